Source: an optimization exercise on an open RTL-to-GDS flow (aim: a short achievable clock period and few clock cycles). Production flows keep margins and buffers that such runs may drop. Function was checked by simulation only, so behaviour that the tests miss may differ from the original. Order is by start time. A run may have started before the one above it ended, and the first run may already hold edits. The series may have gaps, and a smaller design here may also do less where the tests do not look.

--- flow/run.sh ---
#!/bin/bash
# synth_recipe.tcl (not shown) runs the flow's synth.tcl, then flattens the netlist and writes it again
# the make line also repeats each setting of config.mk as NAME=value (left out here)
make -C /OpenROAD-flow-scripts/flow DESIGN_CONFIG=/design/flow/config.mk WORK_HOME=/design/flow/orfs CLKGATE_MAP_FILE= SYNTH_SCRIPT=/design/flow/synth_recipe.tcl finish
--- flow/config.mk ---
export PLATFORM = sky130hd
export DESIGN_NAME = F_cpu
export DESIGN_NICKNAME = F_cpu
export VERILOG_FILES = /design/flow/design.v
export SDC_FILE = /design/flow/constraint.sdc
export NUM_CORES = 4
export LEC_CHECK = 0
export CAP_MARGIN = 20
export CORE_MARGIN = 2
export CORE_UTILIZATION = 30
export SLEW_MARGIN = 20
--- flow/constraint.sdc ---
create_clock -name core_clock -period 17.5 [get_ports {clk}]
set_input_delay 3.5000 -clock core_clock [delete_from_list [all_inputs] [get_ports {clk}]]
set_output_delay 3.5000 -clock core_clock [all_outputs]
set_load 0.01 [all_outputs]
--- flow/design.v ---
module F_cpu (
    input wire clk,
    input wire reset,
    output wire [31:0] mem_addr,
    output wire        mem_wr,
    output wire [31:0] mem_wdata,
    input  wire [31:0] mem_rdata
);
    wire PC_write;
    wire PC_write_cond;
    wire MEMRead;
    wire IRWrite;
    wire MDRWrite;
    wire RegWrite;
    wire A_Write; 
    wire B_Write; 
    wire Hi_Write       = 1;
    wire Lo_Write       = 1;
    wire divMultControl = 1;
    wire AluOutWrite;
    wire EPCWrite;
    wire Overflow;
    wire [1:0] RegDst;
    wire [1:0] ALUSourceA;
    wire [1:0] store_control_sign;
    wire [1:0] load_size_control;
    wire [1:0] shamt_control;
    wire [1:0] shiftSource_control;
    wire [2:0] IorD;
    wire [2:0] MemToReg;
    wire [2:0] AluOp;
    wire [2:0] ALU_control;
    wire [2:0] ALUSourceB;
    wire [2:0] ShiftControl;
    wire [2:0] PCSource;
    wire [31:0] PC_out;
    wire [31:0] MEM_out;
    wire [31:0] RegA_out;
    wire [31:0] RegB_out;
    wire [31:0] ALUOut_out;
    wire [31:0] MDR_out;
    wire [31:0] LS_out;
    wire [31:0] REGS_out1;
    wire [31:0] REGS_out2;
    wire [31:0] SL2_out;
    wire [31:0] SE16_32_out;
    wire [31:0] SE1_32_out;
    wire [31:0] EPC_out;
    wire [31:0] SC_out;
    wire [31:0] Shift_Reg_out;
    wire [31:0] shiftSource_out;
    wire [31:0] HI_out;
    wire [31:0] LO_out;
    wire [31:0] mux_IorD_out;
    wire [31:0] mux_PCSource_out;
    wire [31:0] mux_MemToReg_out;
    wire [31:0] mux_aluA_out;
    wire [31:0] mux_aluB_out;
    wire [31:0] mux_Hi_out;
    wire [31:0] mux_Lo_out;
    wire [4:0]  mux_regDst_out;
    wire [15:0]     OFFSET;
    wire [5:0]      FUNCT       = OFFSET[5:0];
    wire [5:0]      OPCODE;
    wire [4:0]      RS;
    wire [4:0]      RT;
    wire [4:0]      RD          = OFFSET[15:11];
    wire [4:0]  SHAMT           = OFFSET[10:6];
    wire [4:0]  Shamt_Memory    = MDR_out[4:0];
    wire [4:0]  Shamt_B         = RegB_out[4:0];
    wire [4:0]  Shamt_Out;       
    wire [4:0] TW_NINE          = 5'd29;
    wire [4:0] TH_ONE           = 5'd31;
    wire [31:0] OPCODE_INEXISTENTE  = 32'd253;
    wire [31:0] OVERFLOW_EXP        = 32'd254;
    wire [31:0] DIV_ZERO_EXP        = 32'd255;
    wire [31:0] STACK_START         = 32'd227;
    wire [31:0] Data1_Four          = 32'd4;    
    wire [4:0]  Data1_Sixteen       = 5'd16;    
    wire [27:0] extend_26_28_out;
    wire [31:0] extend_28_32_out;
    wire [31:0] ALU_result;
	wire Negativo;
    wire zero;
    wire LT;
    wire GT;
    wire Igual;
    wire PC_w;
    Registrador PC_ (
        clk,
        reset,
        PC_w,
        mux_PCSource_out,
        PC_out
    );
    F_mux_mem M_MEM_ (
        IorD,
        PC_out,
        OPCODE_INEXISTENTE,
        OVERFLOW_EXP,
        DIV_ZERO_EXP,
        RegA_out,
        RegB_out,
        ALUOut_out,
        mux_IorD_out
    );
    assign mem_addr  = mux_IorD_out;
    assign mem_wr    = MEMRead;      
    assign mem_wdata = SC_out;
    assign MEM_out   = mem_rdata;
    F_store_control SC_ (
        store_control_sign,
        RegB_out,
        MDR_out,
        SC_out
    );
    Instr_Reg IR_ (
        clk,
        reset,
        IRWrite,
        MEM_out,
        OPCODE,
        RS,
        RT,
        OFFSET
    );
    F_sign_extend_16_32 SE16_32_ (
        OFFSET,
        SE16_32_out
    );
    F_sign_extend_1_32 SE1_32_ (
        LT,
        SE1_32_out
    );
    F_shift_left_2 Shift_Left2_ (
        SE16_32_out,
		SL2_out
    );
    Registrador MDR_ (
        clk,
        reset,
        MDRWrite,
        MEM_out,
        MDR_out
    );
    F_mux_hi Mux_HI(
        divMultControl,
        32'd7,
        32'd8,
        mux_Hi_out
    );
    Registrador HI_ (
        clk,
        reset,
        Hi_Write,
        mux_Hi_out,
        HI_out
    );
    F_mux_lo Mux_LO(
        divMultControl,
        32'd9,
        32'd10,
        mux_Lo_out
    );
    Registrador LO_ (
        clk,
        reset,
        Lo_Write,
        mux_Lo_out,
        LO_out
    );
    F_load_size LS_ (
        load_size_control,
        MDR_out,
        LS_out
    );
    F_mux_shiftSource shiftSource_ (
        shiftSource_control,
        RegA_out,
        RegB_out,
        SE16_32_out,
        shiftSource_out
    );
    F_mux_shamtControl shamtSource_ (
        shamt_control,
        SHAMT,
        Data1_Sixteen,
        Shamt_Memory,
        Shamt_B,
        Shamt_Out
    );
    RegDesloc Shift_Reg_ (
        clk,
        reset,
        ShiftControl,
        Shamt_Out,		
        shiftSource_out,
        Shift_Reg_out
    );
    F_mux_regDst M_DST_ ( 
        RegDst,           
        RT,
        TW_NINE,
        TH_ONE,                
        RD, 
        mux_regDst_out
    );
    F_mux_regData M_RDATA_ (
        MemToReg,
        ALUOut_out,
        HI_out,
        Shift_Reg_out,
        STACK_START,
        SE1_32_out,
        LO_out,
        LS_out,
        mux_MemToReg_out
    );
    Banco_reg REGS_ (
        clk,
		reset,
		RegWrite,
		RS,
		RT,
		mux_regDst_out,
	    mux_MemToReg_out,
		REGS_out1,
		REGS_out2
    );
    Registrador A_ (
        clk,
        reset,
        A_Write,
        REGS_out1,
        RegA_out
    );
    Registrador B_ (
        clk,
        reset,
        B_Write,
        REGS_out2,
        RegB_out
    );
    F_mux_ulaA M_A_ (
        ALUSourceA,
        PC_out,
        RegA_out,
        MDR_out,
        mux_aluA_out 
    );
    F_mux_ulaB M_B_ (
        ALUSourceB,
        RegB_out,
        Data1_Four, 
        MEM_out,
        SE16_32_out,
        SL2_out,
        MDR_out,  
        mux_aluB_out 
    );
    ula32 ALU_ (
        mux_aluA_out, 				
		mux_aluB_out, 				
		AluOp, 		        
		ALU_result, 				  
		Overflow, 				    
		Negativo,   
		zero, 						
		Igual,	 
		GT,							
		LT
    );
    Registrador ALUOut_ (
        clk,
        reset,
        AluOutWrite,
        ALU_result,
        ALUOut_out
    );
    Registrador EPC_ (
        clk,
        reset,
        EPCWrite,
        ALUOut_out,
        EPC_out
    );
    F_extend_26_28 EX_26_to_28_ (
        RS, 
        RT,
        OFFSET,
        extend_26_28_out
    );
    F_extend_28_32 EX_28_to_32_ (
        PC_out, 
        extend_26_28_out,
        extend_28_32_out
    );
    F_mux_pcSource M_PCS_ (
        PCSource,
        ALU_result,
        ALUOut_out,
        EPC_out,
        extend_28_32_out,
        LS_out,
        RegA_out, 
        mux_PCSource_out 
    );
    F_orgate OR_ (
       PC_write_cond,   
       PC_write,      
       PC_w         
    );
    F_ctrl_unit CONTROL_ (
        clk,
        reset,
        Overflow,
        Negativo,
	    zero,
	    Igual,
	    GT,
	    LT,
        OPCODE,
        FUNCT,
     PC_write,                    
        PC_write_cond,
        MEMRead,
        IRWrite,
        RegWrite,
        A_Write,
        B_Write,
        MDRWrite,
        EPCWrite,
        AluOutWrite,
        RegDst,
        ALUSourceA,
        store_control_sign,
        load_size_control,
        shamt_control,
        shiftSource_control,
        IorD,
        MemToReg,
        ALUSourceB,
        AluOp,
        ShiftControl,
        PCSource
    );
endmodule
module F_ctrl_unit(
    input wire clk,
    input wire reset,
    input wire overflow,
    input wire negativo,
	input wire zero,
	input wire igual,
	input wire gt,
	input lt,
    input wire [5:0] opcode,
    input wire [5:0] funct,
    output reg PC_write,
    output reg PC_write_cond,
    output reg MEMRead,
    output reg IRWrite,
    output reg RegWrite,
    output reg A_write,
    output reg B_write,
    output reg MDR_load,
    output reg EPCWrite,
    output reg AluOutWrite,
    output reg [1:0] RegDst,
    output reg [1:0] ALUSourceA,
    output reg [1:0] storeControl,
    output reg [1:0] loadSizeControl,
    output reg [1:0] shamtControl,
    output reg [1:0] shiftSourceControl,
    output reg [2:0] IorD,
    output reg [2:0] MemToReg,
    output reg [2:0] ALUSourceB,
    output reg [2:0] AluOp,
    output reg [2:0] ShiftControl,
    output reg [2:0] PCSource
);
reg [6:0] STATE;
parameter RESET             = 7'd0;
parameter INSTRUCTION_FETCH = 7'd1;
parameter WAIT              = 7'd2;
parameter WAIT_2            = 7'd3;
parameter DECODE            = 7'd4;
parameter DECODE_WAIT       = 7'd5;  
parameter ADD               = 7'd6;
parameter AND               = 7'd7;
parameter SUB               = 7'd8;
parameter DIV               = 7'd10;
parameter MULT              = 7'd11;
parameter JR                = 7'd12;
parameter MFHI              = 7'd13;
parameter MFLO              = 7'd14;
parameter SLL               = 7'd15;
parameter SLLV              = 7'd16;
parameter SLT               = 7'd17;
parameter SRA               = 7'd18;
parameter SRAV              = 7'd19;
parameter SRL               = 7'd20;
parameter BREAK             = 7'd21;
parameter RTE               = 7'd22;
parameter ADDM              = 7'd23;
parameter ADDI              = 7'd24;
parameter ADDIU             = 7'd25;
parameter BEQ               = 7'd26;
parameter BNE               = 7'd27;
parameter BLE               = 7'd28;
parameter BGT               = 7'd29;
parameter SLLM              = 7'd30;
parameter LB                = 7'd31;
parameter LH                = 7'd32;
parameter LUI               = 7'd33;
parameter LW                = 7'd34;
parameter SB                = 7'd35;
parameter SH                = 7'd36;
parameter SLTI              = 7'd37;
parameter SW                = 7'd38;
parameter J                 = 7'd39;
parameter JAL               = 7'd40;
parameter JAL_FINAL         = 7'd76;
parameter END_ADD_SUB_AND   = 7'd41;
parameter END_IMMEDIATE     = 7'd42;
parameter ATRASA_PROX_INSTR = 7'd43;  
parameter SHIFT_WITH_SHAMT  = 7'd44;
parameter SHIFT_WITH_RT     = 7'd45;
parameter END_SHIFT         = 7'd46;
parameter SHIFT_WAIT        = 7'd47;
parameter END_SLT_SLTI      = 7'd48;
parameter END_BEQ           = 7'd54;
parameter END_BNE           = 7'd55;
parameter END_BLE           = 7'd56;
parameter END_BGT           = 7'd57;
parameter LOAD_STORE_COMMON = 7'd49;
parameter LOAD_BASIC_STEP   = 7'd50;
parameter LOAD_INTER_STEP   = 7'd51;
parameter LOAD_FINAL_STEP   = 7'd52;
parameter LW_FINAL          = 7'd53;
parameter LH_FINAL          = 7'd68;
parameter LB_FINAL          = 7'd69;
parameter STORE_BASIC_STEP  = 7'd58;
parameter STORE_INTER_STEP  = 7'd59;
parameter STORE_FINAL_STEP  = 7'd60;
parameter SW_FINAL          = 7'd61;
parameter SH_FINAL          = 7'd66;
parameter SB_FINAL          = 7'd67;
parameter ADDM_STEP2        = 7'd62;
parameter ADDM_STEP3        = 7'd63;
parameter ADDM_STEP4        = 7'd64;
parameter ADDM_STEP5        = 7'd65;
parameter ADDM_STEP6        = 7'd73;
parameter ADDM_STEP7        = 7'd74;
parameter ADDM_FINAL        = 7'd75;
parameter SHIFT_WITH_CTE    = 7'd70;
parameter LUI_WAIT          = 7'd71;
parameter END_LUI           = 7'd72;
parameter SHIFT_WITH_MEMORY = 7'd85;
parameter SLLM_WAIT         = 7'd86;
parameter END_SLLM          = 7'd87;
parameter OPCODE_EXCEPTION   = 7'd77;
parameter OPCODE_STEP2       = 7'd78;
parameter EXCEPTION_WAIT     = 7'd79;
parameter EXCEPTION_FINAL    = 7'd80;
parameter OVERFLOW_EXCEPTION = 7'd81;
parameter OVERFLOW_STEP2     = 7'd82;
parameter OVERFLOW_WAIT      = 7'd83;
parameter OVERFLOW_FINAL     = 7'd84;
parameter R_FORMAT_OPCODE    = 7'h0;
parameter R_FORMAT_ADD       = 7'h20;
parameter R_FORMAT_AND       = 7'h24;
parameter R_FORMAT_DIV       = 7'h1A;
parameter R_FORMAT_MULT      = 7'h18;
parameter R_FORMAT_JR        = 7'h8;
parameter R_FORMAT_MFHI      = 7'h10;
parameter R_FORMAT_MFLO      = 7'h12;
parameter R_FORMAT_SLL       = 7'h0;
parameter R_FORMAT_SLLV      = 7'h4;
parameter R_FORMAT_SLT       = 7'h2A;
parameter R_FORMAT_SRA       = 7'h3;
parameter R_FORMAT_SRAV      = 7'h7;
parameter R_FORMAT_SRL       = 7'h2;
parameter R_FORMAT_SUB       = 7'h22;
parameter R_FORMAT_BREAK     = 7'hD;
parameter R_FORMAT_RTE       = 7'h13;
parameter R_FORMAT_ADDM      = 7'h5;
parameter I_FORMAT_ADDI    = 7'h8;
parameter I_FORMAT_ADDIU   = 7'h9;
parameter I_FORMAT_BEQ     = 7'h4;
parameter I_FORMAT_BNE     = 7'h5;
parameter I_FORMAT_BLE     = 7'h6;
parameter I_FORMAT_BGT     = 7'h7;
parameter I_FORMAT_SLLM    = 7'h1;
parameter I_FORMAT_LB      = 7'h20;
parameter I_FORMAT_LH      = 7'h21;
parameter I_FORMAT_LUI     = 7'hF;
parameter I_FORMAT_LW      = 7'h23;
parameter I_FORMAT_SB      = 7'h28;
parameter I_FORMAT_SH      = 7'h29;
parameter I_FORMAT_SLTI    = 7'hA;
parameter I_FORMAT_SW      = 7'h2B;
parameter J_FORMAT_JUMP    = 7'h2;
parameter J_FORMAT_JAL     = 7'h3;
always @(posedge clk) begin
    if (reset) begin
            PC_write            <= 1'd0;
            PC_write_cond       <= 1'd0;
            MEMRead             <= 1'd0;
            IRWrite             <= 1'd0;
            RegWrite            <= 1'd1; 
            A_write             <= 1'd0;
            B_write             <= 1'd0;
            MDR_load            <= 1'd0;
            EPCWrite            <= 1'd0;
            AluOutWrite         <= 1'd0;
            RegDst              <= 2'd1; 
            ALUSourceA          <= 2'd0;
            storeControl        <= 2'd0;
            loadSizeControl     <= 2'd0;
            shamtControl        <= 2'd0;
            shiftSourceControl  <= 2'd0;
            IorD                <= 3'd0;
            MemToReg            <= 3'd3; 
            ALUSourceB          <= 3'd0;
            AluOp               <= 3'd0;
            ShiftControl        <= 3'd0;
            PCSource            <= 3'd0;
            STATE <= INSTRUCTION_FETCH;
    end
    else begin
        if(STATE == INSTRUCTION_FETCH) begin
            PC_write            <= 1'd0;
            PC_write_cond       <= 1'd0;
            MEMRead             <= 1'd0;
            IRWrite             <= 1'd0;
            RegWrite            <= 1'd1; 
            A_write             <= 1'd0;
            B_write             <= 1'd0;
            MDR_load            <= 1'd0;
            EPCWrite            <= 1'd0;
            AluOutWrite         <= 1'd0;
            RegDst              <= 2'd1; 
            ALUSourceA          <= 2'd0; 
            storeControl        <= 2'd0;
            loadSizeControl     <= 2'd0;
            shamtControl        <= 2'd0;
            shiftSourceControl  <= 2'd0;
            IorD                <= 3'd0;
            MemToReg            <= 3'd0; 
            ALUSourceB          <= 3'd1; 
            AluOp               <= 3'd1; 
            ShiftControl        <= 3'd0;
            PCSource            <= 3'd0;
            STATE <= WAIT;
        end
        else if(STATE == WAIT) begin
            PC_write            <= 1'd1; 
            PC_write_cond       <= 1'd0;
            MEMRead             <= 1'd0;
            IRWrite             <= 1'd0;
            RegWrite            <= 1'd0;
            A_write             <= 1'd0;
            B_write             <= 1'd0;
            MDR_load            <= 1'd0;
            EPCWrite            <= 1'd0;
            AluOutWrite         <= 1'd0;
            RegDst              <= 2'd0;
            ALUSourceA          <= 2'd0; 
            storeControl        <= 2'd0;
            loadSizeControl     <= 2'd0;
            shamtControl        <= 2'd0;
            shiftSourceControl  <= 2'd0;
            IorD                <= 3'd0;
            MemToReg            <= 3'd0; 
            ALUSourceB          <= 3'd1;
            AluOp               <= 3'd1; 
            ShiftControl        <= 3'd0;
            PCSource            <= 3'd0;
            STATE <= WAIT_2;
        end
        else if(STATE == WAIT_2) begin
            PC_write            <= 1'd0; 
            PC_write_cond       <= 1'd0;
            MEMRead             <= 1'd0;
            IRWrite             <= 1'd1; 
            RegWrite            <= 1'd0;
            A_write             <= 1'd0;
            B_write             <= 1'd0;
            MDR_load            <= 1'd0;
            EPCWrite            <= 1'd0;
            AluOutWrite         <= 1'd0;
            RegDst              <= 2'd0;
            ALUSourceA          <= 2'd0; 
            storeControl        <= 2'd0;
            loadSizeControl     <= 2'd0;
            shamtControl        <= 2'd0;
            shiftSourceControl  <= 2'd0;
            IorD                <= 3'd0;
            MemToReg            <= 3'd3;
            ALUSourceB          <= 3'd1; 
            AluOp               <= 3'd0;
            ShiftControl        <= 3'd0;
            PCSource            <= 3'd0;
            STATE <= DECODE;
        end
        else if(STATE == DECODE) begin
            PC_write            <= 1'd0;
            PC_write_cond       <= 1'd0;
            MEMRead             <= 1'd0;
            IRWrite             <= 1'd0; 
            RegWrite            <= 1'd0;
            A_write             <= 1'd1; 
            B_write             <= 1'd1; 
            MDR_load            <= 1'd0;
            EPCWrite            <= 1'd0; 
            AluOutWrite         <= 1'd1; 
            RegDst              <= 2'd0;
            ALUSourceA          <= 2'd0; 
            storeControl        <= 2'd0;
            loadSizeControl     <= 2'd0;
            shamtControl        <= 2'd0;
            shiftSourceControl  <= 2'd0;
            IorD                <= 3'd0;
            MemToReg            <= 3'd3;
            ALUSourceB          <= 3'd4; 
            AluOp               <= 3'd1; 
            ShiftControl        <= 3'd0;
            PCSource            <= 3'd0;
            STATE <= DECODE_WAIT;
        end
        else if(STATE == DECODE_WAIT) begin
            PC_write            <= 1'd0;
            PC_write_cond       <= 1'd0;
            MEMRead             <= 1'd0;
            IRWrite             <= 1'd0;
            RegWrite            <= 1'd0;
            A_write             <= 1'd0; 
            B_write             <= 1'd0; 
            MDR_load            <= 1'd0;
            EPCWrite            <= 1'd0;
            AluOutWrite         <= 1'd0; 
            RegDst              <= 2'd0;
            ALUSourceA          <= 2'd0;
            storeControl        <= 2'd0;
            loadSizeControl     <= 2'd0;
            shamtControl        <= 2'd0;
            shiftSourceControl  <= 2'd0;
            IorD                <= 3'd0;
            MemToReg            <= 3'd3;
            ALUSourceB          <= 3'd0; 
            AluOp               <= 3'd1;
            ShiftControl        <= 3'd0;
            PCSource            <= 3'd0;
            case (opcode)    
                R_FORMAT_OPCODE: begin          
                    case (funct)     
                        R_FORMAT_ADD: begin
                            STATE <= ADD;
                        end
                        R_FORMAT_SUB: begin
                            STATE <= SUB;
                        end
                        R_FORMAT_AND: begin
                            STATE <= AND;
                        end
                        R_FORMAT_JR: begin
                            STATE <= JR;
                        end
                        R_FORMAT_SLL: begin
                            STATE <= SHIFT_WITH_SHAMT;
                        end
                        R_FORMAT_SRL: begin
                            STATE <= SHIFT_WITH_SHAMT;
                        end
                        R_FORMAT_SRA: begin
                            STATE <= SHIFT_WITH_SHAMT;
                        end
                        R_FORMAT_SRAV: begin
                            STATE <= SHIFT_WITH_RT;
                        end
                        R_FORMAT_SLLV: begin
                            STATE <= SHIFT_WITH_RT;
                        end
                        R_FORMAT_SLT: begin
                            STATE <= SLT;
                        end
                        R_FORMAT_BREAK: begin
                            STATE <= BREAK;
                        end
                        R_FORMAT_ADDM: begin
                            STATE <= ADDM;
                        end
                        R_FORMAT_MFHI: begin
                            STATE <= MFHI;
                        end
                        R_FORMAT_MFLO: begin
                            STATE <= MFLO;
                        end
                        R_FORMAT_RTE: begin
                            STATE <= RTE;
                        end
                        default     : begin
                             STATE <= OPCODE_EXCEPTION;
                        end
                    endcase
                end
                I_FORMAT_ADDI: begin
                    STATE <= ADDI;
                end
                I_FORMAT_ADDIU: begin
                    STATE <= ADDI;  
                end
                I_FORMAT_SLTI: begin
                    STATE <= SLTI;
                end
                I_FORMAT_LW: begin
                    STATE <= LOAD_STORE_COMMON;
                end
                I_FORMAT_LH: begin
                    STATE <= LOAD_STORE_COMMON;
                end
                I_FORMAT_LB: begin
                    STATE <= LOAD_STORE_COMMON;
                end
                I_FORMAT_SW: begin
                    STATE <= LOAD_STORE_COMMON;
                end
                I_FORMAT_SH: begin
                    STATE <= LOAD_STORE_COMMON;
                end
                I_FORMAT_SB: begin
                    STATE <= LOAD_STORE_COMMON;
                end
                I_FORMAT_BEQ: begin
                    STATE <= BEQ;
                end
                I_FORMAT_BNE: begin
                    STATE <= BNE;
                end
                I_FORMAT_BLE: begin
                    STATE <= BLE;
                end
                I_FORMAT_BGT: begin
                    STATE <= BGT;
                end
                I_FORMAT_LUI: begin
                    STATE <= SHIFT_WITH_CTE;
                end
                I_FORMAT_SLLM: begin
                    STATE <= LOAD_STORE_COMMON;
                end
                J_FORMAT_JUMP: begin
                    STATE <= J;
                end
                J_FORMAT_JAL: begin
                    STATE <= JAL;
                end
                default     : begin
                   STATE <= OPCODE_EXCEPTION;
                end
            endcase
        end
        else if(STATE == ADD) begin
            PC_write            <= 1'd0;
            PC_write_cond       <= 1'd0;
            MEMRead             <= 1'd0;
            IRWrite             <= 1'd0;
            RegWrite            <= 1'd0;
            A_write             <= 1'd0;
            B_write             <= 1'd0;
            MDR_load            <= 1'd0;
            EPCWrite            <= 1'd0;
            AluOutWrite         <= 1'd1; 
            RegDst              <= 2'd0;
            ALUSourceA          <= 2'd1; 
            storeControl        <= 2'd0;
            loadSizeControl     <= 2'd0;
            shamtControl        <= 2'd0;
            shiftSourceControl  <= 2'd0;
            IorD                <= 3'd0;
            MemToReg            <= 3'd0;
            ALUSourceB          <= 3'd0; 
            AluOp               <= 3'd1; 
            ShiftControl        <= 3'd0;
            PCSource            <= 3'd0;
            STATE <= END_ADD_SUB_AND;
            if (overflow == 1) begin
                STATE <= OVERFLOW_EXCEPTION;
            end
        end
        else if(STATE == SUB) begin
            PC_write            <= 1'd0;
            PC_write_cond       <= 1'd0;
            MEMRead             <= 1'd0;
            IRWrite             <= 1'd0;
            RegWrite            <= 1'd0;
            A_write             <= 1'd0;
            B_write             <= 1'd0;
            MDR_load            <= 1'd0;
            EPCWrite            <= 1'd0;
            AluOutWrite         <= 1'd1; 
            RegDst              <= 2'd0;
            ALUSourceA          <= 2'd1; 
            storeControl        <= 2'd0;
            loadSizeControl     <= 2'd0;
            shamtControl        <= 2'd0;
            shiftSourceControl  <= 2'd0;
            IorD                <= 3'd0;
            MemToReg            <= 3'd0;
            ALUSourceB          <= 3'd0; 
            AluOp               <= 3'd2; 
            ShiftControl        <= 3'd0;
            PCSource            <= 3'd0;
            STATE <= END_ADD_SUB_AND;
            if (overflow == 1) begin
                STATE <= OVERFLOW_EXCEPTION;
            end
        end
        else if(STATE == AND) begin
            PC_write            <= 1'd0;
            PC_write_cond       <= 1'd0;
            MEMRead             <= 1'd0;
            IRWrite             <= 1'd0;
            RegWrite            <= 1'd0;
            A_write             <= 1'd0;
            B_write             <= 1'd0;
            MDR_load            <= 1'd0;
            EPCWrite            <= 1'd0;
            AluOutWrite         <= 1'd1; 
            RegDst              <= 2'd0;
            ALUSourceA          <= 2'd1; 
            storeControl        <= 2'd0;
            loadSizeControl     <= 2'd0;
            shamtControl        <= 2'd0;
            shiftSourceControl  <= 2'd0;
            IorD                <= 3'd0;
            MemToReg            <= 3'd0;
            ALUSourceB          <= 3'd0; 
            AluOp               <= 3'd3; 
            ShiftControl        <= 3'd0;
            PCSource            <= 3'd0;
            STATE <= END_ADD_SUB_AND;
        end
        else if(STATE == END_ADD_SUB_AND) begin
            PC_write            <= 1'd0;
            PC_write_cond       <= 1'd0;
            MEMRead             <= 1'd0;
            IRWrite             <= 1'd0;
            RegWrite            <= 1'd1; 
            A_write             <= 1'd0;
            B_write             <= 1'd0;
            MDR_load            <= 1'd0;
            EPCWrite            <= 1'd0;
            AluOutWrite         <= 1'd0; 
            RegDst              <= 2'd3; 
            ALUSourceA          <= 2'd0; 
            storeControl        <= 2'd0;
            loadSizeControl     <= 2'd0;
            shamtControl        <= 2'd0;
            shiftSourceControl  <= 2'd0;
            IorD                <= 3'd0;
            MemToReg            <= 3'd0; 
            ALUSourceB          <= 3'd0; 
            AluOp               <= 3'd0; 
            ShiftControl        <= 3'd0;
            PCSource            <= 3'd0;
            STATE <= ATRASA_PROX_INSTR;
        end
        else if(STATE == RTE) begin
            PC_write            <= 1'd1; 
            PC_write_cond       <= 1'd1; 
            MEMRead             <= 1'd0;
            IRWrite             <= 1'd0;
            RegWrite            <= 1'd0;
            A_write             <= 1'd0;
            B_write             <= 1'd0;
            MDR_load            <= 1'd0;
            EPCWrite            <= 1'd0;
            AluOutWrite         <= 1'd0;
            RegDst              <= 2'd0;
            ALUSourceA          <= 2'd0;
            storeControl        <= 2'd0;
            loadSizeControl     <= 2'd0;
            shamtControl        <= 2'd0;
            shiftSourceControl  <= 2'd0;
            IorD                <= 3'd0;
            MemToReg            <= 3'd0;
            ALUSourceB          <= 3'd0;
            AluOp               <= 3'd0;
            ShiftControl        <= 3'd0;
            PCSource            <= 3'd2; 
            STATE <= ATRASA_PROX_INSTR;
        end
        else if(STATE == JR) begin
            PC_write            <= 1'd1;
            PC_write_cond       <= 1'd1;
            MEMRead             <= 1'd0;
            IRWrite             <= 1'd0;
            RegWrite            <= 1'd0;
            A_write             <= 1'd0;
            B_write             <= 1'd0;
            MDR_load            <= 1'd0;
            EPCWrite            <= 1'd0;
            AluOutWrite         <= 1'd0;
            RegDst              <= 2'd0;
            ALUSourceA          <= 2'd0;
            storeControl        <= 2'd0;
            loadSizeControl     <= 2'd0;
            shamtControl        <= 2'd0;
            shiftSourceControl  <= 2'd0;
            IorD                <= 3'd0;
            MemToReg            <= 3'd0;
            ALUSourceB          <= 3'd0;
            AluOp               <= 3'd0;
            ShiftControl        <= 3'd0;
            PCSource            <= 3'd5;
            STATE <= ATRASA_PROX_INSTR;
        end
        else if(STATE == SHIFT_WITH_SHAMT) begin
            PC_write            <= 1'd0;
            PC_write_cond       <= 1'd0;
            MEMRead             <= 1'd0;
            IRWrite             <= 1'd0;
            RegWrite            <= 1'd0;
            A_write             <= 1'd0;
            B_write             <= 1'd0;
            MDR_load            <= 1'd0;
            EPCWrite            <= 1'd0;
            AluOutWrite         <= 1'd0;
            RegDst              <= 2'd0;
            ALUSourceA          <= 2'd0;
            storeControl        <= 2'd0;
            loadSizeControl     <= 2'd0;
            shamtControl        <= 2'd0; 
            shiftSourceControl  <= 2'd1; 
            IorD                <= 3'd0;
            MemToReg            <= 3'd0;
            ALUSourceB          <= 3'd0;
            AluOp               <= 3'd0;
            ShiftControl        <= 3'd1; 
            PCSource            <= 3'd0;
            if(funct == R_FORMAT_SLL) begin
                STATE <= SLL;
            end
            else if(funct == R_FORMAT_SRA) begin
                STATE <= SRA; 
            end
            else if(funct == R_FORMAT_SRL) begin 
                STATE <= SRL;
            end
        end
        else if(STATE == SHIFT_WITH_RT) begin
            PC_write            <= 1'd0;
            PC_write_cond       <= 1'd0;
            MEMRead             <= 1'd0;
            IRWrite             <= 1'd0;
            RegWrite            <= 1'd0;
            A_write             <= 1'd0;
            B_write             <= 1'd0;
            MDR_load            <= 1'd0;
            EPCWrite            <= 1'd0;
            AluOutWrite         <= 1'd0;
            RegDst              <= 2'd0;
            ALUSourceA          <= 2'd0;
            storeControl        <= 2'd0;
            loadSizeControl     <= 2'd0;
            shamtControl        <= 2'd3; 
            shiftSourceControl  <= 2'd0; 
            IorD                <= 3'd0;
            MemToReg            <= 3'd0;
            ALUSourceB          <= 3'd0;
            AluOp               <= 3'd0;
            ShiftControl        <= 3'd1; 
            PCSource            <= 3'd0;
            if(funct == R_FORMAT_SLLV) begin
                STATE <= SLLV;
            end
            else if(funct == R_FORMAT_SRAV) begin
                STATE <= SRAV; 
            end
        end
        else if(STATE == SHIFT_WITH_CTE) begin
            PC_write            <= 1'd0;
            PC_write_cond       <= 1'd0;
            MEMRead             <= 1'd0;
            IRWrite             <= 1'd0;
            RegWrite            <= 1'd0;
            A_write             <= 1'd0;
            B_write             <= 1'd0;
            MDR_load            <= 1'd0;
            EPCWrite            <= 1'd0;
            AluOutWrite         <= 1'd0;
            RegDst              <= 2'd0;
            ALUSourceA          <= 2'd0;
            storeControl        <= 2'd0;
            loadSizeControl     <= 2'd0;
            shamtControl        <= 2'd1; 
            shiftSourceControl  <= 2'd2; 
            IorD                <= 3'd0;
            MemToReg            <= 3'd0;
            ALUSourceB          <= 3'd0;
            AluOp               <= 3'd0;
            ShiftControl        <= 3'd1; 
            PCSource            <= 3'd0;
            STATE <= LUI;
        end
        else if(STATE == SHIFT_WITH_MEMORY) begin
            PC_write            <= 1'd0;
            PC_write_cond       <= 1'd0;
            MEMRead             <= 1'd0;
            IRWrite             <= 1'd0;
            RegWrite            <= 1'd0;
            A_write             <= 1'd0;
            B_write             <= 1'd0;
            MDR_load            <= 1'd0;
            EPCWrite            <= 1'd0;
            AluOutWrite         <= 1'd0;
            RegDst              <= 2'd0;
            ALUSourceA          <= 2'd0;
            storeControl        <= 2'd0;
            loadSizeControl     <= 2'd0;
            shamtControl        <= 2'd2; 
            shiftSourceControl  <= 2'd1; 
            IorD                <= 3'd0;
            MemToReg            <= 3'd0;
            ALUSourceB          <= 3'd0;
            AluOp               <= 3'd0;
            ShiftControl        <= 3'd1; 
            PCSource            <= 3'd0;
            STATE <= SLLM;
        end
        else if(STATE == SLLM) begin
            PC_write            <= 1'd0;
            PC_write_cond       <= 1'd0;
            MEMRead             <= 1'd0;
            IRWrite             <= 1'd0;
            RegWrite            <= 1'd0;
            A_write             <= 1'd0;
            B_write             <= 1'd0;
            MDR_load            <= 1'd0;
            EPCWrite            <= 1'd0;
            AluOutWrite         <= 1'd0;
            RegDst              <= 2'd0;
            ALUSourceA          <= 2'd0;
            storeControl        <= 2'd0;
            loadSizeControl     <= 2'd0;
            shamtControl        <= 2'd2; 
            shiftSourceControl  <= 2'd1; 
            IorD                <= 3'd0;
            MemToReg            <= 3'd0;
            ALUSourceB          <= 3'd0;
            AluOp               <= 3'd0;
            ShiftControl        <= 3'd2; 
            PCSource            <= 3'd0;
            STATE <= END_SLLM;
        end
        else if(STATE == END_SLLM) begin
            PC_write            <= 1'd0;
            PC_write_cond       <= 1'd0;
            MEMRead             <= 1'd0;
            IRWrite             <= 1'd0;
            RegWrite            <= 1'd1; 
            A_write             <= 1'd0;
            B_write             <= 1'd0;
            MDR_load            <= 1'd0;
            EPCWrite            <= 1'd0;
            AluOutWrite         <= 1'd0;
            RegDst              <= 2'd0; 
            ALUSourceA          <= 2'd0;
            storeControl        <= 2'd0;
            loadSizeControl     <= 2'd0;
            shamtControl        <= 2'd0;
            shiftSourceControl  <= 2'd0;
            IorD                <= 3'd0;
            MemToReg            <= 3'd2; 
            ALUSourceB          <= 3'd0;
            AluOp               <= 3'd0;
            ShiftControl        <= 3'd0;
            PCSource            <= 3'd0;
            STATE <= ATRASA_PROX_INSTR;
        end
        else if(STATE == SLL) begin
            PC_write            <= 1'd0;
            PC_write_cond       <= 1'd0;
            MEMRead             <= 1'd0;
            IRWrite             <= 1'd0;
            RegWrite            <= 1'd0;
            A_write             <= 1'd0;
            B_write             <= 1'd0;
            MDR_load            <= 1'd0;
            EPCWrite            <= 1'd0;
            AluOutWrite         <= 1'd0;
            RegDst              <= 2'd0;
            ALUSourceA          <= 2'd0;
            storeControl        <= 2'd0;
            loadSizeControl     <= 2'd0;
            shamtControl        <= 2'd0; 
            shiftSourceControl  <= 2'd1; 
            IorD                <= 3'd0;
            MemToReg            <= 3'd0;
            ALUSourceB          <= 3'd0;
            AluOp               <= 3'd0;
            ShiftControl        <= 3'd2; 
            PCSource            <= 3'd0;
            STATE <= SHIFT_WAIT;
        end
        else if(STATE == SRL) begin
            PC_write            <= 1'd0;
            PC_write_cond       <= 1'd0;
            MEMRead             <= 1'd0;
            IRWrite             <= 1'd0;
            RegWrite            <= 1'd0;
            A_write             <= 1'd0;
            B_write             <= 1'd0;
            MDR_load            <= 1'd0;
            EPCWrite            <= 1'd0;
            AluOutWrite         <= 1'd0;
            RegDst              <= 2'd0;
            ALUSourceA          <= 2'd0;
            storeControl        <= 2'd0;
            loadSizeControl     <= 2'd0;
            shamtControl        <= 2'd0;
            shiftSourceControl  <= 2'd0;
            IorD                <= 3'd0;
            MemToReg            <= 3'd0;
            ALUSourceB          <= 3'd0;
            AluOp               <= 3'd0;
            ShiftControl        <= 3'd3; 
            PCSource            <= 3'd0;
            STATE <= SHIFT_WAIT;
        end
        else if(STATE == SRA) begin
            PC_write            <= 1'd0;
            PC_write_cond       <= 1'd0;
            MEMRead             <= 1'd0;
            IRWrite             <= 1'd0;
            RegWrite            <= 1'd0;
            A_write             <= 1'd0;
            B_write             <= 1'd0;
            MDR_load            <= 1'd0;
            EPCWrite            <= 1'd0;
            AluOutWrite         <= 1'd0;
            RegDst              <= 2'd0;
            ALUSourceA          <= 2'd0;
            storeControl        <= 2'd0;
            loadSizeControl     <= 2'd0;
            shamtControl        <= 2'd0;
            shiftSourceControl  <= 2'd0;
            IorD                <= 3'd0;
            MemToReg            <= 3'd0;
            ALUSourceB          <= 3'd0;
            AluOp               <= 3'd0;
            ShiftControl        <= 3'd4; 
            PCSource            <= 3'd0;
            STATE <= SHIFT_WAIT;
        end
        else if(STATE == SLLV) begin
            PC_write            <= 1'd0;
            PC_write_cond       <= 1'd0;
            MEMRead             <= 1'd0;
            IRWrite             <= 1'd0;
            RegWrite            <= 1'd0;
            A_write             <= 1'd0;
            B_write             <= 1'd0;
            MDR_load            <= 1'd0;
            EPCWrite            <= 1'd0;
            AluOutWrite         <= 1'd0;
            RegDst              <= 2'd0;
            ALUSourceA          <= 2'd0;
            storeControl        <= 2'd0;
            loadSizeControl     <= 2'd0;
            shamtControl        <= 2'd0;
            shiftSourceControl  <= 2'd0;
            IorD                <= 3'd0;
            MemToReg            <= 3'd0;
            ALUSourceB          <= 3'd0;
            AluOp               <= 3'd0;
            ShiftControl        <= 3'd2; 
            PCSource            <= 3'd0;
            STATE <= SHIFT_WAIT;
        end
        else if(STATE == SRAV) begin
            PC_write            <= 1'd0;
            PC_write_cond       <= 1'd0;
            MEMRead             <= 1'd0;
            IRWrite             <= 1'd0;
            RegWrite            <= 1'd0;
            A_write             <= 1'd0;
            B_write             <= 1'd0;
            MDR_load            <= 1'd0;
            EPCWrite            <= 1'd0;
            AluOutWrite         <= 1'd0;
            RegDst              <= 2'd0;
            ALUSourceA          <= 2'd0;
            storeControl        <= 2'd0;
            loadSizeControl     <= 2'd0;
            shamtControl        <= 2'd0;
            shiftSourceControl  <= 2'd0;
            IorD                <= 3'd0;
            MemToReg            <= 3'd0;
            ALUSourceB          <= 3'd0;
            AluOp               <= 3'd0;
            ShiftControl        <= 3'd4; 
            PCSource            <= 3'd0;
            STATE <= SHIFT_WAIT;
        end
        else if(STATE == SHIFT_WAIT) begin
            PC_write            <= 1'd0;
            PC_write_cond       <= 1'd0;
            MEMRead             <= 1'd0;
            IRWrite             <= 1'd0;
            RegWrite            <= 1'd0;
            A_write             <= 1'd0;
            B_write             <= 1'd0;
            MDR_load            <= 1'd0;
            EPCWrite            <= 1'd0;
            AluOutWrite         <= 1'd0;
            RegDst              <= 2'd0;
            ALUSourceA          <= 2'd0;
            storeControl        <= 2'd0;
            loadSizeControl     <= 2'd0;
            shamtControl        <= 2'd0; 
            shiftSourceControl  <= 2'd0; 
            IorD                <= 3'd0;
            MemToReg            <= 3'd0;
            ALUSourceB          <= 3'd0;
            AluOp               <= 3'd0;
            ShiftControl        <= 3'd0; 
            PCSource            <= 3'd0;
            STATE <= END_SHIFT;
        end
        else if(STATE == END_SHIFT) begin
            PC_write            <= 1'd0;
            PC_write_cond       <= 1'd0;
            MEMRead             <= 1'd0;
            IRWrite             <= 1'd0;
            RegWrite            <= 1'd1; 
            A_write             <= 1'd0;
            B_write             <= 1'd0;
            MDR_load            <= 1'd0;
            EPCWrite            <= 1'd0;
            AluOutWrite         <= 1'd0;
            RegDst              <= 2'd3; 
            ALUSourceA          <= 2'd0;
            storeControl        <= 2'd0;
            loadSizeControl     <= 2'd0;
            shamtControl        <= 2'd0; 
            shiftSourceControl  <= 2'd0;
            IorD                <= 3'd0;
            MemToReg            <= 3'd2; 
            ALUSourceB          <= 3'd0;
            AluOp               <= 3'd0;
            ShiftControl        <= 3'd0;
            PCSource            <= 3'd0;
            STATE <= ATRASA_PROX_INSTR;
        end
        else if(STATE == SLT) begin
            PC_write            <= 1'd0;
            PC_write_cond       <= 1'd0;
            MEMRead             <= 1'd0;
            IRWrite             <= 1'd0;
            RegWrite            <= 1'd1; 
            A_write             <= 1'd0;
            B_write             <= 1'd0;
            MDR_load            <= 1'd0;
            EPCWrite            <= 1'd0;
            AluOutWrite         <= 1'd0;
            RegDst              <= 2'd3; 
            ALUSourceA          <= 2'd1; 
            storeControl        <= 2'd0;
            loadSizeControl     <= 2'd0;
            shamtControl        <= 2'd0; 
            shiftSourceControl  <= 2'd0;
            IorD                <= 3'd0;
            MemToReg            <= 3'd4; 
            ALUSourceB          <= 3'd0; 
            AluOp               <= 3'd7; 
            ShiftControl        <= 3'd0;
            PCSource            <= 3'd0;
            STATE <= ATRASA_PROX_INSTR;
        end
        else if(STATE == BREAK) begin
            PC_write            <= 1'd1;
            PC_write_cond       <= 1'd0;
            MEMRead             <= 1'd0;
            IRWrite             <= 1'd0;
            RegWrite            <= 1'd0;
            A_write             <= 1'd0;
            B_write             <= 1'd0;
            MDR_load            <= 1'd0;
            EPCWrite            <= 1'd0;
            AluOutWrite         <= 1'd0;
            RegDst              <= 2'd0;
            ALUSourceA          <= 2'd0; 
            storeControl        <= 2'd0;
            loadSizeControl     <= 2'd0;
            shamtControl        <= 2'd0; 
            shiftSourceControl  <= 2'd0;
            IorD                <= 3'd0;
            MemToReg            <= 3'd0; 
            ALUSourceB          <= 3'd1; 
            AluOp               <= 3'd2; 
            ShiftControl        <= 3'd0;
            PCSource            <= 3'd0; 
            STATE <= ATRASA_PROX_INSTR;
        end
       else if(STATE == ADDM) begin   
            PC_write            <= 1'd0;
            PC_write_cond       <= 1'd0;
            MEMRead             <= 1'd0; 
            IRWrite             <= 1'd0;
            RegWrite            <= 1'd0;
            A_write             <= 1'd0;
            B_write             <= 1'd0;
            MDR_load            <= 1'd0;
            EPCWrite            <= 1'd0;
            AluOutWrite         <= 1'd0;
            RegDst              <= 2'd0;
            ALUSourceA          <= 2'd0;
            storeControl        <= 2'd0;
            loadSizeControl     <= 2'd0;
            shamtControl        <= 2'd0; 
            shiftSourceControl  <= 1'd0;
            IorD                <= 3'd4; 
            MemToReg            <= 3'd0; 
            ALUSourceB          <= 3'd0; 
            AluOp               <= 3'd0; 
            ShiftControl        <= 3'd0;
            PCSource            <= 3'd0;
            STATE <= ADDM_STEP2;
        end
        else if(STATE == ADDM_STEP2) begin  
            PC_write            <= 1'd0;
            PC_write_cond       <= 1'd0;
            MEMRead             <= 1'd0;
            IRWrite             <= 1'd0;
            RegWrite            <= 1'd0;
            A_write             <= 1'd0;
            B_write             <= 1'd0;
            MDR_load            <= 1'd0; 
            EPCWrite            <= 1'd0;
            AluOutWrite         <= 1'd0;
            RegDst              <= 2'd0;
            ALUSourceA          <= 2'd0; 
            storeControl        <= 2'd0;
            loadSizeControl     <= 2'd0;
            shamtControl        <= 2'd0; 
            shiftSourceControl  <= 1'd0;
            IorD                <= 3'd4;
            MemToReg            <= 3'd0; 
            ALUSourceB          <= 3'd0; 
            AluOp               <= 3'd0; 
            ShiftControl        <= 3'd0;
            PCSource            <= 3'd0;
            STATE <= ADDM_STEP3;
        end
        else if(STATE == ADDM_STEP3) begin  
            PC_write            <= 1'd0;
            PC_write_cond       <= 1'd0;
            MEMRead             <= 1'd0; 
            IRWrite             <= 1'd0;
            RegWrite            <= 1'd0;
            A_write             <= 1'd0;
            B_write             <= 1'd0;
            MDR_load            <= 1'd1; 
            EPCWrite            <= 1'd0;
            AluOutWrite         <= 1'd0;
            RegDst              <= 2'd0;
            ALUSourceA          <= 2'd0; 
            storeControl        <= 2'd0;
            loadSizeControl     <= 2'd0;
            shamtControl        <= 2'd0; 
            shiftSourceControl  <= 1'd0;
            IorD                <= 3'd4;
            MemToReg            <= 3'd0; 
            ALUSourceB          <= 3'd0; 
            AluOp               <= 3'd0; 
            ShiftControl        <= 3'd0;
            PCSource            <= 3'd0; 
            STATE <= ADDM_STEP4;
        end
        else if(STATE == ADDM_STEP4) begin  
            PC_write            <= 1'd0;
            PC_write_cond       <= 1'd0;
            MEMRead             <= 1'd0; 
            IRWrite             <= 1'd0;
            RegWrite            <= 1'd0;
            A_write             <= 1'd0;
            B_write             <= 1'd0;
            MDR_load            <= 1'd0;
            EPCWrite            <= 1'd0;
            AluOutWrite         <= 1'd1;
            RegDst              <= 2'd0;
            ALUSourceA          <= 2'd2;
            storeControl        <= 2'd0;
            loadSizeControl     <= 2'd0;
            shamtControl        <= 2'd0; 
            shiftSourceControl  <= 1'd0;
            IorD                <= 3'd5; 
            MemToReg            <= 3'd0; 
            ALUSourceB          <= 3'd2;
            AluOp               <= 3'd1; 
            ShiftControl        <= 3'd0;
            PCSource            <= 3'd0;
            STATE <= ADDM_STEP5;
        end
        else if(STATE == ADDM_STEP5) begin  
            PC_write            <= 1'd0;
            PC_write_cond       <= 1'd0;
            MEMRead             <= 1'd0;
            IRWrite             <= 1'd0;
            RegWrite            <= 1'd0;
            A_write             <= 1'd0;
            B_write             <= 1'd0;
            MDR_load            <= 1'd0;
            EPCWrite            <= 1'd0;
            AluOutWrite         <= 1'd1;
            RegDst              <= 2'd3;
            ALUSourceA          <= 2'd2; 
            storeControl        <= 2'd0;
            loadSizeControl     <= 2'd0;
            shamtControl        <= 2'd0; 
            shiftSourceControl  <= 1'd0;
            IorD                <= 3'd5;
            MemToReg            <= 3'd0;
            ALUSourceB          <= 3'd2; 
            AluOp               <= 3'd1; 
            ShiftControl        <= 3'd0;
            PCSource            <= 3'd0; 
            STATE <= ADDM_STEP6;
        end
        else if(STATE == ADDM_STEP6) begin  
            PC_write            <= 1'd0;
            PC_write_cond       <= 1'd0;
            MEMRead             <= 1'd0;
            IRWrite             <= 1'd0;
            RegWrite            <= 1'd0; 
            A_write             <= 1'd0;
            B_write             <= 1'd0;
            MDR_load            <= 1'd0;
            EPCWrite            <= 1'd0;
            AluOutWrite         <= 1'd0;
            RegDst              <= 2'd3; 
            ALUSourceA          <= 2'd2; 
            storeControl        <= 2'd0;
            loadSizeControl     <= 2'd0;
            shamtControl        <= 2'd0; 
            shiftSourceControl  <= 1'd0;
            IorD                <= 3'd5;
            MemToReg            <= 3'd0; 
            ALUSourceB          <= 3'd2; 
            AluOp               <= 3'd1; 
            ShiftControl        <= 3'd0;
            PCSource            <= 3'd0; 
            STATE <= ADDM_STEP7;
            if (overflow == 1) begin
                STATE <= OVERFLOW_EXCEPTION;
            end
        end
        else if(STATE == ADDM_STEP7) begin  
            PC_write            <= 1'd0;
            PC_write_cond       <= 1'd0;
            MEMRead             <= 1'd0;
            IRWrite             <= 1'd0;
            RegWrite            <= 1'd0; 
            A_write             <= 1'd0;
            B_write             <= 1'd0;
            MDR_load            <= 1'd0;
            EPCWrite            <= 1'd0;
            AluOutWrite         <= 1'd1;
            RegDst              <= 2'd3; 
            ALUSourceA          <= 2'd2; 
            storeControl        <= 2'd0;
            loadSizeControl     <= 2'd0;
            shamtControl        <= 2'd0; 
            shiftSourceControl  <= 1'd0;
            IorD                <= 3'd5;
            MemToReg            <= 3'd0; 
            ALUSourceB          <= 3'd2; 
            AluOp               <= 3'd1; 
            ShiftControl        <= 3'd0;
            PCSource            <= 3'd0; 
            STATE <= ADDM_FINAL;
        end
        else if(STATE == ADDM_FINAL) begin  
            PC_write            <= 1'd0;
            PC_write_cond       <= 1'd0;
            MEMRead             <= 1'd0;
            IRWrite             <= 1'd0;
            RegWrite            <= 1'd1; 
            A_write             <= 1'd0;
            B_write             <= 1'd0;
            MDR_load            <= 1'd0;
            EPCWrite            <= 1'd0;
            AluOutWrite         <= 1'd1;
            RegDst              <= 2'd3; 
            ALUSourceA          <= 2'd2; 
            storeControl        <= 2'd0;
            loadSizeControl     <= 2'd0;
            shamtControl        <= 2'd0; 
            shiftSourceControl  <= 1'd0;
            IorD                <= 3'd5;
            MemToReg            <= 3'd0; 
            ALUSourceB          <= 3'd2; 
            AluOp               <= 3'd1; 
            ShiftControl        <= 3'd0;
            PCSource            <= 3'd0; 
            STATE <= ATRASA_PROX_INSTR;
        end
        else if(STATE == MFHI) begin 
            PC_write            <= 1'd0;
            PC_write_cond       <= 1'd0;
            MEMRead             <= 1'd0;
            IRWrite             <= 1'd0;
            RegWrite            <= 1'd1; 
            A_write             <= 1'd0;
            B_write             <= 1'd0;
            MDR_load            <= 1'd0;
            EPCWrite            <= 1'd0;
            AluOutWrite         <= 1'd1;
            RegDst              <= 2'd3; 
            ALUSourceA          <= 2'd2; 
            storeControl        <= 2'd0;
            loadSizeControl     <= 2'd0;
            shamtControl        <= 2'd0; 
            shiftSourceControl  <= 1'd0;
            IorD                <= 3'd0;
            MemToReg            <= 3'd1; 
            ALUSourceB          <= 3'd0; 
            AluOp               <= 3'd0; 
            ShiftControl        <= 3'd0;
            PCSource            <= 3'd0; 
            STATE <= ATRASA_PROX_INSTR;
        end
        else if(STATE == MFLO) begin 
            PC_write            <= 1'd0;
            PC_write_cond       <= 1'd0;
            MEMRead             <= 1'd0;
            IRWrite             <= 1'd0;
            RegWrite            <= 1'd1; 
            A_write             <= 1'd0;
            B_write             <= 1'd0;
            MDR_load            <= 1'd0;
            EPCWrite            <= 1'd0;
            AluOutWrite         <= 1'd1;
            RegDst              <= 2'd3; 
            ALUSourceA          <= 2'd2; 
            storeControl        <= 2'd0;
            loadSizeControl     <= 2'd0;
            shamtControl        <= 2'd0; 
            shiftSourceControl  <= 1'd0;
            IorD                <= 3'd0;
            MemToReg            <= 3'd5; 
            ALUSourceB          <= 3'd0; 
            AluOp               <= 3'd0; 
            ShiftControl        <= 3'd0;
            PCSource            <= 3'd0; 
            STATE <= ATRASA_PROX_INSTR;
        end
        else if(STATE == ADDI) begin
            PC_write            <= 1'd0;
            PC_write_cond       <= 1'd0;
            MEMRead             <= 1'd0;
            IRWrite             <= 1'd0;
            RegWrite            <= 1'd0;
            A_write             <= 1'd0;
            B_write             <= 1'd0;
            MDR_load            <= 1'd0;
            EPCWrite            <= 1'd0;
            AluOutWrite         <= 1'd1; 
            RegDst              <= 2'd0;
            ALUSourceA          <= 2'd1; 
            storeControl        <= 2'd0;
            loadSizeControl     <= 2'd0;
            shamtControl        <= 2'd0;
            shiftSourceControl  <= 2'd0;
            IorD                <= 3'd0;
            MemToReg            <= 3'd0;
            ALUSourceB          <= 3'd3; 
            AluOp               <= 3'd1; 
            ShiftControl        <= 3'd0;
            PCSource            <= 3'd0;
            STATE <= END_IMMEDIATE;
            if (overflow == 1 && opcode == I_FORMAT_ADDI) begin
                STATE <= OVERFLOW_EXCEPTION;
            end
        end
        else if(STATE == LOAD_STORE_COMMON) begin
            PC_write            <= 1'd0;
            PC_write_cond       <= 1'd0;
            MEMRead             <= 1'd0;
            IRWrite             <= 1'd0;
            RegWrite            <= 1'd0;
            A_write             <= 1'd0;
            B_write             <= 1'd0;
            MDR_load            <= 1'd0;
            EPCWrite            <= 1'd0;
            AluOutWrite         <= 1'd1; 
            RegDst              <= 2'd0;
            ALUSourceA          <= 2'd1; 
            storeControl        <= 2'd0;
            loadSizeControl     <= 2'd0;
            shamtControl        <= 2'd0;
            shiftSourceControl  <= 2'd0;
            IorD                <= 3'd0;
            MemToReg            <= 3'd0;
            ALUSourceB          <= 3'd3; 
            AluOp               <= 3'd1; 
            ShiftControl        <= 3'd0;
            PCSource            <= 3'd0;
            if (opcode == I_FORMAT_LW || opcode == I_FORMAT_LH || opcode == I_FORMAT_LB || opcode == I_FORMAT_SLLM) begin
                STATE <= LOAD_BASIC_STEP;
            end
            else if (opcode == I_FORMAT_SW || opcode == I_FORMAT_SH || opcode == I_FORMAT_SB) begin
                STATE <= STORE_BASIC_STEP;
            end
        end
        else if(STATE == LOAD_BASIC_STEP) begin
            PC_write            <= 1'd0;
            PC_write_cond       <= 1'd0;
            MEMRead             <= 1'd0;
            IRWrite             <= 1'd0;
            RegWrite            <= 1'd0;
            A_write             <= 1'd0;
            B_write             <= 1'd0;
            MDR_load            <= 1'd0;
            EPCWrite            <= 1'd0;
            AluOutWrite         <= 1'd0; 
            RegDst              <= 2'd0;
            ALUSourceA          <= 2'd1; 
            storeControl        <= 2'd0;
            loadSizeControl     <= 2'd0;
            shamtControl        <= 2'd0;
            shiftSourceControl  <= 2'd0;
            IorD                <= 3'd6; 
            MemToReg            <= 3'd0;
            ALUSourceB          <= 3'd3; 
            AluOp               <= 3'd1; 
            ShiftControl        <= 3'd0;
            PCSource            <= 3'd0;
            STATE <= LOAD_INTER_STEP;
        end
        else if(STATE == LOAD_INTER_STEP) begin
            PC_write            <= 1'd0;
            PC_write_cond       <= 1'd0;
            MEMRead             <= 1'd0;
            IRWrite             <= 1'd0;
            RegWrite            <= 1'd0;
            A_write             <= 1'd0;
            B_write             <= 1'd0;
            MDR_load            <= 1'd0;
            EPCWrite            <= 1'd0;
            AluOutWrite         <= 1'd0; 
            RegDst              <= 2'd0;
            ALUSourceA          <= 2'd1; 
            storeControl        <= 2'd0;
            loadSizeControl     <= 2'd0;
            shamtControl        <= 2'd0;
            shiftSourceControl  <= 2'd0;
            IorD                <= 3'd6; 
            MemToReg            <= 3'd0;
            ALUSourceB          <= 3'd3; 
            AluOp               <= 3'd1; 
            ShiftControl        <= 3'd0;
            PCSource            <= 3'd0;
            STATE <= LOAD_FINAL_STEP;
        end
        else if(STATE == LOAD_FINAL_STEP) begin
            PC_write            <= 1'd0;
            PC_write_cond       <= 1'd0;
            MEMRead             <= 1'd0;
            IRWrite             <= 1'd0;
            RegWrite            <= 1'd0;
            A_write             <= 1'd0;
            B_write             <= 1'd0;
            MDR_load            <= 1'd1; 
            EPCWrite            <= 1'd0;
            AluOutWrite         <= 1'd0; 
            RegDst              <= 2'd0;
            ALUSourceA          <= 2'd1; 
            storeControl        <= 2'd0;
            loadSizeControl     <= 2'd0;
            shamtControl        <= 2'd0;
            shiftSourceControl  <= 2'd0;
            IorD                <= 3'd6; 
            MemToReg            <= 3'd0;
            ALUSourceB          <= 3'd3; 
            AluOp               <= 3'd1; 
            ShiftControl        <= 3'd0;
            PCSource            <= 3'd0;
            if(opcode == I_FORMAT_LB) begin
                STATE <= LB_FINAL;
            end
            else if(opcode == I_FORMAT_LH) begin
                STATE <= LH_FINAL;
            end
            else if(opcode == I_FORMAT_LW) begin
                STATE <= LW_FINAL;
            end
            else if(opcode == I_FORMAT_SLLM) begin
                STATE <= SHIFT_WITH_MEMORY;
            end
        end
        else if(STATE == LB_FINAL) begin
            PC_write            <= 1'd0;
            PC_write_cond       <= 1'd0;
            MEMRead             <= 1'd0;
            IRWrite             <= 1'd0;
            RegWrite            <= 1'd1; 
            A_write             <= 1'd0;
            B_write             <= 1'd0;
            MDR_load            <= 1'd0; 
            EPCWrite            <= 1'd0;
            AluOutWrite         <= 1'd0; 
            RegDst              <= 2'd0; 
            ALUSourceA          <= 2'd0; 
            storeControl        <= 2'd0;
            loadSizeControl     <= 2'd2; 
            shamtControl        <= 2'd0;
            shiftSourceControl  <= 2'd0;
            IorD                <= 3'd0; 
            MemToReg            <= 3'd6; 
            ALUSourceB          <= 3'd0; 
            AluOp               <= 3'd0; 
            ShiftControl        <= 3'd0;
            PCSource            <= 3'd0;
            STATE <= ATRASA_PROX_INSTR;
        end
        else if(STATE == LH_FINAL) begin
            PC_write            <= 1'd0;
            PC_write_cond       <= 1'd0;
            MEMRead             <= 1'd0;
            IRWrite             <= 1'd0;
            RegWrite            <= 1'd1; 
            A_write             <= 1'd0;
            B_write             <= 1'd0;
            MDR_load            <= 1'd0; 
            EPCWrite            <= 1'd0;
            AluOutWrite         <= 1'd0; 
            RegDst              <= 2'd0; 
            ALUSourceA          <= 2'd0; 
            storeControl        <= 2'd0;
            loadSizeControl     <= 2'd1; 
            shamtControl        <= 2'd0;
            shiftSourceControl  <= 2'd0;
            IorD                <= 3'd0; 
            MemToReg            <= 3'd6; 
            ALUSourceB          <= 3'd0; 
            AluOp               <= 3'd0; 
            ShiftControl        <= 3'd0;
            PCSource            <= 3'd0;
            STATE <= ATRASA_PROX_INSTR;
        end
        else if(STATE == LW_FINAL) begin
            PC_write            <= 1'd0;
            PC_write_cond       <= 1'd0;
            MEMRead             <= 1'd0;
            IRWrite             <= 1'd0;
            RegWrite            <= 1'd1; 
            A_write             <= 1'd0;
            B_write             <= 1'd0;
            MDR_load            <= 1'd0; 
            EPCWrite            <= 1'd0;
            AluOutWrite         <= 1'd0; 
            RegDst              <= 2'd0; 
            ALUSourceA          <= 2'd0; 
            storeControl        <= 2'd0;
            loadSizeControl     <= 2'd0; 
            shamtControl        <= 2'd0;
            shiftSourceControl  <= 2'd0;
            IorD                <= 3'd0; 
            MemToReg            <= 3'd6; 
            ALUSourceB          <= 3'd0; 
            AluOp               <= 3'd0; 
            ShiftControl        <= 3'd0;
            PCSource            <= 3'd0;
            STATE <= ATRASA_PROX_INSTR;
        end
        else if(STATE == STORE_BASIC_STEP) begin
            PC_write            <= 1'd0;
            PC_write_cond       <= 1'd0;
            MEMRead             <= 1'd0; 
            IRWrite             <= 1'd0;
            RegWrite            <= 1'd0;
            A_write             <= 1'd0;
            B_write             <= 1'd0;
            MDR_load            <= 1'd0;
            EPCWrite            <= 1'd0;
            AluOutWrite         <= 1'd0; 
            RegDst              <= 2'd0;
            ALUSourceA          <= 2'd1; 
            storeControl        <= 2'd0;
            loadSizeControl     <= 2'd0;
            shamtControl        <= 2'd0;
            shiftSourceControl  <= 2'd0;
            IorD                <= 3'd6; 
            MemToReg            <= 3'd0;
            ALUSourceB          <= 3'd3; 
            AluOp               <= 3'd1; 
            ShiftControl        <= 3'd0;
            PCSource            <= 3'd0;
            STATE <= STORE_INTER_STEP;
        end
         else if(STATE == STORE_INTER_STEP) begin
            PC_write            <= 1'd0;
            PC_write_cond       <= 1'd0;
            MEMRead             <= 1'd0; 
            IRWrite             <= 1'd0;
            RegWrite            <= 1'd0;
            A_write             <= 1'd0;
            B_write             <= 1'd0;
            MDR_load            <= 1'd0;
            EPCWrite            <= 1'd0;
            AluOutWrite         <= 1'd0; 
            RegDst              <= 2'd0;
            ALUSourceA          <= 2'd1; 
            storeControl        <= 2'd0;
            loadSizeControl     <= 2'd0;
            shamtControl        <= 2'd0;
            shiftSourceControl  <= 2'd0;
            IorD                <= 3'd6; 
            MemToReg            <= 3'd0;
            ALUSourceB          <= 3'd3; 
            AluOp               <= 3'd1;
            ShiftControl        <= 3'd0;
            PCSource            <= 3'd0;
            STATE <= STORE_FINAL_STEP;
        end
        else if(STATE == STORE_FINAL_STEP) begin
            PC_write            <= 1'd0;
            PC_write_cond       <= 1'd0;
            MEMRead             <= 1'd0; 
            IRWrite             <= 1'd0;
            RegWrite            <= 1'd0;
            A_write             <= 1'd0;
            B_write             <= 1'd0;
            MDR_load            <= 1'd1; 
            EPCWrite            <= 1'd0;
            AluOutWrite         <= 1'd0;
            RegDst              <= 2'd0;
            ALUSourceA          <= 2'd1; 
            storeControl        <= 2'd0;
            loadSizeControl     <= 2'd0;
            shamtControl        <= 2'd0;
            shiftSourceControl  <= 2'd0;
            IorD                <= 3'd6; 
            MemToReg            <= 3'd0;
            ALUSourceB          <= 3'd3; 
            AluOp               <= 3'd1; 
            ShiftControl        <= 3'd0;
            PCSource            <= 3'd0;
            if(opcode == I_FORMAT_SB) begin
                STATE <= SB_FINAL;
            end
            else if(opcode == I_FORMAT_SH) begin
                STATE <= SH_FINAL;
            end
            else if(opcode == I_FORMAT_SW) begin
                STATE <= SW_FINAL;
            end
        end
        else if(STATE == SB_FINAL) begin
            PC_write            <= 1'd0;
            PC_write_cond       <= 1'd0;
            MEMRead             <= 1'd1; 
            IRWrite             <= 1'd0;
            RegWrite            <= 1'd0;
            A_write             <= 1'd0;
            B_write             <= 1'd0;
            MDR_load            <= 1'd0;
            EPCWrite            <= 1'd0;
            AluOutWrite         <= 1'd0; 
            RegDst              <= 2'd0;
            ALUSourceA          <= 2'd0; 
            storeControl        <= 2'd2; 
            loadSizeControl     <= 2'd0; 
            shamtControl        <= 2'd0;
            shiftSourceControl  <= 2'd0;
            IorD                <= 3'd6; 
            MemToReg            <= 3'd0;
            ALUSourceB          <= 3'd0; 
            AluOp               <= 3'd0; 
            ShiftControl        <= 3'd0;
            PCSource            <= 3'd0;
            STATE <= ATRASA_PROX_INSTR;
        end
        else if(STATE == SH_FINAL) begin
            PC_write            <= 1'd0;
            PC_write_cond       <= 1'd0;
            MEMRead             <= 1'd1; 
            IRWrite             <= 1'd0;
            RegWrite            <= 1'd0;
            A_write             <= 1'd0;
            B_write             <= 1'd0;
            MDR_load            <= 1'd0;
            EPCWrite            <= 1'd0;
            AluOutWrite         <= 1'd0; 
            RegDst              <= 2'd0;
            ALUSourceA          <= 2'd0; 
            storeControl        <= 2'd1; 
            loadSizeControl     <= 2'd0; 
            shamtControl        <= 2'd0;
            shiftSourceControl  <= 2'd0;
            IorD                <= 3'd6; 
            MemToReg            <= 3'd0;
            ALUSourceB          <= 3'd0; 
            AluOp               <= 3'd0; 
            ShiftControl        <= 3'd0;
            PCSource            <= 3'd0;
            STATE <= ATRASA_PROX_INSTR;
        end
        else if(STATE == SW_FINAL) begin
            PC_write            <= 1'd0;
            PC_write_cond       <= 1'd0;
            MEMRead             <= 1'd1; 
            IRWrite             <= 1'd0;
            RegWrite            <= 1'd0;
            A_write             <= 1'd0;
            B_write             <= 1'd0;
            MDR_load            <= 1'd0;
            EPCWrite            <= 1'd0;
            AluOutWrite         <= 1'd0; 
            RegDst              <= 2'd0;
            ALUSourceA          <= 2'd0; 
            storeControl        <= 2'd0; 
            loadSizeControl     <= 2'd0; 
            shamtControl        <= 2'd0;
            shiftSourceControl  <= 2'd0;
            IorD                <= 3'd6; 
            MemToReg            <= 3'd0;
            ALUSourceB          <= 3'd0; 
            AluOp               <= 3'd0; 
            ShiftControl        <= 3'd0;
            PCSource            <= 3'd0;
            STATE <= ATRASA_PROX_INSTR;
        end
        else if(STATE == LUI) begin
            PC_write            <= 1'd0;
            PC_write_cond       <= 1'd0;
            MEMRead             <= 1'd0;
            IRWrite             <= 1'd0;
            RegWrite            <= 1'd0;
            A_write             <= 1'd0;
            B_write             <= 1'd0;
            MDR_load            <= 1'd0;
            EPCWrite            <= 1'd0;
            AluOutWrite         <= 1'd0; 
            RegDst              <= 2'd0;
            ALUSourceA          <= 2'd0; 
            storeControl        <= 2'd0;
            loadSizeControl     <= 2'd0; 
            shamtControl        <= 2'd1; 
            shiftSourceControl  <= 2'd2; 
            IorD                <= 3'd0; 
            MemToReg            <= 3'd0;
            ALUSourceB          <= 3'd0; 
            AluOp               <= 3'd0; 
            ShiftControl        <= 3'd2; 
            PCSource            <= 3'd0;
            STATE <= END_LUI;
        end
        else if(STATE == END_LUI) begin
            PC_write            <= 1'd0;
            PC_write_cond       <= 1'd0;
            MEMRead             <= 1'd0;
            IRWrite             <= 1'd0;
            RegWrite            <= 1'd1; 
            A_write             <= 1'd0;
            B_write             <= 1'd0;
            MDR_load            <= 1'd0;
            EPCWrite            <= 1'd0;
            AluOutWrite         <= 1'd0; 
            RegDst              <= 2'd0; 
            ALUSourceA          <= 2'd0; 
            storeControl        <= 2'd0;
            loadSizeControl     <= 2'd0; 
            shamtControl        <= 2'd0; 
            shiftSourceControl  <= 2'd0;
            IorD                <= 3'd0; 
            MemToReg            <= 3'd2; 
            ALUSourceB          <= 3'd0; 
            AluOp               <= 3'd0; 
            ShiftControl        <= 3'd0;
            PCSource            <= 3'd0;
            STATE <= ATRASA_PROX_INSTR;
        end
        else if(STATE == BEQ) begin
            PC_write            <= 1'd0;
            PC_write_cond       <= 1'd0;
            MEMRead             <= 1'd0;
            IRWrite             <= 1'd0;
            RegWrite            <= 1'd0;
            A_write             <= 1'd0;
            B_write             <= 1'd0;
            MDR_load            <= 1'd0;
            EPCWrite            <= 1'd0;
            AluOutWrite         <= 1'd0;
            RegDst              <= 2'd0;
            ALUSourceA          <= 2'd1; 
            storeControl        <= 2'd0;
            loadSizeControl     <= 2'd0;
            shamtControl        <= 2'd0;
            shiftSourceControl  <= 2'd0;
            IorD                <= 3'd0;
            MemToReg            <= 3'd0; 
            ALUSourceB          <= 3'd0; 
            AluOp               <= 3'd2; 
            ShiftControl        <= 3'd0;
            PCSource            <= 3'd1; 
            STATE <= END_BEQ;
        end
        else if(STATE == END_BEQ) begin
            if (igual == 1'd1) begin
                PC_write            <= 1'd0;
                PC_write_cond       <= 1'd1; 
                MEMRead             <= 1'd0;
                IRWrite             <= 1'd0;
                RegWrite            <= 1'd0;
                A_write             <= 1'd0;
                B_write             <= 1'd0;
                MDR_load            <= 1'd0;
                EPCWrite            <= 1'd0;
                AluOutWrite         <= 1'd0;
                RegDst              <= 2'd0; 
                ALUSourceA          <= 2'd0;
                storeControl        <= 2'd0;
                loadSizeControl     <= 2'd0;
                shamtControl        <= 2'd0;
                shiftSourceControl  <= 2'd0;
                IorD                <= 3'd0;
                MemToReg            <= 3'd0;
                ALUSourceB          <= 3'd0;
                AluOp               <= 3'd0;
                ShiftControl        <= 3'd0;
                PCSource            <= 3'd1;
                STATE <= ATRASA_PROX_INSTR;
            end
            else if (igual == 1'd0) begin
                PC_write            <= 1'd0;
                PC_write_cond       <= 1'd0;
                MEMRead             <= 1'd0;
                IRWrite             <= 1'd0;
                RegWrite            <= 1'd0;
                A_write             <= 1'd0;
                B_write             <= 1'd0;
                MDR_load            <= 1'd0;
                EPCWrite            <= 1'd0;
                AluOutWrite         <= 1'd0;
                RegDst              <= 2'd0; 
                ALUSourceA          <= 2'd0;
                storeControl        <= 2'd0;
                loadSizeControl     <= 2'd0;
                shamtControl        <= 2'd0;
                shiftSourceControl  <= 2'd0;
                IorD                <= 3'd0;
                MemToReg            <= 3'd0;
                ALUSourceB          <= 3'd0;
                AluOp               <= 3'd0;
                ShiftControl        <= 3'd0;
                PCSource            <= 3'd0;
                STATE <= ATRASA_PROX_INSTR;
            end
        end
        else if(STATE == BNE) begin
            PC_write            <= 1'd0;
            PC_write_cond       <= 1'd0;
            MEMRead             <= 1'd0;
            IRWrite             <= 1'd0;
            RegWrite            <= 1'd0;
            A_write             <= 1'd0;
            B_write             <= 1'd0;
            MDR_load            <= 1'd0;
            EPCWrite            <= 1'd0;
            AluOutWrite         <= 1'd0;
            RegDst              <= 2'd0;
            ALUSourceA          <= 2'd1; 
            storeControl        <= 2'd0;
            loadSizeControl     <= 2'd0;
            shamtControl        <= 2'd0;
            shiftSourceControl  <= 2'd0;
            IorD                <= 3'd0;
            MemToReg            <= 3'd0; 
            ALUSourceB          <= 3'd0; 
            AluOp               <= 3'd2; 
            ShiftControl        <= 3'd0;
            PCSource            <= 3'd1; 
            STATE <= END_BNE;
        end
        else if(STATE == END_BNE) begin
            if (igual == 1'd0) begin
                PC_write            <= 1'd0;
                PC_write_cond       <= 1'd1; 
                MEMRead             <= 1'd0;
                IRWrite             <= 1'd0;
                RegWrite            <= 1'd0;
                A_write             <= 1'd0;
                B_write             <= 1'd0;
                MDR_load            <= 1'd0;
                EPCWrite            <= 1'd0;
                AluOutWrite         <= 1'd0;
                RegDst              <= 2'd0; 
                ALUSourceA          <= 2'd0;
                storeControl        <= 2'd0;
                loadSizeControl     <= 2'd0;
                shamtControl        <= 2'd0;
                shiftSourceControl  <= 2'd0;
                IorD                <= 3'd0;
                MemToReg            <= 3'd0;
                ALUSourceB          <= 3'd0;
                AluOp               <= 3'd0;
                ShiftControl        <= 3'd0;
                PCSource            <= 3'd1;
                STATE <= ATRASA_PROX_INSTR;
            end
            else if (igual == 1'd1) begin
                PC_write            <= 1'd0;
                PC_write_cond       <= 1'd0;
                MEMRead             <= 1'd0;
                IRWrite             <= 1'd0;
                RegWrite            <= 1'd0;
                A_write             <= 1'd0;
                B_write             <= 1'd0;
                MDR_load            <= 1'd0;
                EPCWrite            <= 1'd0;
                AluOutWrite         <= 1'd0;
                RegDst              <= 2'd0; 
                ALUSourceA          <= 2'd0;
                storeControl        <= 2'd0;
                loadSizeControl     <= 2'd0;
                shamtControl        <= 2'd0;
                shiftSourceControl  <= 2'd0;
                IorD                <= 3'd0;
                MemToReg            <= 3'd0;
                ALUSourceB          <= 3'd0;
                AluOp               <= 3'd0;
                ShiftControl        <= 3'd0;
                PCSource            <= 3'd0;
                STATE <= ATRASA_PROX_INSTR;
            end
        end
        else if(STATE == BLE) begin
            PC_write            <= 1'd0;
            PC_write_cond       <= 1'd0;
            MEMRead             <= 1'd0;
            IRWrite             <= 1'd0;
            RegWrite            <= 1'd0;
            A_write             <= 1'd0;
            B_write             <= 1'd0;
            MDR_load            <= 1'd0;
            EPCWrite            <= 1'd0;
            AluOutWrite         <= 1'd0;
            RegDst              <= 2'd0;
            ALUSourceA          <= 2'd1; 
            storeControl        <= 2'd0;
            loadSizeControl     <= 2'd0;
            shamtControl        <= 2'd0;
            shiftSourceControl  <= 2'd0;
            IorD                <= 3'd0;
            MemToReg            <= 3'd0; 
            ALUSourceB          <= 3'd0; 
            AluOp               <= 3'd2; 
            ShiftControl        <= 3'd0;
            PCSource            <= 3'd1; 
            STATE <= END_BLE;
        end
        else if(STATE == END_BLE) begin
            if (gt == 1'd0) begin
                PC_write            <= 1'd0;
                PC_write_cond       <= 1'd1; 
                MEMRead             <= 1'd0;
                IRWrite             <= 1'd0;
                RegWrite            <= 1'd0;
                A_write             <= 1'd0;
                B_write             <= 1'd0;
                MDR_load            <= 1'd0;
                EPCWrite            <= 1'd0;
                AluOutWrite         <= 1'd0;
                RegDst              <= 2'd0; 
                ALUSourceA          <= 2'd0;
                storeControl        <= 2'd0;
                loadSizeControl     <= 2'd0;
                shamtControl        <= 2'd0;
                shiftSourceControl  <= 2'd0;
                IorD                <= 3'd0;
                MemToReg            <= 3'd0;
                ALUSourceB          <= 3'd0;
                AluOp               <= 3'd0;
                ShiftControl        <= 3'd0;
                PCSource            <= 3'd1;
                STATE <= ATRASA_PROX_INSTR;
            end
            else if (gt == 1'd1) begin
                PC_write            <= 1'd0;
                PC_write_cond       <= 1'd0;
                MEMRead             <= 1'd0;
                IRWrite             <= 1'd0;
                RegWrite            <= 1'd0;
                A_write             <= 1'd0;
                B_write             <= 1'd0;
                MDR_load            <= 1'd0;
                EPCWrite            <= 1'd0;
                AluOutWrite         <= 1'd0;
                RegDst              <= 2'd0; 
                ALUSourceA          <= 2'd0;
                storeControl        <= 2'd0;
                loadSizeControl     <= 2'd0;
                shamtControl        <= 2'd0;
                shiftSourceControl  <= 2'd0;
                IorD                <= 3'd0;
                MemToReg            <= 3'd0;
                ALUSourceB          <= 3'd0;
                AluOp               <= 3'd0;
                ShiftControl        <= 3'd0;
                PCSource            <= 3'd0;
                STATE <= ATRASA_PROX_INSTR;
            end
        end
        else if(STATE == BGT) begin
            PC_write            <= 1'd0;
            PC_write_cond       <= 1'd0;
            MEMRead             <= 1'd0;
            IRWrite             <= 1'd0;
            RegWrite            <= 1'd0;
            A_write             <= 1'd0;
            B_write             <= 1'd0;
            MDR_load            <= 1'd0;
            EPCWrite            <= 1'd0;
            AluOutWrite         <= 1'd0;
            RegDst              <= 2'd0;
            ALUSourceA          <= 2'd1; 
            storeControl        <= 2'd0;
            loadSizeControl     <= 2'd0;
            shamtControl        <= 2'd0;
            shiftSourceControl  <= 2'd0;
            IorD                <= 3'd0;
            MemToReg            <= 3'd0; 
            ALUSourceB          <= 3'd0; 
            AluOp               <= 3'd2; 
            ShiftControl        <= 3'd0;
            PCSource            <= 3'd1; 
            STATE <= END_BGT;
        end
        else if(STATE == END_BGT) begin
            if (gt == 1'd1) begin
                PC_write            <= 1'd0;
                PC_write_cond       <= 1'd1; 
                MEMRead             <= 1'd0;
                IRWrite             <= 1'd0;
                RegWrite            <= 1'd0;
                A_write             <= 1'd0;
                B_write             <= 1'd0;
                MDR_load            <= 1'd0;
                EPCWrite            <= 1'd0;
                AluOutWrite         <= 1'd0;
                RegDst              <= 2'd0; 
                ALUSourceA          <= 2'd0;
                storeControl        <= 2'd0;
                loadSizeControl     <= 2'd0;
                shamtControl        <= 2'd0;
                shiftSourceControl  <= 2'd0;
                IorD                <= 3'd0;
                MemToReg            <= 3'd0;
                ALUSourceB          <= 3'd0;
                AluOp               <= 3'd0;
                ShiftControl        <= 3'd0;
                PCSource            <= 3'd1;
                STATE <= ATRASA_PROX_INSTR;
            end
            else if (gt == 1'd0) begin
                PC_write            <= 1'd0;
                PC_write_cond       <= 1'd0;
                MEMRead             <= 1'd0;
                IRWrite             <= 1'd0;
                RegWrite            <= 1'd0;
                A_write             <= 1'd0;
                B_write             <= 1'd0;
                MDR_load            <= 1'd0;
                EPCWrite            <= 1'd0;
                AluOutWrite         <= 1'd0;
                RegDst              <= 2'd0; 
                ALUSourceA          <= 2'd0;
                storeControl        <= 2'd0;
                loadSizeControl     <= 2'd0;
                shamtControl        <= 2'd0;
                shiftSourceControl  <= 2'd0;
                IorD                <= 3'd0;
                MemToReg            <= 3'd0;
                ALUSourceB          <= 3'd0;
                AluOp               <= 3'd0;
                ShiftControl        <= 3'd0;
                PCSource            <= 3'd0;
                STATE <= ATRASA_PROX_INSTR;
            end
        end
        else if(STATE == END_IMMEDIATE) begin
            PC_write            <= 1'd0;
            PC_write_cond       <= 1'd0;
            MEMRead             <= 1'd0;
            IRWrite             <= 1'd0;
            RegWrite            <= 1'd1; 
            A_write             <= 1'd0;
            B_write             <= 1'd0;
            MDR_load            <= 1'd0;
            EPCWrite            <= 1'd0;
            AluOutWrite         <= 1'd0;
            RegDst              <= 2'd0; 
            ALUSourceA          <= 2'd0;
            storeControl        <= 2'd0;
            loadSizeControl     <= 2'd0;
            shamtControl        <= 2'd0;
            shiftSourceControl  <= 2'd0;
            IorD                <= 3'd0;
            MemToReg            <= 3'd0;
            ALUSourceB          <= 3'd0;
            AluOp               <= 3'd0;
            ShiftControl        <= 3'd0;
            PCSource            <= 3'd0;
            STATE <= ATRASA_PROX_INSTR;
        end
        else if(STATE == SLTI) begin
            PC_write            <= 1'd0;
            PC_write_cond       <= 1'd0;
            MEMRead             <= 1'd0;
            IRWrite             <= 1'd0;
            RegWrite            <= 1'd1; 
            A_write             <= 1'd0;
            B_write             <= 1'd0;
            MDR_load            <= 1'd0;
            EPCWrite            <= 1'd0;
            AluOutWrite         <= 1'd0;
            RegDst              <= 2'd0; 
            ALUSourceA          <= 2'd1; 
            storeControl        <= 2'd0;
            loadSizeControl     <= 2'd0;
            shamtControl        <= 2'd0;
            shiftSourceControl  <= 2'd0;
            IorD                <= 3'd0;
            MemToReg            <= 3'd4; 
            ALUSourceB          <= 3'd3; 
            AluOp               <= 3'd7; 
            ShiftControl        <= 3'd0;
            PCSource            <= 3'd0;
            STATE <= ATRASA_PROX_INSTR;
        end
        else if(STATE == J) begin
            PC_write            <= 1'd1; 
            PC_write_cond       <= 1'd0;
            MEMRead             <= 1'd0;
            IRWrite             <= 1'd0;
            RegWrite            <= 1'd0;
            A_write             <= 1'd0;
            B_write             <= 1'd0;
            MDR_load            <= 1'd0;
            EPCWrite            <= 1'd0;
            AluOutWrite         <= 1'd0;
            RegDst              <= 2'd0;
            ALUSourceA          <= 2'd0;
            storeControl        <= 2'd0;
            loadSizeControl     <= 2'd0;
            shamtControl        <= 2'd0;
            shiftSourceControl  <= 2'd0;
            IorD                <= 3'd0;
            MemToReg            <= 3'd0;
            ALUSourceB          <= 3'd0;
            AluOp               <= 3'd0;
            ShiftControl        <= 3'd0;
            PCSource            <= 3'd3;
            STATE <= ATRASA_PROX_INSTR;
        end
        else if(STATE == JAL) begin
            PC_write            <= 1'd0;
            PC_write_cond       <= 1'd0;
            MEMRead             <= 1'd0;
            IRWrite             <= 1'd0;
            RegWrite            <= 1'd0;
            A_write             <= 1'd0;
            B_write             <= 1'd0;
            MDR_load            <= 1'd0;
            EPCWrite            <= 1'd0;
            AluOutWrite         <= 1'd1; 
            RegDst              <= 2'd0;
            ALUSourceA          <= 2'd0; 
            storeControl        <= 2'd0;
            loadSizeControl     <= 2'd0;
            shamtControl        <= 2'd0;
            shiftSourceControl  <= 2'd0;
            IorD                <= 3'd0;
            MemToReg            <= 3'd4;
            ALUSourceB          <= 3'd0;
            AluOp               <= 3'd0; 
            ShiftControl        <= 3'd0;
            PCSource            <= 3'd3;
            STATE <= JAL_FINAL;
        end
        else if(STATE == JAL_FINAL) begin
            PC_write            <= 1'd1;
            PC_write_cond       <= 1'd0;
            MEMRead             <= 1'd0;
            IRWrite             <= 1'd0;
            RegWrite            <= 1'd1;
            A_write             <= 1'd0;
            B_write             <= 1'd0;
            MDR_load            <= 1'd0;
            EPCWrite            <= 1'd0;
            AluOutWrite         <= 1'd0; 
            RegDst              <= 2'd2;
            ALUSourceA          <= 2'd0; 
            storeControl        <= 2'd0;
            loadSizeControl     <= 2'd0;
            shamtControl        <= 2'd0;
            shiftSourceControl  <= 2'd0;
            IorD                <= 3'd0;
            MemToReg            <= 3'd0;
            ALUSourceB          <= 3'd0;
            AluOp               <= 3'd0; 
            ShiftControl        <= 3'd0;
            PCSource            <= 3'd3;
            STATE <= ATRASA_PROX_INSTR;
        end
        else if(STATE == OPCODE_EXCEPTION) begin
            PC_write            <= 1'd0;
            PC_write_cond       <= 1'd0;
            MEMRead             <= 1'd0;
            IRWrite             <= 1'd0;
            RegWrite            <= 1'd0;
            A_write             <= 1'd0;
            B_write             <= 1'd0;
            MDR_load            <= 1'd0;
            EPCWrite            <= 1'd0;
            AluOutWrite         <= 1'd1; 
            RegDst              <= 2'd0;
            ALUSourceA          <= 2'd0; 
            storeControl        <= 2'd0;
            loadSizeControl     <= 2'd0;
            shamtControl        <= 2'd0;
            shiftSourceControl  <= 2'd0;
            IorD                <= 3'd0;
            MemToReg            <= 3'd0;
            ALUSourceB          <= 3'd1; 
            AluOp               <= 3'd2; 
            ShiftControl        <= 3'd0;
            PCSource            <= 3'd0;
            STATE <= OPCODE_STEP2;
        end
        else if(STATE == OPCODE_STEP2) begin
            PC_write            <= 1'd0;
            PC_write_cond       <= 1'd0;
            MEMRead             <= 1'd0; 
            IRWrite             <= 1'd0;
            RegWrite            <= 1'd0;
            A_write             <= 1'd0;
            B_write             <= 1'd0;
            MDR_load            <= 1'd0;
            EPCWrite            <= 1'd1; 
            AluOutWrite         <= 1'd0; 
            RegDst              <= 2'd0;
            ALUSourceA          <= 2'd0;
            storeControl        <= 2'd0;
            loadSizeControl     <= 2'd0;
            shamtControl        <= 2'd0;
            shiftSourceControl  <= 2'd0;
            IorD                <= 3'd1; 
            MemToReg            <= 3'd0;
            ALUSourceB          <= 3'd1;
            AluOp               <= 3'd1;
            ShiftControl        <= 3'd0;
            PCSource            <= 3'd0;
            STATE <= EXCEPTION_WAIT;
        end
         else if(STATE == EXCEPTION_WAIT) begin
            PC_write            <= 1'd0;
            PC_write_cond       <= 1'd0;
            MEMRead             <= 1'd0;
            IRWrite             <= 1'd0;
            RegWrite            <= 1'd0;
            A_write             <= 1'd0;
            B_write             <= 1'd0;
            MDR_load            <= 1'd1;
            EPCWrite            <= 1'd0;
            AluOutWrite         <= 1'd0;
            RegDst              <= 2'd0;
            ALUSourceA          <= 2'd0;
            storeControl        <= 2'd0;
            loadSizeControl     <= 2'd0;
            shamtControl        <= 2'd0;
            shiftSourceControl  <= 2'd0;
            IorD                <= 3'd1;
            MemToReg            <= 3'd0;
            ALUSourceB          <= 3'd1;
            AluOp               <= 3'd1;
            ShiftControl        <= 3'd0;
            PCSource            <= 3'd0;
            STATE <= EXCEPTION_FINAL;
        end
        else if(STATE == EXCEPTION_FINAL) begin
            PC_write            <= 1'd1; 
            PC_write_cond       <= 1'd0;
            MEMRead             <= 1'd0;
            IRWrite             <= 1'd0;
            RegWrite            <= 1'd0;
            A_write             <= 1'd0;
            B_write             <= 1'd0;
            MDR_load            <= 1'd1; 
            EPCWrite            <= 1'd0;
            AluOutWrite         <= 1'd0;
            RegDst              <= 2'd0;
            ALUSourceA          <= 2'd0;
            storeControl        <= 2'd0;
            loadSizeControl     <= 2'd0;
            shamtControl        <= 2'd0;
            shiftSourceControl  <= 2'd0;
            IorD                <= 3'd1;
            MemToReg            <= 3'd0;
            ALUSourceB          <= 3'd1;
            AluOp               <= 3'd1;
            ShiftControl        <= 3'd0;
            PCSource            <= 3'd4; 
            STATE <= ATRASA_PROX_INSTR;
        end
        else if(STATE == OVERFLOW_EXCEPTION) begin
            PC_write            <= 1'd0;
            PC_write_cond       <= 1'd0;
            MEMRead             <= 1'd0;
            IRWrite             <= 1'd0;
            RegWrite            <= 1'd0;
            A_write             <= 1'd0;
            B_write             <= 1'd0;
            MDR_load            <= 1'd0;
            EPCWrite            <= 1'd0;
            AluOutWrite         <= 1'd1; 
            RegDst              <= 2'd0;
            ALUSourceA          <= 2'd0; 
            storeControl        <= 2'd0;
            loadSizeControl     <= 2'd0;
            shamtControl        <= 2'd0;
            shiftSourceControl  <= 2'd0;
            IorD                <= 3'd0;
            MemToReg            <= 3'd0;
            ALUSourceB          <= 3'd1; 
            AluOp               <= 3'd2; 
            ShiftControl        <= 3'd0;
            PCSource            <= 3'd0;
            STATE <= OVERFLOW_STEP2;
        end
        else if(STATE == OVERFLOW_STEP2) begin
            PC_write            <= 1'd0;
            PC_write_cond       <= 1'd0;
            MEMRead             <= 1'd0; 
            IRWrite             <= 1'd0;
            RegWrite            <= 1'd0;
            A_write             <= 1'd0;
            B_write             <= 1'd0;
            MDR_load            <= 1'd0;
            EPCWrite            <= 1'd1; 
            AluOutWrite         <= 1'd0; 
            RegDst              <= 2'd0;
            ALUSourceA          <= 2'd0;
            storeControl        <= 2'd0;
            loadSizeControl     <= 2'd0;
            shamtControl        <= 2'd0;
            shiftSourceControl  <= 2'd0;
            IorD                <= 3'd2; 
            MemToReg            <= 3'd0;
            ALUSourceB          <= 3'd1;
            AluOp               <= 3'd1;
            ShiftControl        <= 3'd0;
            PCSource            <= 3'd0;
            STATE <= OVERFLOW_WAIT;
        end
         else if(STATE == OVERFLOW_WAIT) begin
            PC_write            <= 1'd0;
            PC_write_cond       <= 1'd0;
            MEMRead             <= 1'd0;
            IRWrite             <= 1'd0;
            RegWrite            <= 1'd0;
            A_write             <= 1'd0;
            B_write             <= 1'd0;
            MDR_load            <= 1'd1;
            EPCWrite            <= 1'd0;
            AluOutWrite         <= 1'd0;
            RegDst              <= 2'd0;
            ALUSourceA          <= 2'd0;
            storeControl        <= 2'd0;
            loadSizeControl     <= 2'd0;
            shamtControl        <= 2'd0;
            shiftSourceControl  <= 2'd0;
            IorD                <= 3'd2;
            MemToReg            <= 3'd0;
            ALUSourceB          <= 3'd1;
            AluOp               <= 3'd1;
            ShiftControl        <= 3'd0;
            PCSource            <= 3'd0;
            STATE <= OVERFLOW_FINAL;
        end
        else if(STATE == OVERFLOW_FINAL) begin
            PC_write            <= 1'd1; 
            PC_write_cond       <= 1'd0;
            MEMRead             <= 1'd0;
            IRWrite             <= 1'd0;
            RegWrite            <= 1'd0;
            A_write             <= 1'd0;
            B_write             <= 1'd0;
            MDR_load            <= 1'd1; 
            EPCWrite            <= 1'd0;
            AluOutWrite         <= 1'd0;
            RegDst              <= 2'd0;
            ALUSourceA          <= 2'd0;
            storeControl        <= 2'd0;
            loadSizeControl     <= 2'd0;
            shamtControl        <= 2'd0;
            shiftSourceControl  <= 2'd0;
            IorD                <= 3'd2;
            MemToReg            <= 3'd0;
            ALUSourceB          <= 3'd1;
            AluOp               <= 3'd1;
            ShiftControl        <= 3'd0;
            PCSource            <= 3'd4; 
            STATE <= ATRASA_PROX_INSTR;
        end
        else if(STATE == ATRASA_PROX_INSTR) begin
            PC_write            <= 1'd0;
            PC_write_cond       <= 1'd0;
            MEMRead             <= 1'd0;
            IRWrite             <= 1'd0;
            RegWrite            <= 1'd0;
            A_write             <= 1'd0;
            B_write             <= 1'd0;
            MDR_load            <= 1'd0;
            EPCWrite            <= 1'd0;
            AluOutWrite         <= 1'd0;
            RegDst              <= 2'd0;
            ALUSourceA          <= 2'd0;
            storeControl        <= 2'd0;
            loadSizeControl     <= 2'd0;
            shamtControl        <= 2'd0;
            shiftSourceControl  <= 2'd0;
            IorD                <= 3'd0;
            MemToReg            <= 3'd0;
            ALUSourceB          <= 3'd0;
            AluOp               <= 3'd0;
            ShiftControl        <= 3'd0;
            PCSource            <= 3'd0;
            STATE <= INSTRUCTION_FETCH;
        end
    end
end
endmodule
module F_extend_26_28(
    input wire [4:0] RS,
    input wire [4:0] RT,
    input wire [15:0] Address_Immediate,
    output wire [27:0] extend_26_28_out
);
    assign extend_26_28_out = {RS, RT, Address_Immediate, 2'b00};  
endmodule
module F_extend_28_32(
    input wire [31:0] PC,
    input wire [27:0] extend_26_28,
    output wire [31:0] extend_28_32_out
);
    assign extend_28_32_out = {PC[31:28], extend_26_28};
endmodule
module F_load_size(
    input   wire  [1:0]   load_size_control, 
    input   wire  [31:0]  mdr_input,
    output  wire  [31:0]  load_size_out
);
    wire [31:0] LWH;  
    assign LWH = (load_size_control[0]) ? {{16'd0}, mdr_input[15:0]} : mdr_input;
    assign load_size_out = (load_size_control[1]) ? {{24'd0}, mdr_input[7:0]} : LWH;  
endmodule
module F_mux_hi (
    input  wire            selector,
    input  wire    [31:0]  Data_0,
    input  wire    [31:0]  Data_1, 
    output wire    [31:0]  Data_out 
);
    assign Data_out = (selector) ? Data_1 : Data_0;
endmodule
module F_mux_lo (
    input  wire            selector,
    input  wire    [31:0]  Data_0,
    input  wire    [31:0]  Data_1, 
    output wire    [31:0]  Data_out 
);
    assign Data_out = (selector) ? Data_1 : Data_0;
endmodule
module F_mux_mem (
    input  wire  [2:0]    selector,     
    input  wire  [31:0]   Data_0,
	input  wire  [31:0]   Data_1,		 
	input  wire  [31:0]   Data_2,		 
	input  wire  [31:0]   Data_3,		 
    input  wire  [31:0]   Data_4,
    input  wire  [31:0]   Data_5,
    input  wire  [31:0]   Data_6,
    output wire  [31:0]   Data_out
);
    wire [31:0] XOX;
    wire [31:0] XIX;
    wire [31:0] OXX;
    wire [31:0] IOX;
    wire [31:0] IXX;
    assign XOX      = (selector[0]) ? Data_1 : Data_0;
    assign XIX      = (selector[0]) ? Data_3 : Data_2;
    assign OXX      = (selector[1]) ? XIX    : XOX;
    assign IOX      = (selector[0]) ? Data_5 : Data_4;
    assign IXX      = (selector[1]) ? Data_6 : IOX;
    assign Data_out = (selector[2]) ? IXX    : OXX;
endmodule
module F_mux_pcSource (
    input  wire    [2:0]   selector,
    input  wire    [31:0]  Data_0,
    input  wire    [31:0]  Data_1,
    input  wire    [31:0]  Data_2,
    input  wire    [31:0]  Data_3,
    input  wire    [31:0]  Data_4,
    input  wire    [31:0]  Data_5, 
    output wire    [31:0]  Data_out 
);
    wire [31:0] W1;
    wire [31:0] W2;
    wire [31:0] W3;
    wire [31:0] W4;
    assign W1       = (selector[0]) ? Data_1 : Data_0; 
    assign W2       = (selector[0]) ? Data_3 : Data_2;
    assign W3       = (selector[0]) ? Data_5 : Data_4;
    assign W4       = (selector[1]) ? W2 : W1;
    assign Data_out = (selector[2]) ? W3 : W4;
endmodule
module F_mux_regData (
    input  wire  [2:0]    selector,    
    input  wire  [31:0]   Data_0,
    input  wire  [31:0]   Data_1,
    input  wire  [31:0]   Data_2,
    input  wire  [31:0]   Data_3,     
    input  wire  [31:0]   Data_4,
    input  wire  [31:0]   Data_5,
    input  wire  [31:0]   Data_6,
    output wire  [31:0]   Data_out
);
    wire [31:0] W1;
    wire [31:0] W2;
    wire [31:0] W3;
    wire [31:0] W4;
    wire [31:0] W5;
    assign W1       = (selector[0]) ? Data_1 : Data_0;  
    assign W2       = (selector[0]) ? Data_3 : Data_2;
    assign W3       = (selector[0]) ? Data_5 : Data_4;
    assign W4       = (selector[1]) ? W2 : W1;
    assign W5       = (selector[1]) ? Data_6 : W3;
    assign Data_out = (selector[2]) ? W5 : W4;
endmodule
module F_mux_regDst (
    input  wire  [1:0]  selector,
    input  wire  [4:0]  Data_0,
    input  wire  [4:0]  Data_1,
    input  wire  [4:0]  Data_2,
    input  wire  [4:0]  Data_3, 
    output wire  [4:0]  Data_out 
);
    wire [31:0] W1;
    wire [31:0] W2;
    assign W1       = (selector[0]) ? Data_1 : Data_0;
    assign W2       = (selector[0]) ? Data_3 : Data_2;
    assign Data_out = (selector[1]) ? W2 : W1;
endmodule
module F_mux_shamtControl (
    input  wire    [1:0]   selector,
    input  wire    [4:0]   Data_0,
    input  wire    [4:0]   Data_1,
    input  wire    [4:0]   Data_2,    
    input  wire    [4:0]   Data_3,
    output wire    [4:0]   Data_out 
);
    wire [4:0] W1;
    wire [4:0] W2;
    assign W1       = (selector[0]) ? Data_1 : Data_0;
    assign W2       = (selector[0]) ? Data_3 : Data_2;
    assign Data_out = (selector[1]) ? W2 : W1;
endmodule
module F_mux_shiftSource (
    input  wire    [1:0]   selector,
    input  wire    [31:0]  Data_0,
    input  wire    [31:0]  Data_1,
    input  wire    [31:0]  Data_2,
    output wire    [31:0]  Data_out 
);
    wire [31:0] W1;
    assign W1       = (selector[0]) ? Data_1 : Data_0;
    assign Data_out = (selector[1]) ? Data_2 : W1;
endmodule
module F_mux_ulaA (
    input  wire    [1:0]   selector,
    input  wire    [31:0]  Data_0,
    input  wire    [31:0]  Data_1,
    input  wire    [31:0]  Data_2, 
    output wire    [31:0]  Data_out 
);
    wire [31:0] W1;
    assign W1       = (selector[0]) ? Data_1 : Data_0;
    assign Data_out = (selector[1]) ? Data_2 : W1;
endmodule
module F_mux_ulaB (
    input  wire    [2:0]   selector,
    input  wire    [31:0]  Data_0,
    input  wire    [31:0]  Data_1,
    input  wire    [31:0]  Data_2,
    input  wire    [31:0]  Data_3,
    input  wire    [31:0]  Data_4,
    input  wire    [31:0]  Data_5, 
    output wire    [31:0]  Data_out 
);
    wire [31:0] W1;
    wire [31:0] W2;
    wire [31:0] W3;
    wire [31:0] W4;
    assign W1       = (selector[0]) ? Data_1 : Data_0; 
    assign W2       = (selector[0]) ? Data_3 : Data_2;
    assign W3       = (selector[0]) ? Data_5 : Data_4;
    assign W4       = (selector[1]) ? W2 : W1;
    assign Data_out = (selector[2]) ? W3 : W4;
endmodule
module F_orgate(
    input  wire   branch_signal,
    input  wire   PC_write_UC,
    output wire   PC_write
);
assign PC_write = branch_signal | PC_write_UC;
endmodule
module F_shift_left_2(
    input  wire [31:0] Data_in,
    output wire [31:0] Data_out
);
    assign Data_out = Data_in << 2;
endmodule
module F_sign_extend_16_32 (
    input  wire    [15:0]  Data_in,
    output wire    [31:0]  Data_out 
);
    assign Data_out = (Data_in[15]) ? {{16{1'b1}}, Data_in} : {{16{1'b0}}, Data_in};
endmodule
module F_sign_extend_1_32 (
    input  wire            Data_in,
    output wire    [31:0]  Data_out 
);
    assign Data_out = {{31{1'b0}}, Data_in};
endmodule
module F_store_control(
    input   wire [1:0]  store_control_sign,
    input   wire [31:0] B,         
    input   wire [31:0] mdr_data,  
    output  wire [31:0] store_control_out
);
    wire [31:0] SWH;
    assign SWH = (store_control_sign[0]) ? {mdr_data[31:16], B[15:0]} : B;
    assign store_control_out = (store_control_sign[1]) ? {mdr_data[31:8], B[7:0]} : SWH;
endmodule
module Registrador (
    input  wire        Clk,
    input  wire        Reset,
    input  wire        Load,
    input  wire [31:0] Entrada,
    output reg  [31:0] Saida
);
    always @(posedge Clk or posedge Reset) begin
        if (Reset)
            Saida <= 32'd0;
        else if (Load)
            Saida <= Entrada;
    end
endmodule
module Instr_Reg (
    input  wire        Clk,
    input  wire        Reset,
    input  wire        Load_ir,
    input  wire [31:0] Entrada,
    output reg  [5:0]  Instr31_26,
    output reg  [4:0]  Instr25_21,
    output reg  [4:0]  Instr20_16,
    output reg  [15:0] Instr15_0
);
    always @(posedge Clk or posedge Reset) begin
        if (Reset) begin
            Instr31_26 <= 6'd0;
            Instr25_21 <= 5'd0;
            Instr20_16 <= 5'd0;
            Instr15_0  <= 16'd0;
        end else if (Load_ir) begin
            Instr31_26 <= Entrada[31:26];
            Instr25_21 <= Entrada[25:21];
            Instr20_16 <= Entrada[20:16];
            Instr15_0  <= Entrada[15:0];
        end
    end
endmodule
module RegDesloc (
    input  wire        Clk,
    input  wire        Reset,
    input  wire [2:0]  Shift,
    input  wire [4:0]  N,
    input  wire [31:0] Entrada,
    output wire [31:0] Saida
);
    reg [31:0] temp;
    reg [4:0]  n_shift;
    always @(posedge Clk or posedge Reset) begin
        if (Reset)
            temp <= 32'd0;
        else begin
            case (Shift)
                3'b001: temp <= Entrada;
                3'b010: temp <= temp << n_shift;
                3'b011: temp <= temp >> n_shift;
                3'b100: temp <= $signed(temp) >>> n_shift;
                3'b101: temp <= (temp >> n_shift) | (temp << (6'd32 - {1'b0, n_shift}));
                3'b110: temp <= (temp << n_shift) | (temp >> (6'd32 - {1'b0, n_shift}));
                default: temp <= temp;
            endcase
        end
    end
    always @(posedge Clk) begin
        if (Shift == 3'b001)
            n_shift <= N;
    end
    assign Saida = temp;
endmodule
module Banco_reg (
    input  wire        Clk,
    input  wire        Reset,
    input  wire        RegWrite,
    input  wire [4:0]  ReadReg1,
    input  wire [4:0]  ReadReg2,
    input  wire [4:0]  WriteReg,
    input  wire [31:0] WriteData,
    output wire [31:0] ReadData1,
    output wire [31:0] ReadData2
);
    reg [31:0] Cluster [0:31];
    integer i;
    assign ReadData1 = Cluster[ReadReg1];
    assign ReadData2 = Cluster[ReadReg2];
    always @(posedge Clk or posedge Reset) begin
        if (Reset) begin
            for (i = 0; i < 32; i = i + 1)
                Cluster[i] <= 32'd0;
        end else if (RegWrite) begin
            Cluster[WriteReg] <= WriteData;
        end
    end
endmodule
module ula32 (
    input  wire [31:0] A,
    input  wire [31:0] B,
    input  wire [2:0]  Seletor,
    output wire [31:0] S,
    output wire        Overflow,
    output wire        Negativo,
    output wire        z,
    output wire        Igual,
    output wire        Maior,
    output wire        Menor
);
    reg  [31:0] s_temp;
    reg  [31:0] novo_B;
    wire [31:0] soma_temp;
    wire [31:0] carry_temp;
    wire        overflow_temp;
    wire        igual_temp;
    always @(*) begin
        case (Seletor)
            3'b000:  s_temp = A;
            3'b001:  s_temp = soma_temp;
            3'b010:  s_temp = soma_temp;
            3'b011:  s_temp = A & B;
            3'b110:  s_temp = A ^ B;
            3'b101:  s_temp = ~A;
            3'b100:  s_temp = soma_temp;
            default: s_temp = 32'd0;
        endcase
    end
    always @(*) begin
        case (Seletor)
            3'b001:  novo_B = B;
            3'b100:  novo_B = 32'd1;
            default: novo_B = ~B;
        endcase
    end
    assign soma_temp[0]  = A[0] ^ novo_B[0] ^ Seletor[1];
    assign carry_temp[0] = (Seletor[1] & (A[0] | novo_B[0])) | (A[0] & novo_B[0]);
    genvar k;
    generate
        for (k = 1; k < 32; k = k + 1) begin : g_add
            assign soma_temp[k]  = A[k] ^ novo_B[k] ^ carry_temp[k-1];
            assign carry_temp[k] = (carry_temp[k-1] & (A[k] | novo_B[k])) | (A[k] & novo_B[k]);
        end
    endgenerate
    assign overflow_temp = carry_temp[31] ^ carry_temp[30];
    assign Overflow      = overflow_temp;
    assign S             = s_temp;
    assign Negativo      = s_temp[31];
    assign z             = (s_temp == 32'd0);
    assign igual_temp    = (soma_temp == 32'd0) ? ~overflow_temp : 1'b0;
    assign Igual         = igual_temp;
    assign Maior         = ((~soma_temp[31] & ~overflow_temp) | (overflow_temp & ~A[31])) & ~igual_temp;
    assign Menor         = (soma_temp[31] & ~overflow_temp) | (overflow_temp & A[31]);
endmodule
==> notes.md, run 1 <==
Outcome:
- The flow ran to the end and the layout has no timing, DRC or antenna violations.

STA:
- The count of final hold-check violations is 0.
- Setup repair after global routing left no endpoint under its margin.
- The worst hold slack across all endpoints is 0.507 ns.
- The worst path needs 17.18 ns of the cycle, external delays included.
- At the pin with the least slew margin, the transition time is 1.29 ns.
- Setup violations remaining at the end of the flow were counted as 0.
- Based on the critical path, the design can be clocked at up to just under 60 MHz.
- For the final database, setup skew stands at just under 0.06 ns.
- The number of slew-limit violations in the final report is 0.
- Across all setup checks in the final design, the least slack found is 0.319 ns.
- The final critical path takes up 98.2% of the cycle.
- The worst slew slack as a fraction of its limit is between 10% and 20%.

Yosys:
- After synthesis, the cell types taking the most area are sky130_fd_sc_hd__dfrtp_1, sky130_fd_sc_hd__a21oi_1, sky130_fd_sc_hd__nor2_1, sky130_fd_sc_hd__a221oi_1, sky130_fd_sc_hd__mux2i_1.
- The complex-gate fraction of the synthesized area is between 20% and 30%.
- The cell area after technology mapping is between 0.07 and 0.08 mm^2.
- Sequential cells were found to cover 42.1% of the synthesized design area.
- The count of state elements after synthesis is 1331.
- After Yosys synthesis, and, or, nand and nor cells account for 13.8% of the synthesized area.
- The number of enable flip-flop cells after synthesis is 5.
- The cell count after synthesis came out at 8938.
- Counting distinct cell types in the post-synthesis netlist gives 105.
- The proportion of synthesized flip-flops having asynchronous set or reset is 96.2%.
- The fraction of synthesized cell area in xor and xnor cells is less than 1%.
- The dominant combinational cell family by area after synthesis is compound AO/OA/AOI/OAI gates.
- The mean post-synth cell area is 8.80 um^2.
- For this run, the leading register cell type out of synthesis is sky130_fd_sc_hd__dfrtp_1.
- By count the netlist is led by sky130_fd_sc_hd__nor2_1, sky130_fd_sc_hd__dfrtp_1, sky130_fd_sc_hd__a21oi_1, sky130_fd_sc_hd__clkbuf_1, sky130_fd_sc_hd__nand2_1.
- The number of synthesis warnings is 7.
- sky130_fd_sc_hd__dfrtp_1 takes more of the synthesized area than any other cell.
- The share of cell area taken by muxes after synthesis is roughly 9.2%.
- The portion of synthesized cell area occupied by the leading cell type is between 40 and 50%.
- Yosys instantiated no cell more often than sky130_fd_sc_hd__nor2_1.
- When the netlist entered floorplanning its net count stood at 9042.
- Summing the areas of all fa, ha and maj instances in the mapped netlist gives 2.01% of the synthesized area.

Place:
- The number of buffers added on ports is 98.
- Timing analysis after detailed placement gives a worst setup slack of -1.58 ns.
- Detailed placement ended at an HPWL of 264 mm.
- Routability-driven placement finished with a final weighted congestion of 0.998.

Finish:
- The signed area change from the synthesized netlist to the final layout is 13.7%.
- Registers take around 0.033 mm^2.
- At the end of the flow, the number of nets in the layout was 8702.
- The area taken by multi-input logic gates is 0.0425 mm^2.
- The total of fill cells in the finished design is 26857.
- The fraction of final layout cells sized beyond drive strength 1 is 12.4%.

Worst setup path:
- At the worst endpoint, the required time is roughly 18 ns.
- The category of the critical setup timing path is primary input to flip-flop.
- The peak per-stage delay on the critical path is between 0.4 and 0.5 ns.
- Data arrives at the worst endpoint at 17.93 ns.
- By instance count, the cell type seen most on the critical path is sky130_fd_sc_hd__fa_1.
- The worst setup path is captured at a flip-flop.
- In this run the worst path has a maximum fanout of 3.
- Among all stages on the critical path, the largest delay is contributed by sky130_fd_sc_hd__fa_2.
- STA classifies the critical path startpoint as a primary input.

GRT:
- The number of global-route vias before repair is 76731.
- Entering global routing, the biggest net connects 181 pins.
- The total global routing track utilization is 31.6%.
- The number of antenna violations at the first check in global routing is 41.
- The first-pass GRT wire length is 604 mm.
- The global-route congestion overflow total is 0.

Hold path:
- The worst hold path belongs to the class flip-flop to flip-flop.

Routing:
- In this run the remaining antenna-violating nets after routing total 0.
- Wires add up to approximately 440 mm.
- The average vias per placed instance is 6.71.
- Dividing the detail-routed wire length by the instance count gives 35.6 um.
- The DRC marker count from the first detailed-route iteration is 13980.
- The via count is between 80000 and 90000.
- The total DRC errors in the routed layout is 0.
- The pre-antenna-repair detailed-routing pass consisted of 8 iterations.

Clocking:
- The clock input transition at the sequential cells of the worst setup and hold paths is 0.06 ns.
- The maximum number of buffers from clock root to sink is 3.
- The clock tree root driver cell is sky130_fd_sc_hd__clkbuf_16.
- TritonCTS built the clock tree.
- The latest clock arrival within the worst-skew pair is ~0.86 ns.
- In this run, post-CTS hold repair placed 0 buffers.
- Counting the buffers created by CTS gives 151.
- Post-CTS timing repair inserted 0 buffers for setup.
- The clock net in this run drives a total of 1331 sinks.
- The H-tree depth is 4.

Floorplan:
- The number of placement rows is between 150 and 200.
- The starting density of the core is 30.1%.
- Measured along the x axis, the die boundary spans 516 um.
- The area of the die is roughly 0.27 mm^2.
- The floorplan die height is 516 um.
- The area of the core is around 0.26 mm^2.
- For this design the top-level I/O count stands at 99.

Flow run:
- The count of maximum capacitance violations is 0.
-- worst paths after layout --
kind / endpoint / cells after the start / slack [ns] / startpoint
setup / recovery: CONTROL_.PCSource[0]$_SDFFE_PP0P_ / 51 / 0.32 / mem_rdata[0]
hold / removal: EPC_.Saida[0]$_DFFE_PP0P_ / 1 / 0.51 / EPC_.Saida[0]$_DFFE_PP0P_
setup reg to reg: CONTROL_.PCSource[0]$_SDFFE_PP0P_ / 49 / 2.23 / CONTROL_.AluOp[0]$_SDFFE_PP0N_
hold reg to reg: EPC_.Saida[0]$_DFFE_PP0P_ / 1 / 0.51 / EPC_.Saida[0]$_DFFE_PP0P_
max in group asynchronous: REGS_.Cluster[19][23]$_DFFE_PP0P_ / 7 / 10.07 / reset
min in group asynchronous: IR_.Instr31_26[3]$_DFFE_PP0P_ / 3 / 3.33 / reset
-- layout by cell type, fill, tap and decap left out, types with 90 or more instances in the layout --
cell type and count:
sky130_fd_sc_hd__a21oi_1 1173, sky130_fd_sc_hd__a221oi_1 485, sky130_fd_sc_hd__a22o_1 416, sky130_fd_sc_hd__a22oi_1 131
sky130_fd_sc_hd__buf_4 298, sky130_fd_sc_hd__clkbuf_16 151, sky130_fd_sc_hd__clkdlybuf4s50_1 96, sky130_fd_sc_hd__dfrtp_1 1281
sky130_fd_sc_hd__inv_1 128, sky130_fd_sc_hd__mux2_2 225, sky130_fd_sc_hd__mux2i_1 364, sky130_fd_sc_hd__nand2_1 599
sky130_fd_sc_hd__nand4_1 144, sky130_fd_sc_hd__nor2_1 1242, sky130_fd_sc_hd__nor2_4 90, sky130_fd_sc_hd__o21ai_0 562
-- worst max-delay path: cells and delay by family --
kind / cells / cell delay, ns
simple gates: 6 / 0.66
fa+ha+maj: 32 / 11.74
mux: 2 / 0.39
buf+inv: 6 / 0.67
compound gates: 5 / 0.98
-- sequential cells by signal, indices dropped and copies added (netlist names), 3 cells and up --
signal / cells
CONTROL_.PCSource: 3
REGS_.Cluster: 1024
CONTROL_.IorD: 3
CONTROL_.AluOp: 3
IR_.Instr15_0: 16
ALUOut_.Saida: 32
CONTROL_.STATE: 7
IR_.Instr25_21: 5
Shift_Reg_.n_shift: 5
PC_.Saida: 32
CONTROL_.MemToReg: 3
A_.Saida: 32
Shift_Reg_.temp: 32
IR_.Instr20_16: 5
EPC_.Saida: 32
B_.Saida: 32
MDR_.Saida: 32
IR_.Instr31_26: 6
CONTROL_.ShiftControl: 3
-- cell families (layout without fill, tap and decap cells) --
logic type,after synthesis,after routing
AND/OR/NAND/NOR,2498,2498
XOR/XNOR,12,12
adder cells (fa/ha/maj),116,116
flip-flops,1331,1331
multiplexers,635,635
AO/OA/AOI/OAI,3304,3304
other,1,32
buffers and inverters,1041,826
-- layer usage --
metal | wire length (um) | GRT usage (%) | part of all wire [%]
met5 | 223 | 0.234 | 0.051
met4 | 39000 | 22.4 | 8.9
met3 | 69100 | 14.0 | 16
met2 | 173000 | 43.9 | 40
met1 | 155000 | 38.7 | 36
-- final cells by class --
| cell class | count | area share [%] |
|---|---|---|
| Multi-Input combinational cell | 6566 | 47.5 |
| Clock inverter | 72 | 1.10 |
| Sequential cell | 1331 | 37.0 |
| Timing Repair Buffer | 412 | 3.96 |
| Clock buffer | 206 | 4.83 |
| Inverter | 136 | 0.575 |
| Tap cell | 3515 | 4.91 |
| Antenna cell | 31 | 0.0867 |
-- timing repair --
item / CTS / global route
setup endpoints to repair: 10 / 10
pin swaps: 4 / 5
gates resized for setup: 14 / 14
-- through the flow --
stage | area, um^2 | TNS (ns) | cells | util, %
6_report | 89500 | 0 | 12269 | 34.2
5_1_grt | 89400 | 0 | 12244 | 34.2
4_1_cts | 89200 | 0 | 12233 | 34.1
3_5_place_dp | 83900 | -38.88 | 11955 | 32.1
3_3_place_gp | 83800 | -45.16 | 11953 | 32.1
2_1_floorplan | 78700 | -5266.07 | 8938 | -
Testbench counts, summed over its fixed seeds: cycles 141,461.
Power of run 1 is not shown: the default activity estimate is doubtful for this run.
==> run 2, diff against run 1 <==
==> flow/design.v (replaced) <==
module F_cpu (
    input  wire        clk,
    input  wire        reset,
    output wire [31:0] mem_addr,
    output wire        mem_wr,
    output wire [31:0] mem_wdata,
    input  wire [31:0] mem_rdata
);
    localparam P_ADD = 0, P_SUB = 1, P_AND = 2, P_SLT = 3, P_SLL = 4, P_SRL = 5,
               P_SRA = 6, P_SLLV = 7, P_SRAV = 8, P_JR = 9, P_MFHI = 10, P_MFLO = 11,
               P_BREAK = 12, P_RTE = 13, P_ADDM = 14, P_ADDI = 15, P_ADDIU = 16,
               P_SLTI = 17, P_LUI = 18, P_LW = 19, P_LH = 20, P_LB = 21, P_SW = 22,
               P_SH = 23, P_SB = 24, P_SLLM = 25, P_BEQ = 26, P_BNE = 27, P_BLE = 28,
               P_BGT = 29, P_J = 30, P_JAL = 31, P_INV = 32,
               P_USERS = 33, P_USERT = 34, P_WBE = 35, P_MEM = 36, P_LD = 37,
               P_OVF = 38, P_RS29 = 39, P_RT29 = 40, P_SHSB = 41, P_D29 = 42,
               PDW = 43;
    function [PDW-1:0] predecode(input [31:0] w);
        reg [5:0] op, fn;
        reg r;
        reg [PDW-1:0] p;
        reg [4:0] dst;
        begin
            op = w[31:26];
            fn = w[5:0];
            r  = (op == 6'h00);
            p  = {PDW{1'b0}};
            p[P_ADD]   = r & (fn == 6'h20);
            p[P_SUB]   = r & (fn == 6'h22);
            p[P_AND]   = r & (fn == 6'h24);
            p[P_SLT]   = r & (fn == 6'h2a);
            p[P_SLL]   = r & (fn == 6'h00);
            p[P_SRL]   = r & (fn == 6'h02);
            p[P_SRA]   = r & (fn == 6'h03);
            p[P_SLLV]  = r & (fn == 6'h04);
            p[P_SRAV]  = r & (fn == 6'h07);
            p[P_JR]    = r & (fn == 6'h08);
            p[P_MFHI]  = r & (fn == 6'h10);
            p[P_MFLO]  = r & (fn == 6'h12);
            p[P_BREAK] = r & (fn == 6'h0d);
            p[P_RTE]   = r & (fn == 6'h13);
            p[P_ADDM]  = r & (fn == 6'h05);
            p[P_ADDI]  = (op == 6'h08);
            p[P_ADDIU] = (op == 6'h09);
            p[P_SLTI]  = (op == 6'h0a);
            p[P_LUI]   = (op == 6'h0f);
            p[P_LW]    = (op == 6'h23);
            p[P_LH]    = (op == 6'h21);
            p[P_LB]    = (op == 6'h20);
            p[P_SW]    = (op == 6'h2b);
            p[P_SH]    = (op == 6'h29);
            p[P_SB]    = (op == 6'h28);
            p[P_SLLM]  = (op == 6'h01);
            p[P_BEQ]   = (op == 6'h04);
            p[P_BNE]   = (op == 6'h05);
            p[P_BLE]   = (op == 6'h06);
            p[P_BGT]   = (op == 6'h07);
            p[P_J]     = (op == 6'h02);
            p[P_JAL]   = (op == 6'h03);
            p[P_INV]   = ~(|p[P_JAL:P_ADD]);
            p[P_USERS] = p[P_ADD] | p[P_SUB] | p[P_AND] | p[P_SLT] | p[P_SLLV] | p[P_SRAV] |
                         p[P_JR] | p[P_ADDM] | p[P_ADDI] | p[P_ADDIU] | p[P_SLTI] |
                         p[P_LW] | p[P_LH] | p[P_LB] | p[P_SW] | p[P_SH] | p[P_SB] | p[P_SLLM] |
                         p[P_BEQ] | p[P_BNE] | p[P_BLE] | p[P_BGT];
            p[P_USERT] = p[P_ADD] | p[P_SUB] | p[P_AND] | p[P_SLT] | p[P_SLL] | p[P_SRL] |
                         p[P_SRA] | p[P_SLLV] | p[P_SRAV] | p[P_ADDM] | p[P_ADDI] |
                         p[P_SW] | p[P_SH] | p[P_SB] | p[P_SLLM] |
                         p[P_BEQ] | p[P_BNE] | p[P_BLE] | p[P_BGT];
            p[P_WBE]   = p[P_ADD] | p[P_SUB] | p[P_AND] | p[P_SLT] | p[P_SLL] | p[P_SRL] |
                         p[P_SRA] | p[P_SLLV] | p[P_SRAV] | p[P_MFHI] | p[P_MFLO] |
                         p[P_ADDI] | p[P_ADDIU] | p[P_SLTI] | p[P_LUI] | p[P_JAL];
            p[P_LD]    = p[P_LW] | p[P_LH] | p[P_LB];
            p[P_SHSB]  = p[P_SH] | p[P_SB];
            p[P_MEM]   = p[P_LD] | p[P_SW] | p[P_SHSB] | p[P_SLLM];
            p[P_OVF]   = p[P_ADD] | p[P_SUB] | p[P_ADDI];
            p[P_RS29]  = (w[25:21] == 5'd29);
            p[P_RT29]  = (w[20:16] == 5'd29);
            dst = p[P_JAL] ? 5'd31 : r ? w[15:11] : w[20:16];
            p[P_D29]   = (dst == 5'd29);
            predecode = p;
        end
    endfunction
    function [4:0] destof(input [31:0] w);
        begin
            destof = (w[31:26] == 6'h03) ? 5'd31 : (w[31:26] == 6'h00) ? w[15:11] : w[20:16];
        end
    endfunction
    reg  [31:0] maddr;
    reg         mwr;
    reg  [31:0] mwdata;
    reg         cur_fetch;       
    reg  [31:0] fpc;             
    assign mem_addr  = maddr;
    assign mem_wr    = mwr;
    assign mem_wdata = mwdata;
    reg         d_v;
    reg  [31:0] d_pc;
    reg  [31:0] d_pc4;
    reg         qv0, qv1, qv2;
    reg  [31:0] qw0, qw1, qw2;
    reg  [31:0] qpc0, qpc1, qpc2;
    reg  [31:0] qpc40, qpc41, qpc42;
    reg  [PDW-1:0] qpd0, qpd1, qpd2;
    reg  [4:0]  qdst0, qdst1, qdst2;
    reg  [31:0] qrs0, qrs1, qrs2;      
    reg  [31:0] qrt0, qrt1, qrt2;      
    reg  [31:0] qdo0, qdo1, qdo2;      
    wire [31:0] rf [0:31];       
    reg  [31:0] AO;              
    reg  [31:0] EPC;
    reg  [31:0] MDR;
    reg  [31:0] npc;             
    reg         m1_v, m1_we, m1_ld, m1_lh, m1_lb, m1_sllm, m1_shsb, m1_sb;
    reg  [4:0]  m1_dst;
    reg  [31:0] m1_addr, m1_b;
    reg         m2_v, m2_we, m2_ld, m2_lh, m2_lb, m2_sllm, m2_shsb, m2_sb;
    reg  [4:0]  m2_dst;
    reg  [31:0] m2_addr, m2_b;
    reg         m3_v, m3_we;
    reg  [4:0]  m3_dst;
    reg  [31:0] m3_b;
    localparam S_IDLE = 4'd0, S_TWAIT = 4'd1, S_TR1 = 4'd2, S_TR2 = 4'd3,
               S_AWAIT = 4'd4, S_AR1 = 4'd5, S_AR2 = 4'd6, S_AR3 = 4'd7, S_AEND = 4'd8;
    reg  [3:0]  sst;
    reg  [31:0] s_vec;
    reg  [31:0] s_a, s_b, s_pc, s_pc4;
    reg  [4:0]  s_rd;
    wire         e_v   = qv0;
    wire [31:0]  w     = qw0;
    wire [31:0]  pc    = qpc0;
    wire [31:0]  pc4   = qpc40;
    wire [PDW-1:0] pd  = qpd0;
    wire [4:0]   e_dst = qdst0;
    wire [4:0]   rs    = w[25:21];
    wire [4:0]   rt    = w[20:16];
    wire [31:0] rs_oh = qrs0;
    wire [31:0] rt_oh = qrt0;
    wire [31:0] do_oh = qdo0;
    reg  [31:0] A, B;
    integer j;
    always @(*) begin
        A = 32'd0;
        B = 32'd0;
        for (j = 0; j < 32; j = j + 1) begin
            A = A | ({32{rs_oh[j]}} & rf[j]);
            B = B | ({32{rt_oh[j]}} & rf[j]);
        end
    end
    wire [31:0] se   = {{16{w[15]}}, w[15:0]};
    wire [31:0] BT   = pc4 + {se[29:0], 2'b00};
    wire [31:0] sum_ab = A + B;
    wire [31:0] dif_ab = A - B;
    wire [31:0] and_ab = A & B;
    wire        lt_ab  = $signed(A) < $signed(B);
    wire        gt_ab  = $signed(A) > $signed(B);
    wire        eq_ab  = (A == B);
    wire [31:0] sum_ai = A + se;
    wire        lt_ai  = $signed(A) < $signed(se);
    wire [31:0] ovs    = pc4 + B;
    wire        ovf    = (pc4[31] == B[31]) & (ovs[31] != pc4[31]);
    wire        shv    = pd[P_SLLV] | pd[P_SRAV];
    wire [31:0] sh_val = shv ? A : B;
    wire [4:0]  sh_amt = shv ? B[4:0] : w[10:6];
    wire [31:0] sh_l   = sh_val << sh_amt;
    wire [31:0] sh_rl  = B >> w[10:6];
    wire [31:0] sh_ra  = $signed(sh_val) >>> sh_amt;
    wire [31:0] e_res =
        ({32{pd[P_ADD]}} & sum_ab) |
        ({32{pd[P_SUB]}} & dif_ab) |
        ({32{pd[P_AND]}} & and_ab) |
        {31'd0, pd[P_SLT] & lt_ab} |
        ({32{pd[P_SLL] | pd[P_SLLV]}} & sh_l) |
        ({32{pd[P_SRL]}} & sh_rl) |
        ({32{pd[P_SRA] | pd[P_SRAV]}} & sh_ra) |
        {28'd0, pd[P_MFHI] | pd[P_MFLO], 1'b0, pd[P_MFLO], 1'b0} |
        ({32{pd[P_ADDI] | pd[P_ADDIU]}} & sum_ai) |
        {31'd0, pd[P_SLTI] & lt_ai} |
        ({32{pd[P_LUI]}} & {w[15:0], 16'd0}) |
        ({32{pd[P_JAL]}} & pc4);
    wire ao_bt = ~(pd[P_ADD] | pd[P_SUB] | pd[P_AND] | pd[P_ADDI] | pd[P_ADDIU] | pd[P_MEM] |
                   pd[P_MFHI] | pd[P_MFLO] | pd[P_JAL]);
    wire [31:0] e_ao =
        ({32{pd[P_ADD]}} & sum_ab) |
        ({32{pd[P_SUB]}} & dif_ab) |
        ({32{pd[P_AND]}} & and_ab) |
        ({32{pd[P_ADDI] | pd[P_ADDIU] | pd[P_MEM]}} & sum_ai) |
        ({32{pd[P_MFHI] | pd[P_MFLO]}} & MDR) |
        ({32{pd[P_JAL]}} & pc4) |
        ({32{ao_bt}} & BT);
    wire e_taken = pd[P_J] | pd[P_JAL] | pd[P_JR] | pd[P_RTE] | pd[P_BREAK] |
                   (pd[P_BEQ] & eq_ab) | (pd[P_BNE] & ~eq_ab) |
                   (pd[P_BLE] & ~gt_ab) | (pd[P_BGT] & gt_ab);
    wire [31:0] e_tgt =
        ({32{pd[P_J] | pd[P_JAL]}} & {pc4[31:28], w[25:0], 2'b00}) |
        ({32{pd[P_JR]}} & A) |
        ({32{pd[P_RTE]}} & EPC) |
        ({32{pd[P_BREAK]}} & pc) |
        ({32{pd[P_BEQ] | pd[P_BNE] | pd[P_BLE] | pd[P_BGT]}} & BT);
    function hit(input v, input we, input [4:0] d, input [4:0] r);
        hit = v & we & (d == r);
    endfunction
    wire raw = (pd[P_USERS] & (hit(m1_v, m1_we, m1_dst, rs) | hit(m2_v, m2_we, m2_dst, rs) |
                               hit(m3_v, m3_we, m3_dst, rs))) |
               (pd[P_USERT] & (hit(m1_v, m1_we, m1_dst, rt) | hit(m2_v, m2_we, m2_dst, rt) |
                               hit(m3_v, m3_we, m3_dst, rt)));
    wire memblk = pd[P_MEM] & ((m1_v & m1_shsb) | (m2_v & m2_shsb) |
                               (pd[P_LD] & m1_v & m1_sllm));
    wire mdrblk = (pd[P_MFHI] | pd[P_MFLO]) & (m1_v | m2_v);
    wire stall  = raw | memblk | mdrblk | (sst != S_IDLE);
    function near(input [31:0] a, input [31:0] p);
        reg [9:0] dd;
        begin
            dd = a[9:0] - p[9:0];
            near = (dd <= 10'd3) | (dd >= 10'd1021);
        end
    endfunction
    wire        c1     = m1_v & m1_shsb;
    wire        c2     = m2_v & m2_shsb;
    wire [31:0] smc_a  = c1 ? m1_addr : c2 ? m2_addr : maddr;
    wire        smc_en = (c1 | c2 | mwr) & (smc_a[31:10] == 22'd0);
    wire smc = smc_en & ((qv0 & near(smc_a, qpc0)) | (qv1 & near(smc_a, qpc1)) |
                         (qv2 & near(smc_a, qpc2)) | (d_v & near(smc_a, d_pc)) |
                         (cur_fetch & near(smc_a, maddr)));
    wire e_go    = e_v & ~stall & ~smc;
    wire e_trap  = e_go & (pd[P_INV] | (pd[P_OVF] & ovf));
    wire e_addm  = e_go & pd[P_ADDM];
    wire e_ok    = e_go & ~e_trap;                   
    wire e_redir = e_ok & e_taken;
    wire e_wr    = e_ok & pd[P_WBE] & ~pd[P_D29];
    wire e_mem   = e_go & pd[P_MEM];
    wire        m_empty = ~m1_v & ~m2_v;
    wire        s_issue = ((sst == S_TWAIT) | (sst == S_AWAIT)) & m_empty | (sst == S_AR1);
    wire [31:0] s_addr  = (sst == S_TWAIT) ? s_vec : (sst == S_AWAIT) ? s_a : s_b;
    reg  [31:0] s_bb;
    wire [31:0] a_sum   = MDR + s_bb;
    wire        a_ovf   = (MDR[31] == s_bb[31]) & (a_sum[31] != MDR[31]);
    wire        s_end_t = (sst == S_TR2);
    wire        s_end_a = (sst == S_AEND) & ~a_ovf;
    wire        flush   = e_redir | e_trap | e_addm | smc;
    wire        redir   = e_redir | smc | s_end_t | s_end_a;
    wire [31:0] rtgt    = s_end_t ? mem_rdata : s_end_a ? s_pc4 : smc ? npc : e_tgt;
    wire [31:0] fpc_eff = cur_fetch ? maddr + 32'd4 : fpc;
    wire [31:0] faddr   = redir ? rtgt : fpc_eff;
    wire [1:0]  qcnt    = {1'b0, qv0} + {1'b0, qv1} + {1'b0, qv2};
    wire [2:0]  occ     = {1'b0, qcnt} + {2'b0, d_v} + {2'b0, cur_fetch} - {2'b0, e_go};
    wire        sbusy_n = (sst != S_IDLE) & ~s_end_t & ~s_end_a;    
    wire        f_ok    = ~e_trap & ~e_addm & ~sbusy_n & (redir | (occ <= 3'd2));
    wire        p_shw   = m2_v & m2_shsb;
    wire        p_ser   = s_issue;
    wire        p_e     = e_mem;
    wire        p_f     = f_ok & ~p_shw & ~p_ser & ~p_e;
    wire [31:0] merged  = m2_sb ? {mem_rdata[31:8], m2_b[7:0]} : {mem_rdata[31:16], m2_b[15:0]};
    wire [31:0] ld_data = m2_lb ? {24'd0, mem_rdata[7:0]} :
                          m2_lh ? {16'd0, mem_rdata[15:0]} : mem_rdata;
    wire        mw_ld   = m2_v & m2_ld & m2_we;
    wire        mw_sl   = m3_v & m3_we;
    wire        mw_ad   = s_end_a & (s_rd != 5'd29);
    wire        mw_en   = mw_ld | mw_sl | mw_ad;
    wire [4:0]  mw_dst  = mw_ld ? m2_dst : mw_sl ? m3_dst : s_rd;
    wire [31:0] mw_data = mw_ld ? ld_data : mw_sl ? (m3_b << MDR[4:0]) : a_sum;
    genvar g;
    generate
        for (g = 0; g < 32; g = g + 1) begin : g_rf
            if (g == 29) begin : g_ao
                assign rf[g] = AO;
            end else begin : g_reg
                reg [31:0] r;
                always @(posedge clk or posedge reset) begin
                    if (reset)
                        r <= 32'd0;
                    else if (e_wr && do_oh[g])
                        r <= e_res;
                    else if (mw_en && mw_dst == g)
                        r <= mw_data;
                end
                assign rf[g] = r;
            end
        end
    endgenerate
    wire [PDW-1:0] in_pd  = predecode(mem_rdata);
    wire [4:0]     in_dst = destof(mem_rdata);
    wire [31:0]    in_rs  = 32'd1 << mem_rdata[25:21];
    wire [31:0]    in_rt  = 32'd1 << mem_rdata[20:16];
    wire [31:0]    in_do  = (32'd1 << in_dst) & ~32'h2000_0000;
    wire           in_v   = d_v & ~flush;
    wire sv0 = e_go ? qv1 : qv0;
    wire sv1 = e_go ? qv2 : qv1;
    wire sv2 = e_go ? 1'b0 : qv2;
    always @(posedge clk or posedge reset) begin
        if (reset) begin
            maddr     <= 32'd0;
            mwr       <= 1'b0;
            mwdata    <= 32'd0;
            cur_fetch <= 1'b1;
            fpc       <= 32'd0;
            d_v       <= 1'b0;
            d_pc      <= 32'd0;
            d_pc4     <= 32'd0;
            qv0 <= 1'b0; qv1 <= 1'b0; qv2 <= 1'b0;
            qw0 <= 32'd0; qw1 <= 32'd0; qw2 <= 32'd0;
            qpc0 <= 32'd0; qpc1 <= 32'd0; qpc2 <= 32'd0;
            qpc40 <= 32'd0; qpc41 <= 32'd0; qpc42 <= 32'd0;
            qpd0 <= {PDW{1'b0}}; qpd1 <= {PDW{1'b0}}; qpd2 <= {PDW{1'b0}};
            qdst0 <= 5'd0; qdst1 <= 5'd0; qdst2 <= 5'd0;
            qrs0 <= 32'd0; qrs1 <= 32'd0; qrs2 <= 32'd0;
            qrt0 <= 32'd0; qrt1 <= 32'd0; qrt2 <= 32'd0;
            qdo0 <= 32'd0; qdo1 <= 32'd0; qdo2 <= 32'd0;
            AO   <= 32'd0;
            EPC  <= 32'd0;
            MDR  <= 32'd0;
            npc  <= 32'd0;
            m1_v <= 1'b0; m1_we <= 1'b0; m1_ld <= 1'b0; m1_lh <= 1'b0; m1_lb <= 1'b0;
            m1_sllm <= 1'b0; m1_shsb <= 1'b0; m1_sb <= 1'b0; m1_dst <= 5'd0;
            m1_addr <= 32'd0; m1_b <= 32'd0;
            m2_v <= 1'b0; m2_we <= 1'b0; m2_ld <= 1'b0; m2_lh <= 1'b0; m2_lb <= 1'b0;
            m2_sllm <= 1'b0; m2_shsb <= 1'b0; m2_sb <= 1'b0; m2_dst <= 5'd0;
            m2_addr <= 32'd0; m2_b <= 32'd0;
            m3_v <= 1'b0; m3_we <= 1'b0; m3_dst <= 5'd0; m3_b <= 32'd0;
            sst   <= S_IDLE;
            s_vec <= 32'd0;
            s_a   <= 32'd0;
            s_b   <= 32'd0;
            s_pc  <= 32'd0;
            s_pc4 <= 32'd0;
            s_rd  <= 5'd0;
            s_bb  <= 32'd0;
        end else begin
            cur_fetch <= p_f;
            fpc       <= faddr;
            if (p_shw) begin
                maddr  <= m2_addr;
                mwr    <= 1'b1;
                mwdata <= merged;
            end else if (p_ser) begin
                maddr  <= s_addr;
                mwr    <= 1'b0;
            end else if (p_e) begin
                maddr  <= sum_ai;
                mwr    <= pd[P_SW];
                mwdata <= B;
            end else begin
                maddr  <= faddr;
                mwr    <= 1'b0;
            end
            d_v   <= cur_fetch & ~flush;
            d_pc  <= maddr;
            d_pc4 <= fpc_eff;
            qv0 <= ~flush & (sv0 | in_v);
            qv1 <= ~flush & (sv1 | (sv0 & in_v));
            qv2 <= ~flush & (sv2 | (sv1 & in_v));
            if (sv0) begin
                if (e_go) begin
                    qw0 <= qw1; qpc0 <= qpc1; qpc40 <= qpc41; qpd0 <= qpd1; qdst0 <= qdst1;
                    qrs0 <= qrs1; qrt0 <= qrt1; qdo0 <= qdo1;
                end
            end else begin
                qw0 <= mem_rdata; qpc0 <= d_pc; qpc40 <= d_pc4; qpd0 <= in_pd; qdst0 <= in_dst;
                qrs0 <= in_rs; qrt0 <= in_rt; qdo0 <= in_do;
            end
            if (sv1) begin
                if (e_go) begin
                    qw1 <= qw2; qpc1 <= qpc2; qpc41 <= qpc42; qpd1 <= qpd2; qdst1 <= qdst2;
                    qrs1 <= qrs2; qrt1 <= qrt2; qdo1 <= qdo2;
                end
            end else begin
                qw1 <= mem_rdata; qpc1 <= d_pc; qpc41 <= d_pc4; qpd1 <= in_pd; qdst1 <= in_dst;
                qrs1 <= in_rs; qrt1 <= in_rt; qdo1 <= in_do;
            end
            if (!sv2) begin
                qw2 <= mem_rdata; qpc2 <= d_pc; qpc42 <= d_pc4; qpd2 <= in_pd; qdst2 <= in_dst;
                qrs2 <= in_rs; qrt2 <= in_rt; qdo2 <= in_do;
            end
            if (e_ok) begin
                AO  <= e_ao;
                npc <= e_taken ? e_tgt : pc4;
            end
            if (e_trap) begin
                AO    <= pc;
                EPC   <= pc;
                s_vec <= pd[P_INV] ? 32'd253 : 32'd254;
                sst   <= S_TWAIT;
            end
            if (e_addm) begin
                s_a   <= A;
                s_b   <= B;
                s_rd  <= e_dst;
                s_pc  <= pc;
                s_pc4 <= pc4;
                sst   <= S_AWAIT;
            end
            m1_v    <= e_mem;
            m1_we   <= (pd[P_LD] | pd[P_SLLM]) & ~pd[P_D29];
            m1_ld   <= pd[P_LD];
            m1_lh   <= pd[P_LH];
            m1_lb   <= pd[P_LB];
            m1_sllm <= pd[P_SLLM];
            m1_shsb <= pd[P_SHSB];
            m1_sb   <= pd[P_SB];
            m1_dst  <= e_dst;
            m1_addr <= sum_ai;
            m1_b    <= B;
            m2_v    <= m1_v;
            m2_we   <= m1_we & ~(e_wr & (e_dst == m1_dst));
            m2_ld   <= m1_ld;
            m2_lh   <= m1_lh;
            m2_lb   <= m1_lb;
            m2_sllm <= m1_sllm;
            m2_shsb <= m1_shsb;
            m2_sb   <= m1_sb;
            m2_dst  <= m1_dst;
            m2_addr <= m1_addr;
            m2_b    <= m1_b;
            if (m2_v) MDR <= mem_rdata;
            m3_v    <= m2_v & m2_sllm;
            m3_we   <= m2_we & ~(e_wr & (e_dst == m2_dst));
            m3_dst  <= m2_dst;
            m3_b    <= m2_b;
            case (sst)
                S_TWAIT: if (m_empty) sst <= S_TR1;
                S_TR1:   sst <= S_TR2;
                S_TR2: begin
                    MDR <= mem_rdata;
                    npc <= mem_rdata;
                    sst <= S_IDLE;
                end
                S_AWAIT: if (m_empty) sst <= S_AR1;
                S_AR1:   sst <= S_AR2;
                S_AR2: begin
                    MDR <= mem_rdata;
                    sst <= S_AR3;
                end
                S_AR3: begin
                    s_bb <= mem_rdata;
                    sst  <= S_AEND;
                end
                S_AEND: begin
                    if (a_ovf) begin
                        AO    <= s_pc;
                        EPC   <= s_pc;
                        s_vec <= 32'd254;
                        sst   <= S_TWAIT;
                    end else begin
                        AO  <= a_sum;
                        npc <= s_pc4;
                        sst <= S_IDLE;
                    end
                end
                default: ;
            endcase
        end
    end
endmodule
==> run 2 against run 1 <==
The layout now fails its checks (antenna violations). Synthesized cell count rose by 69%. Worst setup slack improved by 8.1 ns. Utilization barely moved. Sequential share of layout area rose by 1.6 points. Cell count rose by 71%. First-iteration DRC count rose by 110%.
==> notes.md, run 2 <==
STA:
- The number of slew-limit violations in the final report is 0 (unchanged).
- The ratio of final minimum period to clock period was 51.8% (-46 points).
- The worst clock skew on the final layout is 0.137 ns (+0.0793 ns).
- The sum of negative setup slack is 0 ns (unchanged).
- The post-layout minimum cycle time was 9.06 ns (-8.12 ns).
- The count of endpoints failing setup in the final report is 0 (unchanged).
- Setup repair after global routing left no endpoint under its margin.
- The maximum achievable frequency came to 110 MHz (+90%).
- The worst slew slack as a fraction of its limit is 6.59% (-5.3 points).
- The count of final hold-check violations came to 0 (unchanged).
- The measured slew at the worst slew-check pin is 1.40 ns (+0.113 ns).

Floorplan:
- The starting density of the core is 30.1% (+0.065 points).
- The top-level I/O count came to 99 (unchanged).
- The floorplan die height is 676 um (+31%).
- The die boundary width came to 676 um (+31%).
- The number of placement rows was 246 (+31%).
- The area of the die came to 0.457 mm^2 (+72%).
- The area of the core is 0.449 mm^2 (+72%).

Yosys:
- The leading register cell type out of synthesis is sky130_fd_sc_hd__dfrtp_1.
- The mean post-synth cell area is 8.95 um^2 (+1.7%).
- The cell area after technology mapping came to 0.135 mm^2 (+72%).
- Sorting the synthesized cells by area gives the leading types as sky130_fd_sc_hd__dfrtp_1, sky130_fd_sc_hd__a22oi_1, sky130_fd_sc_hd__nand2_1, sky130_fd_sc_hd__nor2_1, sky130_fd_sc_hd__a21oi_1.
- The sequential fraction of the synthesis area is 43.7% (+1.6 points).
- The number of unique standard cell types used by synthesis is 101 (-3.8%).
- By instance count, the leading cell after synthesis is sky130_fd_sc_hd__dfrtp_1.
- The number of enable flip-flop cells after synthesis was 0 (-5).
- The portion of synthesized cell area occupied by the leading cell type came to 43.7% (+3.0 points).
- The proportion of synthesized flip-flops having asynchronous set or reset is 100% (+3.8 points).
- The count of state elements after synthesis is 2367 (+78%).
- The dominant cell type by area after synthesis is sky130_fd_sc_hd__dfrtp_1.
- The number of cells produced by synthesis came to 15130 (+69%).
- Ranked by instance count, the synthesized netlist is headed by sky130_fd_sc_hd__dfrtp_1, sky130_fd_sc_hd__nand2_1, sky130_fd_sc_hd__nor2_1, sky130_fd_sc_hd__a22oi_1, sky130_fd_sc_hd__a21oi_1.
- The number of synthesis warnings was 1 (-6).
- The number of nets in the synthesized netlist was 15441 (+71%).

Finish:
- From synthesis to final layout, the design area changed by 13.4%.
- The fraction of final layout cells sized beyond drive strength 1 came to 11.4% (-1.0 points).
- Leaving out fill and tap cells, the most frequent cell in the layout is sky130_fd_sc_hd__dfrtp_1.
- The top cell types in the final layout, fill and taps aside, are sky130_fd_sc_hd__dfrtp_1, sky130_fd_sc_hd__nand2_1, sky130_fd_sc_hd__nor2_1, sky130_fd_sc_hd__a22oi_1, sky130_fd_sc_hd__a21oi_1.
- The number of nets at the end of the flow is 15007 (+72%).
- The number of flip-flops in the largest register is 992 (-3.1%).
- The register with the most flip-flops is g_rf.g_reg.r.

GRT:
- The number of global-route vias before repair came to 129430 (+69%).
- The total global routing track utilization came to 35.3% (+3.7 points).
- In this run the most used layer during global routing was met2.
- The number of antenna violations at the first check in global routing is 133 (+220%).
- The global routing met3 resource utilization is 19.5% (+5.5 points).
- The global-route congestion overflow total is 0 (unchanged).
- The met1 usage in global routing is 41.2% (+2.5 points).
- The global-route track usage on met2 is 45.7% (+1.8 points).
- The first-pass GRT wire length is 1120 mm (+86%).
- The maximum number of pins on one net before global-route repair came to 183 (+1.1%).

Routing:
- The average vias per placed instance came to 6.88 (+2.6%).
- The DRC marker count from the first detailed-route iteration came to 29182 (+110%).
- The via count is 144724 (+76%).
- The number of iterations in the first detailed-routing pass is 21 (+13).
- The final routed wirelength across all metal layers is 838 mm (+92%).
- The final antenna-violating net count is 2 (+2).
- The total DRC errors in the routed layout was 0 (unchanged).
- The wire length per cell is 39.8 um (+12%).

Hold path:
- The worst hold path belongs to the class flip-flop to flip-flop.

Worst setup path:
- The buffering stage count on the worst path with inverters included came to 5 (-1).
- Traced cell by cell, the critical path runs through and2_4 -> nand2_1 -> a31oi_1 -> ha_1 -> nand3_1 -> a21oi_1 -> nor4bb_1 -> o21ai_0 -> xnor2_1 -> o311ai_1 -> o31ai_4 -> nand2_1 -> buf_4 -> inv_2 -> nor2_4 -> buf_4 -> buf_4 -> buf_4 -> o21ai_0.
- The slowest stage of the critical path is the sky130_fd_sc_hd__o311ai_1 cell.
- The maximum fanout count along the critical path came to 99 (+96).
- Grouping stages by cell kind, the critical path spends the most delay in buffers and inverters.
- The element type at the critical path start is a flip-flop.
- The dominant cell type by count on the critical path is sky130_fd_sc_hd__buf_4.
- The arrival time of data at the critical path endpoint is 9.86 ns (-8.07 ns).
- The critical path data required time is 18.31 ns (+0.07 ns).
- The category of the critical setup timing path is flip-flop to flip-flop.
- The nature of the critical path endpoint is a flip-flop.
- The peak per-stage delay on the critical path came to 0.95 ns (+0.47 ns).

Clocking:
- The maximum number of buffers from clock root to sink is 4 (+1).
- The TritonCTS clock tree is yes.
- The number of hold-repair buffers added at the cts stage is 0 (unchanged).
- The buffers inserted during post-CTS setup optimization is 0 (unchanged).
- The number of buffers created by CTS came to 262 (+74%).
- The clock input transition at the sequential cells of the worst setup and hold paths is 0.07 ns (about the same).
- The clock tree root driver cell is sky130_fd_sc_hd__clkbuf_16.
- The H-tree depth is 5 (+1).
- The clock sink total was 2367 (+78%).
- The latest clock arrival within the worst-skew pair is 1.05 ns (+0.19 ns).
- The number of cells upsized or downsized after cts was 0 (-14).

Place:
- The final RePlAce weighted congestion is 1.09 (+9.4%).
- The half-perimeter wire length of the detailed placement result came to 546 mm (+110%).
- The number of buffers added on ports came to 98 (unchanged).

Outcome:
- The flow ran to the end, but the layout failed its checks.
- The checks that failed: antenna violations.

Flow run:
- The count of maximum capacitance violations is 0 (unchanged).
run 2: cell types whose count changed after synthesis, sizes merged, moves of 300 or more:
cell,previous run,this run
a211oi,79,498
a221oi,485,106
a22o,416,44
a22oi,131,1325
buf,142,442
dfrtp,1281,2366
nand2,599,1575
o21ai,570,1175
run 2: path summary, 6_finish.rpt:
| check | to | cells past startpoint | slack, ns | startpoint |
|---|---|---|---|---|
| setup / recovery | qrs2[14]$_DFFE_PP0N_ | 19 | 8.44 | m2_v$_DFF_PP0_ |
| hold / removal | m2_b[0]$_DFF_PP0_ | 0 | 0.32 | m1_b[0]$_DFF_PP0_ |
| setup reg to reg | qrs2[14]$_DFFE_PP0N_ | 19 | 8.44 | m2_v$_DFF_PP0_ |
| hold reg to reg | m2_b[0]$_DFF_PP0_ | 0 | 0.32 | m1_b[0]$_DFF_PP0_ |
| max in group asynchronous | qpc0[1]$_DFFE_PP0P_ | 6 | 10.80 | reset |
| min in group asynchronous | g_rf[27].g_reg.r[2]$_DFFE_PP0P_ | 2 | 3.01 | reset |
run 2: stage by stage:
step | setup slack [ns] | hold WS, ns | utilization [%] | cells | instance area [um^2]
after global placement | 8.64 | 0.331 | 32.1 | 20382 | 144000
after global routing | 7.91 | 0.350 | 34.1 | 20884 | 153000
final | 8.44 | 0.322 | 34.2 | 21027 | 154000
after CTS | 8.55 | 0.347 | 34.1 | 20836 | 153000
after detailed placement | 8.54 | 0.335 | 32.1 | 20384 | 144000
after floorplan | -18.90 | 0.331 | - | 15130 | 135000
run 2: area by class of cell:
type / instances / area [um^2]
Clock inverter: 81 / 1140
Antenna cell: 191 / 478
Fill cell: 46163 / 296000
Timing Repair Buffer: 724 / 5840
Inverter: 253 / 953
Tap cell: 5952 / 7450
Multi-Input combinational cell: 11088 / 70900
Sequential cell: 2367 / 59300
Clock buffer: 371 / 7550
run 2: cells by family (layout without fill, tap and decap cells):
logic type	count (synthesis)	count (layout)	share of synthesized area [%]
buffers and inverters	1675	1429	4.98
AO/OA/AOI/OAI	5442	5442	26.4
flip-flops	2367	2367	43.7
XOR/XNOR	181	181	1.17
AND/OR/NAND/NOR	4431	4431	14.8
other	0	191	0
multiplexers	757	757	6.30
adder cells (fa/ha/maj)	277	277	2.63
run 2: per-layer routing:
| layer | share of wire (%) | vias up |
|---|---|---|
| met5 | 0.54 | - |
| met4 | 11 | 88 |
| met3 | 16 | 4958 |
| met2 | 37 | 14230 |
| met1 | 35 | 70331 |
| li1 | - | 55117 |
Testbench counts for the RTL of run 2, summed over its fixed seeds: cycles 24,878.
Power of run 2 is not shown: the default activity estimate is doubtful for this run.
==> run 3, diff against run 2 <==
==> flow/design.v (replaced) <==
module F_cpu (
    input  wire        clk,
    input  wire        reset,
    output wire [31:0] mem_addr,
    output wire        mem_wr,
    output wire [31:0] mem_wdata,
    input  wire [31:0] mem_rdata
);
    localparam P_ADD = 0, P_SUB = 1, P_AND = 2, P_SLT = 3, P_SLL = 4, P_SRL = 5,
               P_SRA = 6, P_SLLV = 7, P_SRAV = 8, P_JR = 9, P_MFHI = 10, P_MFLO = 11,
               P_BREAK = 12, P_RTE = 13, P_ADDM = 14, P_ADDI = 15, P_ADDIU = 16,
               P_SLTI = 17, P_LUI = 18, P_LW = 19, P_LH = 20, P_LB = 21, P_SW = 22,
               P_SH = 23, P_SB = 24, P_SLLM = 25, P_BEQ = 26, P_BNE = 27, P_BLE = 28,
               P_BGT = 29, P_J = 30, P_JAL = 31, P_INV = 32,
               P_USERS = 33, P_USERT = 34, P_WBE = 35, P_MEM = 36, P_LD = 37,
               P_OVF = 38, P_SHSB = 39, P_MWB = 40, P_BR = 41,
               PDW = 42;
    function [PDW-1:0] predecode(input [31:0] iw);
        reg [5:0] op, fn;
        reg r;
        reg [PDW-1:0] p;
        begin
            op = iw[31:26];
            fn = iw[5:0];
            r  = (op == 6'h00);
            p  = {PDW{1'b0}};
            p[P_ADD]   = r & (fn == 6'h20);
            p[P_SUB]   = r & (fn == 6'h22);
            p[P_AND]   = r & (fn == 6'h24);
            p[P_SLT]   = r & (fn == 6'h2a);
            p[P_SLL]   = r & (fn == 6'h00);
            p[P_SRL]   = r & (fn == 6'h02);
            p[P_SRA]   = r & (fn == 6'h03);
            p[P_SLLV]  = r & (fn == 6'h04);
            p[P_SRAV]  = r & (fn == 6'h07);
            p[P_JR]    = r & (fn == 6'h08);
            p[P_MFHI]  = r & (fn == 6'h10);
            p[P_MFLO]  = r & (fn == 6'h12);
            p[P_BREAK] = r & (fn == 6'h0d);
            p[P_RTE]   = r & (fn == 6'h13);
            p[P_ADDM]  = r & (fn == 6'h05);
            p[P_ADDI]  = (op == 6'h08);
            p[P_ADDIU] = (op == 6'h09);
            p[P_SLTI]  = (op == 6'h0a);
            p[P_LUI]   = (op == 6'h0f);
            p[P_LW]    = (op == 6'h23);
            p[P_LH]    = (op == 6'h21);
            p[P_LB]    = (op == 6'h20);
            p[P_SW]    = (op == 6'h2b);
            p[P_SH]    = (op == 6'h29);
            p[P_SB]    = (op == 6'h28);
            p[P_SLLM]  = (op == 6'h01);
            p[P_BEQ]   = (op == 6'h04);
            p[P_BNE]   = (op == 6'h05);
            p[P_BLE]   = (op == 6'h06);
            p[P_BGT]   = (op == 6'h07);
            p[P_J]     = (op == 6'h02);
            p[P_JAL]   = (op == 6'h03);
            p[P_INV]   = ~(|p[P_JAL:P_ADD]);
            p[P_USERS] = p[P_ADD] | p[P_SUB] | p[P_AND] | p[P_SLT] | p[P_SLLV] | p[P_SRAV] |
                         p[P_JR] | p[P_ADDM] | p[P_ADDI] | p[P_ADDIU] | p[P_SLTI] |
                         p[P_LW] | p[P_LH] | p[P_LB] | p[P_SW] | p[P_SH] | p[P_SB] | p[P_SLLM] |
                         p[P_BEQ] | p[P_BNE] | p[P_BLE] | p[P_BGT];
            p[P_USERT] = p[P_ADD] | p[P_SUB] | p[P_AND] | p[P_SLT] | p[P_SLL] | p[P_SRL] |
                         p[P_SRA] | p[P_SLLV] | p[P_SRAV] | p[P_ADDM] | p[P_ADDI] |
                         p[P_SW] | p[P_SH] | p[P_SB] | p[P_SLLM] |
                         p[P_BEQ] | p[P_BNE] | p[P_BLE] | p[P_BGT];
            p[P_WBE]   = p[P_ADD] | p[P_SUB] | p[P_AND] | p[P_SLT] | p[P_SLL] | p[P_SRL] |
                         p[P_SRA] | p[P_SLLV] | p[P_SRAV] | p[P_MFHI] | p[P_MFLO] |
                         p[P_ADDI] | p[P_ADDIU] | p[P_SLTI] | p[P_LUI] | p[P_JAL];
            p[P_LD]    = p[P_LW] | p[P_LH] | p[P_LB];
            p[P_SHSB]  = p[P_SH] | p[P_SB];
            p[P_MEM]   = p[P_LD] | p[P_SW] | p[P_SHSB] | p[P_SLLM];
            p[P_MWB]   = p[P_LD] | p[P_SLLM];
            p[P_OVF]   = p[P_ADD] | p[P_SUB] | p[P_ADDI];
            p[P_BR]    = p[P_BEQ] | p[P_BNE] | p[P_BLE] | p[P_BGT];
            predecode = p;
        end
    endfunction
    function [4:0] destof(input [31:0] iw);
        begin
            destof = (iw[31:26] == 6'h03) ? 5'd31 : (iw[31:26] == 6'h00) ? iw[15:11] : iw[20:16];
        end
    endfunction
    function nearw(input [7:0] a, input [7:0] a1, input [7:0] p, input [7:0] p1);
        nearw = (a == p) | (a1 == p) | (a == p1);
    endfunction
    reg  [31:0] maddr;
    reg         mwr;
    reg  [31:0] mwdata;
    reg         cur_fetch;       
    reg  [31:0] fpc;             
    assign mem_addr  = maddr;
    assign mem_wr    = mwr;
    assign mem_wdata = mwdata;
    reg         d_v;
    reg  [31:0] d_pc;
    reg  [31:0] d_pc4;
    reg  [7:0]  d_pn;                
    reg  [3:0]  slv;                   
    reg  [3:0]  rsel, wsel;            
    reg  [31:0] sw  [0:3];
    reg  [31:0] spc [0:3];
    reg  [7:0]  spn [0:3];             
    reg  [31:0] sp4 [0:3];
    reg  [31:0] srs [0:3];             
    reg  [31:0] srt [0:3];             
    reg         x_v;
    reg  [31:0] x_w;
    reg  [31:0] x_pc, x_pc4, x_bt;
    reg  [7:0]  x_pn;
    reg  [PDW-1:0] x_pd;
    reg  [4:0]  x_ds;
    reg  [31:0] x_do;
    reg  [31:0] xA, xB;
    reg  [31:0] rfr [0:31];      
    reg  [31:0] rvl;             
    reg  [31:0] AO;              
    reg  [31:0] EPC;
    reg  [31:0] MDR;
    reg         epc_v, mdr_v;    
    wire [31:0] EPCq = EPC & {32{epc_v}};
    wire [31:0] MDRq = MDR & {32{mdr_v}};
    reg  [31:0] npc;             
    reg         m1_v, m1_we, m1_ld, m1_lh, m1_lb, m1_sllm, m1_shsb, m1_sb;
    reg  [4:0]  m1_ds;
    reg  [31:0] m1_addr, m1_b;
    reg         m2_v, m2_we, m2_ld, m2_lh, m2_lb, m2_sllm, m2_shsb, m2_sb;
    reg  [4:0]  m2_ds;
    reg  [31:0] m2_addr, m2_b;
    reg         m3_v, m3_we, m3_lh, m3_lb, m3_sllm;
    reg  [4:0]  m3_ds;
    reg  [31:0] m3_b;
    reg  [7:0]  m1_a1, m2_a1;        
    reg         m1_hi0, m2_hi0;      
    reg         w_v;
    reg         c_v;             
    reg  [31:0] c_npc;
    reg  [31:0] w_oh, w_res;
    reg         smc_en;
    reg  [7:0]  sa, sa1;
    localparam S_IDLE = 4'd0, S_TWAIT = 4'd1, S_TR1 = 4'd2, S_TR2 = 4'd3,
               S_AWAIT = 4'd4, S_AR1 = 4'd5, S_AR2 = 4'd6, S_AR3 = 4'd7, S_AEND = 4'd8,
               S_ASUM = 4'd9;
    reg  [3:0]  sst;
    reg  [31:0] s_vec;
    reg  [31:0] s_a, s_b, s_pc, s_pc4;
    reg  [4:0]  s_rd;
    reg  [31:0] s_bb;
    wire [PDW-1:0] xp = x_pd;
    wire [31:0] x_se   = {{16{x_w[15]}}, x_w[15:0]};
    wire [31:0] sum_ab = xA + xB;
    wire [31:0] dif_ab = xA - xB;
    wire [31:0] and_ab = xA & xB;
    wire        lt_ab  = $signed(xA) < $signed(xB);
    wire        gt_ab  = $signed(xA) > $signed(xB);
    wire        eq_ab  = (xA == xB);
    wire [31:0] sum_ai = xA + x_se;
    wire        lt_ai  = $signed(xA) < $signed(x_se);
    wire [31:0] ovs    = x_pc4 + xB;
    wire        ovf    = (x_pc4[31] == xB[31]) & (ovs[31] != x_pc4[31]);
    wire        shv    = xp[P_SLLV] | xp[P_SRAV];
    wire [31:0] sh_val = shv ? xA : xB;
    wire [4:0]  sh_amt = shv ? xB[4:0] : x_w[10:6];
    wire [31:0] sh_l   = sh_val << sh_amt;
    wire [31:0] sh_rl  = xB >> x_w[10:6];
    wire [31:0] sh_ra  = $signed(sh_val) >>> sh_amt;
    wire [31:0] x_res =
        ({32{xp[P_ADD]}} & sum_ab) |
        ({32{xp[P_SUB]}} & dif_ab) |
        ({32{xp[P_AND]}} & and_ab) |
        {31'd0, xp[P_SLT] & lt_ab} |
        ({32{xp[P_SLL] | xp[P_SLLV]}} & sh_l) |
        ({32{xp[P_SRL]}} & sh_rl) |
        ({32{xp[P_SRA] | xp[P_SRAV]}} & sh_ra) |
        {28'd0, xp[P_MFHI] | xp[P_MFLO], 1'b0, xp[P_MFLO], 1'b0} |
        ({32{xp[P_ADDI] | xp[P_ADDIU]}} & sum_ai) |
        {31'd0, xp[P_SLTI] & lt_ai} |
        ({32{xp[P_LUI]}} & {x_w[15:0], 16'd0}) |
        ({32{xp[P_JAL]}} & x_pc4);
    wire ao_bt = ~(xp[P_ADD] | xp[P_SUB] | xp[P_AND] | xp[P_ADDI] | xp[P_ADDIU] | xp[P_MEM] |
                   xp[P_MFHI] | xp[P_MFLO] | xp[P_JAL]);
    wire [31:0] x_ao =
        ({32{xp[P_ADD]}} & sum_ab) |
        ({32{xp[P_SUB]}} & dif_ab) |
        ({32{xp[P_AND]}} & and_ab) |
        ({32{xp[P_ADDI] | xp[P_ADDIU] | xp[P_MEM]}} & sum_ai) |
        ({32{xp[P_MFHI] | xp[P_MFLO]}} & MDRq) |
        ({32{xp[P_JAL]}} & x_pc4) |
        ({32{ao_bt}} & x_bt);
    wire x_taken = (xp[P_JR] | xp[P_RTE] | xp[P_BREAK] |
                    (xp[P_BEQ] & eq_ab) | (xp[P_BNE] & ~eq_ab) |
                    (xp[P_BLE] & ~gt_ab) | (xp[P_BGT] & gt_ab));
    wire [31:0] x_jt = {x_pc4[31:28], x_w[25:0], 2'b00};
    wire [31:0] x_tgt =
        ({32{xp[P_JR]}} & xA) |
        ({32{xp[P_RTE]}} & EPCq) |
        ({32{xp[P_BREAK]}} & x_pc) |
        ({32{xp[P_BR]}} & x_bt);
    wire        c1     = m1_v & m1_shsb;
    wire [7:0]  fa1    = maddr[9:2] + 8'd1;
    wire smc = smc_en & ((x_v & nearw(sa, sa1, x_pc[9:2], x_pn)) |
                         (slv[0] & nearw(sa, sa1, spc[0][9:2], spn[0])) |
                         (slv[1] & nearw(sa, sa1, spc[1][9:2], spn[1])) |
                         (slv[2] & nearw(sa, sa1, spc[2][9:2], spn[2])) |
                         (slv[3] & nearw(sa, sa1, spc[3][9:2], spn[3])) |
                         (d_v & nearw(sa, sa1, d_pc[9:2], d_pn)) |
                         (cur_fetch & nearw(sa, sa1, maddr[9:2], fa1)));
    wire x_go    = x_v & ~smc;
    wire x_trap  = x_go & (xp[P_INV] | (xp[P_OVF] & ovf));
    wire x_addm  = x_go & xp[P_ADDM];
    wire x_ok    = x_go & ~x_trap;
    wire x_redir = x_ok & x_taken;
    wire x_wr    = x_ok & xp[P_WBE];
    wire x_mem   = x_go & xp[P_MEM];
    wire        m_empty = ~m1_v & ~m2_v;
    wire        s_issue = ((sst == S_TWAIT) | (sst == S_AWAIT)) & m_empty | (sst == S_AR1);
    wire [31:0] s_addr  = (sst == S_TWAIT) ? s_vec : (sst == S_AWAIT) ? s_a : s_b;
    wire [31:0] a_sumc  = MDRq + s_bb;
    reg  [31:0] a_sum;
    reg         a_ovf;
    wire        s_end_t = (sst == S_TR2);
    wire        s_end_a = (sst == S_AEND) & ~a_ovf;
    wire        s_busy  = (sst != S_IDLE);
    reg  [31:0] qw0, qpc0, qp40, qrs0, qrt0;
    reg  [7:0]  qpn0;
    integer q;
    always @(*) begin
        qw0 = 32'd0; qpc0 = 32'd0; qp40 = 32'd0; qrs0 = 32'd0; qrt0 = 32'd0; qpn0 = 8'd0;
        for (q = 0; q < 4; q = q + 1) begin
            qw0  = qw0  | ({32{rsel[q]}} & sw[q]);
            qpc0 = qpc0 | ({32{rsel[q]}} & spc[q]);
            qp40 = qp40 | ({32{rsel[q]}} & sp4[q]);
            qrs0 = qrs0 | ({32{rsel[q]}} & srs[q]);
            qrt0 = qrt0 | ({32{rsel[q]}} & srt[q]);
            qpn0 = qpn0 | ({8{rsel[q]}} & spn[q]);
        end
    end
    wire        qv0 = |(rsel & slv);
    wire [PDW-1:0] rp = predecode(qw0);
    wire [4:0]     r_ds = destof(qw0);
    wire [31:0]    r_do = (32'd1 << r_ds) & ~32'h2000_0000;
    wire [31:0] rrs = qrs0 & rvl;
    wire [31:0] rrt = qrt0 & rvl;
    reg  [31:0] ra_rf, rb_rf;
    integer j;
    always @(*) begin
        ra_rf = {32{rrs[29]}} & AO;
        rb_rf = {32{rrt[29]}} & AO;
        for (j = 0; j < 32; j = j + 1) begin
            if (j != 29) begin
                ra_rf = ra_rf | ({32{rrs[j]}} & rfr[j]);
                rb_rf = rb_rf | ({32{rrt[j]}} & rfr[j]);
            end
        end
    end
    wire ba29 = x_v & qrs0[29];
    wire bb29 = x_v & qrt0[29];
    wire bax  = x_v & xp[P_WBE] & (|(x_do & qrs0));
    wire bbx  = x_v & xp[P_WBE] & (|(x_do & qrt0));
    wire baw  = w_v & (|(w_oh & qrs0));
    wire bbw  = w_v & (|(w_oh & qrt0));
    wire [31:0] ra_w = baw ? w_res : ra_rf;
    wire [31:0] rb_w = bbw ? w_res : rb_rf;
    wire [31:0] rA = ba29 ? x_ao : bax ? x_res : ra_w;
    wire [31:0] rB = bb29 ? x_ao : bbx ? x_res : rb_w;
    wire [4:0] r_rs = qw0[25:21];
    wire [4:0] r_rt = qw0[20:16];
    wire xpend = x_v & xp[P_MWB] & (x_ds != 5'd29);
    wire pend_s = (xpend & (x_ds == r_rs)) | (m1_v & m1_we & (m1_ds == r_rs)) |
                  (m2_v & m2_we & (m2_ds == r_rs)) | (m3_v & m3_we & (m3_ds == r_rs));
    wire pend_t = (xpend & (x_ds == r_rt)) | (m1_v & m1_we & (m1_ds == r_rt)) |
                  (m2_v & m2_we & (m2_ds == r_rt)) | (m3_v & m3_we & (m3_ds == r_rt));
    wire r_raw  = (rp[P_USERS] & pend_s) | (rp[P_USERT] & pend_t);
    wire r_memb = rp[P_MEM] & ((x_v & xp[P_SHSB]) | (m1_v & m1_shsb));
    wire r_mdrb = (rp[P_MFHI] | rp[P_MFLO]) & ((x_v & xp[P_MEM]) | m1_v);
    wire r_hold = r_raw | r_memb | r_mdrb | s_busy;
    wire r_go_e = qv0 & ~r_hold;           
    wire        xflush  = x_redir | x_trap | x_addm | smc;
    wire        r_go    = r_go_e & ~xflush;
    wire        d_ok    = d_v & ~xflush;
    wire        d_jdec  = (mem_rdata[31:27] == 5'b00001);      
    wire        d_jmp   = d_ok & d_jdec;
    wire [31:0] d_jt    = {d_pc4[31:28], mem_rdata[25:0], 2'b00};
    wire        redir   = xflush | s_end_t | s_end_a | d_jmp;
    wire        redir_e = s_end_t | s_end_a | smc;
    wire [31:0] npc_eff = c_v ? c_npc : npc;
    wire [31:0] rtgt_e  = s_end_t ? mem_rdata : s_end_a ? s_pc4 : npc_eff;
    wire [31:0] fpc_eff = cur_fetch ? maddr + 32'd4 : fpc;
    wire [31:0] faddr_e = redir_e ? rtgt_e : fpc_eff;
    wire        d_jbase = d_v & ~redir_e;
    wire [31:0] faddr   = x_redir ? x_tgt : (d_jdec & d_jbase) ? d_jt : faddr_e;
    wire [2:0]  qcnt    = {2'b0, slv[0]} + {2'b0, slv[1]} + {2'b0, slv[2]} + {2'b0, slv[3]};
    wire [2:0]  occn    = qcnt + {2'b0, d_v} + {2'b0, cur_fetch};
    wire        occ_ok  = (occn <= 3'd2) | (r_go_e & (occn == 3'd3));
    wire        sbusy_n = s_busy & ~s_end_t & ~s_end_a;
    wire        f_ok    = ~x_trap & ~x_addm & ~sbusy_n & (xflush | s_end_t | s_end_a | occ_ok);
    wire        p_shw   = m2_v & m2_shsb;
    wire        p_ser   = s_issue;
    wire        p_x     = x_mem;
    wire        p_f     = f_ok & ~p_shw & ~p_ser & ~p_x;
    wire [31:0] merged  = m2_sb ? {mem_rdata[31:8], m2_b[7:0]} : {mem_rdata[31:16], m2_b[15:0]};
    wire [31:0] ld_data = m3_lb ? {24'd0, MDRq[7:0]} :
                          m3_lh ? {16'd0, MDRq[15:0]} : MDRq;
    wire        mw_m3   = m3_v & m3_we;
    wire        mw_ad   = s_end_a & (s_rd != 5'd29);
    wire        mw_en   = mw_m3 | mw_ad;
    wire [4:0]  mw_ds   = mw_m3 ? m3_ds : s_rd;
    wire [31:0] mw_data = mw_m3 ? (m3_sllm ? (m3_b << MDRq[4:0]) : ld_data) : a_sum;
    wire [31:0] mw_oh   = mw_en ? (32'd1 << mw_ds) : 32'd0;
    wire [31:0] ww_oh   = w_v ? w_oh : 32'd0;
    wire ao_w = x_ok | x_trap | (sst == S_AEND);
    genvar g;
    generate
        for (g = 0; g < 32; g = g + 1) begin : g_rf
            if (g != 29) begin : g_reg
                always @(posedge clk) begin
                    if (ww_oh[g])
                        rfr[g] <= w_res;
                    else if (mw_oh[g])
                        rfr[g] <= mw_data;
                end
            end
        end
    endgenerate
    always @(posedge clk or posedge reset) begin
        if (reset)
            rvl <= 32'd0;
        else
            rvl <= rvl | ww_oh | mw_oh | {2'b00, ao_w, 29'd0};
    end
    wire [31:0] in_rs  = 32'd1 << mem_rdata[25:21];
    wire [31:0] in_rt  = 32'd1 << mem_rdata[20:16];
    always @(posedge clk) begin
        d_pc  <= maddr;
        d_pn  <= fa1;
        d_pc4 <= fpc_eff;
        for (q = 0; q < 4; q = q + 1) begin
            if (d_v & wsel[q]) begin
                sw[q]  <= mem_rdata;
                spc[q] <= d_pc;
                spn[q] <= d_pn;
                sp4[q] <= d_pc4;
                srs[q] <= in_rs;
                srt[q] <= in_rt;
            end
        end
        begin
            x_w   <= qw0;
            x_pc  <= qpc0;
            x_pn  <= qpn0;
            x_pc4 <= qp40;
            x_bt  <= qp40 + {{14{qw0[15]}}, qw0[15:0], 2'b00};
            x_pd  <= rp;
            x_ds  <= r_ds;
            x_do  <= r_do;
            xA    <= rA;
            xB    <= rB;
        end
        m1_ld   <= xp[P_LD];
        m1_lh   <= xp[P_LH];
        m1_lb   <= xp[P_LB];
        m1_sllm <= xp[P_SLLM];
        m1_sb   <= xp[P_SB];
        m1_ds   <= x_ds;
        m1_addr <= sum_ai;
        m1_a1   <= sum_ai[9:2] + 8'd1;
        m1_hi0  <= (sum_ai[31:10] == 22'd0);
        m2_a1   <= m1_a1;
        m2_hi0  <= m1_hi0;
        m3_lh   <= m2_lh;
        m3_lb   <= m2_lb;
        m3_sllm <= m2_sllm;
        w_res   <= x_res;
        w_oh    <= x_do;
        if (c1) begin
            sa  <= m1_addr[9:2];
            sa1 <= m1_a1;
        end else if (p_shw) begin
            sa  <= m2_addr[9:2];
            sa1 <= m2_a1;
        end else begin
            sa  <= sum_ai[9:2];
            sa1 <= sum_ai[9:2] + 8'd1;
        end
        m1_b    <= xB;
        m2_ld   <= m1_ld;
        m2_lh   <= m1_lh;
        m2_lb   <= m1_lb;
        m2_sllm <= m1_sllm;
        m2_sb   <= m1_sb;
        m2_ds   <= m1_ds;
        m2_addr <= m1_addr;
        m2_b    <= m1_b;
        m3_ds   <= m2_ds;
        m3_b    <= m2_b;
        if (p_shw)
            mwdata <= merged;
        else
            mwdata <= xB;
        if (!s_busy) begin
            s_a   <= xA;
            s_b   <= xB;
            s_rd  <= x_ds;
            s_pc  <= x_pc;
            s_pc4 <= x_pc4;
        end
        if (sst == S_AR3)
            s_bb <= mem_rdata;
        a_sum <= a_sumc;
        a_ovf <= (MDRq[31] == s_bb[31]) & (a_sumc[31] != MDRq[31]);
        fpc <= faddr;
        if (x_trap)
            AO <= x_pc;
        else if (x_ok)
            AO <= x_ao;
        else if (sst == S_AEND)
            AO <= a_ovf ? s_pc : a_sum;
        if (x_trap)
            EPC <= x_pc;
        else if ((sst == S_AEND) & a_ovf)
            EPC <= s_pc;
        if (x_trap)
            s_vec <= xp[P_INV] ? 32'd253 : 32'd254;
        else if ((sst == S_AEND) & a_ovf)
            s_vec <= 32'd254;
        if (m2_v | (sst == S_TR2) | (sst == S_AR2))
            MDR <= mem_rdata;
        c_npc <= x_taken ? x_tgt : xp[P_J] | xp[P_JAL] ? x_jt : x_pc4;
        if (c_v)
            npc <= c_npc;
        else if (sst == S_TR2)
            npc <= mem_rdata;
        else if (s_end_a)
            npc <= s_pc4;
    end
    always @(posedge clk or posedge reset) begin
        if (reset) begin
            maddr     <= 32'd0;
            mwr       <= 1'b0;
            cur_fetch <= 1'b1;
            d_v       <= 1'b0;
            slv  <= 4'd0;
            rsel <= 4'd1;
            wsel <= 4'd1;
            x_v       <= 1'b0;
            epc_v <= 1'b0;
            mdr_v <= 1'b0;
            m1_v <= 1'b0; m1_we <= 1'b0; m1_shsb <= 1'b0;
            m2_v <= 1'b0; m2_we <= 1'b0; m2_shsb <= 1'b0;
            m3_v <= 1'b0; m3_we <= 1'b0;
            w_v  <= 1'b0;
            c_v  <= 1'b0;
            smc_en <= 1'b0;
            sst   <= S_IDLE;
        end else begin
            cur_fetch <= p_f;
            if (x_redir & ~p_shw)
                maddr <= x_tgt;
            else if (p_shw)
                maddr <= m2_addr;
            else if (p_ser)
                maddr <= s_addr;
            else if (d_jdec & d_jbase & ~p_ser & ~p_x)
                maddr <= d_jt;
            else if (p_x)
                maddr <= sum_ai;
            else
                maddr <= faddr_e;
            mwr <= p_shw | (p_x & xp[P_SW]);
            d_v <= cur_fetch & ~redir;
            if (xflush) begin
                slv  <= 4'd0;
                wsel <= rsel;
            end else begin
                slv  <= (slv | ({4{d_ok}} & wsel)) & ~({4{r_go}} & rsel);
                if (d_ok) wsel <= {wsel[2:0], wsel[3]};
                if (r_go) rsel <= {rsel[2:0], rsel[3]};
            end
            x_v <= r_go;
            if (x_trap) begin
                epc_v <= 1'b1;
                sst   <= S_TWAIT;
            end
            if (x_addm)
                sst <= S_AWAIT;
            m1_v    <= x_mem;
            m1_we   <= xp[P_MWB] & (x_ds != 5'd29);
            m1_shsb <= xp[P_SHSB];
            m2_v    <= m1_v;
            m2_we   <= m1_we & ~(x_wr & (x_ds == m1_ds));
            m2_shsb <= m1_shsb;
            m3_v    <= m2_v & (m2_ld | m2_sllm);
            w_v     <= x_wr;
            c_v     <= x_ok;
            smc_en  <= (c1 ? m1_hi0 : p_shw ? m2_hi0 : (sum_ai[31:10] == 22'd0)) &
                       (c1 | p_shw | (x_mem & (xp[P_SHSB] | xp[P_SW])));
            m3_we   <= m2_we & ~(x_wr & (x_ds == m2_ds));
            if (m2_v | (sst == S_TR2) | (sst == S_AR2)) mdr_v <= 1'b1;
            case (sst)
                S_TWAIT: if (m_empty) sst <= S_TR1;
                S_TR1:   sst <= S_TR2;
                S_TR2:   sst <= S_IDLE;
                S_AWAIT: if (m_empty) sst <= S_AR1;
                S_AR1:   sst <= S_AR2;
                S_AR2:   sst <= S_AR3;
                S_AR3:   sst <= S_ASUM;
                S_ASUM:  sst <= S_AEND;
                S_AEND: begin
                    if (a_ovf) begin
                        epc_v <= 1'b1;
                        sst   <= S_TWAIT;
                    end else begin
                        sst   <= S_IDLE;
                    end
                end
                default: ;
            endcase
        end
    end
endmodule
==> run 3 against run 2 <==
The layout fails its checks (max-capacitance violations). Worst setup slack better by 2.7 ns. Global-route usage is 5.2 points lower. Critical path type unchanged. Largest cell class is now sequential cells. First-iteration DRC count is 9.8% lower. Clock skew is 0.065 ns lower.
==> notes.md, run 3 <==
Outcome:
- The run finished, with violations left.
- The checks that failed: max-capacitance violations.

Yosys:
- Sorting the synthesized cells by how often they occur yields sky130_fd_sc_hd__edfxtp_1, sky130_fd_sc_hd__nand2_1, sky130_fd_sc_hd__o21ai_0, sky130_fd_sc_hd__a22oi_1, sky130_fd_sc_hd__clkbuf_1.
- The number of unique standard cell types used by synthesis came to 100 (-0.99%).
- The number of synthesis warnings was 8 (+7).
- The number of nets in the synthesized netlist came to 13255 (-14%).
- The dominant cell type by area after synthesis is sky130_fd_sc_hd__edfxtp_1.
- The proportion of synthesized flip-flops having asynchronous set or reset was 3.45% (-97 points).
- The sequential fraction of the synthesis area is 55.5% (+12 points).
- The number of cells produced by synthesis is 12993 (-14%).
- sky130_fd_sc_hd__edfxtp_1 is the most common cell in the netlist.
- The cell area after technology mapping came to 0.137 mm^2 (+1.4%).
- The count of state elements after synthesis is 2808 (+19%).
- In the post-synthesis netlist, the biggest area contributors are sky130_fd_sc_hd__edfxtp_1, sky130_fd_sc_hd__dfxtp_1, sky130_fd_sc_hd__a22oi_1, sky130_fd_sc_hd__o21ai_0, sky130_fd_sc_hd__nand2_1.
- The mean post-synth cell area is 10.6 um^2 (+18%).
- The number of enable flip-flop cells after synthesis is 1959 (+1959).
- The portion of synthesized cell area occupied by the leading cell type is 42.8% (-0.89 points).
- The leading register cell type out of synthesis is sky130_fd_sc_hd__edfxtp_1.

Worst setup path:
- Among the stages of the critical path, the cell type that occurs most often is sky130_fd_sc_hd__o211ai_1.
- The maximum fanout count along the critical path is 14 (-86%).
- STA classifies the critical path startpoint as a flip-flop.
- The nature of the critical path endpoint is a flip-flop.
- The arrival time of data at the critical path endpoint was 6.98 ns (-2.88 ns).
- Traced cell by cell, the critical path runs through ha_1 -> or3_1 -> nor3_1 -> o211ai_1 -> a31oi_1 -> o211ai_1 -> a21boi_1 -> mux2_2 -> a2111oi_2 -> inv_1 -> a222oi_1 -> and3_1 -> o22ai_1.
- The peak per-stage delay on the critical path is 1.16 ns (+0.21 ns).
- The worst setup path is of the flip-flop to flip-flop kind.
- The cell type of the slowest stage on the worst timing path is sky130_fd_sc_hd__dfxtp_1.
- The critical path data required time is 18.17 ns (-0.14 ns).

Finish:
- The most frequent standard cell in the layout excluding fill and tap cells is sky130_fd_sc_hd__edfxtp_1.
- The final cell utilization of the core came to 34.3% (+0.13 points).
- The area growth from synthesis to layout is 13.9%.
- The number of flip-flops in the largest register is 992 (unchanged).
- The fraction of final layout cells sized beyond drive strength 1 is 11.0% (-0.46 points).
- In the layout the commonest cells are sky130_fd_sc_hd__edfxtp_1, sky130_fd_sc_hd__nand2_1, sky130_fd_sc_hd__o21ai_0, sky130_fd_sc_hd__a22oi_1, sky130_fd_sc_hd__dfxtp_1.
- The register with the most flip-flops is rfr.
- The number of nets at the end of the flow is 12965 (-14%).

STA:
- The ratio of final minimum period to clock period is 36.1% (-16 points).
- The count of endpoints failing setup in the final report is 0 (unchanged).
- The smallest setup slack after layout was 11.19 ns (+2.75 ns).
- The measured slew at the worst slew-check pin is 1.46 ns (+0.0605 ns).
- The maximum achievable frequency is 158 MHz (+44%).
- The sum of negative setup slack is 0 ns (unchanged).
- The post-layout minimum cycle time is 6.31 ns (-2.75 ns).
- Setup repair after global routing left no endpoint under its margin.
- The count of final hold-check violations was 0 (unchanged).
- The number of slew-limit violations in the final report is 0 (unchanged).
- The worst clock skew on the final layout is 0.0724 ns (-0.0648 ns).
- The worst slew slack as a fraction of its limit is 1.75% (-4.8 points).

Routing:
- The via count is 124397 (-14%).
- The wire length per cell is 38.3 um (-3.8%).
- The final antenna-violating net count came to 0 (-2).
- The total DRC errors in the routed layout was 0 (unchanged).
- The DRC marker count from the first detailed-route iteration was 26310 (-9.8%).
- The average vias per placed instance is 6.53 (-5.1%).
- The number of iterations in the first detailed-routing pass is 13 (-38%).
- The final routed wirelength across all metal layers is 729 mm (-13%).

Clocking:
- The latest clock arrival within the worst-skew pair is 0.98 ns (-0.07 ns).
- The number of buffers created by CTS was 304 (+16%).
- The clock sink total was 2808 (+19%).
- The number of cells upsized or downsized after cts was 0 (unchanged).
- The number of hold-repair buffers added at the cts stage came to 0 (unchanged).
- The H-tree depth is 5 (unchanged).
- The TritonCTS clock tree is yes.
- CTS placed an instance of sky130_fd_sc_hd__clkbuf_16 at the clock tree root.
- The clock input transition at the sequential cells of the worst setup and hold paths came to 0.07 ns (about the same).
- The maximum number of buffers from clock root to sink is 4 (unchanged).
- The buffers inserted during post-CTS setup optimization is 0 (unchanged).

GRT:
- The number of global-route vias before repair is 112005 (-13%).
- The maximum number of pins on one net before global-route repair was 134 (-27%).
- The first-pass GRT wire length is 971 mm (-13%).
- The total global routing track utilization is 30.1% (-5.2 points).
- The global-route congestion overflow total is 0 (unchanged).
- The number of antenna violations at the first check in global routing is 83 (-38%).

Place:
- The half-perimeter wire length of the detailed placement result is 475 mm (-13%).
- The placement-stage worst setup slack is 11.16 ns (+2.62 ns).
- The number of buffers added on ports was 98 (unchanged).
- The final RePlAce weighted congestion is 1.06 (-3.1%).

Flow run:
- The count of maximum capacitance violations was 2 (+2).

Floorplan:
- The number of placement rows came to 248 (+0.81%).
- The area of the core came to 0.456 mm^2 (+1.5%).
- The area of the die came to 0.463 mm^2 (+1.4%).
- The starting density of the core came to 30.1% (about the same).
- The floorplan die height is 681 um (+0.71%).
- The top-level I/O count is 99 (unchanged).
- The die boundary width is 681 um (+0.71%).

Hold path:
- The min-delay analysis places its worst path in the category flip-flop to flip-flop.
## run 3: area by class of cell
cell class / instances / area, um^2
Inverter: 211 / 797
Clock buffer: 427 / 8710
Sequential cell: 2808 / 76300
Multi-Input combinational cell: 8794 / 56800
Tap cell: 6000 / 7510
Fill cell: 45175 / 300000
Timing Repair Buffer: 584 / 4690
Antenna cell: 81 / 203
Clock inverter: 134 / 1490
## run 3: per-layer routing
layer	vias to the layer above	wire [um]	global-route usage, %	part of all wire [%]
li1	48582	-	-	-
met1	59549	252000	36.2	35
met2	12409	286000	41.5	39
met3	3793	116000	13.7	16
met4	64	73700	22.9	10
met5	-	2000	1.42	0.27
## run 3: final timing paths
path	slack (ns)	from	cells after the start	endpoint
worst min-delay path	0.31	m1_addr[0]$_DFF_P_	0	m2_addr[0]$_DFF_P_
worst max register to register	11.19	xA[9]$_DFF_P_	13	AO[30]$_DFFE_PP_
worst max-delay path	11.19	xA[9]$_DFF_P_	13	AO[30]$_DFFE_PP_
min in group asynchronous	3.07	reset	2	rvl[23]$_DFF_PP0_
worst min register to register	0.31	m1_addr[0]$_DFF_P_	0	m2_addr[0]$_DFF_P_
max in group asynchronous	12.86	reset	4	rsel[1]$_DFFE_PP0P_
## run 3: critical path, delay by kind of cell, from the launching register on
| family | cells | cell delay [ns] |
|---|---|---|
| AOI/OAI and AO/OA | 7 | 2.78 |
| adders and majority gates | 1 | 0.46 |
| buffers and inverters | 1 | 0.21 |
| DFF | 1 | 1.16 |
| muxes | 1 | 0.40 |
| and+or+nand+nor | 3 | 0.96 |
## run 3: per-stage QoR
step           hold WS (ns)  cell area (um^2)  std cells
3_3_place_gp          0.310            146000      18393
6_report              0.305            157000      19039
4_1_cts               0.310            156000      18957
3_5_place_dp          0.312            146000      18396
2_1_floorplan         0.310            137000      12993
5_1_grt               0.317            156000      18973
## run 3: cell families (layout without fill, tap and decap cells)
group / Yosys count / count (layout) / share of synthesized area [%]
buf+inv: 1391 / 1356 / 3.93
compound gates: 4251 / 4251 / 20.6
flops: 2808 / 2808 / 55.5
fa+ha+maj: 228 / 228 / 2.12
xor+xnor: 333 / 333 / 2.17
other cells: 0 / 81 / 0
simple gates: 3485 / 3485 / 11.6
mux: 497 / 497 / 4.03
Testbench counts for the RTL of run 3, summed over its fixed seeds: cycles 24,897.
Power of run 3 is not shown: the default activity estimate is doubtful for this run.
==> run 4, diff against run 3 <==
--- a/flow/design.v
+++ b/flow/design.v
@@ -99,6 +99,11 @@
     reg  [7:0]  d_pn;                
     reg  [3:0]  slv;                   
     reg  [3:0]  rsel, wsel;            
+    reg  [3:0]  rsn;                   
+    reg  [31:0] hrs, hrt;              
+    reg  [3:0]  spd [0:3];             
+    reg  [3:0]  hpd;                   
+    reg  [1:0]  rptr;                  
     reg  [31:0] sw  [0:3];
     reg  [31:0] spc [0:3];
     reg  [7:0]  spn [0:3];             
@@ -107,20 +112,26 @@
     reg  [31:0] srt [0:3];             
     reg         x_v;
     reg  [31:0] x_w;
-    reg  [31:0] x_pc, x_pc4, x_bt;
+    reg  [31:0] x_pc, x_pc4;
     reg  [7:0]  x_pn;
     reg  [PDW-1:0] x_pd;
     reg  [4:0]  x_ds;
     reg  [31:0] x_do;
     reg  [31:0] xA, xB;
+    reg  [31:0] xBs;             
+    reg         x_sub;
+    reg  [31:0] x_shv;           
+    reg  [4:0]  x_sha;           
+    reg  [31:0] x_rpre;          
+    reg  [31:0] x_apre;          
+    reg  [31:0] x_tpre;          
     reg  [31:0] rfr [0:31];      
-    reg  [31:0] rvl;             
+    reg         clr;             
     reg  [31:0] AO;              
     reg  [31:0] EPC;
     reg  [31:0] MDR;
-    reg         epc_v, mdr_v;    
-    wire [31:0] EPCq = EPC & {32{epc_v}};
-    wire [31:0] MDRq = MDR & {32{mdr_v}};
+    wire [31:0] EPCq = EPC;
+    wire [31:0] MDRq = MDR;
     reg  [31:0] npc;             
     reg         m1_v, m1_we, m1_ld, m1_lh, m1_lb, m1_sllm, m1_shsb, m1_sb;
     reg  [4:0]  m1_ds;
@@ -149,44 +160,37 @@
     reg  [31:0] s_bb;
     wire [PDW-1:0] xp = x_pd;
     wire [31:0] x_se   = {{16{x_w[15]}}, x_w[15:0]};
-    wire [31:0] sum_ab = xA + xB;
-    wire [31:0] dif_ab = xA - xB;
+    wire [31:0] x_bt   = x_pc4 + {x_se[29:0], 2'b00};
+    wire [31:0] as_ab  = xA + xBs + {31'd0, x_sub};       
     wire [31:0] and_ab = xA & xB;
-    wire        lt_ab  = $signed(xA) < $signed(xB);
-    wire        gt_ab  = $signed(xA) > $signed(xB);
+    wire        sov    = (xA[31] != xB[31]) & (as_ab[31] != xA[31]);
+    wire        lt_ab  = as_ab[31] ^ sov;                  
     wire        eq_ab  = (xA == xB);
+    wire        gt_ab  = ~lt_ab & ~eq_ab;
     wire [31:0] sum_ai = xA + x_se;
     wire        lt_ai  = $signed(xA) < $signed(x_se);
     wire [31:0] ovs    = x_pc4 + xB;
     wire        ovf    = (x_pc4[31] == xB[31]) & (ovs[31] != x_pc4[31]);
-    wire        shv    = xp[P_SLLV] | xp[P_SRAV];
-    wire [31:0] sh_val = shv ? xA : xB;
-    wire [4:0]  sh_amt = shv ? xB[4:0] : x_w[10:6];
-    wire [31:0] sh_l   = sh_val << sh_amt;
-    wire [31:0] sh_rl  = xB >> x_w[10:6];
-    wire [31:0] sh_ra  = $signed(sh_val) >>> sh_amt;
+    wire [31:0] sh_l   = x_shv << x_sha;
+    wire [31:0] sh_rl  = x_shv >> x_sha;
+    wire [31:0] sh_ra  = $signed(x_shv) >>> x_sha;
     wire [31:0] x_res =
-        ({32{xp[P_ADD]}} & sum_ab) |
-        ({32{xp[P_SUB]}} & dif_ab) |
+        ({32{xp[P_ADD] | xp[P_SUB]}} & as_ab) |
         ({32{xp[P_AND]}} & and_ab) |
         {31'd0, xp[P_SLT] & lt_ab} |
         ({32{xp[P_SLL] | xp[P_SLLV]}} & sh_l) |
         ({32{xp[P_SRL]}} & sh_rl) |
         ({32{xp[P_SRA] | xp[P_SRAV]}} & sh_ra) |
-        {28'd0, xp[P_MFHI] | xp[P_MFLO], 1'b0, xp[P_MFLO], 1'b0} |
         ({32{xp[P_ADDI] | xp[P_ADDIU]}} & sum_ai) |
         {31'd0, xp[P_SLTI] & lt_ai} |
-        ({32{xp[P_LUI]}} & {x_w[15:0], 16'd0}) |
-        ({32{xp[P_JAL]}} & x_pc4);
+        x_rpre;
     wire ao_bt = ~(xp[P_ADD] | xp[P_SUB] | xp[P_AND] | xp[P_ADDI] | xp[P_ADDIU] | xp[P_MEM] |
                    xp[P_MFHI] | xp[P_MFLO] | xp[P_JAL]);
     wire [31:0] x_ao =
-        ({32{xp[P_ADD]}} & sum_ab) |
-        ({32{xp[P_SUB]}} & dif_ab) |
+        ({32{xp[P_ADD] | xp[P_SUB]}} & as_ab) |
         ({32{xp[P_AND]}} & and_ab) |
         ({32{xp[P_ADDI] | xp[P_ADDIU] | xp[P_MEM]}} & sum_ai) |
-        ({32{xp[P_MFHI] | xp[P_MFLO]}} & MDRq) |
-        ({32{xp[P_JAL]}} & x_pc4) |
+        x_apre |
         ({32{ao_bt}} & x_bt);
     wire x_taken = (xp[P_JR] | xp[P_RTE] | xp[P_BREAK] |
                     (xp[P_BEQ] & eq_ab) | (xp[P_BNE] & ~eq_ab) |
@@ -194,9 +198,8 @@
     wire [31:0] x_jt = {x_pc4[31:28], x_w[25:0], 2'b00};
     wire [31:0] x_tgt =
         ({32{xp[P_JR]}} & xA) |
-        ({32{xp[P_RTE]}} & EPCq) |
-        ({32{xp[P_BREAK]}} & x_pc) |
-        ({32{xp[P_BR]}} & x_bt);
+        ({32{xp[P_BR]}} & x_bt) |
+        x_tpre;
     wire        c1     = m1_v & m1_shsb;
     wire [7:0]  fa1    = maddr[9:2] + 8'd1;
     wire smc = smc_en & ((x_v & nearw(sa, sa1, x_pc[9:2], x_pn)) |
@@ -224,24 +227,26 @@
     wire        s_busy  = (sst != S_IDLE);
     reg  [31:0] qw0, qpc0, qp40, qrs0, qrt0;
     reg  [7:0]  qpn0;
+    reg  [3:0]  qpd4;
     integer q;
     always @(*) begin
-        qw0 = 32'd0; qpc0 = 32'd0; qp40 = 32'd0; qrs0 = 32'd0; qrt0 = 32'd0; qpn0 = 8'd0;
+        qw0 = 32'd0; qpc0 = 32'd0; qp40 = 32'd0; qrs0 = 32'd0; qrt0 = 32'd0; qpn0 = 8'd0; qpd4 = 4'd0;
         for (q = 0; q < 4; q = q + 1) begin
             qw0  = qw0  | ({32{rsel[q]}} & sw[q]);
-            qpc0 = qpc0 | ({32{rsel[q]}} & spc[q]);
-            qp40 = qp40 | ({32{rsel[q]}} & sp4[q]);
-            qrs0 = qrs0 | ({32{rsel[q]}} & srs[q]);
-            qrt0 = qrt0 | ({32{rsel[q]}} & srt[q]);
-            qpn0 = qpn0 | ({8{rsel[q]}} & spn[q]);
+            qpc0 = qpc0 | ({32{rptr == q[1:0]}} & spc[q]);
+            qp40 = qp40 | ({32{rptr == q[1:0]}} & sp4[q]);
+            qrs0 = qrs0 | ({32{rsn[q]}} & srs[q]);    
+            qrt0 = qrt0 | ({32{rsn[q]}} & srt[q]);
+            qpd4 = qpd4 | ({4{rsn[q]}} & spd[q]);
+            qpn0 = qpn0 | ({8{rptr == q[1:0]}} & spn[q]);
         end
     end
     wire        qv0 = |(rsel & slv);
     wire [PDW-1:0] rp = predecode(qw0);
     wire [4:0]     r_ds = destof(qw0);
     wire [31:0]    r_do = (32'd1 << r_ds) & ~32'h2000_0000;
-    wire [31:0] rrs = qrs0 & rvl;
-    wire [31:0] rrt = qrt0 & rvl;
+    wire [31:0] rrs = hrs;
+    wire [31:0] rrt = hrt;
     reg  [31:0] ra_rf, rb_rf;
     integer j;
     always @(*) begin
@@ -254,26 +259,23 @@
             end
         end
     end
-    wire ba29 = x_v & qrs0[29];
-    wire bb29 = x_v & qrt0[29];
-    wire bax  = x_v & xp[P_WBE] & (|(x_do & qrs0));
-    wire bbx  = x_v & xp[P_WBE] & (|(x_do & qrt0));
-    wire baw  = w_v & (|(w_oh & qrs0));
-    wire bbw  = w_v & (|(w_oh & qrt0));
+    wire ba29 = x_v & hrs[29];
+    wire bb29 = x_v & hrt[29];
+    wire bax  = x_v & xp[P_WBE] & (|(x_do & hrs));
+    wire bbx  = x_v & xp[P_WBE] & (|(x_do & hrt));
+    wire baw  = w_v & (|(w_oh & hrs));
+    wire bbw  = w_v & (|(w_oh & hrt));
     wire [31:0] ra_w = baw ? w_res : ra_rf;
     wire [31:0] rb_w = bbw ? w_res : rb_rf;
     wire [31:0] rA = ba29 ? x_ao : bax ? x_res : ra_w;
     wire [31:0] rB = bb29 ? x_ao : bbx ? x_res : rb_w;
-    wire [4:0] r_rs = qw0[25:21];
-    wire [4:0] r_rt = qw0[20:16];
-    wire xpend = x_v & xp[P_MWB] & (x_ds != 5'd29);
-    wire pend_s = (xpend & (x_ds == r_rs)) | (m1_v & m1_we & (m1_ds == r_rs)) |
-                  (m2_v & m2_we & (m2_ds == r_rs)) | (m3_v & m3_we & (m3_ds == r_rs));
-    wire pend_t = (xpend & (x_ds == r_rt)) | (m1_v & m1_we & (m1_ds == r_rt)) |
-                  (m2_v & m2_we & (m2_ds == r_rt)) | (m3_v & m3_we & (m3_ds == r_rt));
-    wire r_raw  = (rp[P_USERS] & pend_s) | (rp[P_USERT] & pend_t);
-    wire r_memb = rp[P_MEM] & ((x_v & xp[P_SHSB]) | (m1_v & m1_shsb));
-    wire r_mdrb = (rp[P_MFHI] | rp[P_MFLO]) & ((x_v & xp[P_MEM]) | m1_v);
+    wire [31:0] pend_oh = ({32{x_v & xp[P_MWB] & (x_ds != 5'd29)}} & (32'd1 << x_ds)) |
+                          ({32{m1_v & m1_we}} & (32'd1 << m1_ds)) |
+                          ({32{m2_v & m2_we}} & (32'd1 << m2_ds)) |
+                          ({32{m3_v & m3_we}} & (32'd1 << m3_ds));
+    wire r_raw  = (hpd[3] & (|(hrs & pend_oh))) | (hpd[2] & (|(hrt & pend_oh)));
+    wire r_memb = hpd[1] & ((x_v & xp[P_SHSB]) | (m1_v & m1_shsb));
+    wire r_mdrb = hpd[0] & ((x_v & xp[P_MEM]) | m1_v);
     wire r_hold = r_raw | r_memb | r_mdrb | s_busy;
     wire r_go_e = qv0 & ~r_hold;           
     wire        xflush  = x_redir | x_trap | x_addm | smc;
@@ -292,7 +294,7 @@
     wire [31:0] faddr   = x_redir ? x_tgt : (d_jdec & d_jbase) ? d_jt : faddr_e;
     wire [2:0]  qcnt    = {2'b0, slv[0]} + {2'b0, slv[1]} + {2'b0, slv[2]} + {2'b0, slv[3]};
     wire [2:0]  occn    = qcnt + {2'b0, d_v} + {2'b0, cur_fetch};
-    wire        occ_ok  = (occn <= 3'd2) | (r_go_e & (occn == 3'd3));
+    wire        occ_ok  = (occn <= 3'd3) | (r_go_e & (occn == 3'd4));
     wire        sbusy_n = s_busy & ~s_end_t & ~s_end_a;
     wire        f_ok    = ~x_trap & ~x_addm & ~sbusy_n & (xflush | s_end_t | s_end_a | occ_ok);
     wire        p_shw   = m2_v & m2_shsb;
@@ -315,7 +317,9 @@
         for (g = 0; g < 32; g = g + 1) begin : g_rf
             if (g != 29) begin : g_reg
                 always @(posedge clk) begin
-                    if (ww_oh[g])
+                    if (clr)
+                        rfr[g] <= 32'd0;
+                    else if (ww_oh[g])
                         rfr[g] <= w_res;
                     else if (mw_oh[g])
                         rfr[g] <= mw_data;
@@ -325,16 +329,27 @@
     endgenerate
     always @(posedge clk or posedge reset) begin
         if (reset)
-            rvl <= 32'd0;
+            clr <= 1'b1;
         else
-            rvl <= rvl | ww_oh | mw_oh | {2'b00, ao_w, 29'd0};
+            clr <= 1'b0;
     end
     wire [31:0] in_rs  = 32'd1 << mem_rdata[25:21];
+    wire [PDW-1:0] in_pd = predecode(mem_rdata);
+    wire [3:0]  in_pd4 = {in_pd[P_USERS], in_pd[P_USERT], in_pd[P_MEM], in_pd[P_MFHI] | in_pd[P_MFLO]};
     wire [31:0] in_rt  = 32'd1 << mem_rdata[20:16];
     always @(posedge clk) begin
         d_pc  <= maddr;
         d_pn  <= fa1;
         d_pc4 <= fpc_eff;
+        if (r_go_e) begin
+            hrs <= |(rsn & slv) ? qrs0 : in_rs;
+            hrt <= |(rsn & slv) ? qrt0 : in_rt;
+            hpd <= |(rsn & slv) ? qpd4 : in_pd4;
+        end else if (!qv0) begin
+            hrs <= in_rs;
+            hrt <= in_rt;
+            hpd <= in_pd4;
+        end
         for (q = 0; q < 4; q = q + 1) begin
             if (d_v & wsel[q]) begin
                 sw[q]  <= mem_rdata;
@@ -343,6 +358,7 @@
                 sp4[q] <= d_pc4;
                 srs[q] <= in_rs;
                 srt[q] <= in_rt;
+                spd[q] <= in_pd4;
             end
         end
         begin
@@ -350,7 +366,17 @@
             x_pc  <= qpc0;
             x_pn  <= qpn0;
             x_pc4 <= qp40;
-            x_bt  <= qp40 + {{14{qw0[15]}}, qw0[15:0], 2'b00};
+            xBs   <= rp[P_SUB] | rp[P_SLT] | rp[P_BR] ? ~rB : rB;
+            x_sub <= rp[P_SUB] | rp[P_SLT] | rp[P_BR];
+            x_shv <= rp[P_SLLV] | rp[P_SRAV] ? rA : rB;
+            x_sha <= rp[P_SLLV] | rp[P_SRAV] ? rB[4:0] : qw0[10:6];
+            x_rpre <= ({32{rp[P_LUI]}} & {qw0[15:0], 16'd0}) |
+                      {28'd0, rp[P_MFHI] | rp[P_MFLO], 1'b0, rp[P_MFLO], 1'b0} |
+                      ({32{rp[P_JAL]}} & qp40);
+            x_apre <= ({32{rp[P_MFHI] | rp[P_MFLO]}} & (m2_v ? mem_rdata : MDRq)) |
+                      ({32{rp[P_JAL]}} & qp40);
+            x_tpre <= ({32{rp[P_RTE]}} & EPCq) |
+                      ({32{rp[P_BREAK]}} & qpc0);
             x_pd  <= rp;
             x_ds  <= r_ds;
             x_do  <= r_do;
@@ -410,13 +436,17 @@
         a_sum <= a_sumc;
         a_ovf <= (MDRq[31] == s_bb[31]) & (a_sumc[31] != MDRq[31]);
         fpc <= faddr;
-        if (x_trap)
+        if (clr)
+            AO <= 32'd0;
+        else if (x_trap)
             AO <= x_pc;
         else if (x_ok)
             AO <= x_ao;
         else if (sst == S_AEND)
             AO <= a_ovf ? s_pc : a_sum;
-        if (x_trap)
+        if (clr)
+            EPC <= 32'd0;
+        else if (x_trap)
             EPC <= x_pc;
         else if ((sst == S_AEND) & a_ovf)
             EPC <= s_pc;
@@ -424,7 +454,9 @@
             s_vec <= xp[P_INV] ? 32'd253 : 32'd254;
         else if ((sst == S_AEND) & a_ovf)
             s_vec <= 32'd254;
-        if (m2_v | (sst == S_TR2) | (sst == S_AR2))
+        if (clr)
+            MDR <= 32'd0;
+        else if (m2_v | (sst == S_TR2) | (sst == S_AR2))
             MDR <= mem_rdata;
         c_npc <= x_taken ? x_tgt : xp[P_J] | xp[P_JAL] ? x_jt : x_pc4;
         if (c_v)
@@ -442,10 +474,10 @@
             d_v       <= 1'b0;
             slv  <= 4'd0;
             rsel <= 4'd1;
+            rsn  <= 4'b0010;
+            rptr <= 2'd0;
             wsel <= 4'd1;
             x_v       <= 1'b0;
-            epc_v <= 1'b0;
-            mdr_v <= 1'b0;
             m1_v <= 1'b0; m1_we <= 1'b0; m1_shsb <= 1'b0;
             m2_v <= 1'b0; m2_we <= 1'b0; m2_shsb <= 1'b0;
             m3_v <= 1'b0; m3_we <= 1'b0;
@@ -475,11 +507,14 @@
             end else begin
                 slv  <= (slv | ({4{d_ok}} & wsel)) & ~({4{r_go}} & rsel);
                 if (d_ok) wsel <= {wsel[2:0], wsel[3]};
-                if (r_go) rsel <= {rsel[2:0], rsel[3]};
+                if (r_go) begin
+                    rsel <= {rsel[2:0], rsel[3]};
+                    rsn  <= {rsn[2:0], rsn[3]};
+                    rptr <= rptr + 2'd1;
+                end
             end
             x_v <= r_go;
             if (x_trap) begin
-                epc_v <= 1'b1;
                 sst   <= S_TWAIT;
             end
             if (x_addm)
@@ -496,7 +531,6 @@
             smc_en  <= (c1 ? m1_hi0 : p_shw ? m2_hi0 : (sum_ai[31:10] == 22'd0)) &
                        (c1 | p_shw | (x_mem & (xp[P_SHSB] | xp[P_SW])));
             m3_we   <= m2_we & ~(x_wr & (x_ds == m2_ds));
-            if (m2_v | (sst == S_TR2) | (sst == S_AR2)) mdr_v <= 1'b1;
             case (sst)
                 S_TWAIT: if (m_empty) sst <= S_TR1;
                 S_TR1:   sst <= S_TR2;
@@ -508,7 +542,6 @@
                 S_ASUM:  sst <= S_AEND;
                 S_AEND: begin
                     if (a_ovf) begin
-                        epc_v <= 1'b1;
                         sst   <= S_TWAIT;
                     end else begin
                         sst   <= S_IDLE;
--- a/flow/config.mk
+++ b/flow/config.mk
@@ -5,7 +5,7 @@
 export SDC_FILE = /design/flow/constraint.sdc
 export NUM_CORES = 4
 export LEC_CHECK = 0
-export CAP_MARGIN = 20
+export CAP_MARGIN = 50
 export CORE_MARGIN = 2
 export CORE_UTILIZATION = 30
-export SLEW_MARGIN = 20
+export SLEW_MARGIN = 50
==> run 4 against run 3 <==
The layout fails its checks (antenna violations). Maximum frequency up 3.1%. Area after synthesis is 5.5% higher. Clock-buffer cell count rose by 40. Via count up 11%.
==> notes.md, run 4 <==
Outcome:
- The flow ran to the end, but the layout failed its checks.
- In this run the layout check failures are antenna violations.

Yosys:
- The mean post-synth cell area came to 10.0 um^2 (-5.3%).
- The cell area after technology mapping is 0.145 mm^2 (+5.5%).
- Ranked by total cell area, the synthesized netlist is headed by sky130_fd_sc_hd__dfxtp_1, sky130_fd_sc_hd__edfxtp_1, sky130_fd_sc_hd__mux2i_1, sky130_fd_sc_hd__a211oi_1, sky130_fd_sc_hd__nor2_1.
- The proportion of synthesized flip-flops having asynchronous set or reset was 2.33% (-1.1 points).
- The number of nets in the synthesized netlist is 14743 (+11%).
- Counting instances in the post-synthesis netlist gives the leading cell types as sky130_fd_sc_hd__dfxtp_1, sky130_fd_sc_hd__nor2_1, sky130_fd_sc_hd__clkbuf_1, sky130_fd_sc_hd__mux2i_1, sky130_fd_sc_hd__a211oi_1.
- The count of state elements after synthesis is 3000 (+6.8%).
- The sequential fraction of the synthesis area is 48.3% (-7.3 points).
- The portion of synthesized cell area occupied by the leading cell type is 27.3% (-16 points).
- The most frequent cell after synthesis is sky130_fd_sc_hd__dfxtp_1.
- The number of enable flip-flop cells after synthesis is 955 (-51%).
- The number of unique standard cell types used by synthesis is 113 (+13%).
- The dominant cell type by area after synthesis is sky130_fd_sc_hd__dfxtp_1.
- The most used flip-flop cell after synthesis is sky130_fd_sc_hd__dfxtp_1.
- The number of synthesis warnings is 9 (+1).
- The number of cells produced by synthesis is 14479 (+11%).

Floorplan:
- The floorplan die height was 699 um (+2.7%).
- The top-level I/O count is 99 (unchanged).
- The area of the die is 0.489 mm^2 (+5.5%).
- The number of placement rows came to 255 (+2.8%).
- The starting density of the core is 30.1% (about the same).
- The die boundary width is 699 um (+2.7%).
- The area of the core is 0.482 mm^2 (+5.6%).

Finish:
- The signed area change from the synthesized netlist to the final layout is 15.9%.
- The fraction of final layout cells sized beyond drive strength 1 came to 12.6% (+1.6 points).
- The number of nets at the end of the flow is 14380 (+11%).
- The area taken by multi-input logic gates came to 0.0710 mm^2 (+25%).
- The final instance count without filler cells was 20905 (+9.8%).
- The sequential standard cell area is 0.0701 mm^2 (-8.2%).
- The library cells used most frequently in the layout, excluding fill and tap cells, are sky130_fd_sc_hd__dfxtp_1, sky130_fd_sc_hd__nor2_1, sky130_fd_sc_hd__mux2i_1, sky130_fd_sc_hd__a211oi_1, sky130_fd_sc_hd__edfxtp_1.
- The total of fill cells in the finished design came to 48184 (+6.7%).
- The number of flip-flops in the largest register is 992 (unchanged).
- The register with the most flip-flops is rfr.
- The most frequent standard cell in the layout excluding fill and tap cells is sky130_fd_sc_hd__dfxtp_1.
- The final cell utilization of the core was 34.9% (+0.56 points).

STA:
- The maximum achievable frequency is 163 MHz (+3.1%).
- Setup repair after global routing left no endpoint under its margin.
- The number of slew-limit violations in the final report is 0 (unchanged).
- The count of final hold-check violations was 0 (unchanged).
- The count of endpoints failing setup in the final report is 0 (unchanged).
- The sum of negative setup slack is 0 ns (unchanged).
- The post-layout minimum cycle time is 6.12 ns (-0.192 ns).
- The worst slew slack as a fraction of its limit is 38.9% (+37 points).
- The ratio of final minimum period to clock period was 35.0% (-1.1 points).
- The worst hold slack across all endpoints is 0.322 ns (+0.0166 ns).
- The measured slew at the worst slew-check pin is 0.917 ns (-0.545 ns).
- The worst clock skew on the final layout came to 0.163 ns (+0.0907 ns).

Clocking:
- The H-tree depth is 5 (unchanged).
- The buffers inserted during post-CTS setup optimization is 0 (unchanged).
- The maximum number of buffers from clock root to sink was 4 (unchanged).
- The number of cells upsized or downsized after cts is 0 (unchanged).
- The number of buffers created by CTS is 329 (+8.2%).
- The latest clock arrival within the worst-skew pair is 1.08 ns (+0.10 ns).
- The TritonCTS clock tree is yes.
- The clock sink total was 3000 (+6.8%).
- The clock input transition at the sequential cells of the worst setup and hold paths is 0.06 ns (about the same).
- The number of hold-repair buffers added at the cts stage was 0 (unchanged).
- The tree is rooted in a sky130_fd_sc_hd__clkbuf_16.

Routing:
- The final routed wirelength across all metal layers came to 810 mm (+11%).
- The total DRC errors in the routed layout is 0 (unchanged).
- The wire length per cell is 38.7 um (+1.1%).
- The DRC marker count from the first detailed-route iteration came to 28174 (+7.1%).
- The final antenna-violating net count was 5 (+5).
- The number of iterations in the first detailed-routing pass is 14 (+1).
- The via count is 138496 (+11%).
- The average vias per placed instance is 6.63 (+1.4%).

Worst setup path:
- The path length in cells of the critical path is 1 (-12).
- Traced cell by cell, the critical path runs through clkdlybuf4s50_1.
- The worst setup path is captured at an output pin.
- The startpoint of the worst setup timing path is maddr[7]$_DFF_PP0_.
- The peak per-stage delay on the critical path is 0.91 ns (-0.25 ns).
- The critical path is of the flip-flop to output pin type.
- The critical path data required time was 14.00 ns (-4.17 ns).
- The maximum fanout count along the critical path is 8 (-6).
- The critical path ends at mem_addr[7].
- The largest individual stage delay along the critical path comes from the cell sky130_fd_sc_hd__clkdlybuf4s50_1.
- The arrival time of data at the critical path endpoint is 2.62 ns (-4.36 ns).
- The worst register-to-register path ends at maddr[28]$_DFF_PP0_.
- The buffering stage count on the worst path with inverters included is 1 (unchanged).
- Broken down by cell family, the worst path's largest delay share belongs to buffers and inverters.
- The worst-case reg-to-reg path depth is 12 (-1).
- In this run the critical register-to-register path is launched from xA[24]$_DFF_P_.
- STA classifies the critical path startpoint as a flip-flop.
- The reg2reg setup slack was 11.93 ns (+0.74 ns).

GRT:
- The global-route congestion overflow total is 0 (unchanged).
- The number of global-route vias before repair was 123589 (+10%).
- The maximum number of pins on one net before global-route repair was 99 (-26%).
- The number of antenna violations at the first check in global routing is 97 (+17%).
- The total global routing track utilization is 31.5% (+1.3 points).
- The first-pass GRT wire length is 1080 mm (+11%).

Place:
- The total instance count after detailed placement is 20186 (+9.7%).
- The half-perimeter wire length of the detailed placement result is 526 mm (+11%).
- The final RePlAce weighted congestion is 1.04 (-1.5%).
- The number of buffers added on ports is 98 (unchanged).

Hold path:
- The worst min-delay path category is flip-flop to flip-flop.

Flow run:
- The count of maximum capacitance violations is 0 (-2).
[run 4: kinds of logic after synthesis]
kind of cell    count (synthesis)  synth area share, %
fa+ha+maj                     231                 2.03
flops                        3000                 48.3
xor+xnor                      333                 2.02
mux                          1427                 10.9
buf+inv                      1599                 4.32
other cells                     1              0.00259
compound gates               4137                 21.0
simple gates                 3751                 11.5
[run 4: worst min-delay path by stage]
stage / start / slack, ns / cells past startpoint / end
floorplan: x_pd[21]$_DFF_P_ / 0.31 / 0 / m1_lb$_DFF_P_
global placement: m1_addr[14]$_DFF_P_ / 0.31 / 0 / m2_addr[14]$_DFF_P_
detailed placement: m1_b[16]$_DFF_P_ / 0.31 / 0 / m2_b[16]$_DFF_P_
CTS: m1_b[23]$_DFF_P_ / 0.32 / 0 / m2_b[23]$_DFF_P_
global route: m1_b[20]$_DFF_P_ / 0.33 / 0 / m2_b[20]$_DFF_P_
finish: m1_b[20]$_DFF_P_ / 0.32 / 0 / m2_b[20]$_DFF_P_
[run 4: per-layer routing]
metal | wire length, um | GRT usage [%]
met4 | 69200 | 20.2
met5 | 673 | 0.755
met3 | 131000 | 15.1
met1 | 306000 | 40.6
met2 | 303000 | 41.1
[run 4: per-stage QoR]
stage          instance area [um^2]  setup slack, ns
3_3_place_gp                 154000            10.99
2_1_floorplan                145000             4.57
5_1_grt                      168000            11.38
3_5_place_dp                 156000            11.09
6_report                     168000            11.38
4_1_cts                      167000            11.38
[run 4: area by class of cell]
| type | instances | share of cell area (%) |
|---|---|---|
| Timing Repair Buffer | 682 | 3.85 |
| Antenna cell | 91 | 0.136 |
| Multi-Input combinational cell | 9880 | 42.3 |
| Sequential cell | 3000 | 41.7 |
| Clock buffer | 467 | 5.67 |
| Tap cell | 6425 | 4.79 |
| Clock inverter | 137 | 1.06 |
| Inverter | 223 | 0.501 |
[run 4: worst register-to-register path: stages (launching register included)]
cell and delay [ns]:
sky130_fd_sc_hd__dfxtp_1 0.81, sky130_fd_sc_hd__ha_1 0.37, sky130_fd_sc_hd__a21oi_1 0.09, sky130_fd_sc_hd__o21ai_0 0.57
sky130_fd_sc_hd__a31oi_1 0.24, sky130_fd_sc_hd__a211oi_1 0.70, sky130_fd_sc_hd__o221ai_1 0.47, sky130_fd_sc_hd__nand3_1 0.30
sky130_fd_sc_hd__nand2_4 0.34, sky130_fd_sc_hd__nor3_4 0.30, sky130_fd_sc_hd__buf_4 0.48, sky130_fd_sc_hd__nor2_1 0.35
sky130_fd_sc_hd__a221oi_1 0.34
Testbench counts for the RTL of run 4, summed over its fixed seeds: cycles 24,731.
Power of run 4 is not shown: the default activity estimate is doubtful for this run.
==> run 5, diff against run 4 <==
--- a/flow/design.v
+++ b/flow/design.v
@@ -267,13 +267,14 @@
     wire bbw  = w_v & (|(w_oh & hrt));
     wire [31:0] ra_w = baw ? w_res : ra_rf;
     wire [31:0] rb_w = bbw ? w_res : rb_rf;
-    wire [31:0] rA = ba29 ? x_ao : bax ? x_res : ra_w;
-    wire [31:0] rB = bb29 ? x_ao : bbx ? x_res : rb_w;
+    wire [31:0] rA = ra_w;
+    wire [31:0] rB = rb_w;
     wire [31:0] pend_oh = ({32{x_v & xp[P_MWB] & (x_ds != 5'd29)}} & (32'd1 << x_ds)) |
                           ({32{m1_v & m1_we}} & (32'd1 << m1_ds)) |
                           ({32{m2_v & m2_we}} & (32'd1 << m2_ds)) |
                           ({32{m3_v & m3_we}} & (32'd1 << m3_ds));
-    wire r_raw  = (hpd[3] & (|(hrs & pend_oh))) | (hpd[2] & (|(hrt & pend_oh)));
+    wire [31:0] xdep_oh = {2'b00, x_v, 29'd0} | ({32{x_v & xp[P_WBE]}} & x_do);
+    wire r_raw  = (hpd[3] & (|(hrs & (pend_oh | xdep_oh)))) | (hpd[2] & (|(hrt & (pend_oh | xdep_oh))));
     wire r_memb = hpd[1] & ((x_v & xp[P_SHSB]) | (m1_v & m1_shsb));
     wire r_mdrb = hpd[0] & ((x_v & xp[P_MEM]) | m1_v);
     wire r_hold = r_raw | r_memb | r_mdrb | s_busy;
--- a/flow/config.mk
+++ b/flow/config.mk
@@ -7,5 +7,5 @@
 export LEC_CHECK = 0
 export CAP_MARGIN = 50
 export CORE_MARGIN = 2
-export CORE_UTILIZATION = 30
+export CORE_UTILIZATION = 40
 export SLEW_MARGIN = 50
==> run 5 against run 4 <==
Largest cell class is now sequential cells. Via count decreased by 0.93%. Register-to-register slack got worse by 0.07 ns. Worst setup slack better by 0.28 ns. Critical endpoint is now mem_addr[2]. The layout still fails its checks (antenna violations). Global-route usage up 10 points. Hold slack worse by 0.030 ns. Non-clock buffer count shrank 23. Sequential share of layout area is 1.7 points higher.
==> notes.md, run 5 <==
Worst setup path:
- Traced cell by cell, the critical path runs through clkdlybuf4s50_1.
- The maximum fanout count along the critical path is 8 (unchanged).
- Broken down by cell family, the worst path's largest delay share belongs to buffers and inverters.
- STA classifies the critical path endpoint as an output pin.
- The peak per-stage delay on the critical path is 0.69 ns (-0.22 ns).
- The category of the critical setup timing path is flip-flop to output pin.
- The element type at the critical path start is a flip-flop.
- The cell type of the slowest stage on the worst timing path is sky130_fd_sc_hd__clkdlybuf4s50_1.
- The buffering stage count on the worst path with inverters included was 1 (unchanged).
- The arrival time of data at the critical path endpoint is 2.34 ns (-0.28 ns).
- The critical path data required time came to 14.00 ns (about the same).

STA:
- The maximum achievable frequency is 171 MHz (+4.8%).
- The measured slew at the worst slew-check pin is 0.925 ns (+0.00839 ns).
- Setup repair after global routing left no endpoint under its margin.
- The post-layout minimum cycle time is 5.84 ns (-0.280 ns).
- The number of slew-limit violations in the final report was 0 (unchanged).
- The worst slew slack as a fraction of its limit was 38.3% (-0.56 points).
- The count of endpoints failing setup in the final report is 0 (unchanged).
- The count of final hold-check violations is 0 (unchanged).
- The ratio of final minimum period to clock period was 33.4% (-1.6 points).
- The sum of negative setup slack is 0 ns (unchanged).
- The worst hold slack across all endpoints was 0.292 ns (-0.0303 ns).
- The worst clock skew on the final layout came to 0.126 ns (-0.0367 ns).
- The smallest setup slack after layout came to 11.66 ns (+0.280 ns).

Finish:
- The number of flip-flops in the largest register was 992 (unchanged).
- The number of nets at the end of the flow was 14682 (+2.1%).
- In the layout the commonest cells are sky130_fd_sc_hd__dfxtp_1, sky130_fd_sc_hd__nor2_1, sky130_fd_sc_hd__nand2_1, sky130_fd_sc_hd__a22oi_1, sky130_fd_sc_hd__edfxtp_1.
- The most frequent standard cell in the layout excluding fill and tap cells is sky130_fd_sc_hd__dfxtp_1.
- The total of fill cells in the finished design came to 33425 (-31%).
- The signed area change from the synthesized netlist to the final layout is 14.0%.
- The sequential standard cell area came to 0.0700 mm^2 (about the same).
- The register with the most flip-flops is rfr.
- The fraction of final layout cells sized beyond drive strength 1 is 11.3% (-1.2 points).
- The area taken by multi-input logic gates is 0.0671 mm^2 (-5.6%).

Clocking:
- TritonCTS built the clock tree.
- The number of buffers created by CTS is 336 (+2.1%).
- The clock input transition at the sequential cells of the worst setup and hold paths is 0.06 ns (about the same).
- The buffers inserted during post-CTS setup optimization was 0 (unchanged).
- The number of cells upsized or downsized after cts is 0 (unchanged).
- The clock sink total came to 3000 (unchanged).
- The H-tree depth is 5 (unchanged).
- The maximum number of buffers from clock root to sink is 4 (unchanged).
- The latest clock arrival within the worst-skew pair is 1.02 ns (-0.06 ns).
- The number of hold-repair buffers added at the cts stage is 0 (unchanged).
- The clock tree root driver cell is sky130_fd_sc_hd__clkbuf_16.

Routing:
- The via count is 137207 (-0.93%).
- The wire length per cell is 39.7 um (+2.4%).
- The total DRC errors in the routed layout is 0 (unchanged).
- The final antenna-violating net count is 4 (-1).
- The number of iterations in the first detailed-routing pass is 13 (-1).
- The average vias per placed instance is 7.01 (+5.8%).
- The final routed wirelength across all metal layers is 776 mm (-4.2%).
- The DRC marker count from the first detailed-route iteration is 27353 (-2.9%).

Yosys:
- The sequential fraction of the synthesis area is 49.4% (+1.2 points).
- Among all cell types in the netlist, the one instantiated most often is sky130_fd_sc_hd__dfxtp_1.
- The count of state elements after synthesis came to 3000 (unchanged).
- The proportion of synthesized flip-flops having asynchronous set or reset is 2.33% (unchanged).
- Sorting the synthesized cells by area gives the leading types as sky130_fd_sc_hd__dfxtp_1, sky130_fd_sc_hd__edfxtp_1, sky130_fd_sc_hd__a22oi_1, sky130_fd_sc_hd__nor2_1, sky130_fd_sc_hd__mux2i_1.
- The number of nets in the synthesized netlist is 15120 (+2.6%).
- The commonest cells after synthesis are sky130_fd_sc_hd__dfxtp_1, sky130_fd_sc_hd__nor2_1, sky130_fd_sc_hd__nand2_1, sky130_fd_sc_hd__clkbuf_1, sky130_fd_sc_hd__a22oi_1.
- The number of unique standard cell types used by synthesis is 107 (-5.3%).
- The cell area after technology mapping is 0.142 mm^2 (-2.4%).
- The portion of synthesized cell area occupied by the leading cell type came to 27.9% (+0.66 points).
- For this run, the leading register cell type out of synthesis is sky130_fd_sc_hd__dfxtp_1.
- The number of synthesis warnings is 9 (unchanged).
- The number of enable flip-flop cells after synthesis was 955 (unchanged).
- The number of cells produced by synthesis was 14856 (+2.6%).
- The dominant cell type by area after synthesis is sky130_fd_sc_hd__dfxtp_1.
- The mean post-synth cell area came to 9.53 um^2 (-4.8%).

Outcome:
- The flow ran to the end, but the layout failed its checks.
- The violated checks flagged are antenna violations.

Floorplan:
- The die boundary width was 599 um (-14%).
- The area of the core is 0.352 mm^2 (-27%).
- The number of placement rows is 218 (-15%).
- The starting density of the core is 40.2% (+10 points).
- The area of the die came to 0.359 mm^2 (-27%).
- The top-level I/O count is 99 (unchanged).
- The floorplan die height is 599 um (-14%).

GRT:
- The number of antenna violations at the first check in global routing is 101 (+4.1%).
- The total global routing track utilization is 41.8% (+10 points).
- The first-pass GRT wire length is 1040 mm (-3.3%).
- The global-route congestion overflow total was 0 (unchanged).
- The maximum number of pins on one net before global-route repair is 106 (+7.1%).
- The number of global-route vias before repair is 121304 (-1.8%).

Flow run:
- The count of maximum capacitance violations is 0 (unchanged).

Place:
- The placement-stage worst setup slack is 10.95 ns (-0.134 ns).
- The half-perimeter wire length of the detailed placement result is 502 mm (-4.5%).
- The final RePlAce weighted congestion is 1.01 (-2.9%).
- The number of buffers added on ports is 98 (unchanged).

Hold path:
- The min-delay analysis places its worst path in the category flip-flop to flip-flop.
-- run 5: cell types whose count changed after synthesis, sizes merged, moves of 68 or more --
| cell | previous run | this run |
|---|---|---|
| a211oi | 1080 | 655 |
| a21oi | 475 | 692 |
| a22o | 353 | 285 |
| a22oi | 833 | 973 |
| clkbuf | 1172 | 1248 |
| mux2i | 1162 | 496 |
| nand2 | 880 | 1265 |
| nand3 | 149 | 248 |
| nor2 | 1738 | 1887 |
| nor3 | 203 | 95 |
| o211ai | 68 | 465 |
| o21ai | 346 | 774 |
-- run 5: logic make-up after synthesis --
group | share of synthesized area [%]
compound gates | 23.3
simple gates | 12.7
flops | 49.4
buf+inv | 4.43
mux | 5.84
xor+xnor | 2.19
fa+ha+maj | 2.08
other cells | 0.00265
-- run 5: final timing paths --
check,from,to,slack [ns],cells past startpoint
min in group asynchronous,reset,mwr$_DFF_PP0_,2.84,2
setup reg to reg,xA[8]$_DFF_P_,rsn[0]$_DFFE_PP0P_,11.86,14
hold reg to reg,m1_addr[25]$_DFF_P_,m2_addr[25]$_DFF_P_,0.29,0
setup / recovery,maddr[2]$_DFF_PP0_,mem_addr[2],11.66,1
hold / removal,m1_addr[25]$_DFF_P_,m2_addr[25]$_DFF_P_,0.29,0
max in group asynchronous,reset,rsn[3]$_DFFE_PP0P_,13.61,3
-- run 5: routing by layer --
metal	up-vias	part of all wire [%]	wire, um	GRT usage (%)
met2	12397	39	306000	57.1
met4	37	8.8	68000	27.3
met5	-	0.092	714	1.74
met1	66206	37	290000	52.9
met3	3939	14	111000	18.2
li1	54628	-	-	-
-- run 5: layout make-up --
type,instances,area share (%)
Sequential cell,3000,43.4
Antenna cell,140,0.217
Clock inverter,127,0.946
Timing Repair Buffer,659,3.73
Multi-Input combinational cell,10224,41.6
Tap cell,4730,3.67
Clock buffer,491,6.04
Inverter,197,0.461
-- run 5: per-stage QoR --
| step | utilization [%] | cells | area, um^2 |
|---|---|---|---|
| floorplan | - | 14856 | 142000 |
| global placement | 42.0 | 18758 | 148000 |
| detailed placement | 42.4 | 18794 | 149000 |
| CTS | 45.6 | 19412 | 161000 |
| global route | 45.7 | 19442 | 161000 |
| finish | 45.8 | 19568 | 161000 |
Testbench counts for the RTL of run 5, summed over its fixed seeds: cycles 25,106.
Power of run 5 is not shown: the default activity estimate is doubtful for this run.
==> run 6, diff against run 5 <==
==> flow/config.mk (replaced) <==
export PLATFORM = sky130hd
export DESIGN_NAME = F_cpu
export DESIGN_NICKNAME = F_cpu
export VERILOG_FILES = /design/flow/design.v
export SDC_FILE = /design/flow/constraint.sdc
export NUM_CORES = 4
export LEC_CHECK = 0
export CAP_MARGIN = 35
export CORE_MARGIN = 2
export CORE_UTILIZATION = 30
export SLEW_MARGIN = 20
==> run 6 against run 5 <==
Final area up 1.3%. Die area up 33%. Global-route usage down 10 points. Sequential share of layout area down 0.59 points. Area after synthesis unchanged. Sequential cell count unchanged. Worst setup slack worse by 0.037 ns. Highest routed layer unchanged. Wire length up 3.2%. The layout still fails its checks (antenna violations). Cell count up 8.2%. Clock skew up 0.0027 ns. Maximum frequency down 0.62%. First-iteration DRC count up 5.6%.
==> notes.md, run 6 <==
Outcome:
- The run finished, with violations left.
- The run did not pass the layout checks because of antenna violations.

Clocking:
- The tree is rooted in a sky130_fd_sc_hd__clkbuf_16.
- The maximum number of buffers from clock root to sink is 4 (unchanged).
- TritonCTS built the clock tree.
- The latest clock arrival within the worst-skew pair was 1.11 ns (+0.09 ns).
- The clock sink total is 3000 (unchanged).
- The H-tree depth was 5 (unchanged).
- The buffers inserted during post-CTS setup optimization came to 0 (unchanged).
- The number of hold-repair buffers added at the cts stage was 0 (unchanged).
- The clock input transition at the sequential cells of the worst setup and hold paths is 0.06 ns (about the same).
- The number of cells upsized or downsized after cts is 0 (unchanged).
- The number of buffers created by CTS is 334 (-0.60%).

Routing:
- The total DRC errors in the routed layout is 0 (unchanged).
- The DRC marker count from the first detailed-route iteration is 28888 (+5.6%).
- The average vias per placed instance is 6.59 (-6.0%).
- The final antenna-violating net count is 2 (-2).
- The wire length per cell is 37.8 um (-4.6%).
- The via count was 139513 (+1.7%).
- The final routed wirelength across all metal layers was 801 mm (+3.2%).
- The number of iterations in the first detailed-routing pass was 22 (+9).

Worst setup path:
- The arrival time of data at the critical path endpoint is 2.38 ns (+0.04 ns).
- The maximum fanout count along the critical path came to 9 (+1).
- The peak per-stage delay on the critical path was 0.70 ns (about the same).
- The critical path data required time was 14.00 ns (about the same).
- The setup path with the least slack is of type flip-flop to output pin.
- The buffering stage count on the worst path with inverters included is 1 (unchanged).
- The critical path goes through clkdlybuf4s50_1.
- The family with the most delay on the worst path is flip-flops.
- The slowest stage of the critical path belongs to the cell sky130_fd_sc_hd__dfrtp_1.
- The worst setup path is captured at an output pin.
- The element type at the critical path start is a flip-flop.

Yosys:
- The most frequent cell after synthesis is sky130_fd_sc_hd__dfxtp_1.
- The dominant cell type by area after synthesis is sky130_fd_sc_hd__dfxtp_1.
- The number of nets in the synthesized netlist is 15120 (unchanged).
- The number of synthesis warnings is 9 (unchanged).
- The proportion of synthesized flip-flops having asynchronous set or reset was 2.33% (unchanged).
- The cell area after technology mapping is 0.142 mm^2 (unchanged).
- The mean post-synth cell area is 9.53 um^2 (unchanged).
- The count of state elements after synthesis is 3000 (unchanged).
- The portion of synthesized cell area occupied by the leading cell type came to 27.9% (unchanged).
- By count the netlist is led by sky130_fd_sc_hd__dfxtp_1, sky130_fd_sc_hd__nor2_1, sky130_fd_sc_hd__nand2_1, sky130_fd_sc_hd__clkbuf_1, sky130_fd_sc_hd__a22oi_1.
- The sequential fraction of the synthesis area came to 49.4% (unchanged).
- The number of enable flip-flop cells after synthesis came to 955 (unchanged).
- The number of unique standard cell types used by synthesis is 107 (unchanged).
- The most used flip-flop cell after synthesis is sky130_fd_sc_hd__dfxtp_1.
- The number of cells produced by synthesis is 14856 (unchanged).
- Sorting the synthesized cells by area gives the leading types as sky130_fd_sc_hd__dfxtp_1, sky130_fd_sc_hd__edfxtp_1, sky130_fd_sc_hd__a22oi_1, sky130_fd_sc_hd__nor2_1, sky130_fd_sc_hd__mux2i_1.

Finish:
- From synthesis to final layout, the design area changed by 15.6%.
- The final cell area excluding filler cells is 0.164 mm^2 (+1.3%).
- The top cell types in the final layout, fill and taps aside, are sky130_fd_sc_hd__dfxtp_1, sky130_fd_sc_hd__nor2_1, sky130_fd_sc_hd__nand2_1, sky130_fd_sc_hd__a22oi_1, sky130_fd_sc_hd__edfxtp_1.
- The most frequent standard cell in the layout excluding fill and tap cells is sky130_fd_sc_hd__dfxtp_1.
- The total of fill cells in the finished design is 47348 (+42%).
- The number of nets at the end of the flow is 14769 (+0.59%).
- The sequential standard cell area is 0.0700 mm^2 (about the same).
- The fraction of final layout cells sized beyond drive strength 1 is 11.3% (-0.016 points).
- The final instance count without filler cells came to 21176 (+8.2%).
- The number of flip-flops in the largest register is 992 (unchanged).
- The area taken by multi-input logic gates is 0.0664 mm^2 (-0.96%).
- The register with the most flip-flops is rfr.

Floorplan:
- The top-level I/O count is 99 (unchanged).
- The area of the core is 0.470 mm^2 (+33%).
- The floorplan die height is 691 um (+15%).
- The area of the die is 0.477 mm^2 (+33%).
- The starting density of the core is 30.1% (-10 points).
- The die boundary width is 691 um (+15%).
- The number of placement rows is 252 (+16%).

Place:
- The total instance count after detailed placement came to 20351 (+8.3%).
- The number of buffers added on ports came to 98 (unchanged).
- The final RePlAce weighted congestion was 1.06 (+5.0%).
- The half-perimeter wire length of the detailed placement result was 523 mm (+4.2%).
- The standard cell area after detailed placement is 0.151 mm^2 (+1.2%).

STA:
- The number of slew-limit violations in the final report is 0 (unchanged).
- The ratio of final minimum period to clock period is 33.6% (+0.21 points).
- The sum of negative setup slack came to 0 ns (unchanged).
- The worst hold slack across all endpoints is 0.275 ns (-0.0168 ns).
- The post-layout minimum cycle time is 5.88 ns (+0.0366 ns).
- Setup repair after global routing left no endpoint under its margin.
- The worst slew slack as a fraction of its limit is 16.2% (-22 points).
- The maximum achievable frequency is 170 MHz (-0.62%).
- The count of final hold-check violations is 0 (unchanged).
- The count of endpoints failing setup in the final report is 0 (unchanged).
- The measured slew at the worst slew-check pin is 1.26 ns (+0.331 ns).
- The worst clock skew on the final layout came to 0.129 ns (+0.00267 ns).

Flow run:
- The count of maximum capacitance violations is 0 (unchanged).

GRT:
- The number of global-route vias before repair was 120858 (-0.37%).
- The first-pass GRT wire length is 1060 mm (+1.6%).
- The total global routing track utilization was 31.7% (-10 points).
- The number of antenna violations at the first check in global routing came to 140 (+39%).
- The global-route congestion overflow total was 0 (unchanged).
- The maximum number of pins on one net before global-route repair is 100 (-5.7%).

Hold path:
- The path class of the tightest hold or removal check is flip-flop to flip-flop.
## run 6: worst paths after layout
kind                                             to  slack [ns]                start  cells after the start
min in group asynchronous          slv[0]$_DFF_PP0_        2.92                reset                      2
worst min register to register  m2_addr[22]$_DFF_P_        0.27  m1_addr[22]$_DFF_P_                      0
worst max-delay path                    mem_addr[9]       11.62   maddr[9]$_DFF_PP0_                      1
worst min-delay path            m2_addr[22]$_DFF_P_        0.27  m1_addr[22]$_DFF_P_                      0
max in group asynchronous          sst[0]$_DFF_PP0_       13.23                reset                      3
worst max register to register     hrt[8]$_DFFE_PP_       11.69       m2_v$_DFF_PP0_                     13
## run 6: final cells by class
class | count | area share [%]
antenna | 164 | 0.251
inverter | 197 | 0.454
clock buffer | 454 | 5.76
multi-input combinational | 10224 | 40.6
clock inverter | 166 | 1.23
sequential | 3000 | 42.8
timing repair buffer | 748 | 4.14
tap | 6223 | 4.76
## run 6: layer usage
layer	vias up	global-route usage, %	wire, um
li1	54828	-	-
met1	67355	40.7	299000
met2	13453	41.2	297000
met3	3824	14.9	129000
met4	53	22.2	74900
met5	-	0.170	580
## run 6: cell families (layout without fill, tap and decap cells)
logic type / count (synthesis) / in the layout / synth area share, %
AO/OA/AOI/OAI: 4740 / 4740 / 23.3
buffers and inverters: 1632 / 1565 / 4.43
flip-flops: 3000 / 3000 / 49.4
other: 1 / 165 / 0.00265
multiplexers: 735 / 735 / 5.84
adder cells (fa/ha/maj): 231 / 231 / 2.08
AND/OR/NAND/NOR: 4166 / 4166 / 12.7
XOR/XNOR: 351 / 351 / 2.19
## run 6: per-stage QoR
stage,util (%),setup WS (ns)
2_1_floorplan,-,1.12
3_3_place_gp,31.9,10.54
3_5_place_dp,32.1,10.79
4_1_cts,34.5,11.61
5_1_grt,34.7,11.41
6_report,34.8,11.62
Power of run 6 is not shown: the default activity estimate is doubtful for this run.

-- what the ideal ports hide --
No port has a modelled driver above. Below, the same layouts with a new extraction and two added sets of constraints.
Step 1 sets driving cells, clkbuf_16 on the clock port and buf_2 on the other inputs (assumed; they add their load-dependent delay and slew).
Step 2 adds t to the input delays and takes it off the output delays; t is the mean of the earliest and latest rising clock arrival at the registers after step 1. Input paths then give back, and output paths get back, about the clock's delay inside the block.
a / b / c = ideal / step 1 / step 2; a / b = the first two.
run	t, ns	setup WS [ns]	worst setup path after step 2	worst data-port slew with drivers (ns)	cell pins on the clock port's net
run 1	0.925	0.319 / 0.382 / -0.543	input to register	0.21	1
run 2	1.097	8.442 / 8.442 / 8.442	register to register	0.09	1
run 3	1.059	11.189 / 11.189 / 11.082	input to register	0.08	1
run 4	1.115	11.381 / 11.264 / 10.933	input to register	0.06	1
run 5	1.075	11.661 / 11.541 / 10.771	input to register	0.13	1
run 6	1.169	11.624 / 11.492 / 10.552	input to register	0.09	1
With both steps, setup timing fails in run 1, where it was met with ideal ports. For run 6, which loses most, drivers alone change the setup slack by -0.132 ns; drivers and shift together by -1.072 ns.
